Context: an optimization exercise on an open-source flow, tuned for small area. The choices shown serve that exercise and are no tape-out recipe. At most, simulation tests tie the RTL to the original design; equivalence was not proved. Order is by start time. A run may have started before the one above it ended, and the first run may already hold edits. Not every run is shown, and edits may drop behaviour that the tests do not exercise. For runs 2, 5, 6, 15, 16, 19 and 21, only the layout was checked, not whether the RTL still works. The clock input has no modelled driver; a real chip could not lean on it and would need a root buffer or a full tree. Power figures rest on the tool's default switching activity, not on a simulated workload.

`config.mk`:
```
export PLATFORM = sky130hd
export DESIGN_NAME = AXI_raddr
export DESIGN_NICKNAME = AXI_raddr
export VERILOG_FILES = /design/flow/design.v
export SDC_FILE = /design/flow/constraint.sdc
export NUM_CORES = 4
export LEC_CHECK = 0
export CAP_MARGIN = 20
export CORE_MARGIN = 2
export CORE_UTILIZATION = 40
export SLEW_MARGIN = 20
```
`constraint.sdc`:
```
create_clock -name core_clock -period 5.0 [get_ports {aclk}]
set_input_delay 1.0000 -clock core_clock [delete_from_list [all_inputs] [get_ports {aclk}]]
set_output_delay 1.0000 -clock core_clock [all_outputs]
set_load 0.01 [all_outputs]
```
`design.v`:
```
module AXI_raddr(
	aclk,
	areset,
	araddr,
	arlen,
	arvalid,
	arready,
	dma_axi_start,
	dma_axi_raddr_free,
	dma_cfg_saddr,
	dma_cfg_number,
	dma_cfg_sexceed_4k
);
input aclk;
input areset;
output [31:0] araddr;
output [3:0] arlen;
output arvalid;
input arready;
input dma_axi_start;
output dma_axi_raddr_free;
input [31:0] dma_cfg_saddr;
input [13:0] dma_cfg_number;
input dma_cfg_sexceed_4k;
localparam AXI_raddr_idle = 1'd0;
localparam AXI_raddr_busy = 1'd1;
reg [31:0] araddr;
wire [3:0] arlen;
reg arvalid;
reg dma_axi_raddr_free;
reg [4:0] len;
reg [13:0] axi_raddr_number;
wire [4:0] next_len = (axi_raddr_number > 5'd16)?5'd16:axi_raddr_number;
wire [3:0] align_len = 5'b1_0000 - dma_cfg_saddr[3:0];
assign arlen = len - 1'd1;
reg state;
always@(posedge aclk) begin
	if(!areset) begin
		state <= AXI_raddr_idle;
		araddr <= 32'd0;
		len <= 4'd1;
		arvalid <= 1'd0;
		dma_axi_raddr_free <= 1'd1;
		axi_raddr_number <= 14'd0;
	end
	else begin
		case(state)
		AXI_raddr_idle:begin
			if(dma_axi_start) begin
				state <= AXI_raddr_busy;
				araddr <= dma_cfg_saddr;
				arvalid <= 1'd1;
				dma_axi_raddr_free <= 1'd0;
				if(dma_cfg_sexceed_4k) begin
					len <= align_len;
					axi_raddr_number <= dma_cfg_number - align_len;
				end
				else begin
					if(dma_cfg_number > 5'd16) begin
						len <= 5'd16;
						axi_raddr_number <= dma_cfg_number - 5'd16;
					end
					else begin
						len <= dma_cfg_number;
						axi_raddr_number <= 14'd0;
					end
				end
			end
			else begin
				state <= AXI_raddr_idle;
				araddr <= araddr;
				arvalid <= 1'd0;
				dma_axi_raddr_free <= 1'd1;
				len <= len;
				axi_raddr_number <= 14'd0;
			end
		end
		AXI_raddr_busy:begin
			if(arready) begin
				if(axi_raddr_number == 14'd0) begin
					state <= AXI_raddr_idle;
					araddr <= araddr;
					arvalid <= 1'd0;
					dma_axi_raddr_free <= 1'd1;
					len <= len;
					axi_raddr_number <= 14'd0;
				end
				else begin
					state <= AXI_raddr_busy;
					araddr <= araddr + len;
					arvalid <= 1'd1;
					dma_axi_raddr_free <= 1'd0;
					len <= next_len;
					axi_raddr_number <= axi_raddr_number - next_len;
				end
			end
			else begin
				state <= AXI_raddr_busy;
				araddr <= araddr;
				arvalid <= 1'd1;
				dma_axi_raddr_free <= 1'd0;
				len <= len;
				axi_raddr_number <= axi_raddr_number;
			end
		end
		endcase
	end
end
endmodule
```
`run.sh`:
```
#!/bin/bash
# synth_recipe.tcl (not shown) runs the flow's synth.tcl, then flattens the netlist and writes it again
# the make line also repeats each setting of config.mk as NAME=value (left out here)
make -C /OpenROAD-flow-scripts/flow DESIGN_CONFIG=/design/flow/config.mk WORK_HOME=/design/flow/orfs CLKGATE_MAP_FILE= SYNTH_SCRIPT=/design/flow/synth_recipe.tcl finish
```
==> results of run 1 <==
## sequential cells by signal, summed over array words and instances (netlist names)
| signal | count |
|---|---|
| araddr | 32 |
| arvalid | 1 |
| axi_raddr_number | 14 |
| dma_axi_raddr_free | 1 |
| len | 5 |
## worst max-delay path: cells and delay by family
family	cells	cell delay, ns
AND/OR/NAND/NOR	3	0.37
XOR/XNOR	2	0.35
adder cells (fa/ha/maj)	2	0.49
AO/OA/AOI/OAI	2	0.86
buffers and inverters	2	0.59
## layout make-up
| class | instances | area, um^2 | share of cell area, % |
|---|---|---|---|
| flip-flops and latches | 53 | 1060 | 21.5 |
| well taps | 133 | 166 | 3.37 |
| repair buffers | 94 | 926 | 18.7 |
| clock inverters | 2 | 10.0 | 0.203 |
| clock buffers | 6 | 72.6 | 1.47 |
| multi-input cells | 418 | 2620 | 53.1 |
| inverters | 21 | 78.8 | 1.60 |
## report_power, final
part	internal, mW	leakage [nW]	switching (mW)
registers	0.473	0.437	0.0706
clock network	0.0979	0.0450	0.153
logic	0.259	1.30	0.297
## kinds of logic after synthesis
| group | count (synthesis) | share of synthesized area (%) |
|---|---|---|
| AND/OR/NAND/NOR | 193 | 24.8 |
| XOR/XNOR | 12 | 2.67 |
| other | 1 | 0.0954 |
| flip-flops | 53 | 27.0 |
| AO/OA/AOI/OAI | 194 | 33.1 |
| buffers and inverters | 53 | 6.33 |
| adder cells (fa/ha/maj) | 16 | 5.47 |
| multiplexers | 2 | 0.541 |
## stage by stage
step	instances	hold slack [ns]	power [mW]	cell area (um^2)	util [%]
floorplan	524	0.452	0.899	3930	-
global route	727	0.524	1.44	4940	51.2
CTS	727	0.495	1.35	4940	51.2
finish	727	0.492	1.35	4940	51.2
detailed placement	719	0.480	1.10	4860	50.4
global placement	719	0.470	1.10	4860	50.4
## synthesized netlist by cell type, drive strengths merged, types with 3 or more instances
cell type	instances	area, um^2
a211oi	7	57.6
a21boi	3	22.5
a21oi	56	284
a221oi	4	41.3
a22oi	4	30.0
a31oi	11	83.8
a41oi	3	26.3
and3	8	50.1
and4	3	26.3
buf	10	87.6
clkbuf	22	82.6
dfxtp	53	1060
ha	14	175
inv	21	78.8
nand2	55	206
nand2b	5	31.3
nand3	18	90.1
nand4	3	18.8
nor2	43	161
nor2b	11	68.8
nor3	18	101
nor3b	4	30.0
nor4	8	50.1
o211a	3	30.0
o211ai	5	37.5
o21a	8	60.1
o21ai	41	205
o221a	3	33.8
o221ai	3	26.3
o22ai	8	50.1
o31a	11	96.3
o31ai	5	37.5
or3	5	31.3
or4	7	67.6
xnor2	6	52.6
xor2	6	52.6
## worst max path at each step
stage | startpoint | endpoint | depth (start not counted)
5_1_grt | dma_cfg_saddr[0] | axi_raddr_number[12]$_SDFFE_PN0P_ | 11
6_report | dma_cfg_saddr[1] | axi_raddr_number[12]$_SDFFE_PN0P_ | 11
2_1_floorplan | dma_cfg_saddr[0] | axi_raddr_number[12]$_SDFFE_PN0P_ | 10
3_5_place_dp | dma_cfg_saddr[0] | axi_raddr_number[12]$_SDFFE_PN0P_ | 11
3_3_place_gp | dma_cfg_saddr[0] | axi_raddr_number[12]$_SDFFE_PN0P_ | 11
4_1_cts | dma_cfg_saddr[0] | axi_raddr_number[12]$_SDFFE_PN0P_ | 11
## layer usage
| metal | wire [um] | vias to the layer above | GRT usage [%] | share of wire, % |
|---|---|---|---|---|
| met3 | 682 | 11 | 2.44 | 5.6 |
| met2 | 5660 | 139 | 39.4 | 46 |
| met4 | 137 | 0 | 5.36 | 1.1 |
| met1 | 5690 | 1942 | 31.3 | 47 |
| li1 | - | 2094 | - | - |
| met5 | 0 | - | 0 | 0 |
==> out/metrics.cfg, run 1 <==
[worst_setup_path]
critPathCaptureType=flop
worst-r2r-cell-count=10
critPathMaxStageDelay_ns=0.57
required_ns=5.20
critPathArrivalTime_ns=3.67
cp_cell_sequence=clkdlybuf4s50_1, inv_1, ha_1, xor2_1, ha_1, nor2b_1, o31ai_1, nand3_1, xor2_1, nor2_1, o31a_1
cpMaxStageDelayCell=o31ai_1
cp-start-kind=input pin
r2r_slack_ns=1.84
timing.rr.end=axi_raddr_number[8]$_SDFFE_PN0P_
crit_type=input pin to flop
timing.rr.start=axi_raddr_number[1]$_SDFFE_PN0P_
worst-path-max-fanout=5

[cells_and_area]
final_layout_size_suffix_gt1_share_pct=4.71
final_common_cell=clkdlybuf4s50_1
diodes=0
syn2layout_area_growth_pct=25.6
nets=660
final_cell_mix=clkdlybuf4s50_1 (88), nand2_1 (55), a21oi_1 (55)
fillers=969

[flow_run]
maxCapViolCount=0

[global_routing]
groute.usage.overall_pct=23.0
gr-total-overflow=0
grt_max_degree=39
grt_pass1_vias=3900
antenna_found_initial=0
grt_pass1_wl_um=19600

[timing]
final.min_clock_period_ns=3.47
hold_viol=0
fin_ws_ns=1.53
tightest_slew_ns=0.852
setup_viol=0
fin_skew_ns=0.0149
period_share_pct=69.4
tns_ns=0
clock.fmax_mhz=288
rsz0062_at_grt=no
slew_violations=0
max_slew_margin_pct=43.2

[worst_hold_path]
hold-path-endpoint=araddr[3]$_SDFFE_PN0P_
hold_depth=2
hold_start=araddr[3]$_SDFFE_PN0P_
min_path_type=flop to flop

[logic_synthesis]
synth-edff-count=0
synth.yosys.seq_area_share_pct=27.0
synth.distinct_cells=67
ys_async_sr_fraction_pct=0
ys.warnings.count=1
syn_area_per_cell_um2=7.50
synth_seq_cells=53
syn-num-nets=591
ys.flop_type=dfxtp_1
syn_area_um2=3930
syn_inst=524

[placed_design]
port_buffers=88
dp_hpwl_um=8640
pre_cts_ws_ns=1.17
place_congestion=0.831

[die]
core_um2=9640
pin_count=89
dieWidth_um=103
dieArea_um2=10600
fp.dieH_um=103
initial_utilization_pct=40.8
num_rows=36

[cts]
clk_latency_ns=0.31
cts-htree-levels=2
cts_buffers=5
tritoncts=built
cts_buffer_depth=2
cts.repair.resized=0
root_buffer=clkbuf_8
cts.sinks=53
cts_hold_buf=0
clk_pin_slew_ns=0.11
post-cts-setup-buffers=0

[pwr]
ir_drop_mv=0.146
power.leakage_nw=1.78
powerDensity_nw_per_um2=273

[detailed_routing]
ant_nets=0
drt_iter0_drc=256
wl_per_cell_um=16.7
vias_per_cell=5.76
via_count=4186
wirelength_um=12200
drtPass1Iterations=4
drc=0

[run_status]
run_status=complete, no violations

==> inputs of run 2 (changes only) <==
==> design.v (replaced) <==
module AXI_raddr(
	aclk,
	areset,
	araddr,
	arlen,
	arvalid,
	arready,
	dma_axi_start,
	dma_axi_raddr_free,
	dma_cfg_saddr,
	dma_cfg_number,
	dma_cfg_sexceed_4k
);
input aclk;
input areset;
output [31:0] araddr;
output [3:0] arlen;
output arvalid;
input arready;
input dma_axi_start;
output dma_axi_raddr_free;
input [31:0] dma_cfg_saddr;
input [13:0] dma_cfg_number;
input dma_cfg_sexceed_4k;
reg busy;
reg [31:0] araddr;
reg [3:0] arlen;
reg len_zero;
reg [13:0] cnt;
reg last;
assign arvalid = busy;
assign dma_axi_raddr_free = ~busy;
wire load = ~busy & dma_axi_start;
wire take = busy & arready & ~len_zero;
wire adv = busy & arready & ~last;
wire [13:0] cnt_in = busy ? cnt : dma_cfg_number;
wire [13:0] cnt_sub = busy ? (take ? {10'h3ff, ~arlen} : 14'd0) : 14'h3fff;
wire [4:0] cnt_lo = {1'b0, cnt_in[3:0]} + {1'b0, cnt_sub[3:0]};
wire cnt_dec = cnt_sub[4] & ~cnt_lo[4];
wire [13:0] cnt_nx;
assign cnt_nx[3:0] = cnt_lo[3:0];
genvar i;
generate
	for (i = 4; i < 14; i = i + 1) begin : g_cnt
		if (i == 4) begin : g_b
			assign cnt_nx[i] = cnt_in[i] ^ cnt_dec;
		end else begin : g_n
			assign cnt_nx[i] = cnt_in[i] ^ (cnt_dec & ~|cnt_in[i-1:4]);
		end
	end
endgenerate
wire cnt_hi = |cnt_nx[13:4];
wire cnt_ones = &cnt_nx;
wire [3:0] len_nx = cnt_hi ? 4'hf : cnt_nx[3:0];
wire [3:0] s = dma_cfg_saddr[3:0];
wire s_zero = ~|s;
wire first_last = dma_cfg_sexceed_4k ?
	(s_zero ? cnt_ones : (~cnt_hi & (cnt_nx[3:0] == ~s))) :
	(~cnt_hi | cnt_ones);
wire add = adv & ~len_zero;
wire [4:0] addr_lo = {1'b0, araddr[3:0]} + {1'b0, add ? arlen : 4'd0} + {4'd0, add};
wire [31:0] addr_nx;
assign addr_nx[3:0] = addr_lo[3:0];
generate
	for (i = 4; i < 32; i = i + 1) begin : g_addr
		if (i == 4) begin : g_b
			assign addr_nx[i] = araddr[i] ^ addr_lo[4];
		end else begin : g_n
			assign addr_nx[i] = araddr[i] ^ (addr_lo[4] & &araddr[i-1:4]);
		end
	end
endgenerate
always @(posedge aclk) begin
	if (!areset) begin
		busy <= 1'b0;
		araddr <= 32'd0;
		arlen <= 4'd0;
		len_zero <= 1'b0;
	end else begin
		if (busy)
			busy <= ~(arready & last);
		else
			busy <= dma_axi_start;
		araddr <= load ? dma_cfg_saddr : addr_nx;
		if (load & dma_cfg_sexceed_4k) begin
			arlen <= ~s;
			len_zero <= s_zero;
		end else if (load | adv) begin
			arlen <= len_nx;
			len_zero <= cnt_ones;
		end
	end
	cnt <= cnt_nx;
	if (load)
		last <= first_last;
	else if (adv)
		last <= ~cnt_hi;
end
endmodule
==> flow/run.sh (new file) <==
#!/bin/bash
# Standard ORFS layout with two changes: the port buffers use the smallest
# buffer cell, and (if flow/abc.script exists) ABC maps with an area-oriented script.
set -euo pipefail
here=$(pwd)
if [[ -f flow/abc.script ]]; then
  cp -r "$FLOW_HOME/scripts" "$here/scripts"
  cp flow/abc.script "$here/scripts/abc_speed.script"
  export SCRIPTS_DIR="$here/scripts"
fi
export BUFFER_PORTS_ARGS="-buffer_cell sky130_fd_sc_hd__buf_1"
bash standard.sh > standard_flow.log 2>&1
==> flow/abc.script (new file) <==
strash
dc2
strash
dch -f
amap
==> standard.sh (new file) <==
#!/bin/bash
# synth_recipe.tcl (not shown) runs the flow's synth.tcl, then flattens the netlist and writes it again
# the make line also repeats each setting of config.mk as NAME=value (left out here)
make -C /OpenROAD-flow-scripts/flow DESIGN_CONFIG=/design/flow/config.mk WORK_HOME=/design/flow/orfs CLKGATE_MAP_FILE= SYNTH_SCRIPT=/design/flow/synth_recipe.tcl "${@:-finish}"
--- a/config.mk
+++ b/config.mk
@@ -9,3 +9,4 @@
 export CORE_MARGIN = 2
 export CORE_UTILIZATION = 40
+export GPL_TIMING_DRIVEN = 0
 export SLEW_MARGIN = 20
removed: run.sh
==> run 2 against run 1 <==
Die area fell by 32%. Design area fell by 28%. Area after synthesis fell by 33%. First-iteration DRC count fell by 66%. Global-route usage fell by 3.5 points. Non-clock buffer count rose by 15. Utilization rose by 4.5 points. Count of clock-buffer cells in the layout did not move. Sequential cell count did not move. Register-to-register slack got worse by 1.7 ns. Critical endpoint is now araddr[30]$_SDFF_PN0_. Largest cell class unchanged. Highest routed layer unchanged.
==> out/metrics.cfg, run 2 <==
[run_status]
run_status=complete, no violations

[worst_hold_path]
min_path_type=flop to flop
hold_start=araddr[31]$_SDFF_PN0_
hold_depth=2
hold-path-endpoint=araddr[31]$_SDFF_PN0_

[timing]
final.min_clock_period_ns=4.95
max_slew_margin_pct=33.9
hold_viol=0
period_share_pct=99.0
tightest_slew_ns=0.985
fin_skew_ns=0.0127
rsz0062_at_grt=yes
fin_ws_ns=0.0517
slew_violations=0
setup_viol=0
clock.fmax_mhz=202

[global_routing]
grt_pass1_wl_um=11500
grt_pass1_vias=2480
antenna_found_initial=0
gr-total-overflow=0
grt_max_degree=38
groute.usage.overall_pct=19.5

[placed_design]
dp_hpwl_um=4860
place_congestion=0.866
port_buffers=88
numPlacedInstances=470
place_area_um2=3180
pre_cts_ws_ns=-0.875

[detailed_routing]
wl_per_cell_um=14.5
vias_per_cell=5.43
drc=0
via_count=2711
drtPass1Iterations=4
ant_nets=0
wirelength_um=7240
drt_iter0_drc=87

[cells_and_area]
regMostFlops=araddr
final_cells=499
syn2layout_area_growth_pct=34.5
final_common_cell=buf_1
postLayoutCoreUtil_pct=55.7
final_layout_size_suffix_gt1_share_pct=16.1
diodes=0
nets=484
largest_registers=araddr: 32 flops, cnt: 14 flops, arlen: 4 flops
stdcell_area_um2=3560
final_cell_mix=buf_1 (86), nor2_1 (62), dfxtp_1 (51)
largest_reg_flops=32

[worst_setup_path]
worst-path-max-fanout=4
worst-r2r-cell-count=25
cp-start-kind=input pin
crit_type=input pin to flop
critPathArrivalTime_ns=5.15
timing.rr.start=busy$_SDFF_PN0_
required_ns=5.20
r2r_slack_ns=0.14
critPathCaptureType=flop
timing.rr.end=araddr[30]$_SDFF_PN0_
crit_top_cell=and3_4
cpMaxStageDelayCell=fa_2
critPathMaxStageDelay_ns=0.37

[cts]
cts_buffers=5
root_buffer=clkbuf_8
cts-htree-levels=2
cts.sinks=53
cts_buffer_depth=2
tritoncts=built
cts_hold_buf=0
clk_latency_ns=0.31
clk_pin_slew_ns=0.09

[die]
initial_utilization_pct=41.4
core_um2=6390
pin_count=89
fp.dieH_um=85.3
dieWidth_um=85.3
num_rows=29
dieArea_um2=7280

[logic_synthesis]
syn-num-nets=368
ys.flop_type=dfxtp_1
syn_area_um2=2650
synth.yosys.seq_area_share_pct=40.5
ys_async_sr_fraction_pct=0
yosys-top-cells-area=dfxtp_1 (39%), o221a_1 (14%), nor2_1 (8.9%)
synth_seq_cells=53
synth.most_common_cell=nor2_1
ys.warnings.count=1
yosys-top-cells-count=nor2_1 (63), dfxtp_1 (52), o221a_1 (34), clkinv_1 (25), and3_1 (24)
synth_area_leader_cell=dfxtp_1
syn_inst=305
synth-edff-count=1
synth.distinct_cells=33
syn_area_per_cell_um2=8.68
synth_top_area_share_pct=39.3

[flow_run]
maxCapViolCount=0

[pwr]
ir_drop_mv=0.195
power.leakage_nw=1.41
powerDensity_nw_per_um2=304

-- run 2: cell count changes in the layout (fill, tap and decap cells not counted), moves of 14 or more --
cell	before	now
nand3_1	18	0
o221a_1	1	34
nor2_1	43	62
clkdlybuf4s50_1	88	0
o21ai_0	38	13
clkinv_1	0	22
nand2_1	55	13
inv_1	21	0
a21oi_1	55	12
buf_1	0	86
nor3_1	17	3
and3_4	0	16
-- run 2: worst max-delay path: cells and delay by family --
family                   cells  cell delay, ns
AND/OR/NAND/NOR             16            2.70
AO/OA/AOI/OAI                4            0.54
adder cells (fa/ha/maj)      2            0.58
buffers and inverters        4            0.33
-- run 2: timing repair --
action / CTS / global route
setup endpoints to repair: 13 / 13
pin swaps: 7 / 3
gates cloned: 0 / 0
setup buffers: 14 / 7
resized for setup: 7 / 21
-- run 2: logic make-up (layout without fill, tap and decap cells) --
| family | Yosys count | after routing | share of synthesized area (%) |
|---|---|---|---|
| adder cells (fa/ha/maj) | 12 | 12 | 6.52 |
| AND/OR/NAND/NOR | 127 | 127 | 22.7 |
| flip-flops | 53 | 53 | 40.5 |
| AO/OA/AOI/OAI | 88 | 88 | 26.8 |
| buffers and inverters | 25 | 142 | 3.55 |
-- run 2: layer usage --
metal | wire, um | global-route usage (%)
met5 | 0 | 0
met4 | 126 | 7.07
met3 | 370 | 3.89
met2 | 3340 | 31.0
met1 | 3410 | 26.3
-- run 2: stage by stage --
step	TNS, ns	hold WS, ns	total power, mW
after CTS	0	0.505	1.08
final	0	0.498	1.08
after detailed placement	-8.58	0.492	0.751
after floorplan	-0.600	0.471	0.669
after global routing	-0.366	0.516	1.14
after global placement	-7.80	0.479	0.746
-- run 2: final cells by class --
type	count	area [um^2]
inverter	25	114
tap	77	96.3
timing repair buffer	109	508
clock buffer	6	93.8
sequential	53	1070
fill	630	2830
clock inverter	2	35.0
multi-input combinational	227	1640
-- run 2: worst max-delay path by stage --
stage                            end     from  cells after the start
2_1_floorplan  araddr[30]$_SDFF_PN0_  arready                     25
3_3_place_gp   araddr[30]$_SDFF_PN0_  arready                     26
3_5_place_dp   araddr[31]$_SDFF_PN0_  arready                     26
4_1_cts        arlen[2]$_SDFFE_PN0P_  arready                     25
5_1_grt        araddr[31]$_SDFF_PN0_  arready                     26
6_report       araddr[30]$_SDFF_PN0_  arready                     26
-- run 2: power by group --
group,internal [mW],switching (mW)
Clock,0.179,0.152
Sequential,0.477,0.0348
Combinational,0.0981,0.143
Total,0.754,0.330
==> inputs of run 3 (changes only) <==
==> design.v (replaced) <==
module AXI_raddr(
	aclk,
	areset,
	araddr,
	arlen,
	arvalid,
	arready,
	dma_axi_start,
	dma_axi_raddr_free,
	dma_cfg_saddr,
	dma_cfg_number,
	dma_cfg_sexceed_4k
);
input aclk;
input areset;
output [31:0] araddr;
output [3:0] arlen;
output arvalid;
input arready;
input dma_axi_start;
output dma_axi_raddr_free;
input [31:0] dma_cfg_saddr;
input [13:0] dma_cfg_number;
input dma_cfg_sexceed_4k;
reg busy;
reg [31:0] araddr;
reg [3:0] arlen;
reg len_zero;
reg [13:0] cnt;
reg last;
assign arvalid = busy;
assign dma_axi_raddr_free = ~busy;
genvar i;
wire load = ~busy & dma_axi_start;
wire take = busy & arready & ~len_zero;
wire adv = busy & arready & ~last;
wire [13:0] cnt_in = busy ? cnt : dma_cfg_number;
wire [3:0] sub_lo = busy ? (take ? ~arlen : 4'd0) : 4'hf;
wire sub_hi = ~busy | take;
wire [4:0] cnt_lo = {1'b0, cnt_in[3:0]} + {1'b0, sub_lo};
wire dec = sub_hi & ~cnt_lo[4];
wire [9:0] x = cnt_in[13:4];
wire [13:0] cnt_nx;
assign cnt_nx[3:0] = cnt_lo[3:0];
assign cnt_nx[4] = x[0] ^ dec;
generate
	for (i = 1; i < 10; i = i + 1) begin : g_cnt
		assign cnt_nx[4+i] = x[i] ^ (dec & ~|x[i-1:0]);
	end
endgenerate
wire hi = |x[9:1] | (x[0] ^ dec);
wire [3:0] len_nx = hi ? 4'hf : cnt_lo[3:0];
wire [3:0] s = dma_cfg_saddr[3:0];
wire s_zero = ~|s;
wire num_zero = ~|dma_cfg_number;
wire first_last = dma_cfg_sexceed_4k ?
	(~|dma_cfg_number[13:4] & &(cnt_lo[3:0] ^ s)) :
	(~hi | num_zero);
wire add = adv & ~len_zero;
wire [4:0] addr_lo = {1'b0, araddr[3:0]} + {1'b0, add ? arlen : 4'd0} + {4'd0, add};
wire [4:0] gen_lo = {1'b0, araddr[3:0]} + {1'b0, arlen} + 5'd1;
wire [31:0] addr_nx;
assign addr_nx[3:0] = addr_lo[3:0];
wire [7:0] blk;
assign blk[0] = gen_lo[4];
generate
	for (i = 0; i < 7; i = i + 1) begin : g_blk
		assign blk[i+1] = blk[i] & &araddr[4*i+7:4*i+4];
		assign addr_nx[4*i+4] = araddr[4*i+4] ^ (add & blk[i]);
		assign addr_nx[4*i+5] = araddr[4*i+5] ^ (add & blk[i] & araddr[4*i+4]);
		assign addr_nx[4*i+6] = araddr[4*i+6] ^ (add & blk[i] & &araddr[4*i+5:4*i+4]);
		assign addr_nx[4*i+7] = araddr[4*i+7] ^ (add & blk[i] & &araddr[4*i+6:4*i+4]);
	end
endgenerate
always @(posedge aclk) begin
	if (!areset) begin
		busy <= 1'b0;
		araddr <= 32'd0;
		arlen <= 4'd0;
		len_zero <= 1'b0;
	end else begin
		if (busy)
			busy <= ~(arready & last);
		else
			busy <= dma_axi_start;
		araddr <= load ? dma_cfg_saddr : addr_nx;
		if (load & dma_cfg_sexceed_4k) begin
			arlen <= ~s;
			len_zero <= s_zero;
		end else if (load) begin
			arlen <= len_nx;
			len_zero <= num_zero;
		end else if (adv) begin
			arlen <= len_nx;
			len_zero <= 1'b0;
		end
	end
	cnt <= cnt_nx;
	if (load)
		last <= first_last;
	else if (adv)
		last <= ~hi;
end
endmodule
==> flow/abc.script (replaced) <==
&get -n
&st
&dch -f
&nf -a -R 1000
&put
==> run 3 against run 2 <==
Still clean. Worst hold slack improved by 0.0071 ns. Cell count decreased by 3.6%. First-iteration DRC count decreased by 57%. Critical path depth decreased by 14. Synthesized cell count decreased by 0.33%. Count of clock-buffer cells in the layout increased by 1. Worst setup slack improved by 0.74 ns. Combinational power about the same. Critical endpoint is now araddr[28]$_SDFF_PN0_. Largest power group unchanged.
==> out/metrics.cfg, run 3 <==
[run_status]
run_status=complete, no violations

[cts]
cts-htree-levels=2
cts_buffers=5
cts.sinks=53
root_buffer=clkbuf_8
clk_pin_slew_ns=0.10
cts_buffer_depth=2
cts_hold_buf=0
clk_latency_ns=0.31
post-cts-setup-buffers=0
tritoncts=built
cts.repair.resized=0

[global_routing]
antenna_found_initial=0
groute.usage.overall_pct=16.7
met3_usage_pct=3.52
use_met2_pct=28.8
grt_pass1_wl_um=10100
grt_max_degree=39
grt-busiest-layer=met2
grt_pass1_vias=2271
gr-total-overflow=0
met1_usage_pct=21.2

[logic_synthesis]
synth.most_common_cell=dfxtp_1
yosys-top-cells-count=dfxtp_1 (52), o21ai_0 (49), a21oi_1 (32), nor2_1 (23), nand2_1 (20)
synth_area_leader_cell=dfxtp_1
synth_top_area_share_pct=38.0
syn-num-nets=374
ys.flop_type=dfxtp_1
synth-edff-count=1
synth.yosys.seq_area_share_pct=39.1
synth.distinct_cells=34
ys_async_sr_fraction_pct=0
syn_area_per_cell_um2=9.00
yosys-top-cells-area=dfxtp_1 (38%), o21ai_0 (9.0%), ha_1 (7.3%)
synth_seq_cells=53
syn_area_um2=2740
ys.warnings.count=1
syn_inst=304

[die]
initial_utilization_pct=40.7
core_um2=6720
dieWidth_um=86.7
num_rows=30
pin_count=89
fp.dieH_um=86.7
dieArea_um2=7520

[worst_setup_path]
crit_type=flop to flop
r2r_slack_ns=0.79
setup.worst_path.end=araddr[28]$_SDFF_PN0_
critPathArrivalTime_ns=4.42
cp_cell_sequence=nand2_1, or2_0, nor2_1, nand2_1, nor4_1, and3_1, and3_1, and2_0, and4_1, ha_1, nor2_1, nor2_1
critPathMaxStageDelay_ns=0.99
critPathBufInv=0
required_ns=5.21
crit_top_cell=nor2_1
timing.rr.end=araddr[28]$_SDFF_PN0_
cp_top_family=simple AND/OR/NAND/NOR gates
cp-start-kind=flop
worst-path-max-fanout=25
worstSetupStartpoint=busy$_SDFF_PN0_
critPathCaptureType=flop
timing.rr.start=busy$_SDFF_PN0_
cpMaxStageDelayCell=dfxtp_1
worstSetupPathDepth=12
worst-r2r-cell-count=12

[flow_run]
maxCapViolCount=0

[detailed_routing]
via_count=2526
wirelength_um=6230
drtPass1Iterations=4
ant_nets=0
drt_iter0_drc=37
vias_per_cell=5.25
wl_per_cell_um=13.0
drc=0

[cells_and_area]
diodes=0
final_cell_mix=buf_1 (87), dfxtp_1 (52), o21ai_0 (49)
regMostFlops=araddr
final_common_cell=buf_1
nets=470
syn2layout_area_growth_pct=21.1
largest_reg_flops=32
final_layout_size_suffix_gt1_share_pct=2.49
largest_registers=araddr: 32 flops, cnt: 14 flops, arlen: 4 flops

[placed_design]
place_congestion=0.743
dp_hpwl_um=4660
port_buffers=88

[pwr]
combPwrFrac_pct=22.4
power.switching_uw=315
p_seq_share_pct=49.0
internal_power_uw=754
swShare_pct=29.5
finalPower_mw=1.07
ir_drop_mv=0.150
power.leakage_nw=1.25
powerDensity_nw_per_um2=323
pwr-share-clk_pct=28.6

[timing]
hold_viol=0
rsz0062_at_grt=no
final.min_clock_period_ns=4.21
clock.fmax_mhz=237
tns_ns=0
slew_violations=0
period_share_pct=84.2
max_slew_margin_pct=33.5
setup_viol=0
fin_skew_ns=0.00511
hold_slack_ns=0.505
tightest_slew_ns=0.987

[worst_hold_path]
min_path_type=flop to flop

[run 3: power groups by stage]
stage	logic, mW	registers [mW]	clock network (mW)
5_1_grt	0.275	0.533	0.334
6_report	0.239	0.524	0.306
2_1_floorplan	0.155	0.538	0
4_1_cts	0.244	0.525	0.316
3_5_place_dp	0.242	0.534	0
3_3_place_gp	0.234	0.534	0
[run 3: final cells by class]
class	instances	area, um^2
fill	707	3400
timing repair buffer	89	359
tap	80	100
sequential	53	1070
inverter	3	11.3
multi-input combinational	248	1660
clock buffer	7	86.3
clock inverter	1	30.0
[run 3: worst reg2reg max path, cell delays in order (launching register included)]
cell and delay, ns:
dfxtp_1 0.99, nand2_1 0.13, or2_0 0.36, nor2_1 0.41, nand2_1 0.21, nor4_1 0.58, and3_1 0.34, and3_1 0.24
and2_0 0.24, and4_1 0.22, ha_1 0.23, nor2_1 0.10, nor2_1 0.06
[run 3: logic make-up after synthesis]
logic type,after synthesis,synth area share (%)
AOI/OAI and AO/OA,104,21.6
xor gates and xnor gates,29,9.28
adders and majority gates,19,9.51
buffers and inverters,3,0.411
DFF,53,39.1
muxes,14,5.40
and+or+nand+nor,82,14.7
[run 3: worst min path at each step]
stage                    from              end  slack (ns)  cells after the start
2_1_floorplan  last$_DFFE_PP_  busy$_SDFF_PN0_        0.46                      1
3_3_place_gp   last$_DFFE_PP_  busy$_SDFF_PN0_        0.49                      1
3_5_place_dp   last$_DFFE_PP_  busy$_SDFF_PN0_        0.49                      1
4_1_cts        last$_DFFE_PP_  busy$_SDFF_PN0_        0.51                      1
5_1_grt        last$_DFFE_PP_  busy$_SDFF_PN0_        0.55                      1
6_report       last$_DFFE_PP_  busy$_SDFF_PN0_        0.51                      1
[run 3: per-stage QoR]
stage	instances	setup slack, ns	area [um^2]	utilization (%)
after floorplan	304	1.32	2740	-
after global placement	472	0.623	3170	47.1
after detailed placement	473	0.645	3200	47.6
after CTS	481	0.690	3310	49.3
after global routing	481	0.285	3310	49.3
final	481	0.788	3310	49.3
[run 3: per-layer routing]
metal  up-vias  part of all wire [%]
met5         -                     0
met4         0                   1.2
met3         7                   5.0
met2        55                    48
met1      1155                    46
li1       1309                     -
==> inputs of run 4 (changes only) <==
==> flow/abc.script (replaced) <==
strash
dc2
strash
dch -f
amap
==> run 4 against run 3 <==
Critical path type is now input pin to flop. Combinational power fell by 8%. Area after synthesis fell by 2.7%. Count of clock-buffer cells in the layout did not move. First-iteration DRC count rose to 2.7 times the previous value. Largest power group unchanged. Global-route usage rose by 1.4 points. Routed wire length rose by 5.3%. Largest cell class unchanged. Synthesized cell count fell by 2.6%. Non-clock buffer count fell by 1.
==> out/metrics.cfg, run 4 <==
[placed_design]
dp_hpwl_um=4750
port_buffers=88
place_congestion=0.798
numPlacedInstances=461

[die]
fp.dieH_um=85.6
core_um2=6390
pin_count=89
dieArea_um2=7320
num_rows=29
initial_utilization_pct=41.7
dieWidth_um=85.6

[logic_synthesis]
syn_inst=296
yosys-top-cells-count=dfxtp_1 (52), nor2_1 (52), o221a_1 (30), o21ai_0 (20), nand2_1 (17)
synth-edff-count=1
syn-num-nets=366
synth.distinct_cells=28
ys.warnings.count=1
ys.flop_type=dfxtp_1
synth_top_area_share_pct=39.1
yosys-top-cells-area=dfxtp_1 (39%), o221a_1 (13%), ha_1 (7.5%)
synth_seq_cells=53
syn_area_um2=2660
synth.yosys.seq_area_share_pct=40.2
ys_async_sr_fraction_pct=0
syn_area_per_cell_um2=9.00
synth_area_leader_cell=dfxtp_1

[cells_and_area]
regMostFlops=araddr
fillers=635
postLayoutCoreUtil_pct=50.0
largest_reg_flops=32
final_cell_mix=buf_1 (87), nor2_1 (52), dfxtp_1 (51)
multi_input_area_um2=1550
diodes=0
final_cells=469
final_layout_size_suffix_gt1_share_pct=2.81
nets=461
regArea_um2=1070
syn2layout_area_growth_pct=20.0
largest_registers=araddr: 32 flops, cnt: 14 flops, arlen: 4 flops
final_common_cell=buf_1

[worst_setup_path]
worst-path-max-fanout=6
cp-start-kind=input pin
critPathMaxStageDelay_ns=0.25
critPathArrivalTime_ns=4.82
critPathBufInv=1
timing.rr.start=busy$_SDFF_PN0_
critPathCaptureType=flop
cp_top_family=simple AND/OR/NAND/NOR gates
crit_top_cell=and3_1
required_ns=5.20
worst-r2r-cell-count=19
r2r_slack_ns=0.51
timing.rr.end=araddr[30]$_SDFF_PN0_
crit_type=input pin to flop
cp_cell_sequence=buf_1, nand2_1, nor2_1, nand2_1, nor2_1, and3_1, and3_1, and3_1, and3_1, and3_1, and3_1, and3_1, and3_1, and3_1, and3_1, and3_1, and3_1, nand4_1, nor2b_1, o221a_1
cpMaxStageDelayCell=and3_1

[detailed_routing]
drc=0
drt_iter0_drc=101
vias_per_cell=5.38
wl_per_cell_um=14.0
ant_nets=0
wirelength_um=6560
via_count=2525
drtPass1Iterations=4

[timing]
max_slew_margin_pct=37.5
fin_skew_ns=0.00517
rsz0062_at_grt=no
slew_violations=0
period_share_pct=92.4
clock.fmax_mhz=217
hold_viol=0
tightest_slew_ns=0.932
setup_viol=0
final.min_clock_period_ns=4.62

[flow_run]
maxCapViolCount=0

[cts]
clk_latency_ns=0.30
cts-htree-levels=2
cts_hold_buf=0
cts_buffer_depth=2
root_buffer=clkbuf_8
tritoncts=built
clk_pin_slew_ns=0.10
cts_buffers=5
cts.sinks=53
post-cts-setup-buffers=0
cts.repair.resized=0

[global_routing]
gr-total-overflow=0
grt_pass1_vias=2322
groute.usage.overall_pct=18.1
grt_pass1_wl_um=10900
grt_max_degree=39
antenna_found_initial=0

[pwr]
ir_drop_mv=0.179
power.leakage_nw=1.27
powerDensity_nw_per_um2=314
finalPower_mw=1.00

[worst_hold_path]
hold-path-endpoint=araddr[31]$_SDFF_PN0_
hold_depth=2
hold_start=araddr[31]$_SDFF_PN0_
min_path_type=flop to flop

[run_status]
run_status=complete, no violations

## run 4: cell count changes after synthesis, moves of 7 or more
cell	before	now
o21ai_0	49	20
clkinv_1	3	12
a31oi_1	2	10
nor2_1	23	52
xnor2_1	18	1
and3_1	6	13
a21oi_1	32	16
o221a_1	0	30
mux2i_1	8	0
xor2_1	11	0
nand4_1	9	2
## run 4: tightest hold or removal path, cell delays in order (launching register included)
cell	delay, ns
dfxtp_1	0.33
nand2_1	0.06
a31oi_1	0.07
## run 4: layer usage
layer  track usage (%)  routed length (um)  part of all wire (%)
met5                 0                   0                     0
met3              3.85                 462                   7.0
met1              25.5                3150                    48
met4              3.75                  38                  0.58
met2              28.8                2910                    44
## run 4: worst max path at each step
stage                    start                    end  slack (ns)  depth (start not counted)
3_5_place_dp           arready  araddr[30]$_SDFF_PN0_        0.03                         20
2_1_floorplan          arready  araddr[30]$_SDFF_PN0_        0.73                         19
3_3_place_gp   busy$_SDFF_PN0_  len_zero$_SDFFE_PN0P_       -0.15                          8
5_1_grt                arready  araddr[30]$_SDFF_PN0_        0.01                         20
6_report               arready  araddr[30]$_SDFF_PN0_        0.38                         20
4_1_cts        busy$_SDFF_PN0_  araddr[30]$_SDFF_PN0_        0.19                         19
## run 4: per-stage QoR
| step | TNS (ns) | hold slack (ns) | instance area, um^2 | setup slack (ns) |
|---|---|---|---|---|
| finish | 0 | 0.504 | 3200 | 0.382 |
| global route | 0 | 0.557 | 3200 | 0.0139 |
| CTS | 0 | 0.498 | 3190 | 0.190 |
| detailed placement | 0 | 0.483 | 3090 | 0.0316 |
| global placement | -0.146 | 0.472 | 3090 | -0.146 |
| floorplan | 0 | 0.500 | 2660 | 0.729 |
## run 4: final cells by class
type,count,area share [%]
well taps,77,3.01
repair buffers,88,10.4
inverters,12,1.41
multi-input cells,231,48.5
clock inverters,1,0.157
clock buffers,7,3.01
flip-flops and latches,53,33.6
## run 4: kinds of logic (layout without fill, tap and decap cells)
logic type               after synthesis  count (layout)  share of synthesized area [%]
AND/OR/NAND/NOR                      113             113                           19.9
AO/OA/AOI/OAI                         98              98                           28.1
adder cells (fa/ha/maj)               19              19                           9.77
XOR/XNOR                               1               1                          0.329
flip-flops                            53              53                           40.2
buffers and inverters                 12             108                           1.69
## run 4: report_power, final
part	switching (mW)	leakage, nW	internal, mW
logic	0.126	0.772	0.0945
clock network	0.143	0.0542	0.126
registers	0.0352	0.444	0.479
total	0.305	1.27	0.699
==> inputs of run 5 (changes only) <==
--- a/design.v
+++ b/design.v
@@ -73,8 +73,11 @@
 	end
 endgenerate
+wire sel_load = areset & load;
+wire sel_next = areset & ~load;
+always @(posedge aclk)
+	araddr <= ({32{sel_load}} & dma_cfg_saddr) | ({32{sel_next}} & addr_nx);
 always @(posedge aclk) begin
 	if (!areset) begin
 		busy <= 1'b0;
-		araddr <= 32'd0;
 		arlen <= 4'd0;
 		len_zero <= 1'b0;
@@ -84,5 +87,4 @@
 		else
 			busy <= dma_axi_start;
-		araddr <= load ? dma_cfg_saddr : addr_nx;
 		if (load & dma_cfg_sexceed_4k) begin
 			arlen <= ~s;
==> flow/abc.script (replaced) <==
&get -n
&st
&dch -f
&nf -a -R 1000
&put
--- a/config.mk
+++ b/config.mk
@@ -9,4 +9,6 @@
 export CORE_MARGIN = 2
 export CORE_UTILIZATION = 40
+export CTS_CLUSTER_DIAMETER = 300
+export CTS_CLUSTER_SIZE = 60
 export GPL_TIMING_DRIVEN = 0
 export SLEW_MARGIN = 20
==> run 5 against run 4 <==
Routed wire length is 6.8% lower. Cell count is 2.6% lower. Clock power is 7% lower. Maximum frequency is 6.7% higher. Die area is 0.98% lower. Worst hold slack better by 0.026 ns. Critical path depth is 6 lower. Sequential power hardly changed. Critical path type unchanged.
==> out/metrics.cfg, run 5 <==
[logic_synthesis]
synth_area_leader_cell=dfxtp_1
synth-edff-count=1
syn_inst=284
synth.most_common_cell=dfxtp_1
syn-num-nets=354
syn_area_per_cell_um2=9.28
yosys-top-cells-count=dfxtp_1 (52), nand2_1 (40), o21ai_0 (25), ha_1 (16), xnor2_1 (15)
synth_top_area_share_pct=39.5
synth.distinct_cells=38
ys.warnings.count=1
syn_area_um2=2640
ys.flop_type=dfxtp_1
synth_seq_cells=53
synth.yosys.seq_area_share_pct=40.6
ys_async_sr_fraction_pct=0
yosys-top-cells-area=dfxtp_1 (40%), ha_1 (7.6%), nand2_1 (5.7%)

[worst_setup_path]
timing.rr.start=busy$_SDFF_PN0_
crit_top_cell=and3_1
cpMaxStageDelayCell=a211oi_1
cp-start-kind=input pin
r2r_slack_ns=0.74
worst-path-max-fanout=7
worst-r2r-cell-count=13
cp_cell_sequence=buf_1, nand2_1, or2_0, a211oi_1, and3_1, and3_1, nand3_1, nor3_1, and3_1, and3_1, and4_1, o21ai_0, a21oi_1, a21o_1
required_ns=5.25
crit_type=input pin to flop
critPathMaxStageDelay_ns=0.49
worstSetupStartpoint=arready
critPathArrivalTime_ns=4.58
critPathCaptureType=flop

[timing]
final.min_clock_period_ns=4.33
rsz0062_at_grt=no
max_slew_margin_pct=34.6
setup_viol=0
fin_skew_ns=0.00569
clock.fmax_mhz=231
hold_viol=0
tightest_slew_ns=0.979
period_share_pct=86.6
tns_ns=0
slew_violations=0
hold_slack_ns=0.530
fin_ws_ns=0.672

[pwr]
power.leakage_nw=1.21
powerDensity_nw_per_um2=307
ir_drop_mv=0.129

[cts]
cts_hold_buf=0
cts_buffer_depth=2
cts-htree-levels=2
clk_latency_ns=0.30
clk_pin_slew_ns=0.09
cts_buffers=5
cts.sinks=53
root_buffer=clkbuf_8
tritoncts=built

[cells_and_area]
nets=450
regMostFlops=araddr
stdcell_area_um2=3170
final_cell_mix=buf_1 (88), dfxtp_1 (51), nand2_1 (40)
largest_registers=araddr: 32 flops, cnt: 14 flops, arlen: 4 flops
largest_reg_flops=32
diodes=0
final_layout_size_suffix_gt1_share_pct=2.37
postLayoutCoreUtil_pct=49.9
syn2layout_area_growth_pct=20.2
final_common_cell=buf_1

[die]
num_rows=29
pin_count=89
fp.dieH_um=85.2
core_um2=6350
dieWidth_um=85.2
initial_utilization_pct=41.5
dieArea_um2=7250

[placed_design]
dp_hpwl_um=4700
port_buffers=88
pre_cts_ws_ns=0.329
place_congestion=0.755
place_area_um2=3080

[detailed_routing]
via_count=2404
drt_iter0_drc=66
drtPass1Iterations=5
wl_per_cell_um=13.4
ant_nets=0
drc=0
wirelength_um=6110
vias_per_cell=5.26

[global_routing]
grt_max_degree=26
grt_pass1_vias=2345
groute.usage.overall_pct=17.3
grt_pass1_wl_um=10300
antenna_found_initial=0
gr-total-overflow=0

[flow_run]
maxCapViolCount=0

[run_status]
run_status=complete, no violations

[worst_hold_path]
hold_depth=1
min_path_type=flop to flop
hold_start=last$_DFFE_PP_

-- run 5: per-layer routing --
layer  vias to the layer above  global-route usage (%)  part of all wire (%)
met5                         -                       0                     0
met4                         0                    3.90                  0.98
met3                         7                    4.47                   6.2
met2                        68                    30.4                    47
met1                      1097                    21.4                    46
li1                       1232                       -                     -
-- run 5: report_power, final --
part / switching (mW) / leakage, nW / internal (mW) / total, mW
clock network: 0.140 / 0.0433 / 0.110 / 0.250
registers: 0.0347 / 0.441 / 0.480 / 0.514
logic: 0.116 / 0.727 / 0.0925 / 0.209
total: 0.291 / 1.21 / 0.682 / 0.973
-- run 5: layout make-up --
type	instances	area [um^2]
Fill cell	658	3180
Multi-Input combinational cell	223	1530
Sequential cell	53	1070
Timing Repair Buffer	89	345
Tap cell	77	96.3
Clock buffer	6	82.6
Inverter	8	30.0
Clock inverter	1	7.51
-- run 5: cells by family after synthesis --
group | after synthesis | synth area share (%)
and+or+nand+nor | 87 | 15.5
AOI/OAI and AO/OA | 83 | 20.4
DFF | 53 | 40.6
xor gates and xnor gates | 20 | 6.65
adders and majority gates | 19 | 9.88
muxes | 14 | 5.79
buffers and inverters | 8 | 1.14
-- run 5: path summary, 6_finish.rpt --
check / to
setup / recovery: araddr[31]$_DFF_P_
hold / removal: busy$_SDFF_PN0_
setup reg to reg: araddr[31]$_DFF_P_
hold reg to reg: busy$_SDFF_PN0_
-- run 5: critical path, delay by kind of cell --
family	cells	cell delay [ns]
AOI/OAI and AO/OA	4	0.84
buffers and inverters	1	0.10
and+or+nand+nor	9	2.63
-- run 5: what timing repair did --
item                                    CTS  global route
endpoints found under the hold margin     0             0
endpoints found under the setup margin    0             1
resized for setup                         0             1
buffers inserted                          0             0
-- run 5: through the flow --
stage	cells	power, mW
6_report	457	0.973
5_1_grt	457	1.04
4_1_cts	457	0.988
3_5_place_dp	450	0.735
3_3_place_gp	449	0.728
2_1_floorplan	284	0.662
==> inputs of run 6 (changes only) <==
--- a/flow/run.sh
+++ b/flow/run.sh
@@ -9,4 +9,5 @@
   export SCRIPTS_DIR="$here/scripts"
 fi
+if [[ -f flow/cts_args ]]; then export CTS_ARGS="$(cat flow/cts_args)"; fi
 export BUFFER_PORTS_ARGS="-buffer_cell sky130_fd_sc_hd__buf_1"
 bash standard.sh > standard_flow.log 2>&1
==> flow/cts_args (new file) <==
-sink_clustering_enable -repair_clock_nets -buf_list sky130_fd_sc_hd__clkbuf_16 -root_buf sky130_fd_sc_hd__clkbuf_16 -sink_buffer_max_cap_derate 1.0 -dont_use_dummy_load
==> run 6 against run 5 <==
Sequential power hardly changed. Maximum frequency is 0.77% lower. Die area unchanged. Global-route usage up 0.10 points. Cell count down 0.44%. Critical path type unchanged. Largest cell class unchanged. Largest power group unchanged.
==> out/metrics.cfg, run 6 <==
[run_status]
run_status=complete, no violations

[worst_setup_path]
worst-r2r-cell-count=13
setup.worst_path.end=araddr[31]$_DFF_P_
crit_top_cell=and3_1
required_ns=5.23
timing.rr.start=busy$_SDFF_PN0_
cpMaxStageDelayCell=a211oi_1
critPathArrivalTime_ns=4.59
cp_top_family=simple AND/OR/NAND/NOR gates
critPathBufInv=1
crit_type=input pin to flop
worst-path-max-fanout=7
timing.rr.end=araddr[31]$_DFF_P_
worstSetupPathDepth=14
cp_cell_sequence=buf_1, nand2_1, or2_0, a211oi_1, and3_1, and3_1, nand3_1, nor3_1, and3_1, and3_1, and4_1, o21ai_0, a21oi_1, a21o_1
cp-start-kind=input pin
worstSetupStartpoint=arready
r2r_slack_ns=0.73
critPathMaxStageDelay_ns=0.50
critPathCaptureType=flop

[logic_synthesis]
synth.yosys.seq_area_share_pct=40.6
syn-num-nets=354
synth_area_leader_cell=dfxtp_1
ys.warnings.count=1
ys.flop_type=dfxtp_1
yosys-top-cells-area=dfxtp_1 (40%), ha_1 (7.6%), nand2_1 (5.7%)
synth_top_area_share_pct=39.5
syn_area_per_cell_um2=9.28
yosys-top-cells-count=dfxtp_1 (52), nand2_1 (40), o21ai_0 (25), ha_1 (16), xnor2_1 (15)
synth-edff-count=1
synth_seq_cells=53
syn_inst=284
synth.most_common_cell=dfxtp_1
syn_area_um2=2640
ys_async_sr_fraction_pct=0
synth.distinct_cells=38

[die]
dieArea_um2=7250
initial_utilization_pct=41.5
core_um2=6350
pin_count=89
fp.dieH_um=85.2
dieWidth_um=85.2
num_rows=29

[cells_and_area]
stdcell_area_um2=3200
largest_registers=araddr: 32 flops, cnt: 14 flops, arlen: 4 flops
postLayoutCoreUtil_pct=50.4
fillers=652
regMostFlops=araddr
syn2layout_area_growth_pct=21.6
regArea_um2=1070
final_cell_mix=buf_1 (88), dfxtp_1 (51), nand2_1 (40)
final_layout_size_suffix_gt1_share_pct=1.85
final_common_cell=buf_1
multi_input_area_um2=1530
nets=450
final_cells=455
diodes=0
largest_reg_flops=32

[placed_design]
place_area_um2=3080
numPlacedInstances=450
port_buffers=88
place_congestion=0.755
dp_hpwl_um=4700

[cts]
cts.sinks=53
root_buffer=clkbuf_16
post-cts-setup-buffers=0
cts_buffers=5
tritoncts=built
clk_pin_slew_ns=0.07
cts_buffer_depth=2
clk_latency_ns=0.28
cts-htree-levels=2

[pwr]
combPwrFrac_pct=20.0
swShare_pct=28.1
powerDensity_nw_per_um2=326
internal_power_uw=750
power.leakage_nw=1.23
power.switching_uw=293
p_seq_share_pct=49.4
finalPower_mw=1.04
pwr-share-clk_pct=30.6
ir_drop_mv=0.148

[global_routing]
grt_max_degree=26
grt_pass1_wl_um=10400
gr-total-overflow=0
antenna_found_initial=0
grt_pass1_vias=2362
groute.usage.overall_pct=17.4

[detailed_routing]
vias_per_cell=5.29
drtPass1Iterations=4
via_count=2408
wirelength_um=6130
drt_iter0_drc=80
drc=0
ant_nets=0
wl_per_cell_um=13.5

[timing]
max_slew_margin_pct=35.2
tightest_slew_ns=0.970
fin_skew_ns=0.00991
period_share_pct=87.2
setup_viol=0
clock.fmax_mhz=229
final.min_clock_period_ns=4.36
tns_ns=0
rsz0062_at_grt=no
slew_violations=0
hold_viol=0

[worst_hold_path]
min_path_type=flop to flop

[flow_run]
maxCapViolCount=0

run 6: changes by cell type in the layout (fill, tap and decap cells not counted), sizes merged:
| cell | before | now |
|---|---|---|
| clkbuf | 6 | 5 |
| clkinvlp | 1 | 0 |
run 6: cell type report:
cell class | instances | area share, %
multi-input combinational | 223 | 47.9
sequential | 53 | 33.5
timing repair buffer | 89 | 10.8
clock buffer | 5 | 3.91
tap | 77 | 3.01
inverter | 8 | 0.938
run 6: metal layers:
metal	vias up	GRT usage [%]	part of all wire [%]
met3	5	3.31	5.8
met2	68	30.5	47
met1	1104	21.7	46
li1	1231	-	-
met4	0	5.19	0.90
met5	-	0	0
run 6: stage by stage:
stage | hold WS, ns | worst slack (ns)
finish | 0.525 | 0.638
global route | 0.542 | 0.233
global placement | 0.509 | 0.329
detailed placement | 0.518 | 0.329
floorplan | 0.485 | 1.13
CTS | 0.530 | 0.369
run 6: power by group through the flow:
stage	Combinational [mW]	Clock [mW]	Sequential, mW
floorplan	0.136	0	0.525
global placement	0.205	0	0.522
detailed placement	0.210	0	0.525
CTS	0.211	0.329	0.516
global route	0.241	0.343	0.523
finish	0.209	0.319	0.515
run 6: worst min path at each step:
| stage | start | to | slack (ns) | depth (start not counted) |
|---|---|---|---|---|
| 3_5_place_dp | len_zero$_SDFFE_PN0P_ | len_zero$_SDFFE_PN0P_ | 0.52 | 1 |
| 2_1_floorplan | last$_DFFE_PP_ | busy$_SDFF_PN0_ | 0.48 | 1 |
| 6_report | araddr[27]$_DFF_P_ | araddr[27]$_DFF_P_ | 0.53 | 2 |
| 4_1_cts | last$_DFFE_PP_ | busy$_SDFF_PN0_ | 0.53 | 1 |
| 3_3_place_gp | len_zero$_SDFFE_PN0P_ | len_zero$_SDFFE_PN0P_ | 0.51 | 1 |
| 5_1_grt | last$_DFFE_PP_ | busy$_SDFF_PN0_ | 0.54 | 1 |
run 6: logic make-up after synthesis:
kind of cell	share of synthesized area (%)
compound gates	20.4
buf+inv	1.14
xor+xnor	6.65
simple gates	15.5
mux	5.79
fa+ha+maj	9.88
flops	40.6
run 6: timing repair:
| item | in CTS | in global routing |
|---|---|---|
| hold buffers | 0 | 0 |
| gates resized for setup | 0 | 1 |
| endpoints found under the setup margin | 0 | 1 |
run 6: worst register-to-register path: stages, from the launching register on:
cell and delay [ns]:
dfxtp_2 0.66, nand2_1 0.13, or2_0 0.36, a211oi_1 0.50
and3_1 0.37, and3_1 0.31, nand3_1 0.17, nor3_1 0.49
and3_1 0.35, and3_1 0.26, and4_1 0.26, o21ai_0 0.08
a21oi_1 0.17, a21o_1 0.09
==> inputs of run 7 (changes only) <==
--- a/design.v
+++ b/design.v
@@ -58,17 +58,16 @@
 	(~hi | num_zero);
 wire add = adv & ~len_zero;
-wire [4:0] addr_lo = {1'b0, araddr[3:0]} + {1'b0, add ? arlen : 4'd0} + {4'd0, add};
-wire [4:0] gen_lo = {1'b0, araddr[3:0]} + {1'b0, arlen} + 5'd1;
+wire [4:0] sum_lo = {1'b0, araddr[3:0]} + {1'b0, arlen} + 5'd1;
 wire [31:0] addr_nx;
-assign addr_nx[3:0] = addr_lo[3:0];
+assign addr_nx[3:0] = add ? sum_lo[3:0] : araddr[3:0];
 wire [7:0] blk;
-assign blk[0] = gen_lo[4];
+assign blk[0] = add & sum_lo[4];
 generate
 	for (i = 0; i < 7; i = i + 1) begin : g_blk
 		assign blk[i+1] = blk[i] & &araddr[4*i+7:4*i+4];
-		assign addr_nx[4*i+4] = araddr[4*i+4] ^ (add & blk[i]);
-		assign addr_nx[4*i+5] = araddr[4*i+5] ^ (add & blk[i] & araddr[4*i+4]);
-		assign addr_nx[4*i+6] = araddr[4*i+6] ^ (add & blk[i] & &araddr[4*i+5:4*i+4]);
-		assign addr_nx[4*i+7] = araddr[4*i+7] ^ (add & blk[i] & &araddr[4*i+6:4*i+4]);
+		assign addr_nx[4*i+4] = araddr[4*i+4] ^ blk[i];
+		assign addr_nx[4*i+5] = araddr[4*i+5] ^ (blk[i] & araddr[4*i+4]);
+		assign addr_nx[4*i+6] = araddr[4*i+6] ^ (blk[i] & &araddr[4*i+5:4*i+4]);
+		assign addr_nx[4*i+7] = araddr[4*i+7] ^ (blk[i] & &araddr[4*i+6:4*i+4]);
 	end
 endgenerate
==> flow/abc.script (replaced) <==
strash
dc2
strash
dch -f
amap
==> flow/cts_args (replaced) <==
-sink_clustering_enable -repair_clock_nets -buf_list sky130_fd_sc_hd__clkbuf_8 -root_buf sky130_fd_sc_hd__clkbuf_8 -dont_use_dummy_load
--- a/config.mk
+++ b/config.mk
@@ -9,6 +9,4 @@
 export CORE_MARGIN = 2
 export CORE_UTILIZATION = 40
-export CTS_CLUSTER_DIAMETER = 300
-export CTS_CLUSTER_SIZE = 60
 export GPL_TIMING_DRIVEN = 0
 export SLEW_MARGIN = 20
==> run 7 against run 6 <==
Sequential cell count stayed put. Via count increased by 4.7%. Worst setup slack got worse by 0.25 ns. Still clean on timing, DRC and antenna. Critical path type unchanged. Die area fell by 2.5%. Sequential share of layout area grew 0.95 points. Cell count increased by 6.2%. Non-clock buffer count up 1. Clock power shrank 32%. Synthesized cell count increased by 9.5%. Global-route usage is 0.22 points higher. First-iteration DRC count rose by 16%. Count of clock-buffer cells in the layout stayed put.
==> out/metrics.cfg, run 7 <==
[logic_synthesis]
synth_area_leader_cell=dfxtp_1
synth-edff-count=1
ys.warnings.count=1
syn_area_um2=2570
syn_inst=311
synth.yosys.seq_area_share_pct=41.7
syn_area_per_cell_um2=8.26
synth.distinct_cells=34
synth_seq_cells=53
syn-num-nets=380
synth.most_common_cell=dfxtp_1
synth_top_area_share_pct=40.5
ys_async_sr_fraction_pct=0
yosys-top-cells-area=dfxtp_1 (41%), ha_1 (7.8%), nor2_1 (6.7%)
yosys-top-cells-count=dfxtp_1 (52), nor2_1 (46), nand2_1 (37), clkinv_1 (36), o21ai_0 (28)
ys.flop_type=dfxtp_1

[timing]
rsz0062_at_grt=no
hold_slack_ns=0.491
hold_viol=0
tightest_slew_ns=0.927
slew_violations=0
setup_viol=0
clock.fmax_mhz=217
period_share_pct=92.3
final.min_clock_period_ns=4.61
max_slew_margin_pct=38.0
fin_skew_ns=0.0191

[cells_and_area]
largest_registers=araddr: 32 flops, cnt: 14 flops, arlen: 4 flops
stdcell_area_um2=3110
diodes=0
fillers=662
final_cell_mix=buf_1 (88), dfxtp_1 (51), nor2_1 (40)
largest_reg_flops=32
final_layout_size_suffix_gt1_share_pct=3.94
final_common_cell=buf_1
regMostFlops=araddr
final_cells=483
syn2layout_area_growth_pct=21.3
nets=477

[pwr]
internal_power_uw=673
combPwrFrac_pct=24.9
ir_drop_mv=0.152
powerDensity_nw_per_um2=315
pwr-share-clk_pct=22.0
swShare_pct=31.3
p_seq_share_pct=53.0
power.leakage_nw=1.22
power.switching_uw=307

[detailed_routing]
wirelength_um=6190
drtPass1Iterations=4
drc=0
drt_iter0_drc=93
vias_per_cell=5.22
via_count=2520
wl_per_cell_um=12.8
ant_nets=0

[global_routing]
grt_max_degree=23
grt_pass1_wl_um=10300
gr-total-overflow=0
groute.usage.overall_pct=17.7
antenna_found_initial=0
grt_pass1_vias=2382

[placed_design]
place_area_um2=3010
port_buffers=88
numPlacedInstances=477
place_congestion=0.810
dp_hpwl_um=4740

[worst_setup_path]
worst-path-max-fanout=5
worstSetupStartpoint=arready
critPathCaptureType=flop
cpMaxStageDelayCell=and4_1
required_ns=5.18
cp-start-kind=input pin
critPathArrivalTime_ns=4.80
critPathMaxStageDelay_ns=0.26
crit_type=input pin to flop
timing.rr.start=busy$_SDFF_PN0_

[worst_hold_path]
min_path_type=flop to flop
hold_start=arlen[0]$_SDFFE_PN0P_

[cts]
clk_latency_ns=0.30
tritoncts=built
clk_pin_slew_ns=0.09
cts_buffers=5
cts-htree-levels=2
cts_buffer_depth=2
root_buffer=clkbuf_8
cts_hold_buf=0
cts.sinks=53

[die]
dieArea_um2=7080
fp.dieH_um=84.1
initial_utilization_pct=40.9
pin_count=89
dieWidth_um=84.1
core_um2=6280
num_rows=29

[run_status]
run_status=complete, no violations

[flow_run]
maxCapViolCount=0

run 7: changes by cell type after synthesis, moves of 8 or more:
cell,before,now
mux2_1,10,0
clkinv_1,8,36
xnor2_1,15,0
a22o_1,8,19
nor2_1,12,46
o22ai_1,1,9
o31ai_1,12,0
run 7: final timing paths:
kind                           end  slack (ns)  cells after the start
max             araddr[31]$_DFF_P_        0.39                     25
min          arlen[0]$_SDFFE_PN0P_        0.49                      2
max reg2reg  arlen[2]$_SDFFE_PN0P_        0.39                     18
min reg2reg  arlen[0]$_SDFFE_PN0P_        0.49                      2
run 7: power groups by stage:
stage	clock network, mW	logic (mW)	registers, mW
after CTS	0.230	0.245	0.520
after global placement	0	0.238	0.526
after global routing	0.243	0.280	0.527
after floorplan	0	0.157	0.531
after detailed placement	0	0.242	0.529
final	0.216	0.244	0.520
run 7: what timing repair did:
item                                    CTS  global route
pin swaps                                 0             1
endpoints found under the setup margin    5             5
gates resized for setup                   4             5
buffers inserted                          0             1
run 7: stage by stage:
stage	utilization (%)	power (mW)	TNS [ns]	setup WS, ns
2_1_floorplan	-	0.688	0	0.197
3_3_place_gp	47.7	0.764	-2.99	-0.621
3_5_place_dp	48.0	0.771	-3.44	-0.696
4_1_cts	49.3	0.995	0	0.0321
5_1_grt	49.6	1.05	0	0.00322
6_report	49.6	0.980	0	0.387
run 7: logic make-up after synthesis:
kind of cell    synth area share (%)
simple gates                    18.5
fa+ha+maj                       9.36
flops                           41.7
compound gates                  25.1
buf+inv                         5.26
run 7: worst max-delay path: cells and delay by family:
family | cells | cell delay, ns
AO/OA/AOI/OAI | 1 | 0.17
AND/OR/NAND/NOR | 22 | 3.39
buffers and inverters | 2 | 0.24
run 7: per-layer routing:
layer | GRT usage (%) | vias to the layer above | share of wire [%]
met1 | 21.8 | 1139 | 47
met5 | 0 | - | 0
met2 | 30.7 | 68 | 46
met3 | 4.65 | 2 | 6.3
li1 | - | 1311 | -
met4 | 4.25 | 0 | 0.47
run 7: layout make-up:
| type | instances | area, um^2 | share of cell area, % |
|---|---|---|---|
| Multi-Input combinational cell | 222 | 1390 | 44.6 |
| Sequential cell | 53 | 1070 | 34.4 |
| Timing Repair Buffer | 90 | 353 | 11.3 |
| Inverter | 36 | 136 | 4.38 |
| Tap cell | 77 | 96.3 | 3.09 |
| Clock buffer | 5 | 68.8 | 2.21 |
==> inputs of run 8 (changes only) <==
==> flow/abc.script (replaced) <==
&get -n
&st
&deepsyn -T 60
&put
strash
dch -f
amap
==> run 8 against run 7 <==
Largest cell class unchanged. Design area fell by 0.60%. Worst setup slack improved by 0.012 ns. Sequential cell count did not move. Maximum frequency rose by 0.25%. Via count rose by 0.63%. Synthesized cell count rose by 0.32%. Cell count fell by 0.21%. Routed wire length rose by 1.6%. Count of clock-buffer cells in the layout did not move.
==> out/metrics.cfg, run 8 <==
[detailed_routing]
drt_iter0_drc=95
wl_per_cell_um=13.1
drc=0
drtPass1Iterations=5
ant_nets=0
wirelength_um=6290
via_count=2536
vias_per_cell=5.26

[logic_synthesis]
synth_area_leader_cell=dfxtp_1
synth-adder-area-share_pct=9.35
synth.yosys.seq_area_share_pct=41.7
synth-edff-count=1
synth_seq_cells=53
ys_async_sr_fraction_pct=0
synth_top_family_by_area=compound AO/OA/AOI/OAI gates
yosys-top-cells-area=dfxtp_1 (41%), ha_1 (7.8%), nor2_1 (6.4%)
ys.flop_type=dfxtp_1
syn-num-nets=381
syn_inst=312
synth_xor_area_share_pct=0
synth_top_area_share_pct=40.5
yosys.area_share.simple_pct=18.6
syn_area_per_cell_um2=8.24
synth.distinct_cells=29
synth.most_common_cell=dfxtp_1
synthMuxAreaShare_pct=0
yosys-top-cells-count=dfxtp_1 (52), nor2_1 (44), clkinv_1 (43), nand2_1 (32), o21ai_0 (31)
synth-compound-area-share_pct=24.1
syn_area_um2=2570
ys.warnings.count=1

[worst_setup_path]
cp-start-kind=flop
critPathMaxStageDelay_ns=0.37
crit_type=flop to flop
critPathArrivalTime_ns=4.81
crit_top_cell=and3_1
critPathCaptureType=flop
cpMaxStageDelayCell=dfxtp_1
worst-path-max-fanout=3
required_ns=5.20

[cells_and_area]
final_common_cell=buf_1
largest_registers=araddr: 32 flops, cnt: 14 flops, arlen: 4 flops
regArea_um2=1070
fillers=659
diodes=0
final_cells=482
syn2layout_area_growth_pct=20.4
final_cell_mix=buf_1 (88), dfxtp_1 (52), clkinv_1 (43)
regMostFlops=araddr
nets=476
multi_input_area_um2=1370
final_layout_size_suffix_gt1_share_pct=2.96
largest_reg_flops=32

[die]
initial_utilization_pct=40.9
dieArea_um2=7080
pin_count=89
num_rows=29
dieWidth_um=84.2
core_um2=6280
fp.dieH_um=84.2

[cts]
tritoncts=built
clk_latency_ns=0.30
cts-htree-levels=2
root_buffer=clkbuf_8
cts_buffers=5
clk_pin_slew_ns=0.09
cts.sinks=53
cts_buffer_depth=2
cts_hold_buf=0

[pwr]
power.leakage_nw=1.17
powerDensity_nw_per_um2=301
ir_drop_mv=0.158

[timing]
max_slew_margin_pct=48.0
period_share_pct=92.0
final.min_clock_period_ns=4.60
fin_skew_ns=0.0133
clock.fmax_mhz=217
slew_violations=0
setup_viol=0
hold_viol=0
tightest_slew_ns=0.779
tns_ns=0

[global_routing]
groute.usage.overall_pct=17.6
grt_max_degree=24
gr-total-overflow=0
grt_pass1_vias=2229
antenna_found_initial=0
grt_pass1_wl_um=10300

[placed_design]
dp_hpwl_um=4760
numPlacedInstances=477
port_buffers=88
place_congestion=0.823

[run_status]
run_status=complete, no violations

[worst_hold_path]
min_path_type=flop to flop

[flow_run]
maxCapViolCount=0

[run 8: changes by cell type after synthesis, moves of 5 or more]
cell,delta
a21oi_1,-9
and3_1,+7
clkinv_1,+7
o32ai_1,+7
a22o_1,-6
and2_0,+6
nand2_1,-5
o211ai_1,-5
[run 8: cells by family (layout without fill, tap and decap cells)]
group / after synthesis / after routing
simple gates: 107 / 107
compound gates: 91 / 91
buf+inv: 43 / 136
fa+ha+maj: 18 / 18
flops: 53 / 53
[run 8: metrics by stage]
step	instance area [um^2]	power [mW]	utilization, %	setup WS, ns	hold WS, ns
3_3_place_gp	3000	0.713	47.7	0.144	0.480
6_report	3100	0.930	49.3	0.398	0.509
4_1_cts	3070	0.941	48.9	0.340	0.512
3_5_place_dp	3000	0.719	47.8	0.119	0.490
5_1_grt	3100	0.994	49.3	-0.00878	0.552
2_1_floorplan	2570	0.646	-	0.774	0.503
[run 8: critical path: cells and delay by family (launching register included)]
kind                     cells  cell delay [ns]
AO/OA/AOI/OAI                1             0.23
adder cells (fa/ha/maj)      2             0.36
buffers and inverters        3             0.27
flip-flops                   1             0.37
AND/OR/NAND/NOR             20             3.29
[run 8: final timing paths]
path                        endpoint  cells after the start  slack, ns                   from
setup / recovery  araddr[31]$_DFF_P_                     26       0.40  arlen[0]$_SDFFE_PN0P_
hold / removal     araddr[0]$_DFF_P_                      2       0.51      araddr[0]$_DFF_P_
setup reg to reg  araddr[31]$_DFF_P_                     26       0.40  arlen[0]$_SDFFE_PN0P_
hold reg to reg    araddr[0]$_DFF_P_                      2       0.51      araddr[0]$_DFF_P_
[run 8: layout make-up]
| cell class | count | area share (%) |
|---|---|---|
| clock buffers | 5 | 2.22 |
| inverters | 43 | 5.21 |
| repair buffers | 88 | 10.7 |
| multi-input cells | 216 | 44.2 |
| well taps | 77 | 3.11 |
| flip-flops and latches | 53 | 34.6 |
[run 8: metal layers]
| layer | wire length [um] | global-route usage (%) | part of all wire [%] |
|---|---|---|---|
| met5 | 0 | 0 | 0 |
| met1 | 3050 | 24.6 | 48 |
| met3 | 407 | 3.44 | 6.5 |
| met2 | 2790 | 28.2 | 44 |
| met4 | 44 | 4.25 | 0.70 |
[run 8: timing repair]
item,CTS,global route
buffers inserted,0,0
resized for setup,0,6
endpoints found under the setup margin,0,1
[run 8: report_power, final]
part	internal, mW	switching, mW	total (mW)	leakage [nW]
combinational	0.0804	0.125	0.205	0.697
clock	0.0908	0.130	0.221	0.0359
sequential	0.473	0.0312	0.504	0.441
total	0.644	0.286	0.930	1.17
==> inputs of run 9 (changes only) <==
==> flow/run.sh (replaced) <==
#!/bin/bash
# Standard ORFS layout (standard.sh) with these changes:
#  - port buffers use the smallest buffer cell (buf_1);
#  - if flow/abc.script exists, ABC maps with it instead of the speed script;
#  - if flow/noadder exists, Yosys leaves adders to ABC (no full/half-adder cells);
#  - if flow/cts_args exists, it replaces the clock_tree_synthesis arguments.
set -euo pipefail
here=$(pwd)
if [[ -f flow/abc.script ]]; then
  cp -r "$FLOW_HOME/scripts" "$here/scripts"
  cp flow/abc.script "$here/scripts/abc_speed.script"
  export SCRIPTS_DIR="$here/scripts"
fi
if [[ -f flow/noadder ]]; then export ADDER_MAP_FILE=; fi
if [[ -f flow/cts_args ]]; then export CTS_ARGS="$(cat flow/cts_args)"; fi
export BUFFER_PORTS_ARGS="-buffer_cell sky130_fd_sc_hd__buf_1"
bash standard.sh > standard_flow.log 2>&1
==> flow/abc.script (replaced) <==
strash
dc2
strash
dch -f
amap
==> flow/noadder (new file) <==
Yosys leaves adders to ABC
==> run 9 against run 8 <==
Design area is 0.81% lower. Sequential cell count stayed put. Register-to-register slack better by 0.05 ns. Total power is 2.2% higher. Die area is 2.6% lower. Count of clock-buffer cells in the layout stayed put. Routed wire length is 0.73% lower.
==> out/metrics.cfg, run 9 <==
[run_status]
run_status=complete, no violations

[detailed_routing]
ant_nets=0
wl_per_cell_um=12.8
drt_iter0_drc=90
drc=0
drtPass1Iterations=4
vias_per_cell=5.31
via_count=2587
wirelength_um=6250

[logic_synthesis]
syn_inst=318
syn-num-nets=369
synth_seq_cells=53
synth.yosys.seq_area_share_pct=42.9
synth-edff-count=1
synth.most_common_cell=nor2_1
synth_area_leader_cell=dfxtp_1
ys.flop_type=dfxtp_1
syn_area_um2=2500
yosys-top-cells-area=dfxtp_1 (42%), o32ai_1 (11%), nor2_1 (8.1%)
ys_async_sr_fraction_pct=0
synth_top_area_share_pct=41.7
synth.distinct_cells=28
syn_area_per_cell_um2=7.86
ys.warnings.count=1
yosys-top-cells-count=nor2_1 (54), dfxtp_1 (52), clkinv_1 (48), o32ai_1 (32), and3_1 (25)

[pwr]
power.switching_uw=298
p_seq_share_pct=53.9
powerDensity_nw_per_um2=310
power.leakage_nw=1.10
combPwrFrac_pct=23.2
swShare_pct=31.3
pwr-share-clk_pct=23.0
internal_power_uw=653
ir_drop_mv=0.188

[cells_and_area]
final_cells=487
final_layout_size_suffix_gt1_share_pct=5.34
postLayoutCoreUtil_pct=51.3
nets=465
regMostFlops=araddr
syn2layout_area_growth_pct=22.9
largest_reg_flops=32
largest_registers=araddr: 32 flops, cnt: 14 flops, arlen: 4 flops
stdcell_area_um2=3070
diodes=0
final_cell_mix=buf_1 (88), nor2_1 (53), dfxtp_1 (50)
final_common_cell=buf_1

[worst_setup_path]
required_ns=5.21
critPathMaxStageDelay_ns=0.28
crit_top_cell=and3_4
crit_type=input pin to flop
critPathCaptureType=flop
cp_cell_sequence=buf_1, nand2_1, nor3_4, inv_2, nor2_2, and3_4, and3_4, and3_4, and3_4, and3_4, and3_1, and3_1, and3_1, and3_1, and3_4, and3_1, and3_4, and3_4, and2_0, nor2_1, o32ai_1
r2r_slack_ns=0.45
worst-r2r-cell-count=25
worstSetupPathDepth=21
cp-start-kind=input pin
critPathBufInv=2
cp_top_family=simple AND/OR/NAND/NOR gates
critPathArrivalTime_ns=4.77
cpMaxStageDelayCell=nor3_4
worst-path-max-fanout=5

[cts]
tritoncts=built
cts.sinks=53
clk_pin_slew_ns=0.09
cts_buffers=5
cts_hold_buf=0
post-cts-setup-buffers=0
clk_latency_ns=0.30

[placed_design]
port_buffers=88
place_congestion=0.800
place_area_um2=2940
numPlacedInstances=482
dp_hpwl_um=4600
pre_cts_ws_ns=-0.466

[die]
core_um2=5990
fp.dieH_um=83.0
dieArea_um2=6890
dieWidth_um=83.0
initial_utilization_pct=41.7
num_rows=28
pin_count=89

[worst_hold_path]
hold_depth=2
min_path_type=flop to flop

[timing]
hold_viol=0
final.min_clock_period_ns=4.55
slew_violations=0
fin_skew_ns=0.0189
period_share_pct=91.1
fin_ws_ns=0.445
setup_viol=0
tightest_slew_ns=0.672
max_slew_margin_pct=55.1
clock.fmax_mhz=220
tns_ns=0

[global_routing]
grt_max_degree=34
gr-total-overflow=0
groute.usage.overall_pct=17.9
antenna_found_initial=0
grt_pass1_wl_um=10500
grt_pass1_vias=2459

[flow_run]
maxCapViolCount=0

[run 9: cell types whose count changed in the layout (fill, tap and decap cells not counted), moves of 3 or more]
cell	before	now
o221ai_1	4	0
and3_4	5	8
and2_0	7	4
ha_1	16	0
and3_1	10	17
o21ai_0	31	21
a22o_1	13	5
nor2_1	42	53
clkinv_1	43	46
nand2_1	32	19
a21oi_1	7	12
nor3_1	1	4
o32ai_1	14	32
[run 9: power by group through the flow]
| stage | logic [mW] | clock network, mW | registers, mW |
|---|---|---|---|
| after floorplan | 0.137 | 0 | 0.524 |
| after global placement | 0.214 | 0 | 0.519 |
| after detailed placement | 0.217 | 0 | 0.520 |
| after CTS | 0.219 | 0.229 | 0.511 |
| after global routing | 0.252 | 0.244 | 0.520 |
| final | 0.220 | 0.219 | 0.512 |
[run 9: routing by layer]
metal / track usage (%) / vias to the layer above / wire, um
li1: - / 1350 / -
met1: 23.9 / 1161 / 3110
met2: 28.8 / 71 / 2760
met3: 4.08 / 5 / 333
met4: 5.07 / 0 / 46
met5: 0 / - / 0
[run 9: per-stage QoR]
step                hold slack, ns  power [mW]
global route                 0.552        1.02
floorplan                    0.500       0.661
finish                       0.501       0.951
detailed placement           0.496       0.737
global placement             0.494       0.732
CTS                          0.509       0.959
[run 9: path summary, 6_finish.rpt]
path | from | end
worst min register to register | arlen[3]$_SDFFE_PN0P_ | arlen[3]$_SDFFE_PN0P_
worst max register to register | araddr[1]$_DFF_P_ | araddr[31]$_DFF_P_
worst min-delay path | arlen[3]$_SDFFE_PN0P_ | arlen[3]$_SDFFE_PN0P_
worst max-delay path | arready | araddr[31]$_DFF_P_
[run 9: timing repair]
| action | CTS | global route |
|---|---|---|
| pin swaps | 0 | 1 |
| endpoints found under the setup margin | 2 | 4 |
| resized for setup | 2 | 16 |
[run 9: logic make-up after synthesis]
| logic type | share of synthesized area [%] |
|---|---|
| flip-flops | 42.9 |
| AO/OA/AOI/OAI | 26.8 |
| buffers and inverters | 7.21 |
| AND/OR/NAND/NOR | 23.1 |
[run 9: worst min-delay path: stages (launching register included)]
cell and delay (ns):
dfxtp_1 0.31, clkinv_1 0.08, a21oi_1 0.07
[run 9: cell type report]
type	count	area, um^2
fillers	651	2920
multi-input cells	217	1310
flip-flops and latches	53	1070
repair buffers	89	345
inverters	48	180
well taps	75	93.8
clock buffers	5	68.8
==> inputs of run 10 (changes only) <==
==> flow/abc.script (replaced) <==
&get -n
&st
&deepsyn -T 60
&put
strash
dch -f
amap
==> run 10 against run 9 <==
Critical path type unchanged. Via count is 2.1% higher. Maximum frequency is 5.2% lower. Largest cell class unchanged. Synthesized cell count is 1.9% higher. Worst hold slack better by 0.0065 ns. Clock power is 2% lower. Design area grew 4.2%. Still clean on timing, DRC and antenna. Area after synthesis fell by 0.75%. Largest power group unchanged. Non-clock buffer count up 10. Die area down 0.71%. Sequential share of layout area shrank 1.4 points. First-iteration DRC count is 8.9% higher.
==> out/metrics.cfg, run 10 <==
[run_status]
run_status=complete, no violations

[worst_setup_path]
r2r_slack_ns=0.29
critPathArrivalTime_ns=5.00
crit_top_cell=and3_1
cp-start-kind=input pin
critPathCaptureType=flop
cp_top_family=simple AND/OR/NAND/NOR gates
worst-path-max-fanout=3
critPathMaxStageDelay_ns=0.25
cpMaxStageDelayCell=o32ai_1
critPathBufInv=5
required_ns=5.20
crit_type=input pin to flop

[timing]
hold_viol=0
fin_skew_ns=0.0101
setup_viol=0
period_share_pct=96.1
slew_violations=0
max_slew_margin_pct=55.6
final.min_clock_period_ns=4.80
tightest_slew_ns=0.664
fin_ws_ns=0.197
clock.fmax_mhz=208
tns_ns=0

[cells_and_area]
syn2layout_area_growth_pct=29.0
diodes=0
regArea_um2=1070
stdcell_area_um2=3200
largest_reg_flops=32
regMostFlops=araddr
largest_registers=araddr: 32 flops, cnt: 14 flops, arlen: 4 flops
final_common_cell=buf_1
fillers=612
nets=481
postLayoutCoreUtil_pct=53.7
multi_input_area_um2=1310
final_layout_size_suffix_gt1_share_pct=10.0
final_cell_mix=buf_1 (87), nor2_1 (53), clkinv_1 (52)

[logic_synthesis]
synth.most_common_cell=clkinv_1
yosys.area_share.simple_pct=23.8
ys.warnings.count=1
syn_area_um2=2480
synth-adder-area-share_pct=0
ys.flop_type=dfxtp_1
syn_inst=324
synth_xor_area_share_pct=0
yosys-top-cells-area=dfxtp_1 (42%), o32ai_1 (11%), clkinv_1 (8.5%)
syn_area_per_cell_um2=7.65
synth_top_area_share_pct=42.0
synth-compound-area-share_pct=24.6
yosys-top-cells-count=clkinv_1 (56), nor2_1 (55), dfxtp_1 (52), o32ai_1 (32)
synthMuxAreaShare_pct=0
synth_top_family_by_area=compound AO/OA/AOI/OAI gates
synth_seq_cells=53
synth-edff-count=1
synth.distinct_cells=27
synth_area_leader_cell=dfxtp_1
synth.yosys.seq_area_share_pct=43.2
ys_async_sr_fraction_pct=0
syn-num-nets=375

[die]
dieWidth_um=82.7
num_rows=28
pin_count=89
dieArea_um2=6850
initial_utilization_pct=41.6
core_um2=5960
fp.dieH_um=82.7

[placed_design]
pre_cts_ws_ns=-0.774
dp_hpwl_um=4680
port_buffers=88
place_area_um2=2950
place_congestion=0.782

[cts]
tritoncts=built
clk_pin_slew_ns=0.08
clk_latency_ns=0.30
cts_buffers=5
cts_hold_buf=0
cts.sinks=53

[global_routing]
antenna_found_initial=0
grt_max_degree=19
groute.usage.overall_pct=18.2
gr-total-overflow=0
grt_pass1_wl_um=9780
grt_pass1_vias=2226

[detailed_routing]
ant_nets=0
drc=0
drt_iter0_drc=98
drtPass1Iterations=4
wl_per_cell_um=12.6
via_count=2641
vias_per_cell=5.25
wirelength_um=6350

[pwr]
power.leakage_nw=1.12
ir_drop_mv=0.139
powerDensity_nw_per_um2=288

[worst_hold_path]
min_path_type=flop to flop

[flow_run]
maxCapViolCount=0

## run 10: changes by cell type after synthesis, moves of 3 or more
| cell | delta |
|---|---|
| clkinv_1 | +8 |
| nand2_1 | +7 |
| a22o_1 | -5 |
| o221ai_1 | +4 |
| a21o_1 | -3 |
| o21ai_0 | -3 |
| or4_1 | -3 |
## run 10: final cells by class
class	count	area share [%]
clock buffer	5	2.15
inverter	56	6.89
multi-input combinational	215	41.0
sequential	53	33.6
tap	75	2.93
timing repair buffer	99	13.4
## run 10: worst paths after layout
kind / from / cells after the start / endpoint
worst min-delay path: len_zero$_SDFFE_PN0P_ / 2 / len_zero$_SDFFE_PN0P_
worst max-delay path: arready / 26 / araddr[26]$_DFF_P_
worst max register to register: busy$_SDFF_PN0_ / 25 / araddr[26]$_DFF_P_
worst min register to register: len_zero$_SDFFE_PN0P_ / 2 / len_zero$_SDFFE_PN0P_
## run 10: layer usage
| metal | global-route usage, % | wire (um) |
|---|---|---|
| met1 | 23.8 | 3050 |
| met2 | 30.2 | 2870 |
| met3 | 3.80 | 370 |
| met4 | 5.57 | 68 |
| met5 | 0 | 0 |
## run 10: per-stage QoR
step,cells,hold WS (ns),power (mW)
after floorplan,324,0.471,0.630
after global placement,487,0.483,0.698
after detailed placement,489,0.498,0.703
after CTS,498,0.509,0.926
after global routing,503,0.560,0.975
final,503,0.507,0.921
## run 10: report_power, final
| part | leakage (nW) | internal (mW) | switching (mW) |
|---|---|---|---|
| Sequential | 0.442 | 0.469 | 0.0351 |
| Combinational | 0.646 | 0.0783 | 0.123 |
| Clock | 0.0359 | 0.0907 | 0.124 |
## run 10: cells by family after synthesis
logic type / Yosys count
compound gates: 87
buf+inv: 56
flops: 53
simple gates: 128
## run 10: tightest hold or removal path: stages, from the launching register on
cell and delay (ns):
dfxtp_1 0.34, nand2_1 0.06, a31oi_1 0.06
## run 10: repair_timing
item,CTS,global route
setup buffers,4,5
hold endpoints to repair,0,0
endpoints found under the setup margin,8,8
pin swaps,3,6
resized for setup,19,12
==> inputs of run 11 (changes only) <==
==> flow/abc.script (replaced) <==
strash
dc2
strash
dch -f
amap
--- a/config.mk
+++ b/config.mk
@@ -9,4 +9,4 @@
 export CORE_MARGIN = 2
 export CORE_UTILIZATION = 40
-export GPL_TIMING_DRIVEN = 0
+export GPL_TIMING_DRIVEN = 1
 export SLEW_MARGIN = 20
==> run 11 against run 10 <==
Clock power about the same. Register-to-register slack better by 0.15 ns. Global-route usage down 0.96 points. Total power up 2.9%. Critical path type unchanged. Highest routed layer unchanged.
==> out/metrics.cfg, run 11 <==
[worst_setup_path]
critPathCaptureType=flop
cp_cell_sequence=buf_1, nand2_1, nor3_1, clkinv_1, nor2_2, and3_4, and3_1, and3_1, and3_1, and3_1, and3_4, and3_4, and3_1, and3_4, and3_4, and3_1, and3_2, and3_1, and2_0, nor2_1, o32ai_1
cpMaxStageDelayCell=nor3_1
cp-start-kind=input pin
crit_type=input pin to flop
worst-path-max-fanout=4
worst-r2r-cell-count=25
timing.rr.end=araddr[31]$_DFF_P_
cp_top_family=simple AND/OR/NAND/NOR gates
r2r_slack_ns=0.44
crit_top_cell=and3_1
critPathBufInv=2
required_ns=5.21
critPathMaxStageDelay_ns=0.31
timing.rr.start=araddr[1]$_DFF_P_
critPathArrivalTime_ns=4.86

[logic_synthesis]
yosys-top-cells-area=dfxtp_1 (42%), o32ai_1 (11%), nor2_1 (8.1%)
syn-num-nets=369
synth.distinct_cells=28
synth_seq_cells=53
synth.most_common_cell=nor2_1
synth.yosys.seq_area_share_pct=42.9
yosys-top-cells-count=nor2_1 (54), dfxtp_1 (52), clkinv_1 (48), o32ai_1 (32), and3_1 (25)
syn_inst=318
syn_area_um2=2500
syn_area_per_cell_um2=7.86
ys.warnings.count=1
synth_top_area_share_pct=41.7
synth-edff-count=1
synth_area_leader_cell=dfxtp_1
ys_async_sr_fraction_pct=0
ys.flop_type=dfxtp_1

[timing]
fin_skew_ns=0.0188
period_share_pct=93.0
slew_violations=0
hold_slack_ns=0.521
max_slew_margin_pct=57.6
hold_viol=0
tightest_slew_ns=0.629
final.min_clock_period_ns=4.65
setup_viol=0
clock.fmax_mhz=215

[pwr]
powerDensity_nw_per_um2=309
finalPower_uw=947
power.switching_uw=292
p_seq_share_pct=53.5
swShare_pct=30.9
combPwrFrac_pct=24.0
pwr-share-clk_pct=22.5
internal_power_uw=655
power.leakage_nw=1.12
ir_drop_mv=0.132

[placed_design]
dp_hpwl_um=4750
place_congestion=0.795
port_buffers=88
numPlacedInstances=485

[run_status]
run_status=complete, no violations

[die]
fp.dieH_um=83.0
dieArea_um2=6890
core_um2=5990
num_rows=28
dieWidth_um=83.0
initial_utilization_pct=41.7
pin_count=89

[cells_and_area]
multi_input_area_um2=1290
syn2layout_area_growth_pct=22.8
largest_reg_flops=32
final_cells=491
final_common_cell=buf_1
final_cell_mix=buf_1 (88), nor2_1 (53), dfxtp_1 (51)
final_layout_size_suffix_gt1_share_pct=5.29
fillers=625
largest_registers=araddr: 32 flops, cnt: 14 flops, arlen: 4 flops
regArea_um2=1070
nets=469
diodes=0
regMostFlops=araddr

[detailed_routing]
drt_iter0_drc=80
drtPass1Iterations=4
wl_per_cell_um=12.8
ant_nets=0
vias_per_cell=5.32
drc=0
wirelength_um=6260
via_count=2613

[cts]
cts_hold_buf=0
cts_buffers=5
tritoncts=built
clk_pin_slew_ns=0.09
cts.sinks=53
clk_latency_ns=0.30

[global_routing]
antenna_found_initial=0
groute.usage.overall_pct=17.3
gr-total-overflow=0
grt_max_degree=34
grt_pass1_vias=2243
grt_pass1_wl_um=10100

[worst_hold_path]
hold_start=arlen[3]$_SDFFE_PN0P_
hold-path-endpoint=arlen[3]$_SDFFE_PN0P_
hold_depth=2
min_path_type=flop to flop

[flow_run]
maxCapViolCount=0

-- run 11: cell count changes after synthesis, moves of 3 or more --
cell      before  now
a21o_1         1    4
o21ai_0       19   22
or4_1          1    4
nand2_1       27   20
a22o_1         0    5
o221ai_1       4    0
clkinv_1      56   48
-- run 11: layout make-up --
class	count	share of cell area (%)
Clock buffer	5	2.24
Inverter	48	5.87
Multi-Input combinational cell	217	41.9
Sequential cell	53	34.9
Tap cell	75	3.06
Timing Repair Buffer	93	12.0
-- run 11: logic make-up (layout without fill, tap and decap cells) --
group,Yosys count,in the layout,synth area share [%]
AND/OR/NAND/NOR,121,121,23.1
AO/OA/AOI/OAI,96,96,26.8
flip-flops,53,53,42.9
buffers and inverters,48,146,7.21
-- run 11: routing by layer --
| layer | GRT usage [%] | share of wire, % | vias up |
|---|---|---|---|
| met4 | 4.02 | 0.54 | 0 |
| met5 | 0 | 0 | - |
| li1 | - | - | 1355 |
| met1 | 23.0 | 49 | 1182 |
| met2 | 28.1 | 45 | 72 |
| met3 | 4.37 | 5.3 | 4 |
-- run 11: power by group through the flow --
stage / combinational, mW / sequential [mW] / clock [mW]
after global routing: 0.257 / 0.512 / 0.240
after CTS: 0.228 / 0.505 / 0.225
after global placement: 0.224 / 0.514 / 0
after detailed placement: 0.226 / 0.515 / 0
final: 0.228 / 0.506 / 0.213
after floorplan: 0.137 / 0.524 / 0
-- run 11: per-stage QoR --
stage	utilization (%)	setup TNS, ns	setup WS [ns]	cell area [um^2]
3_3_place_gp	49.3	0	0.117	2950
5_1_grt	51.2	-0.0115	-0.0115	3070
3_5_place_dp	49.3	0	0.00327	2950
2_1_floorplan	-	0	0.347	2500
4_1_cts	50.4	0	0.309	3020
6_report	51.2	0	0.349	3070
-- run 11: worst max-delay path by stage --
stage	startpoint	endpoint	slack, ns	depth (start not counted)
after floorplan	arready	araddr[31]$_DFF_P_	0.35	20
after global placement	arready	araddr[31]$_DFF_P_	0.12	21
after detailed placement	arready	araddr[31]$_DFF_P_	0.003	21
after CTS	araddr[1]$_DFF_P_	araddr[31]$_DFF_P_	0.31	25
after global routing	araddr[1]$_DFF_P_	araddr[31]$_DFF_P_	-0.01	25
final	arready	araddr[31]$_DFF_P_	0.35	21
-- run 11: what timing repair did --
action | 4_1_cts | 5_1_grt
buffers inserted | 0 | 1
hold endpoints to repair | 0 | 0
setup endpoints to repair | 0 | 3
resized for setup | 0 | 11
-- run 11: worst register-to-register path, delay by kind of cell (launching register included) --
family,cells,cell delay (ns)
flops,1,0.36
compound gates,4,0.63
simple gates,20,3.40
buf+inv,1,0.10
==> inputs of run 12 (changes only) <==
--- a/config.mk
+++ b/config.mk
@@ -8,5 +8,5 @@
 export CAP_MARGIN = 20
 export CORE_MARGIN = 2
-export CORE_UTILIZATION = 40
-export GPL_TIMING_DRIVEN = 1
+export CORE_UTILIZATION = 80
+export GPL_TIMING_DRIVEN = 0
 export SLEW_MARGIN = 20
==> run 12 against run 11 <==
The flow now stops in global placement. Area after synthesis is the same. Synthesized cell count stayed put.
==> out/metrics.cfg, run 12 <==
[run_status]
run_status=did not finish
lastStage=global placement
tool.error=[ERROR GPL-0301] Utilization 108.398 % exceeds 100%.

[die]
pin_count=89
initial_utilization_pct=83.2
num_rows=20
fp.dieH_um=59.9
dieWidth_um=59.9

[logic_synthesis]
ys_async_sr_fraction_pct=0
yosys-top-cells-count=nor2_1 (54), dfxtp_1 (52), clkinv_1 (48), o32ai_1 (32), and3_1 (25)
syn_area_um2=2500
syn-num-nets=369
synth.distinct_cells=28
synth.most_common_cell=nor2_1
syn_inst=318
ys.flop_type=dfxtp_1
syn_area_per_cell_um2=7.86
synth.yosys.seq_area_share_pct=42.9
synth-edff-count=1
yosys-top-cells-area=dfxtp_1 (42%), o32ai_1 (11%), nor2_1 (8.1%)
ys.warnings.count=1
synth_seq_cells=53
synth_area_leader_cell=dfxtp_1
synth_top_area_share_pct=41.7

[placed_design]
port_buffers=88

[run 12: cells by family after synthesis]
logic type      after synthesis  share of synthesized area (%)
simple gates                121                           23.1
compound gates               96                           26.8
buf+inv                      48                           7.21
flops                        53                           42.9
==> inputs of run 13 (changes only) <==
--- a/config.mk
+++ b/config.mk
@@ -8,5 +8,5 @@
 export CAP_MARGIN = 20
 export CORE_MARGIN = 2
-export CORE_UTILIZATION = 80
-export GPL_TIMING_DRIVEN = 0
+export CORE_UTILIZATION = 70
+export GPL_TIMING_DRIVEN = 1
 export SLEW_MARGIN = 20
==> run 13 against run 12 <==
Now clean on timing, DRC and antenna. Synthesized cell count unchanged. Area after synthesis unchanged.
==> out/metrics.cfg, run 13 <==
[worst_setup_path]
cp-start-kind=input pin
cp_cell_sequence=buf_1, nand2_1, nor3_1, clkinv_1, nor2_2, and3_4, and3_1, and3_4, and3_4, and3_1, and3_1, and3_1, and3_4, and3_1, and3_1, and3_4, and3_4, and3_1, and2_0, nor2_1, o32ai_1
r2r_slack_ns=0.35
worst-path-max-fanout=4
cp_top_family=simple AND/OR/NAND/NOR gates
worstSetupPathDepth=21
required_ns=5.20
cpMaxStageDelayCell=o32ai_1
crit_top_cell=and3_1
critPathArrivalTime_ns=4.87
worst-r2r-cell-count=25
critPathMaxStageDelay_ns=0.26
crit_type=input pin to flop
critPathCaptureType=flop
critPathBufInv=2

[logic_synthesis]
synth_top_area_share_pct=41.7
synth_seq_cells=53
ys.flop_type=dfxtp_1
syn_area_um2=2500
synth.yosys.seq_area_share_pct=42.9
syn-num-nets=369
synth_area_leader_cell=dfxtp_1
syn_area_per_cell_um2=7.86
synth-edff-count=1
syn_inst=318
ys_async_sr_fraction_pct=0
synth.most_common_cell=nor2_1
ys.warnings.count=1
synth.distinct_cells=28
yosys-top-cells-area=dfxtp_1 (42%), o32ai_1 (11%), nor2_1 (8.1%)
yosys-top-cells-count=nor2_1 (54), dfxtp_1 (52), clkinv_1 (48), o32ai_1 (32), and3_1 (25)

[global_routing]
met3_usage_pct=7.75
antenna_found_initial=0
met1_usage_pct=37.3
grt_pass1_vias=2573
gr-total-overflow=0
grt-busiest-layer=met2
grt_pass1_wl_um=10900
groute.usage.overall_pct=33.2
use_met2_pct=59.3
grt_max_degree=34

[placed_design]
place_area_um2=2920
pre_cts_ws_ns=-0.0630
dp_hpwl_um=4820
place_congestion=0.981
port_buffers=88

[run_status]
run_status=complete, no violations

[cells_and_area]
nets=468
largest_reg_flops=32
diodes=0
stdcell_area_um2=3030
largest_registers=araddr: 32 flops, cnt: 14 flops, arlen: 4 flops
regMostFlops=araddr
final_layout_size_suffix_gt1_share_pct=4.82
final_common_cell=buf_1
final_cell_mix=buf_1 (88), nor2_1 (53), dfxtp_1 (51)
syn2layout_area_growth_pct=21.1
postLayoutCoreUtil_pct=89.3

[timing]
tightest_slew_ns=1.07
clock.fmax_mhz=214
setup_viol=0
fin_ws_ns=0.333
hold_viol=0
max_slew_margin_pct=28.2
period_share_pct=93.3
slew_violations=0
fin_skew_ns=0.00975
final.min_clock_period_ns=4.67

[die]
dieWidth_um=63.7
pin_count=89
fp.dieH_um=63.7
core_um2=3390
num_rows=21
dieArea_um2=4060
initial_utilization_pct=73.7

[cts]
cts_hold_buf=0
clk_pin_slew_ns=0.08
cts.sinks=53
clk_latency_ns=0.31
tritoncts=built
cts_buffers=5

[pwr]
power.leakage_nw=1.11
powerDensity_nw_per_um2=317
ir_drop_mv=0.229

[worst_hold_path]
hold_depth=2
min_path_type=flop to flop

[detailed_routing]
drtPass1Iterations=5
wl_per_cell_um=14.7
via_count=2822
drc=0
drt_iter0_drc=283
ant_nets=0
wirelength_um=6770
vias_per_cell=6.12

[flow_run]
maxCapViolCount=0

-- run 13: cell counts after synthesis --
Identical to the previous run, type by type.
-- run 13: where the power goes --
group / switching [mW] / total (mW) / internal [mW]
sequential: 0.0315 / 0.509 / 0.477
clock: 0.129 / 0.219 / 0.0907
combinational: 0.145 / 0.231 / 0.0862
total: 0.305 / 0.959 / 0.654
-- run 13: repair_timing --
action,4_1_cts,5_1_grt
buffers inserted,0,0
resized for setup,0,11
setup endpoints to repair,0,3
endpoints found under the hold margin,0,0
-- run 13: stage by stage --
step	hold slack, ns	total power, mW	std cells	setup TNS [ns]
final	0.515	0.959	461	0
after global placement	0.488	0.731	456	0
after detailed placement	0.504	0.740	456	-0.0630
after floorplan	0.500	0.661	318	0
after CTS	0.517	0.949	461	0
after global routing	0.535	1.00	461	-0.00893
-- run 13: tightest hold or removal path: cells and delay by family, from the launching register on --
kind,cells,cell delay [ns]
flip-flops,1,0.32
buffers and inverters,1,0.09
AO/OA/AOI/OAI,1,0.07
-- run 13: layout make-up --
type,count,area [um^2]
clock buffer,5,68.8
fill,185,363
inverter,48,180
multi-input combinational,217,1290
sequential,53,1070
tap,46,57.6
timing repair buffer,92,360
-- run 13: worst paths after layout --
check / start / endpoint
max reg2reg: araddr[1]$_DFF_P_ / araddr[31]$_DFF_P_
min: arlen[3]$_SDFFE_PN0P_ / arlen[3]$_SDFFE_PN0P_
max: arready / araddr[31]$_DFF_P_
min reg2reg: arlen[3]$_SDFFE_PN0P_ / arlen[3]$_SDFFE_PN0P_
-- run 13: logic make-up (layout without fill, tap and decap cells) --
family | Yosys count | count (layout) | synth area share [%]
AO/OA/AOI/OAI | 96 | 96 | 26.8
buffers and inverters | 48 | 145 | 7.21
flip-flops | 53 | 53 | 42.9
AND/OR/NAND/NOR | 121 | 121 | 23.1
-- run 13: layer usage --
metal	wire [um]	vias up
li1	-	1357
met1	2690	1280
met2	3420	161
met3	507	24
met4	155	0
met5	0	-
==> inputs of run 14 (changes only) <==
--- a/config.mk
+++ b/config.mk
@@ -8,5 +8,5 @@
 export CAP_MARGIN = 20
 export CORE_MARGIN = 2
-export CORE_UTILIZATION = 70
-export GPL_TIMING_DRIVEN = 1
+export CORE_UTILIZATION = 65
+export GPL_TIMING_DRIVEN = 0
 export SLEW_MARGIN = 20
==> run 14 against run 13 <==
Non-clock buffer count down 4. Maximum frequency decreased by 0.69%. Sequential cell count stayed put. Critical path type unchanged. Via count decreased by 5.3%. Cell count fell by 0.43%. Design area down 0.74%.
==> out/metrics.cfg, run 14 <==
[run_status]
run_status=complete, no violations

[cells_and_area]
multi_input_area_um2=1290
syn2layout_area_growth_pct=20.2
final_cell_mix=buf_1 (88), nor2_1 (53), dfxtp_1 (50)
postLayoutCoreUtil_pct=81.4
largest_reg_flops=32
final_layout_size_suffix_gt1_share_pct=4.38
diodes=0
regMostFlops=araddr
final_common_cell=buf_1
nets=464
largest_registers=araddr: 32 flops, cnt: 14 flops, arlen: 4 flops
regArea_um2=1070
fillers=261
final_cells=459

[flow_run]
maxCapViolCount=0

[logic_synthesis]
ys_async_sr_fraction_pct=0
synth-edff-count=1
ys.warnings.count=1
synth.yosys.seq_area_share_pct=42.9
synth_seq_cells=53
syn_area_um2=2500
synth_area_leader_cell=dfxtp_1
ys.flop_type=dfxtp_1
synth.most_common_cell=nor2_1
syn_inst=318
synth.distinct_cells=28
synth_top_area_share_pct=41.7
syn-num-nets=369
yosys-top-cells-count=nor2_1 (54), dfxtp_1 (52), clkinv_1 (48), o32ai_1 (32), and3_1 (25)
yosys-top-cells-area=dfxtp_1 (42%), o32ai_1 (11%), nor2_1 (8.1%)
syn_area_per_cell_um2=7.86

[worst_setup_path]
critPathCaptureType=flop
worst-path-max-fanout=5
timing.rr.start=araddr[1]$_DFF_P_
cp_top_family=simple AND/OR/NAND/NOR gates
critPathArrivalTime_ns=4.91
critPathMaxStageDelay_ns=0.29
crit_top_cell=and3_1
worst-r2r-cell-count=25
cp-start-kind=input pin
r2r_slack_ns=0.36
cpMaxStageDelayCell=nor3_4
crit_type=input pin to flop
critPathBufInv=2
timing.rr.end=araddr[31]$_DFF_P_
cp_cell_sequence=buf_1, nand2_1, nor3_4, inv_2, nor2_2, and3_1, and3_4, and3_4, and3_1, and3_1, and3_1, and3_1, and3_1, and3_1, and3_1, and3_1, and3_4, and3_4, and2_0, nor2_1, o32ai_1
required_ns=5.21
worstSetupStartpoint=arready

[die]
num_rows=22
dieWidth_um=66
initial_utilization_pct=67.7
fp.dieH_um=66
pin_count=89
dieArea_um2=4360
core_um2=3690

[placed_design]
dp_hpwl_um=4510
numPlacedInstances=454
port_buffers=88
place_congestion=0.880

[global_routing]
use_met2_pct=52.1
grt-busiest-layer=met2
grt_pass1_wl_um=9740
antenna_found_initial=0
groute.usage.overall_pct=28.4
grt_pass1_vias=2360
met1_usage_pct=33.1
gr-total-overflow=0
met3_usage_pct=6.64
grt_max_degree=34

[detailed_routing]
wirelength_um=6150
drt_iter0_drc=177
vias_per_cell=5.82
drtPass1Iterations=4
via_count=2673
wl_per_cell_um=13.4
drc=0
ant_nets=0

[timing]
slew_violations=0
tightest_slew_ns=0.659
clock.fmax_mhz=213
max_slew_margin_pct=55.6
period_share_pct=94.0
fin_skew_ns=0.00257
final.min_clock_period_ns=4.70
hold_viol=0
setup_viol=0

[cts]
cts_buffers=5
clk_latency_ns=0.30
tritoncts=built
clk_pin_slew_ns=0.08
post-cts-setup-buffers=0
cts.sinks=53

[worst_hold_path]
hold_depth=2
hold-path-endpoint=arlen[3]$_SDFFE_PN0P_
min_path_type=flop to flop
hold_start=arlen[3]$_SDFFE_PN0P_

[pwr]
powerDensity_nw_per_um2=316
power.leakage_nw=1.10
ir_drop_mv=0.205

-- run 14: cell counts after synthesis --
No cell type changed its count.
-- run 14: worst max-delay path by stage --
stage	endpoint	cells after the start
after CTS	araddr[31]$_DFF_P_	21
after global routing	araddr[31]$_DFF_P_	25
after floorplan	araddr[31]$_DFF_P_	20
final	araddr[31]$_DFF_P_	21
after detailed placement	araddr[31]$_DFF_P_	21
after global placement	araddr[31]$_DFF_P_	21
-- run 14: what timing repair did --
item                       in CTS  in global routing
gates resized for setup         2                 11
hold buffers                    0                  0
setup endpoints to repair       3                  4
-- run 14: layer usage --
metal	vias to the layer above	part of all wire [%]
li1	1355	-
met1	1224	43
met2	88	50
met3	6	6.3
met4	0	0.73
met5	-	0
-- run 14: tightest hold or removal path, stage by stage (launching register included) --
cell,delay (ns)
dfxtp_1,0.32
clkinv_1,0.08
a21oi_1,0.07
-- run 14: layout make-up --
cell class	instances	area share [%]
multi-input combinational	217	43.0
sequential	53	35.7
timing repair buffer	88	11.0
inverter	48	6.00
clock buffer	5	2.29
tap	48	2.00
-- run 14: stage by stage --
stage | instance area [um^2] | TNS [ns] | hold WS, ns | worst slack [ns] | total power [mW]
floorplan | 2500 | 0 | 0.500 | 0.347 | 0.661
detailed placement | 2890 | -1.11 | 0.490 | -0.453 | 0.734
finish | 3000 | 0 | 0.509 | 0.300 | 0.950
global route | 3000 | -0.00256 | 0.543 | -0.00256 | 1.00
global placement | 2890 | -0.686 | 0.485 | -0.358 | 0.725
CTS | 2960 | 0 | 0.503 | 0.0338 | 0.947
-- run 14: logic make-up (layout without fill, tap and decap cells) --
logic type | Yosys count | count (layout) | share of synthesized area (%)
buffers and inverters | 48 | 141 | 7.21
AO/OA/AOI/OAI | 96 | 96 | 26.8
AND/OR/NAND/NOR | 121 | 121 | 23.1
flip-flops | 53 | 53 | 42.9
-- run 14: power breakdown --
| group | internal [mW] | switching [mW] | leakage [nW] |
|---|---|---|---|
| Sequential | 0.477 | 0.0349 | 0.442 |
| Combinational | 0.0832 | 0.136 | 0.624 |
| Clock | 0.0907 | 0.127 | 0.0359 |
| Total | 0.651 | 0.298 | 1.10 |
==> inputs of run 15 (changes only) <==
--- a/design.v
+++ b/design.v
@@ -74,6 +74,12 @@
 wire sel_load = areset & load;
 wire sel_next = areset & ~load;
+wire [31:0] araddr_d;
+generate
+	for (i = 0; i < 32; i = i + 1) begin : g_sel
+		AXI_raddr_sel u_sel(.sel_a(sel_load), .a(dma_cfg_saddr[i]), .sel_b(sel_next), .b(addr_nx[i]), .y(araddr_d[i]));
+	end
+endgenerate
 always @(posedge aclk)
-	araddr <= ({32{sel_load}} & dma_cfg_saddr) | ({32{sel_next}} & addr_nx);
+	araddr <= araddr_d;
 always @(posedge aclk) begin
 	if (!areset) begin
@@ -104,2 +110,7 @@
 end
 endmodule
+module AXI_raddr_sel(sel_a, a, sel_b, b, y);
+input sel_a, a, sel_b, b;
+output y;
+assign y = (sel_a & a) | (sel_b & b);
+endmodule
--- a/flow/run.sh
+++ b/flow/run.sh
@@ -4,5 +4,6 @@
 #  - if flow/abc.script exists, ABC maps with it instead of the speed script;
 #  - if flow/noadder exists, Yosys leaves adders to ABC (no full/half-adder cells);
-#  - if flow/cts_args exists, it replaces the clock_tree_synthesis arguments.
+#  - if flow/cts_args exists, it replaces the clock_tree_synthesis arguments;
+#  - if flow/post_cts.tcl exists, it runs at the end of the CTS step.
 set -euo pipefail
 here=$(pwd)
@@ -14,4 +15,5 @@
 if [[ -f flow/noadder ]]; then export ADDER_MAP_FILE=; fi
 if [[ -f flow/cts_args ]]; then export CTS_ARGS="$(cat flow/cts_args)"; fi
+if [[ -f flow/post_cts.tcl ]]; then export POST_CTS_TCL="$here/flow/post_cts.tcl"; fi
 export BUFFER_PORTS_ARGS="-buffer_cell sky130_fd_sc_hd__buf_1"
 bash standard.sh > standard_flow.log 2>&1
==> flow/post_cts.tcl (new file) <==
set block [ord::get_db_block]
set port_net [$block findNet aclk]
set loads {}
foreach it [$port_net getITerms] { lappend loads $it }
if { [llength $loads] == 1 } {
  set root [[lindex $loads 0] getInst]
  set master [[$root getMaster] getName]
  set out_net ""
  foreach it [$root getITerms] {
    if { [$it isOutputSignal] } { set out_net [$it getNet] }
  }
  if { [string match "sky130_fd_sc_hd__clkbuf_*" $master] && $out_net != "" } {
    set sinks {}
    foreach it [$out_net getITerms] {
      if { [$it getInst] != $root } { lappend sinks $it }
    }
    if { [llength $sinks] <= 4 && [llength [$out_net getBTerms]] == 0 } {
      puts "post_cts: removing root clock buffer [$root getName] ($master), port now drives [llength $sinks] pins"
      foreach it $sinks {
        $it disconnect
        $it connect $port_net
      }
      [lindex $loads 0] disconnect
      odb::dbInst_destroy $root
      odb::dbNet_destroy $out_net
    }
  }
}
--- a/config.mk
+++ b/config.mk
@@ -11,2 +11,4 @@
 export GPL_TIMING_DRIVEN = 0
 export SLEW_MARGIN = 20
+export SYNTH_HIERARCHICAL = 1
+export SYNTH_MINIMUM_KEEP_SIZE = 0
==> run 15 against run 14 <==
Still clean. Sequential power about the same. Global-route usage rose by 0.50 points. Sequential cell count is the same. Maximum frequency grew 0.13%. Register-to-register slack gained 0.04 ns. Combinational power is essentially flat. Total power shrank 4.5%. First-iteration DRC count increased by 0.56%. Routed wire length decreased by 3.7%. Sequential share of layout area decreased by 0.062 points. Worst hold slack gained 0.0029 ns.
==> out/metrics.cfg, run 15 <==
[worst_setup_path]
cp-start-kind=input pin
crit_type=input pin to flop
critPathArrivalTime_ns=4.74
required_ns=5.05
worst-path-max-fanout=6
critPathCaptureType=flop

[pwr]
powerDensity_nw_per_um2=301
ir_drop_mv=0.262
power.leakage_nw=1.23
finalPower_uw=907

[timing]
tightest_slew_ns=0.721
fin_skew_ns=0.0104
hold_viol=0
slew_violations=0
final.min_clock_period_ns=4.69
hold_slack_ns=0.512
clock.fmax_mhz=213
setup_viol=0
period_share_pct=93.9
max_slew_margin_pct=51.8

[placed_design]
port_buffers=88
place_congestion=0.900
dp_hpwl_um=4500
numPlacedInstances=442

[global_routing]
grt_pass1_vias=2345
grt_max_degree=33
groute.usage.overall_pct=28.9
grt_pass1_wl_um=9900
antenna_found_initial=0
gr-total-overflow=0

[die]
dieWidth_um=65.6
pin_count=89
dieArea_um2=4300
core_um2=3660
fp.dieH_um=65.6
num_rows=22
initial_utilization_pct=67.4

[cells_and_area]
largest_registers=araddr: 32 flops, cnt: 14 flops, arlen: 4 flops
final_cell_mix=buf_1 (88), nor2_1 (78), dfxtp_1 (51)
final_common_cell=buf_1
diodes=0
final_layout_size_suffix_gt1_share_pct=4.51
final_cells=447
postLayoutCoreUtil_pct=82.3
syn2layout_area_growth_pct=22.1
largest_reg_flops=32
regMostFlops=araddr
nets=452

[logic_synthesis]
synth.most_common_cell=nor2_1
synth.yosys.seq_area_share_pct=43.4
syn_area_per_cell_um2=8.09
synth_top_area_share_pct=42.2
syn-num-nets=356
synth_seq_cells=53
synth_area_leader_cell=dfxtp_1
synth.distinct_cells=29
yosys-top-cells-count=nor2_1 (81), dfxtp_1 (52), a22o_1 (38), and3_1 (25), o21ai_0 (19)
yosys-top-cells-area=dfxtp_1 (42%), a22o_1 (13%), nor2_1 (12%)
ys.warnings.count=7
ys_async_sr_fraction_pct=0
syn_inst=305
syn_area_um2=2470
ys.flop_type=dfxtp_1
synth-edff-count=1

[cts]
clk_pin_slew_ns=0.09
clk_latency_ns=0.15
cts.sinks=53

[detailed_routing]
wl_per_cell_um=13.3
ant_nets=0
drt_iter0_drc=178
vias_per_cell=5.78
drc=0
wirelength_um=5920
via_count=2583
drtPass1Iterations=4

[run_status]
run_status=complete, no violations

[flow_run]
maxCapViolCount=0

[worst_hold_path]
min_path_type=flop to flop

run 15: cell count changes after synthesis, moves of 3 or more:
cell      before  now
a21oi_1       12   18
a22o_1         5   38
a31oi_1        3    0
clkinv_1      48   11
nand2_1       20   16
nor2_1        54   81
o21ai_0       22   19
o221ai_1       0    3
o22ai_1       11    7
o32ai_1       32    0
run 15: worst paths after layout:
path	endpoint	slack, ns	cells after the start	from
setup / recovery	araddr[31]$_DFF_P_	0.31	21	arready
hold / removal	len_zero$_SDFFE_PN0P_	0.51	2	len_zero$_SDFFE_PN0P_
setup reg to reg	araddr[31]$_DFF_P_	0.40	25	arlen[1]$_SDFFE_PN0P_
hold reg to reg	len_zero$_SDFFE_PN0P_	0.51	2	len_zero$_SDFFE_PN0P_
run 15: worst max-delay path: stages:
cell	delay (ns)
buf_1	0.19
nand2b_4	0.11
nor2_4	0.13
inv_2	0.08
nor2_2	0.13
and2_1	0.17
and3_1	0.20
and3_1	0.21
and3_1	0.21
and3_4	0.20
and3_1	0.20
and3_1	0.21
and3_1	0.20
and3_1	0.21
and3_4	0.21
and3_4	0.19
and3_1	0.20
and3_4	0.21
and3_1	0.20
a21oi_1	0.08
a22o_1	0.20
run 15: cell families (layout without fill, tap and decap cells):
logic type	count (synthesis)	after routing	synth area share [%]
compound gates	101	101	29.4
buf+inv	11	105	1.67
flops	53	53	43.4
simple gates	140	140	25.5
run 15: modules after synthesis, one instance, submodules excluded:
module	flip-flops and latches	copies in the design
AXI_raddr	53	1
AXI_raddr_sel	0	32
run 15: layer usage:
| layer | part of all wire (%) | GRT usage, % |
|---|---|---|
| met2 | 48 | 51.9 |
| met5 | 0 | 0 |
| met1 | 45 | 36.1 |
| met3 | 5.8 | 4.11 |
| met4 | 1.0 | 7.55 |
run 15: through the flow:
step	setup TNS [ns]	setup WS [ns]	area (um^2)
after global routing	-0.00165	-0.00165	3010
after floorplan	0	0.0214	2470
final	0	0.306	3010
after detailed placement	-4.07	-0.829	2900
after global placement	-3.08	-0.695	2860
run 15: final cells by class:
type | count | area [um^2]
multi-input cells | 241 | 1410
flip-flops and latches | 53 | 1070
fillers | 264 | 648
repair buffers | 90 | 365
well taps | 48 | 60.1
clock buffers | 4 | 55.1
inverters | 11 | 46.3
run 15: report_power, final:
group	leakage [nW]	switching (mW)	internal [mW]
logic	0.761	0.131	0.0896
registers	0.442	0.0354	0.475
clock network	0.0288	0.103	0.0735
total	1.23	0.269	0.638
==> inputs of run 16 (changes only) <==
==> flow/abc.script (replaced) <==
strash
dch -f
amap
topo
==> run 16 against run 15 <==
Count of clock-buffer cells in the layout did not move. Critical path type unchanged. Utilization fell by 0.24 points. Critical path depth did not move. Worst hold slack improved by 0.026 ns. Maximum frequency rose by 4.0%. Highest routed layer unchanged. Via count rose by 4.7%. Non-clock buffer count fell by 1.
==> out/metrics.cfg, run 16 <==
[die]
dieWidth_um=66.1
num_rows=22
core_um2=3690
dieArea_um2=4370
pin_count=89
initial_utilization_pct=68.0
fp.dieH_um=66.1

[cts]
clk_pin_slew_ns=0.08
clk_latency_ns=0.15
cts.sinks=53

[cells_and_area]
regMostFlops=araddr
postLayoutCoreUtil_pct=82.1
fillers=284
final_layout_size_suffix_gt1_share_pct=2.90
diodes=0
stdcell_area_um2=3030
syn2layout_area_growth_pct=20.7
nets=467
final_cells=462
largest_reg_flops=32
largest_registers=araddr: 32 flops, cnt: 14 flops, arlen: 4 flops
final_cell_mix=buf_1 (88), dfxtp_1 (52), nor2_1 (47)
final_common_cell=buf_1

[detailed_routing]
via_count=2705
drtPass1Iterations=4
vias_per_cell=5.85
drc=0
drt_iter0_drc=176
wirelength_um=6220
wl_per_cell_um=13.5
ant_nets=0

[worst_hold_path]
min_path_type=flop to flop
hold-path-endpoint=arlen[3]$_SDFFE_PN0P_
hold_start=arlen[3]$_SDFFE_PN0P_
hold_depth=2

[global_routing]
antenna_found_initial=0
grt_max_degree=33
met3_usage_pct=5.62
gr-total-overflow=0
grt_pass1_vias=2411
met1_usage_pct=34.5
grt-busiest-layer=met2
use_met2_pct=51.4
grt_pass1_wl_um=9900
groute.usage.overall_pct=28.6

[pwr]
ir_drop_mv=0.239
power.switching_uw=247
power.leakage_nw=1.03
combPwrFrac_pct=22.1
powerDensity_nw_per_um2=285
finalPower_uw=862
swShare_pct=28.6
p_seq_share_pct=57.5
internal_power_uw=615
pwr-share-clk_pct=20.4

[timing]
hold_viol=0
setup_viol=0
rsz0062_at_grt=no
max_slew_margin_pct=49.5
clock.fmax_mhz=221
period_share_pct=90.3
fin_skew_ns=0.0150
slew_violations=0
final.min_clock_period_ns=4.52
tightest_slew_ns=0.757

[placed_design]
dp_hpwl_um=4620
place_congestion=0.804
port_buffers=88
numPlacedInstances=458
place_area_um2=2940

[worst_setup_path]
r2r_slack_ns=0.55
timing.rr.start=busy$_SDFF_PN0_
critPathMaxStageDelay_ns=0.36
cp-start-kind=input pin
worst-r2r-cell-count=20
critPathArrivalTime_ns=4.59
required_ns=5.08
cp_top_family=simple AND/OR/NAND/NOR gates
critPathBufInv=3
crit_type=input pin to flop
cpMaxStageDelayCell=or2_1
crit_top_cell=nand2_1
cp_cell_sequence=buf_1, nand2_1, or2_1, nor2_4, o21ai_1, nor3_2, nand2_1, nor3_1, nand2_1, nor3_1, nand2_1, nor3_2, nand2_1, nor3_2, clkinv_1, nor3_2, clkinv_1, nor2_1, nor2_1, a21oi_1, a22o_1
worst-path-max-fanout=6
critPathCaptureType=flop
timing.rr.end=araddr[31]$_DFF_P_

[logic_synthesis]
syn_area_um2=2510
syn-num-nets=372
syn_inst=321
ys_async_sr_fraction_pct=0
synth_seq_cells=53
ys.flop_type=dfxtp_1
yosys-top-cells-area=dfxtp_1 (42%), a22o_1 (11%), o21ai_0 (7.4%)
synth-edff-count=1
yosys-top-cells-count=dfxtp_1 (52), nor2_1 (49), nand2_1 (37), o21ai_0 (37), a22o_1 (32)
synth.yosys.seq_area_share_pct=42.7
ys.warnings.count=7
syn_area_per_cell_um2=7.81
synth_area_leader_cell=dfxtp_1
synth.distinct_cells=28
synth.most_common_cell=dfxtp_1
synth_top_area_share_pct=41.5

[run_status]
run_status=complete, no violations

[flow_run]
maxCapViolCount=0

-- run 16: cell count changes after synthesis, moves of 18 or more --
cell	change
o21ai_0	+18
nor2_1	-32
and3_1	-24
nand2_1	+21
clkinv_1	+19
-- run 16: stage by stage --
stage | TNS, ns | setup WS, ns | hold WS, ns
after floorplan | 0 | 0.753 | 0.457
after global placement | 0 | 0.0549 | 0.474
after detailed placement | -0.240 | -0.154 | 0.482
after global routing | 0 | 0.0315 | 0.563
final | 0 | 0.485 | 0.539
-- run 16: area by class of cell --
cell class	instances	area (um^2)	area share (%)
Multi-Input combinational cell	238	1370	45.3
Sequential cell	53	1070	35.4
Timing Repair Buffer	89	358	11.8
Inverter	30	113	3.72
Tap cell	48	60.1	1.98
Clock buffer	4	55.1	1.82
-- run 16: worst min-delay path: cells and delay by family (launching register included) --
family          cells  cell delay, ns
compound gates      1            0.05
simple gates        1            0.08
flops               1            0.37
-- run 16: how the worst max path moves through the flow --
stage | startpoint | endpoint | slack [ns] | depth (start not counted)
global route | arready | araddr[31]$_DFF_P_ | 0.03 | 21
detailed placement | arready | araddr[31]$_DFF_P_ | -0.15 | 20
finish | arready | araddr[31]$_DFF_P_ | 0.48 | 21
global placement | arready | araddr[31]$_DFF_P_ | 0.05 | 20
floorplan | arready | araddr[31]$_DFF_P_ | 0.75 | 19
-- run 16: Yosys stat by module, one instance, submodules excluded --
module | cell area [um^2] | flip-flops and latches | cells | copies in the design
AXI_raddr_sel | 8.76 | 0 | 1 | 32
AXI_raddr | 2230 | 53 | 289 | 1
-- run 16: logic make-up (layout without fill, tap and decap cells) --
group,Yosys count,count (layout),share of synthesized area [%]
buffers and inverters,30,123,4.49
AND/OR/NAND/NOR,112,112,18.6
flip-flops,53,53,42.7
AO/OA/AOI/OAI,126,126,34.2
-- run 16: per-layer routing --
metal | share of wire [%] | wire length (um) | vias up
met4 | 1.5 | 95 | 0
met3 | 5.6 | 350 | 13
li1 | - | - | 1373
met1 | 44 | 2760 | 1216
met5 | 0 | 0 | -
met2 | 48 | 3010 | 103
-- run 16: power by group through the flow --
stage                     logic [mW]  registers (mW)  clock network [mW]
after floorplan                0.113           0.509                   0
after global placement         0.174           0.503                   0
after detailed placement       0.186           0.505                   0
after global routing           0.212           0.500               0.190
final                          0.190           0.496               0.176
==> inputs of run 17 (changes only) <==
--- a/design.v
+++ b/design.v
@@ -74,12 +74,6 @@
 wire sel_load = areset & load;
 wire sel_next = areset & ~load;
-wire [31:0] araddr_d;
-generate
-	for (i = 0; i < 32; i = i + 1) begin : g_sel
-		AXI_raddr_sel u_sel(.sel_a(sel_load), .a(dma_cfg_saddr[i]), .sel_b(sel_next), .b(addr_nx[i]), .y(araddr_d[i]));
-	end
-endgenerate
 always @(posedge aclk)
-	araddr <= araddr_d;
+	araddr <= ({32{sel_load}} & dma_cfg_saddr) | ({32{sel_next}} & addr_nx);
 always @(posedge aclk) begin
 	if (!areset) begin
@@ -110,7 +104,2 @@
 end
 endmodule
-module AXI_raddr_sel(sel_a, a, sel_b, b, y);
-input sel_a, a, sel_b, b;
-output y;
-assign y = (sel_a & a) | (sel_b & b);
-endmodule
==> flow/abc.script (replaced) <==
strash
dc2
strash
dch -f
amap
--- a/config.mk
+++ b/config.mk
@@ -11,4 +11,2 @@
 export GPL_TIMING_DRIVEN = 0
 export SLEW_MARGIN = 20
-export SYNTH_HIERARCHICAL = 1
-export SYNTH_MINIMUM_KEEP_SIZE = 0
==> run 17 against run 16 <==
Via count fell by 1.0%. Worst hold slack got worse by 0.028 ns. Highest routed layer unchanged. Die area fell by 0.33%. Sequential share of layout area rose by 0.42 points. Design area fell by 0.95%. Still clean. Clock power barely moved. Critical endpoint unchanged.
==> out/metrics.cfg, run 17 <==
[cells_and_area]
regMostFlops=araddr
largest_registers=araddr: 32 flops, cnt: 14 flops, arlen: 4 flops
diodes=0
largest_reg_flops=32
fillers=258
final_cell_mix=buf_1 (88), nor2_1 (53), dfxtp_1 (50)
syn2layout_area_growth_pct=20.0
final_common_cell=buf_1
postLayoutCoreUtil_pct=81.3
final_layout_size_suffix_gt1_share_pct=4.38
nets=464

[global_routing]
grt-busiest-layer=met2
grt_pass1_vias=2362
met3_usage_pct=5.11
grt_pass1_wl_um=9720
gr-total-overflow=0
use_met2_pct=51.9
antenna_found_initial=0
grt_max_degree=34
groute.usage.overall_pct=28.1
met1_usage_pct=33.1

[worst_setup_path]
worst-path-max-fanout=5
cp-start-kind=input pin
critPathArrivalTime_ns=4.79
crit_type=input pin to flop
timing.rr.start=araddr[1]$_DFF_P_
required_ns=5.06
worstSetupStartpoint=arready
critPathCaptureType=flop

[pwr]
powerDensity_nw_per_um2=304
power.leakage_nw=1.10
ir_drop_mv=0.206

[logic_synthesis]
syn_area_per_cell_um2=7.86
synth.distinct_cells=28
synth-edff-count=1
synth_top_area_share_pct=41.7
syn_area_um2=2500
synth_seq_cells=53
synth.yosys.seq_area_share_pct=42.9
ys.warnings.count=1
syn-num-nets=369
ys_async_sr_fraction_pct=0
synth.most_common_cell=nor2_1
synth_area_leader_cell=dfxtp_1
ys.flop_type=dfxtp_1
yosys-top-cells-count=nor2_1 (54), dfxtp_1 (52), clkinv_1 (48), o32ai_1 (32), and3_1 (25)
syn_inst=318
yosys-top-cells-area=dfxtp_1 (42%), o32ai_1 (11%), nor2_1 (8.1%)

[timing]
tns_ns=0
setup_viol=0
hold_viol=0
tightest_slew_ns=0.638
max_slew_margin_pct=57.3
slew_violations=0
final.min_clock_period_ns=4.73
clock.fmax_mhz=211
fin_skew_ns=0.00451
period_share_pct=94.6
hold_slack_ns=0.510

[die]
dieWidth_um=66
core_um2=3690
fp.dieH_um=66
num_rows=22
pin_count=89
dieArea_um2=4360
initial_utilization_pct=67.7

[flow_run]
maxCapViolCount=0

[detailed_routing]
wirelength_um=6150
vias_per_cell=5.83
drtPass1Iterations=4
via_count=2678
drt_iter0_drc=183
wl_per_cell_um=13.4
ant_nets=0
drc=0

[placed_design]
port_buffers=88
place_congestion=0.880
dp_hpwl_um=4510

[worst_hold_path]
min_path_type=flop to flop
hold_start=arlen[3]$_SDFFE_PN0P_

[run_status]
run_status=complete, no violations

[cts]
cts.sinks=53
clk_latency_ns=0.14
clk_pin_slew_ns=0.08

-- run 17: cell count changes after synthesis, moves of 5 or more --
cell / before / now
a21oi_1: 22 / 12
a22o_1: 32 / 5
and2_0: 0 / 5
and3_1: 1 / 25
clkinv_1: 30 / 48
nand2_1: 37 / 20
nand3_1: 7 / 1
nor2_1: 49 / 54
nor3_1: 10 / 5
o21ai_0: 37 / 22
o22a_1: 5 / 0
o32ai_1: 0 / 32
-- run 17: final timing paths --
kind	endpoint	slack, ns	depth (start not counted)
worst max-delay path	araddr[31]$_DFF_P_	0.27	21
worst min-delay path	arlen[3]$_SDFFE_PN0P_	0.51	2
worst max register to register	araddr[31]$_DFF_P_	0.31	25
worst min register to register	arlen[3]$_SDFFE_PN0P_	0.51	2
-- run 17: kinds of logic (layout without fill, tap and decap cells) --
group / count (synthesis) / in the layout / share of synthesized area (%)
compound gates: 96 / 96 / 26.8
simple gates: 121 / 121 / 23.1
flops: 53 / 53 / 42.9
buf+inv: 48 / 141 / 7.21
-- run 17: worst max-delay path, stage by stage --
cell	delay, ns
buf_1	0.08
nand2_1	0.12
nor3_4	0.20
inv_2	0.10
nor2_2	0.14
and3_1	0.22
and3_4	0.21
and3_4	0.19
and3_1	0.19
and3_1	0.21
and3_1	0.21
and3_1	0.22
and3_1	0.21
and3_1	0.21
and3_1	0.20
and3_1	0.22
and3_4	0.22
and3_4	0.20
and2_0	0.17
nor2_1	0.05
o32ai_1	0.23
-- run 17: cell type report --
type | instances | area [um^2] | area share [%]
Sequential cell | 53 | 1070 | 35.8
Inverter | 48 | 180 | 6.01
Tap cell | 48 | 60.1 | 2.00
Timing Repair Buffer | 89 | 338 | 11.3
Clock buffer | 4 | 55.1 | 1.84
Multi-Input combinational cell | 217 | 1290 | 43.1
-- run 17: metrics by stage --
stage	power, mW	instance area (um^2)	worst slack, ns	cells
finish	0.911	3000	0.270	459
global route	0.966	3000	-0.0320	459
detailed placement	0.734	2890	-0.453	454
global placement	0.725	2890	-0.358	454
floorplan	0.661	2500	0.347	318
-- run 17: layer usage --
metal | vias to the layer above | part of all wire, %
met4 | 0 | 0.86
met2 | 89 | 51
met1 | 1225 | 42
li1 | 1357 | -
met3 | 7 | 6.1
met5 | - | 0
-- run 17: power by group --
| part | internal, mW | switching (mW) | total [mW] |
|---|---|---|---|
| registers | 0.477 | 0.0349 | 0.512 |
| logic | 0.0836 | 0.138 | 0.221 |
| clock network | 0.0735 | 0.104 | 0.178 |
| total | 0.635 | 0.277 | 0.911 |
==> inputs of run 18 (changes only) <==
==> flow/cts_args (replaced) <==
-sink_clustering_enable -repair_clock_nets -buf_list sky130_fd_sc_hd__buf_6 -root_buf sky130_fd_sc_hd__buf_6 -dont_use_dummy_load
==> run 18 against run 17 <==
Still clean on timing, DRC and antenna. Count of clock-buffer cells in the layout is 1 higher. Non-clock buffer count fell by 1. Area after synthesis did not move. Clock power up 14%. Critical path depth is the same. Utilization decreased by 0.17 points.
==> out/metrics.cfg, run 18 <==
[cells_and_area]
final_layout_size_suffix_gt1_share_pct=4.38
regArea_um2=1070
nets=464
diodes=0
final_cell_mix=buf_1 (88), nor2_1 (53), dfxtp_1 (50)
largest_registers=araddr: 32 flops, cnt: 14 flops, arlen: 4 flops
syn2layout_area_growth_pct=19.7
largest_reg_flops=32
regMostFlops=araddr
multi_input_area_um2=1290
final_common_cell=buf_1
fillers=262
final_cells=459

[die]
pin_count=89
fp.dieH_um=66
initial_utilization_pct=67.7
num_rows=22
core_um2=3690
dieArea_um2=4360
dieWidth_um=66

[global_routing]
antenna_found_initial=0
grt_max_degree=34
groute.usage.overall_pct=28.1
grt_pass1_wl_um=9670
grt_pass1_vias=2313
gr-total-overflow=0

[timing]
period_share_pct=93.8
fin_skew_ns=0.00506
hold_viol=0
final.min_clock_period_ns=4.69
fin_ws_ns=0.311
tightest_slew_ns=0.635
max_slew_margin_pct=57.5
clock.fmax_mhz=213
setup_viol=0
slew_violations=0

[logic_synthesis]
ys_async_sr_fraction_pct=0
ys.warnings.count=1
syn_area_um2=2500
ys.flop_type=dfxtp_1
yosys-top-cells-count=nor2_1 (54), dfxtp_1 (52), clkinv_1 (48), o32ai_1 (32), and3_1 (25)
syn_inst=318
yosys-top-cells-area=dfxtp_1 (42%), o32ai_1 (11%), nor2_1 (8.1%)
synth.distinct_cells=28
synth_area_leader_cell=dfxtp_1
syn-num-nets=369
synth.yosys.seq_area_share_pct=42.9
synth_seq_cells=53
synth.most_common_cell=nor2_1
syn_area_per_cell_um2=7.86
synth_top_area_share_pct=41.7
synth-edff-count=1

[worst_setup_path]
cp-start-kind=input pin
critPathCaptureType=flop
cp_top_family=simple AND/OR/NAND/NOR gates
cpMaxStageDelayCell=nor3_4
critPathBufInv=2
worst-path-max-fanout=5
critPathMaxStageDelay_ns=0.24
critPathArrivalTime_ns=4.85
required_ns=5.16
crit_top_cell=and3_1
cp_cell_sequence=buf_1, nand2_1, nor3_4, inv_2, nor2_2, and3_1, and3_4, and3_4, and3_1, and3_1, and3_1, and3_1, and3_1, and3_1, and3_1, and3_1, and3_4, and3_4, and2_0, nor2_1, o32ai_1
crit_type=input pin to flop

[flow_run]
maxCapViolCount=0

[placed_design]
numPlacedInstances=454
pre_cts_ws_ns=-0.453
dp_hpwl_um=4510
place_congestion=0.880
port_buffers=88

[detailed_routing]
wl_per_cell_um=13.2
ant_nets=0
wirelength_um=6060
via_count=2684
drtPass1Iterations=4
drc=0
vias_per_cell=5.85
drt_iter0_drc=199

[worst_hold_path]
min_path_type=flop to flop

[pwr]
finalPower_uw=936
power.leakage_nw=1.10
ir_drop_mv=0.209
powerDensity_nw_per_um2=313

[cts]
clk_latency_ns=0.25
cts.sinks=53
clk_pin_slew_ns=0.09
tritoncts=built

[run_status]
run_status=complete, no violations

run 18: kinds of logic (layout without fill, tap and decap cells):
logic type / count (synthesis) / after routing / synth area share [%]
AO/OA/AOI/OAI: 96 / 96 / 26.8
AND/OR/NAND/NOR: 121 / 121 / 23.1
flip-flops: 53 / 53 / 42.9
buffers and inverters: 48 / 141 / 7.21
run 18: per-stage QoR:
step                cell area, um^2   TNS, ns  hold WS [ns]  utilization [%]
floorplan                      2500         0         0.500                -
global placement               2890    -0.686         0.485             78.3
detailed placement             2890     -1.11         0.490             78.3
global route                   2990  -0.00363         0.544             81.1
finish                         2990         0         0.504             81.1
run 18: cell type report:
| class | instances | share of cell area, % |
|---|---|---|
| multi-input combinational | 217 | 43.2 |
| sequential | 53 | 35.9 |
| timing repair buffer | 88 | 11.0 |
| inverter | 48 | 6.02 |
| tap | 48 | 2.01 |
| clock buffer | 5 | 1.88 |
run 18: worst paths after layout:
path / from / to / slack (ns) / cells past startpoint
max: arready / araddr[31]$_DFF_P_ / 0.31 / 21
min: arlen[3]$_SDFFE_PN0P_ / arlen[3]$_SDFFE_PN0P_ / 0.50 / 2
max reg2reg: araddr[1]$_DFF_P_ / araddr[31]$_DFF_P_ / 0.38 / 25
min reg2reg: arlen[3]$_SDFFE_PN0P_ / arlen[3]$_SDFFE_PN0P_ / 0.50 / 2
run 18: power by group:
| group | switching (mW) | internal (mW) |
|---|---|---|
| Sequential | 0.0355 | 0.478 |
| Combinational | 0.136 | 0.0831 |
| Clock | 0.125 | 0.0785 |
| Total | 0.296 | 0.640 |
run 18: metal layers:
metal / vias up / wire length [um] / GRT usage [%]
li1: 1354 / - / -
met1: 1228 / 2580 / 33.8
met2: 94 / 3020 / 52.1
met3: 8 / 408 / 4.94
met4: 0 / 59 / 5.87
met5: - / 0 / 0
run 18: worst min-delay path: cells and delay by family (launching register included):
| family | cells | cell delay, ns |
|---|---|---|
| compound gates | 1 | 0.07 |
| flops | 1 | 0.32 |
| buf+inv | 1 | 0.08 |
==> inputs of run 19 (changes only) <==
--- a/design.v
+++ b/design.v
@@ -74,6 +74,12 @@
 wire sel_load = areset & load;
 wire sel_next = areset & ~load;
+wire [31:0] araddr_d;
+generate
+	for (i = 0; i < 32; i = i + 1) begin : g_sel
+		AXI_raddr_sel u_sel(.sel_a(sel_load), .a(dma_cfg_saddr[i]), .sel_b(sel_next), .b(addr_nx[i]), .y(araddr_d[i]));
+	end
+endgenerate
 always @(posedge aclk)
-	araddr <= ({32{sel_load}} & dma_cfg_saddr) | ({32{sel_next}} & addr_nx);
+	araddr <= araddr_d;
 always @(posedge aclk) begin
 	if (!areset) begin
@@ -104,2 +110,7 @@
 end
 endmodule
+module AXI_raddr_sel(sel_a, a, sel_b, b, y);
+input sel_a, a, sel_b, b;
+output y;
+assign y = (sel_a & a) | (sel_b & b);
+endmodule
--- a/config.mk
+++ b/config.mk
@@ -11,2 +11,4 @@
 export GPL_TIMING_DRIVEN = 0
 export SLEW_MARGIN = 20
+export SYNTH_HIERARCHICAL = 1
+export SYNTH_MINIMUM_KEEP_SIZE = 0
==> run 19 against run 18 <==
Area after synthesis is 1.3% lower. Sequential cell count did not move. Global-route usage is 1.4 points higher. Critical path type unchanged. Clock power about the same. Routed wire length fell by 1.1%. Largest cell class unchanged. Still clean on timing, DRC and antenna. Combinational power hardly changed. Via count is 3.1% lower. Maximum frequency grew 0.60%. Count of clock-buffer cells in the layout stayed put. Worst setup slack better by 0.028 ns. First-iteration DRC count decreased by 9.0%. Synthesized cell count decreased by 4.1%.
==> out/metrics.cfg, run 19 <==
[worst_setup_path]
critPathMaxStageDelay_ns=0.23
critPathBufInv=2
cp_top_family=simple AND/OR/NAND/NOR gates
r2r_slack_ns=0.37
cpMaxStageDelayCell=and3_1
worst-path-max-fanout=6
crit_top_cell=and3_1
cp-start-kind=input pin
critPathArrivalTime_ns=4.81
required_ns=5.15
cp_cell_sequence=buf_1, nand2b_2, nor2_4, inv_2, nor2_2, and2_1, and3_1, and3_1, and3_1, and3_1, and3_1, and3_1, and3_1, and3_1, and3_4, and3_4, and3_1, and3_1, and3_1, a21oi_1, a22o_1
crit_type=input pin to flop
critPathCaptureType=flop

[die]
num_rows=22
dieWidth_um=65.6
initial_utilization_pct=67.4
dieArea_um2=4300
pin_count=89
fp.dieH_um=65.6
core_um2=3660

[detailed_routing]
wirelength_um=6000
wl_per_cell_um=13.4
vias_per_cell=5.80
via_count=2600
drtPass1Iterations=4
drt_iter0_drc=181
ant_nets=0
drc=0

[placed_design]
dp_hpwl_um=4500
place_congestion=0.900
port_buffers=88
numPlacedInstances=442

[cells_and_area]
regMostFlops=araddr
final_cell_mix=buf_1 (88), nor2_1 (78), dfxtp_1 (51)
syn2layout_area_growth_pct=21.6
diodes=0
nets=453
final_layout_size_suffix_gt1_share_pct=4.25
largest_reg_flops=32
largest_registers=araddr: 32 flops, cnt: 14 flops, arlen: 4 flops
final_cells=448
final_common_cell=buf_1

[cts]
clk_pin_slew_ns=0.10
cts.sinks=53
tritoncts=built
clk_latency_ns=0.26

[logic_synthesis]
synth.most_common_cell=nor2_1
synth.distinct_cells=29
ys.warnings.count=7
syn_area_um2=2470
synth.yosys.seq_area_share_pct=43.4
syn-num-nets=356
yosys-top-cells-area=dfxtp_1 (42%), a22o_1 (13%), nor2_1 (12%)
synth-edff-count=1
ys_async_sr_fraction_pct=0
synth_seq_cells=53
ys.flop_type=dfxtp_1
synth_area_leader_cell=dfxtp_1
syn_inst=305
yosys-top-cells-count=nor2_1 (81), dfxtp_1 (52), a22o_1 (38), and3_1 (25), o21ai_0 (19)
synth_top_area_share_pct=42.2
syn_area_per_cell_um2=8.09

[timing]
hold_viol=0
tns_ns=0
max_slew_margin_pct=51.6
tightest_slew_ns=0.724
period_share_pct=93.2
clock.fmax_mhz=215
setup_viol=0
fin_skew_ns=0.0115
slew_violations=0
final.min_clock_period_ns=4.66

[global_routing]
gr-total-overflow=0
grt_pass1_wl_um=9960
grt_pass1_vias=2357
groute.usage.overall_pct=29.5
grt_max_degree=33
antenna_found_initial=0

[worst_hold_path]
min_path_type=flop to flop

[flow_run]
maxCapViolCount=0

[run_status]
run_status=complete, no violations

[pwr]
powerDensity_nw_per_um2=311
power.leakage_nw=1.23
ir_drop_mv=0.259

[run 19: cell types whose count changed after synthesis, sizes merged, moves of 3 or more]
cell,previous run,this run
a21oi,12,18
a22o,5,38
a31oi,3,0
clkinv,48,11
nand2,20,16
nor2,54,81
o21ai,22,19
o221ai,0,3
o22ai,11,7
o32ai,32,0
[run 19: worst min-delay path, stage by stage, from the launching register on]
cell     delay, ns
dfxtp_1       0.32
nor2_1        0.10
nor3_1        0.05
[run 19: modules after synthesis, one instance, submodules excluded]
module / cells inside / flops+latches
AXI_raddr: 273 / 53
AXI_raddr_sel: 1 / 0
[run 19: logic make-up after synthesis]
logic type	synth area share (%)
compound gates	29.4
buf+inv	1.67
flops	43.4
simple gates	25.5
[run 19: layout make-up]
type	instances	area, um^2
fillers	268	662
flip-flops and latches	53	1070
repair buffers	90	365
clock buffers	5	56.3
multi-input cells	241	1400
inverters	11	46.3
well taps	48	60.1
[run 19: final timing paths]
| kind | startpoint | to | depth (start not counted) |
|---|---|---|---|
| worst min register to register | len_zero$_SDFFE_PN0P_ | len_zero$_SDFFE_PN0P_ | 2 |
| worst max-delay path | arready | araddr[31]$_DFF_P_ | 21 |
| worst min-delay path | len_zero$_SDFFE_PN0P_ | len_zero$_SDFFE_PN0P_ | 2 |
| worst max register to register | arlen[1]$_SDFFE_PN0P_ | araddr[31]$_DFF_P_ | 25 |
[run 19: through the flow]
stage	instance area (um^2)	hold slack (ns)	power [mW]	util, %	setup WS (ns)
after floorplan	2470	0.464	0.656	-	0.0214
after global placement	2860	0.480	0.717	78.1	-0.695
after detailed placement	2900	0.479	0.732	79.3	-0.829
after global routing	3000	0.547	0.991	81.9	-0.0189
final	3000	0.507	0.934	81.9	0.338
[run 19: metal layers]
metal | global-route usage (%) | share of wire [%] | vias up
met3 | 6.16 | 6.8 | 9
met2 | 52.2 | 47 | 99
met1 | 36.2 | 45 | 1162
li1 | - | - | 1330
met4 | 8.33 | 1.2 | 0
met5 | 0 | 0 | -
[run 19: where the power goes]
group	internal (mW)	total [mW]	switching (mW)	leakage, nW
registers	0.475	0.509	0.0332	0.442
logic	0.0895	0.222	0.132	0.762
clock network	0.0785	0.204	0.125	0.0303
==> inputs of run 20 (changes only) <==
--- a/design.v
+++ b/design.v
@@ -74,12 +74,6 @@
 wire sel_load = areset & load;
 wire sel_next = areset & ~load;
-wire [31:0] araddr_d;
-generate
-	for (i = 0; i < 32; i = i + 1) begin : g_sel
-		AXI_raddr_sel u_sel(.sel_a(sel_load), .a(dma_cfg_saddr[i]), .sel_b(sel_next), .b(addr_nx[i]), .y(araddr_d[i]));
-	end
-endgenerate
 always @(posedge aclk)
-	araddr <= araddr_d;
+	araddr <= ({32{sel_load}} & dma_cfg_saddr) | ({32{sel_next}} & addr_nx);
 always @(posedge aclk) begin
 	if (!areset) begin
@@ -110,7 +104,2 @@
 end
 endmodule
-module AXI_raddr_sel(sel_a, a, sel_b, b, y);
-input sel_a, a, sel_b, b;
-output y;
-assign y = (sel_a & a) | (sel_b & b);
-endmodule
--- a/flow/post_cts.tcl
+++ b/flow/post_cts.tcl
@@ -10,5 +10,5 @@
     if { [$it isOutputSignal] } { set out_net [$it getNet] }
   }
-  if { [string match "sky130_fd_sc_hd__clkbuf_*" $master] && $out_net != "" } {
+  if { ([string match "sky130_fd_sc_hd__clkbuf_*" $master] || [string match "sky130_fd_sc_hd__buf_*" $master]) && $out_net != "" } {
     set sinks {}
     foreach it [$out_net getITerms] {
--- a/config.mk
+++ b/config.mk
@@ -11,4 +11,2 @@
 export GPL_TIMING_DRIVEN = 0
 export SLEW_MARGIN = 20
-export SYNTH_HIERARCHICAL = 1
-export SYNTH_MINIMUM_KEEP_SIZE = 0
==> run 20 against run 19 <==
Area after synthesis is 1.3% higher. Combinational power hardly changed. Worst setup slack worse by 0.085 ns. Routed wire length is 0.70% higher. Sequential power is 0.8% higher. Clock power is 16% lower. Utilization is 0.81 points lower. Via count is 3.2% higher. Highest routed layer unchanged. Still clean.
==> out/metrics.cfg, run 20 <==
[cells_and_area]
largest_registers=araddr: 32 flops, cnt: 14 flops, arlen: 4 flops
nets=463
final_common_cell=buf_1
syn2layout_area_growth_pct=19.7
regMostFlops=araddr
diodes=0
final_cells=458
final_cell_mix=buf_1 (88), nor2_1 (53), dfxtp_1 (51)
stdcell_area_um2=2990
largest_reg_flops=32
final_layout_size_suffix_gt1_share_pct=4.39
fillers=260

[detailed_routing]
drtPass1Iterations=4
drc=0
wl_per_cell_um=13.2
wirelength_um=6040
vias_per_cell=5.86
drt_iter0_drc=185
ant_nets=0
via_count=2683

[pwr]
power.leakage_nw=1.08
finalPower_uw=904
powerDensity_nw_per_um2=302
ir_drop_mv=0.211

[logic_synthesis]
yosys-top-cells-area=dfxtp_1 (42%), o32ai_1 (11%), nor2_1 (8.1%)
syn_area_um2=2500
synth.most_common_cell=nor2_1
synth_area_leader_cell=dfxtp_1
synth_top_area_share_pct=41.7
ys.flop_type=dfxtp_1
synth_seq_cells=53
syn-num-nets=369
ys.warnings.count=1
yosys-top-cells-count=nor2_1 (54), dfxtp_1 (52), clkinv_1 (48), o32ai_1 (32), and3_1 (25)
synth.distinct_cells=28
syn_area_per_cell_um2=7.86
syn_inst=318
ys_async_sr_fraction_pct=0
synth-edff-count=1
synth.yosys.seq_area_share_pct=42.9

[worst_hold_path]
hold_depth=2
min_path_type=flop to flop

[placed_design]
dp_hpwl_um=4510
place_area_um2=2890
numPlacedInstances=454
place_congestion=0.880
port_buffers=88
pre_cts_ws_ns=-0.453

[global_routing]
groute.usage.overall_pct=27.8
grt_pass1_vias=2312
grt_pass1_wl_um=9640
antenna_found_initial=0
gr-total-overflow=0
grt_max_degree=34

[timing]
setup_viol=0
tightest_slew_ns=0.632
max_slew_margin_pct=57.7
final.min_clock_period_ns=4.75
clock.fmax_mhz=211
period_share_pct=94.9
fin_ws_ns=0.254
hold_viol=0
fin_skew_ns=0.00724
slew_violations=0

[die]
dieArea_um2=4360
fp.dieH_um=66
num_rows=22
dieWidth_um=66
pin_count=89
core_um2=3690
initial_utilization_pct=67.7

[worst_setup_path]
required_ns=5.04
worst-path-max-fanout=5
worstSetupPathDepth=21
worst-r2r-cell-count=25
cp-start-kind=input pin
critPathCaptureType=flop
crit_top_cell=and3_1
critPathBufInv=2
cp_top_family=simple AND/OR/NAND/NOR gates
critPathMaxStageDelay_ns=0.23
crit_type=input pin to flop
cp_cell_sequence=buf_1, nand2_2, nor3_4, inv_2, nor2_2, and3_1, and3_4, and3_4, and3_1, and3_4, and3_1, and3_4, and3_1, and3_1, and3_1, and3_1, and3_4, and3_4, and2_0, nor2_1, o32ai_1
cpMaxStageDelayCell=nor3_4
critPathArrivalTime_ns=4.78

[flow_run]
maxCapViolCount=0

[cts]
clk_latency_ns=0.12
clk_pin_slew_ns=0.09
cts.sinks=53

[run_status]
run_status=complete, no violations

==> run 20: cell types whose count changed after synthesis, moves of 6 or more <==
cell | before | now
nor2_1 | 81 | 54
o32ai_1 | 0 | 32
clkinv_1 | 11 | 48
a21oi_1 | 18 | 12
a22o_1 | 38 | 5
==> run 20: final timing paths <==
check | from | to | slack (ns)
worst max register to register | arlen[1]$_SDFFE_PN0P_ | araddr[31]$_DFF_P_ | 0.35
worst min-delay path | arlen[3]$_SDFFE_PN0P_ | arlen[3]$_SDFFE_PN0P_ | 0.50
worst max-delay path | arready | araddr[31]$_DFF_P_ | 0.25
worst min register to register | arlen[3]$_SDFFE_PN0P_ | arlen[3]$_SDFFE_PN0P_ | 0.50
==> run 20: routing by layer <==
layer	vias to the layer above	global-route usage (%)	share of wire, %
met5	-	0	0
met4	0	4.59	0.48
met3	4	4.43	5.9
met2	93	52.0	50
met1	1235	33.8	43
li1	1351	-	-
==> run 20: where the power goes <==
group | leakage [nW] | switching, mW | internal (mW)
Sequential | 0.441 | 0.0355 | 0.478
Combinational | 0.618 | 0.136 | 0.0831
Clock | 0.0242 | 0.108 | 0.0642
Total | 1.08 | 0.279 | 0.625
==> run 20: kinds of logic after synthesis <==
logic type | Yosys count | share of synthesized area (%)
AND/OR/NAND/NOR | 121 | 23.1
buffers and inverters | 48 | 7.21
flip-flops | 53 | 42.9
AO/OA/AOI/OAI | 96 | 26.8
==> run 20: per-stage QoR <==
stage	TNS (ns)	utilization, %	hold WS (ns)
after detailed placement	-1.11	78.3	0.490
after floorplan	0	-	0.500
final	0	81.1	0.503
after global routing	-0.0196	81.1	0.544
after global placement	-0.686	78.3	0.485
==> run 20: tightest hold or removal path: cells and delay by family, from the launching register on <==
family                 cells  cell delay (ns)
AOI/OAI and AO/OA          1             0.06
buffers and inverters      1             0.08
DFF                        1             0.32
==> run 20: area by class of cell <==
type                            instances  area, um^2  share of cell area (%)
Clock buffer                            4        45.0                    1.51
Inverter                               48         180                    6.02
Multi-Input combinational cell        217        1300                    43.6
Sequential cell                        53        1070                    35.8
Tap cell                               48        60.1                    2.01
Timing Repair Buffer                   88         330                    11.0
==> inputs of run 21 (changes only) <==
--- a/design.v
+++ b/design.v
@@ -74,6 +74,12 @@
 wire sel_load = areset & load;
 wire sel_next = areset & ~load;
+wire [31:0] araddr_d;
+generate
+	for (i = 0; i < 32; i = i + 1) begin : g_sel
+		AXI_raddr_sel u_sel(.sel_a(sel_load), .a(dma_cfg_saddr[i]), .sel_b(sel_next), .b(addr_nx[i]), .y(araddr_d[i]));
+	end
+endgenerate
 always @(posedge aclk)
-	araddr <= ({32{sel_load}} & dma_cfg_saddr) | ({32{sel_next}} & addr_nx);
+	araddr <= araddr_d;
 always @(posedge aclk) begin
 	if (!areset) begin
@@ -104,2 +110,7 @@
 end
 endmodule
+module AXI_raddr_sel(sel_a, a, sel_b, b, y);
+input sel_a, a, sel_b, b;
+output y;
+assign y = (sel_a & a) | (sel_b & b);
+endmodule
--- a/config.mk
+++ b/config.mk
@@ -11,2 +11,4 @@
 export GPL_TIMING_DRIVEN = 0
 export SLEW_MARGIN = 20
+export SYNTH_HIERARCHICAL = 1
+export SYNTH_MINIMUM_KEEP_SIZE = 0
==> run 21 against run 20 <==
Routed wire length fell by 0.89%. Still clean on timing, DRC and antenna. Sequential power is essentially flat. Critical endpoint unchanged. Critical path depth unchanged. First-iteration DRC count is 5.4% lower. Combinational power about the same. Sequential cell count is the same. Non-clock buffer count rose by 2.
==> out/metrics.cfg, run 21 <==
[worst_setup_path]
critPathArrivalTime_ns=4.66
cp_cell_sequence=clkbuf_2, nand2b_4, nor2_4, inv_2, nor2_2, and2_1, and3_1, and3_1, and3_1, and3_4, and3_1, and3_1, and3_1, and3_1, and3_4, and3_4, and3_1, and3_4, and3_1, a21oi_1, a22o_1
crit_top_cell=and3_1
critPathCaptureType=flop
timing.rr.start=arlen[1]$_SDFFE_PN0P_
critPathBufInv=2
r2r_slack_ns=0.40
cp_top_family=simple AND/OR/NAND/NOR gates
timing.rr.end=araddr[31]$_DFF_P_
crit_type=input pin to flop
critPathMaxStageDelay_ns=0.21
worst-r2r-cell-count=25
cpMaxStageDelayCell=and3_1
worst-path-max-fanout=6
cp-start-kind=input pin
required_ns=5.02

[logic_synthesis]
synth-edff-count=1
ys_async_sr_fraction_pct=0
synth_area_leader_cell=dfxtp_1
yosys-top-cells-count=nor2_1 (81), dfxtp_1 (52), a22o_1 (38), and3_1 (25), o21ai_0 (19)
syn_area_per_cell_um2=8.09
synth.yosys.seq_area_share_pct=43.4
synth_seq_cells=53
syn_inst=305
synth.distinct_cells=29
syn-num-nets=356
synth.most_common_cell=nor2_1
ys.warnings.count=7
ys.flop_type=dfxtp_1
syn_area_um2=2470
synth_top_area_share_pct=42.2
yosys-top-cells-area=dfxtp_1 (42%), a22o_1 (13%), nor2_1 (12%)

[pwr]
power.switching_uw=269
swShare_pct=30.0
ir_drop_mv=0.261
pwr-share-clk_pct=18.6
power.leakage_nw=1.23
p_seq_share_pct=56.8
internal_power_uw=629
powerDensity_nw_per_um2=299
combPwrFrac_pct=24.5

[cells_and_area]
nets=452
diodes=0
final_common_cell=buf_1
stdcell_area_um2=3000
largest_registers=araddr: 32 flops, cnt: 14 flops, arlen: 4 flops
final_layout_size_suffix_gt1_share_pct=4.76
fillers=268
largest_reg_flops=32
syn2layout_area_growth_pct=21.8
final_cell_mix=buf_1 (87), nor2_1 (78), dfxtp_1 (51)
regMostFlops=araddr
regArea_um2=1070
multi_input_area_um2=1410

[detailed_routing]
vias_per_cell=5.82
drt_iter0_drc=175
drtPass1Iterations=4
ant_nets=0
wirelength_um=5980
drc=0
via_count=2601
wl_per_cell_um=13.4

[timing]
rsz0062_at_grt=no
final.min_clock_period_ns=4.63
period_share_pct=92.7
slew_violations=0
max_slew_margin_pct=52.8
fin_skew_ns=0.0114
setup_viol=0
clock.fmax_mhz=216
tightest_slew_ns=0.707
hold_slack_ns=0.510
hold_viol=0

[cts]
clk_latency_ns=0.12
clk_pin_slew_ns=0.09
cts.sinks=53

[worst_hold_path]
hold_depth=2
hold-path-endpoint=len_zero$_SDFFE_PN0P_
min_path_type=flop to flop
hold_start=len_zero$_SDFFE_PN0P_

[placed_design]
port_buffers=88
place_congestion=0.900
dp_hpwl_um=4500
place_area_um2=2900

[global_routing]
grt_pass1_vias=2347
grt_max_degree=33
groute.usage.overall_pct=29.1
gr-total-overflow=0
antenna_found_initial=0
grt_pass1_wl_um=9920

[die]
pin_count=89
dieWidth_um=65.6
fp.dieH_um=65.6
core_um2=3660
dieArea_um2=4300
num_rows=22
initial_utilization_pct=67.4

[run_status]
run_status=complete, no violations

[flow_run]
maxCapViolCount=0

## run 21: per-stage QoR
step                utilization, %  TNS (ns)  cells  total power, mW  worst slack [ns]
floorplan                        -         0    305            0.656            0.0214
global placement              78.1     -3.08    441            0.717            -0.695
detailed placement            79.3     -4.07    442            0.732            -0.829
global route                  82.1         0    447            0.953            0.0487
finish                        82.1         0    447            0.899             0.366
## run 21: worst max path at each step
stage	from	to	slack, ns	cells after the start
finish	arready	araddr[31]$_DFF_P_	0.37	21
global route	busy$_SDFF_PN0_	araddr[31]$_DFF_P_	0.05	22
detailed placement	busy$_SDFF_PN0_	araddr[31]$_DFF_P_	-0.83	21
global placement	busy$_SDFF_PN0_	araddr[31]$_DFF_P_	-0.69	21
floorplan	busy$_SDFF_PN0_	araddr[31]$_DFF_P_	0.02	21
## run 21: Yosys stat by module (local to each module, per instance)
module         flip-flops and latches  copies in the design  cells
AXI_raddr                          53                     1    273
AXI_raddr_sel                       0                    32      1
## run 21: worst register-to-register path: cells and delay by family (launching register included)
kind / cells / cell delay [ns]
AND/OR/NAND/NOR: 18 / 2.93
flip-flops: 1 / 0.37
AO/OA/AOI/OAI: 6 / 1.08
buffers and inverters: 1 / 0.14
## run 21: layout make-up
class | count | area share [%]
flip-flops and latches | 53 | 35.8
multi-input cells | 241 | 47.0
inverters | 11 | 1.54
clock buffers | 4 | 1.50
well taps | 48 | 2.00
repair buffers | 90 | 12.2
## run 21: logic make-up after synthesis
group,count (synthesis),share of synthesized area [%]
flip-flops,53,43.4
buffers and inverters,11,1.67
AO/OA/AOI/OAI,101,29.4
AND/OR/NAND/NOR,140,25.5
## run 21: power by group through the flow
stage                     registers (mW)  logic [mW]  clock network, mW
after global routing               0.517       0.250              0.186
after floorplan                    0.523       0.133                  0
after global placement             0.517       0.200                  0
final                              0.511       0.220              0.167
after detailed placement           0.519       0.214                  0
## run 21: per-layer routing
metal	vias to the layer above	part of all wire (%)	track usage, %
li1	1329	-	-
met1	1169	45	36.2
met2	94	48	52.2
met3	9	6.4	5.14
met4	0	1.1	6.77
met5	-	0	0

-- separate check: timing with driven ports --
The flow's constraints put no driver on any port. The routed layouts listed below were extracted and timed again, unchanged, in two steps.
Step 1 assumes that a clkbuf_16 drives the clock port and a buf_2 every other input.
Step 2 also shifts input and output timing later by t, the mid clock arrival at the registers, as if the neighbouring blocks saw the same clock.
a / b / c = ideal ports / drivers / drivers and shift; a / b = the first two.
| run | shift t [ns] | slack for setup (ns) | cell pins on the clock port's net |
|---|---|---|---|
| run 1 | 0.344 | 1.531 / 1.545 / 1.201 | 1 |
| run 2 | 0.340 | 0.052 / 0.020 / -0.319 | 1 |
| run 3 | 0.331 | 0.788 / 0.788 / 0.706 | 1 |
| run 4 | 0.326 | 0.382 / 0.388 / 0.062 | 1 |
| run 5 | 0.329 | 0.672 / 0.665 / 0.336 | 1 |
| run 6 | 0.314 | 0.638 / 0.636 / 0.322 | 1 |
| run 7 | 0.322 | 0.387 / 0.385 / 0.063 | 1 |
| run 8 | 0.324 | 0.398 / 0.398 / 0.185 | 1 |
| run 9 | 0.322 | 0.445 / 0.433 / 0.112 | 1 |
| run 10 | 0.321 | 0.197 / 0.199 / -0.122 | 1 |
| run 11 | 0.318 | 0.349 / 0.338 / 0.020 | 1 |
| run 13 | 0.332 | 0.333 / 0.314 / -0.018 | 1 |
| run 14 | 0.324 | 0.300 / 0.284 / -0.040 | 1 |
| run 15 | 0.193 | 0.306 / 0.324 / 0.131 | 4 |
| run 16 | 0.191 | 0.485 / 0.514 / 0.323 | 4 |
| run 17 | 0.198 | 0.270 / 0.280 / 0.082 | 4 |
| run 18 | 0.275 | 0.311 / 0.294 / 0.020 | 1 |
| run 19 | 0.279 | 0.338 / 0.336 / 0.057 | 1 |
| run 20 | 0.173 | 0.254 / 0.263 / 0.090 | 4 |
| run 21 | 0.174 | 0.366 / 0.390 / 0.216 | 4 |
With both steps, setup timing fails in run 2, run 10, run 13 and run 14, where it was met with ideal ports. The setup slack of run 2, which loses most, moves by -0.032 ns with the drivers and by -0.371 ns with both steps.
